What follows belongs to an exercise in optimizing a design on an open flow for small area; a production flow would make more cautious choices.
At most, simulation tests tie the RTL to the original design; equivalence was not proved.
Runs are listed by start time; runs that overlapped did not see each other's results, and the first one shown may already differ from the original design.
The series may have gaps, and a smaller design here may also do less where the tests do not look.
Function not checked in run 13: the RTL went through the layout flow alone.
The clock cells of runs 7 to 16 come from the design's own scripts or RTL, not from TritonCTS.
The clock input has no modelled driver; a real chip could not lean on it and would need a root buffer or a full tree.
Power and IR drop assume default switching activity.

[design/flow/constraint.sdc]
create_clock -name core_clock -period 5.0 [get_ports {clk}]
set_input_delay 1.0000 -clock core_clock [delete_from_list [all_inputs] [get_ports {clk}]]
set_output_delay 1.0000 -clock core_clock [all_outputs]
set_load 0.01 [all_outputs]
[design/flow/config.mk]
export PLATFORM = sky130hd
export DESIGN_NAME = fifo_wrapper
export DESIGN_NICKNAME = fifo_wrapper
export VERILOG_FILES = /design/flow/design.v
export SDC_FILE = /design/flow/constraint.sdc
export NUM_CORES = 4
export LEC_CHECK = 0
export CAP_MARGIN = 20
export CORE_MARGIN = 2
export CORE_UTILIZATION = 40
export SLEW_MARGIN = 20
[design/flow/design.v]
module fifo_core (
    clk,                     
    reset,
    wr_en,                   
    rd_en,                   
    input_data,
    output_data,
    full,
    empty,
    count                    
);
parameter DEPTH = 16;            
parameter WIDTH = 8;             
parameter POINTER_WIDTH = 4;     
input clk;
input reset;
input wr_en;
input rd_en;
input [WIDTH-1:0] input_data;
output reg [WIDTH-1:0] output_data;
output reg full;
output reg empty;
output reg [POINTER_WIDTH:0] count;
reg [WIDTH-1:0] static_mem [DEPTH-1:0];     
reg [POINTER_WIDTH-1:0] wr_ptr;             
reg [POINTER_WIDTH-1:0] rd_ptr;             
reg [POINTER_WIDTH:0] fifo_count;           
always @ (*) begin
    if (reset) begin
        full = 1'b0;
        empty = 1'b1;
    end
    else begin
        full = (fifo_count == DEPTH);
        empty = (fifo_count == 0);
    end
end
always @(posedge clk) begin
    if (wr_en && !full)
        static_mem[wr_ptr] <= input_data;
end
always @(posedge clk or posedge reset) begin
    if (reset) begin
        wr_ptr <= 0;
    end else if (wr_en && !full) begin
        wr_ptr <= (wr_ptr + 1) % DEPTH;      
    end
end
always @(posedge clk or posedge reset) begin
    if (reset) begin
        rd_ptr <= 0;
        output_data <= 0;
    end else if (rd_en && !empty) begin
        output_data <= static_mem[rd_ptr];
        rd_ptr <= (rd_ptr + 1) % DEPTH;      
    end
end
always @(posedge clk or posedge reset) begin
    if (reset)
        fifo_count <= 0;
    else if (wr_en && !full && rd_en && !empty)
        fifo_count <= fifo_count;   
    else if (wr_en && !full)
        fifo_count <= fifo_count + 1;   
    else if (rd_en && !empty)
        fifo_count <= fifo_count - 1;   
end
always @(*) begin
    count = fifo_count;
end
endmodule
module fifo_csr (
    clk,
    reset,
    avalon_address,             
    avalon_write,               
    avalon_read,                
    avalon_writedata,           
    avalon_readdata,            
    full,                       
    empty,                      
    count,                      
    wr_en,                      
    rd_en,                      
    fifo_input_data,            
    fifo_output_data            
);
parameter WIDTH = 8;
parameter POINTER_WIDTH = 4;
parameter STATUS_REG_ADDR = 2'b00;          
parameter FIFO_READ_ADDR = 2'b01;           
parameter FIFO_WRITE_ADDR = 2'b10;          
parameter CONTROL_REG_ADDR = 2'b11;         
input clk;
input reset;
input [1:0] avalon_address;
input avalon_write;
input avalon_read;
input [WIDTH-1:0] avalon_writedata;
output [WIDTH-1:0] avalon_readdata;
input full;
input empty;
input [POINTER_WIDTH:0] count;
output wr_en;
output rd_en;
output [WIDTH-1:0] fifo_input_data;
input [WIDTH-1:0] fifo_output_data;
reg [WIDTH-1:0] control_reg;                
reg [WIDTH-1:0] csr_readdata;               
reg fifo_read_q;                            
assign wr_en = avalon_write && (avalon_address == FIFO_WRITE_ADDR);
assign rd_en = avalon_read && (avalon_address == FIFO_READ_ADDR);
assign fifo_input_data = avalon_writedata;
assign avalon_readdata = fifo_read_q ? fifo_output_data : csr_readdata;
always @(posedge clk or posedge reset) begin
    if (reset) begin
        control_reg <= 0;
        csr_readdata <= 0;
        fifo_read_q <= 0;
    end else begin
        if (avalon_write && avalon_address == CONTROL_REG_ADDR)
            control_reg <= avalon_writedata;       
        if (avalon_read) begin
            fifo_read_q <= (avalon_address == FIFO_READ_ADDR);
            case (avalon_address)
                STATUS_REG_ADDR: begin
                    csr_readdata <= {4'b0, full, empty, count};
                end
                CONTROL_REG_ADDR: begin
                    csr_readdata <= control_reg;     
                end
                default: begin
                end
            endcase
        end
    end
end
endmodule
module fifo_wrapper (
    clk,
    reset,
    avalon_address,             
    avalon_write,               
    avalon_read,                
    avalon_writedata,           
    avalon_readdata,            
    avalon_status               
);
parameter WIDTH = 8;
parameter DEPTH = 16;
parameter POINTER_WIDTH = 4;
input clk;
input reset;
input [1:0] avalon_address;
input avalon_write;
input avalon_read;
input [WIDTH-1:0] avalon_writedata;
output [WIDTH-1:0] avalon_readdata;
output [1:0] avalon_status;
wire wr_en, rd_en;
wire full, empty;
wire [WIDTH-1:0] fifo_output_data;
wire [POINTER_WIDTH:0] count;               
wire [WIDTH-1:0] fifo_input_data;
fifo_csr #(
    .WIDTH(WIDTH),
    .POINTER_WIDTH(POINTER_WIDTH)
) csr_inst (
    .clk(clk),
    .reset(reset),
    .avalon_address(avalon_address),
    .avalon_write(avalon_write),
    .avalon_read(avalon_read),
    .avalon_writedata(avalon_writedata),
    .avalon_readdata(avalon_readdata),
    .full(full),
    .empty(empty),
    .wr_en(wr_en),
    .rd_en(rd_en),
    .fifo_input_data(fifo_input_data),
    .fifo_output_data(fifo_output_data),
    .count(count)                           
);
fifo_core #(
    .DEPTH(DEPTH),
    .WIDTH(WIDTH),
    .POINTER_WIDTH(POINTER_WIDTH)
) core_inst (
    .clk(clk),
    .reset(reset),
    .wr_en(wr_en),
    .rd_en(rd_en),
    .input_data(fifo_input_data),
    .output_data(fifo_output_data),
    .full(full),
    .empty(empty),
    .count(count)                          
);
assign avalon_status = {full, empty};
endmodule
[design/flow/run.sh]
#!/bin/bash
# synth_recipe.tcl (not shown) runs the flow's synth.tcl, then flattens the netlist and writes it again
# the make line also repeats each setting of config.mk as NAME=value (left out here)
make -C /OpenROAD-flow-scripts/flow DESIGN_CONFIG=/design/flow/config.mk WORK_HOME=/design/flow/orfs CLKGATE_MAP_FILE= SYNTH_SCRIPT=/design/flow/synth_recipe.tcl finish
==> results of run 1 <==
[per-stage QoR]
| stage | cells | setup WS, ns | power, mW |
|---|---|---|---|
| 2_1_floorplan | 373 | 1.43 | 2.39 |
| 3_3_place_gp | 604 | 1.52 | 2.68 |
| 3_5_place_dp | 604 | 1.43 | 2.71 |
| 4_1_cts | 636 | 1.55 | 3.95 |
| 5_1_grt | 636 | 1.49 | 4.09 |
| 6_report | 636 | 1.60 | 3.90 |
[worst max-delay path: stages (launching register included)]
cell	delay (ns)
dfrtp_1	0.47
or4_4	0.61
o21ai_0	0.30
clkdlybuf4s50_1	0.60
[cells in the final DEF, fill, tap and decap left out, types with 2 or more instances in the layout]
cell	n
xnor2_1	8
o22ai_1	16
a21o_1	2
clkinv_2	5
o211ai_1	2
mux2_2	29
nor3_1	2
and4_1	4
nand4_1	3
clkdlybuf4s50_1	23
xor2_1	2
clkbuf_16	18
ha_1	11
inv_1	7
nand2_1	16
clkbuf_8	4
o21ai_0	10
and2_1	4
a21oi_1	10
dfrtp_1	37
nor3b_1	4
mux4_2	32
clkinv_4	3
edfxtp_1	128
buf_4	9
mux2i_1	7
and3_1	4
[cells by family after synthesis]
kind of cell,after synthesis
AO/OA/AOI/OAI,44
XOR/XNOR,10
adder cells (fa/ha/maj),12
buffers and inverters,28
flip-flops,166
multiplexers,68
AND/OR/NAND/NOR,45
[cell type report]
cell class / instances / area share [%]
Clock inverter: 10 / 0.844
Sequential cell: 166 / 61.0
Tap cell: 220 / 3.50
Inverter: 7 / 0.334
Clock buffer: 22 / 6.43
Multi-Input combinational cell: 179 / 24.1
Timing Repair Buffer: 32 / 3.79
[per-layer routing]
| layer | vias to the layer above | wire length [um] |
|---|---|---|
| met2 | 76 | 6950 |
| li1 | 1540 | - |
| met1 | 1812 | 6520 |
| met3 | 10 | 633 |
| met4 | 0 | 177 |
| met5 | - | 0 |
[worst min path at each step]
stage                        startpoint                        to  slack, ns  cells past startpoint
2_1_floorplan  csr_inst.csr_readdata[0]  csr_inst.csr_readdata[0]       0.45                      2
3_3_place_gp   csr_inst.csr_readdata[0]  csr_inst.csr_readdata[0]       0.47                      2
3_5_place_dp   csr_inst.csr_readdata[0]  csr_inst.csr_readdata[0]       0.48                      2
4_1_cts        csr_inst.csr_readdata[0]  csr_inst.csr_readdata[0]       0.49                      2
5_1_grt        csr_inst.csr_readdata[4]  csr_inst.csr_readdata[4]       0.53                      2
6_report       csr_inst.csr_readdata[0]  csr_inst.csr_readdata[0]       0.49                      2
[power by group through the flow]
| stage | clock network, mW | logic, mW | registers, mW |
|---|---|---|---|
| 3_3_place_gp | 0 | 0.828 | 1.85 |
| 6_report | 1.24 | 0.837 | 1.83 |
| 4_1_cts | 1.26 | 0.850 | 1.83 |
| 3_5_place_dp | 0 | 0.846 | 1.86 |
| 2_1_floorplan | 0 | 0.668 | 1.73 |
| 5_1_grt | 1.32 | 0.911 | 1.86 |
==> flow_metrics.py, run 1 <==
metrics = {
    "layout": {
        "num-nets-final": 429,
        "antennaDiodeCount": 0,
        "fillers": 1406,
        "seq_area_um2": 4800,
        "syn2layout_area_growth_pct": 15.4,
        "design_area_um2": 7860,
        "regMostFlops": "core_inst.static_mem",
        "layout-drive-gt1-share_pct": 25.5,
        "multi_input_area_um2": 1890,
        "largest_reg_flops": 128,
        "finish.utilization_pct": 47.2,
    },
    "drt": {
        "ant_nets": 0,
        "drc": 0,
        "drt_iter0_markers": 242,
        "routed_via_density": 5.41,
        "vias": 3438,
        "finalWirelength_um": 14300,
        "wl_per_cell_um": 22.5,
        "firstDrtPassIters": 4,
    },
    "timing": {
        "fin_crit_sh_pct": 68.0,
        "relSlewSlack_pct": 48.2,
        "finalHoldViolations": 0,
        "finalCriticalPeriod_ns": 3.40,
        "hold_ws_ns": 0.487,
        "rsz0062_at_grt": "false",
        "setup_viol": 0,
        "tightestPinTransition_ns": 0.775,
        "finClkSkew_ns": 0.0100,
        "fmax_mhz": 294,
        "setup-tns-final_ns": 0,
        "slew_violations": 0,
    },
    "placed_design": {
        "place.gp.congestion": 0.769,
        "numPortBuffers": 23,
        "dpl_cell_area_um2": 7290,
        "dpl.hpwl_um": 9320,
    },
    "power": {
        "intPower_mw": 2.79,
        "switching_share_pct": 28.4,
        "combPwrFrac_pct": 21.4,
        "p_seq_share_pct": 46.8,
        "p_sw_mw": 1.11,
        "vdd_ir_drop_max_v": 0.000261,
        "p_leak_nw": 2.67,
        "cellPowerDensity_nw_per_um2": 497,
        "clock_power_share_pct": 31.7,
    },
    "die": {
        "io_pins": 24,
        "rows": 47,
        "fp.dieW_um": 134,
        "core_um2": 16600,
        "start_util_pct": 40.9,
        "fp.dieH_um": 134,
        "die-area_um2": 18100,
    },
    "global_route": {
        "met3_usage_pct": 3.68,
        "grt_overflow": 0,
        "grt_pass1_vias": 3546,
        "grt_pass1_wl_um": 21800,
        "busiest_layer": "met2",
        "use_met1_pct": 24.0,
        "grt_usage_pct": 16.8,
        "antenna_found_initial": 0,
        "grt_max_degree": 35,
        "grtUsageMet2_pct": 26.0,
    },
    "clocking": {
        "cts_sinks": 166,
        "worst_skew_pair.late_latency_ns": 0.42,
        "cts_tree": "done",
        "cts_root_buffer": "clkbuf_16",
        "post-cts-setup-buffers": 0,
        "cts_buffer_depth": 2,
        "path_clk_slew_ns": 0.06,
        "cts_resized": 0,
        "numCtsBuffers": 17,
        "htreeDepth": 4,
        "ctsHoldBuffers": 0,
    },
    "worst_setup_path": {
        "r2r_setup_slack_ns": 2.37,
        "critPathLaunchType": "flop",
        "r2r_cells": 9,
        "rr_endpoint": "core_inst.fifo_count[4]",
        "regToRegStartpoint": "core_inst.fifo_count[0]",
        "endpoint": "avalon_status[0]",
        "startpoint": "core_inst.fifo_count[0]",
        "cp_max_fo": 6,
        "criticalPathCategory": "reg2out",
        "cp.arrival_ns": 2.40,
        "crit_required_ns": 4.00,
        "end_kind": "output port",
    },
    "synthesis": {
        "synthesis.nets": 399,
        "ys_ff_latch": 166,
        "ys_seq_area_share_pct": 70.4,
        "synth_mux_area_share_pct": 16.4,
        "syn_avg_cell_area_um2": 18.3,
        "synthXorXnorAreaFrac_pct": 1.29,
        "synth_compound_area_share_pct": 3.93,
        "yosys.area_share.adder_pct": 2.31,
        "synth_top_area_share_pct": 56.4,
        "synth_top_family_by_area": "multiplexers",
        "synth_edf_count": 128,
        "yosysWarningCount": 2,
        "syn_inst": 373,
        "synth_area_leaders": "edfxtp_1, dfrtp_1, mux4_2, mux2_2, ha_1",
        "ys.flop_type": "edfxtp_1",
        "synthArstFlopShare_pct": 22.9,
        "synthDistinctLibCells": 38,
        "yosysTopAreaCell": "edfxtp_1",
        "netlist_top_cells_count": "edfxtp_1, dfrtp_1, mux4_2",
        "synth.most_common_cell": "edfxtp_1",
        "yosys.area_share.simple_pct": 3.86,
        "synth_area_um2": 6810,
    },
    "run_status": {
        "status": "finished clean",
    },
    "run": {
        "maxCapViolCount": 0,
    },
    "worst_hold_path": {
        "hold_path_class": "reg2reg",
    },
}
==> inputs of run 2 (changes only) <==
==> design/flow/design.v (replaced) <==
module fifo_core (
    clk,
    reset,
    wr_en,
    rd_en,
    input_data,
    output_data,
    full,
    empty,
    count
);
parameter DEPTH = 16;
parameter WIDTH = 8;
parameter POINTER_WIDTH = 4;
input clk;
input reset;
input wr_en;
input rd_en;
input [WIDTH-1:0] input_data;
output [WIDTH-1:0] output_data;        
output full;
output empty;
output [POINTER_WIDTH:0] count;
reg [WIDTH-1:0] mem [DEPTH-1:0];
reg [POINTER_WIDTH:0] fifo_count;
assign full  = fifo_count[POINTER_WIDTH];
assign empty = (fifo_count == 0);
assign count = fifo_count;
wire push = wr_en && !full;
wire pop  = rd_en && !empty;
integer i;
always @(posedge clk) begin
    if (push) begin
        mem[0] <= input_data;
        for (i = 1; i < DEPTH; i = i + 1)
            mem[i] <= mem[i-1];
    end
end
always @(posedge clk or posedge reset) begin
    if (reset)
        fifo_count <= 0;
    else if (push)
        fifo_count <= fifo_count + 1'b1;
    else if (pop)
        fifo_count <= fifo_count - 1'b1;
end
assign output_data = mem[fifo_count[POINTER_WIDTH-1:0]];
endmodule
module fifo_csr (
    clk,
    reset,
    avalon_address,
    avalon_write,
    avalon_read,
    avalon_writedata,
    avalon_readdata,
    full,
    empty,
    count,
    wr_en,
    rd_en,
    fifo_input_data,
    fifo_output_data
);
parameter WIDTH = 8;
parameter POINTER_WIDTH = 4;
input clk;
input reset;
input [1:0] avalon_address;
input avalon_write;
input avalon_read;
input [WIDTH-1:0] avalon_writedata;
output [WIDTH-1:0] avalon_readdata;
input full;
input empty;
input [POINTER_WIDTH:0] count;
output wr_en;
output rd_en;
output [WIDTH-1:0] fifo_input_data;
input [WIDTH-1:0] fifo_output_data;
reg [WIDTH-1:0] control_reg;
reg [1:0] addr_q;                   
assign wr_en = avalon_write && (avalon_address == 2'b10);
assign rd_en = avalon_read && (avalon_address == 2'b01);
assign fifo_input_data = avalon_writedata;
always @(posedge clk or posedge reset) begin
    if (reset)
        control_reg <= 0;
    else if (avalon_write && avalon_address == 2'b11)
        control_reg <= avalon_writedata;
end
always @(posedge clk)
    addr_q <= avalon_address;
assign avalon_readdata = addr_q[1] ? control_reg :
                         addr_q[0] ? fifo_output_data :
                         {1'b0, full, empty, count};
endmodule
module fifo_wrapper (
    clk,
    reset,
    avalon_address,             
    avalon_write,               
    avalon_read,                
    avalon_writedata,           
    avalon_readdata,            
    avalon_status               
);
parameter WIDTH = 8;
parameter DEPTH = 16;
parameter POINTER_WIDTH = 4;
input clk;
input reset;
input [1:0] avalon_address;
input avalon_write;
input avalon_read;
input [WIDTH-1:0] avalon_writedata;
output [WIDTH-1:0] avalon_readdata;
output [1:0] avalon_status;
wire wr_en, rd_en;
wire full, empty;
wire [WIDTH-1:0] fifo_output_data;
wire [POINTER_WIDTH:0] count;               
wire [WIDTH-1:0] fifo_input_data;
fifo_csr #(
    .WIDTH(WIDTH),
    .POINTER_WIDTH(POINTER_WIDTH)
) csr_inst (
    .clk(clk),
    .reset(reset),
    .avalon_address(avalon_address),
    .avalon_write(avalon_write),
    .avalon_read(avalon_read),
    .avalon_writedata(avalon_writedata),
    .avalon_readdata(avalon_readdata),
    .full(full),
    .empty(empty),
    .wr_en(wr_en),
    .rd_en(rd_en),
    .fifo_input_data(fifo_input_data),
    .fifo_output_data(fifo_output_data),
    .count(count)                           
);
fifo_core #(
    .DEPTH(DEPTH),
    .WIDTH(WIDTH),
    .POINTER_WIDTH(POINTER_WIDTH)
) core_inst (
    .clk(clk),
    .reset(reset),
    .wr_en(wr_en),
    .rd_en(rd_en),
    .input_data(fifo_input_data),
    .output_data(fifo_output_data),
    .full(full),
    .empty(empty),
    .count(count)                          
);
assign avalon_status = {full, empty};
endmodule
==> flow_metrics.py, run 2 <==
metrics = {
    "run_status": {
        "status": "finished clean",
    },
    "drt": {
        "drc": 0,
        "wl_per_cell_um": 21.5,
        "drt_iter0_markers": 447,
        "vias": 3478,
        "routed_via_density": 5.76,
        "finalWirelength_um": 13000,
        "ant_nets": 0,
        "firstDrtPassIters": 6,
    },
    "worst_setup_path": {
        "startpoint": "core_inst.fifo_count[3]",
        "endpoint": "avalon_readdata[6]",
        "criticalPathCategory": "reg2out",
        "path_depth": 7,
        "critPathTopFamily": "buffers and inverters",
        "crit_required_ns": 4.00,
        "slowest_stage": "dfrtp_1",
        "r2r_cells": 5,
        "cp_max_fo": 22,
        "end_kind": "output port",
        "crit_chain": "buf_4 -> mux2_2 -> a32oi_1 -> o22ai_1 -> nor4_1 -> a21oi_1 -> clkdlybuf4s50_1",
        "cp.arrival_ns": 3.33,
        "path_buf_inv": 2,
        "regToRegStartpoint": "core_inst.fifo_count[0]",
        "rr_endpoint": "core_inst.fifo_count[1]",
        "crit_path_max_incr_delay_ns": 0.73,
        "r2r_setup_slack_ns": 2.59,
        "critPathLaunchType": "flop",
    },
    "global_route": {
        "grt_pass1_wl_um": 19900,
        "grt_overflow": 0,
        "grt_max_degree": 52,
        "grt_pass1_vias": 3465,
        "antenna_found_initial": 0,
        "grt_usage_pct": 17.1,
    },
    "synthesis": {
        "synthArstFlopShare_pct": 9.09,
        "ys.flop_type": "edfxtp_1",
        "ys_seq_area_share_pct": 71.6,
        "synth_top_area_share_pct": 65.4,
        "ys_ff_latch": 143,
        "syn_avg_cell_area_um2": 15.4,
        "synthDistinctLibCells": 54,
        "synthesis.nets": 400,
        "yosysTopAreaCell": "edfxtp_1",
        "yosysWarningCount": 3,
        "synth_area_um2": 5880,
        "syn_inst": 382,
        "synth_edf_count": 128,
        "synth_area_leaders": "edfxtp_1, dfrtp_1, a22oi_1, mux2_2, o21ai_0",
        "synth.most_common_cell": "edfxtp_1",
        "netlist_top_cells_count": "edfxtp_1, a22oi_1, mux2_2",
    },
    "clocking": {
        "cts_sinks": 143,
        "post-cts-setup-buffers": 0,
        "cts_resized": 0,
        "path_clk_slew_ns": 0.05,
        "cts_root_buffer": "clkbuf_16",
        "htreeDepth": 4,
        "ctsHoldBuffers": 0,
        "numCtsBuffers": 17,
        "worst_skew_pair.late_latency_ns": 0.42,
        "cts_buffer_depth": 2,
        "cts_tree": "done",
    },
    "die": {
        "start_util_pct": 40.7,
        "io_pins": 24,
        "die-area_um2": 15700,
        "rows": 44,
        "core_um2": 14400,
        "fp.dieW_um": 125,
        "fp.dieH_um": 125,
    },
    "timing": {
        "fmax_mhz": 231,
        "slew_violations": 0,
        "relSlewSlack_pct": 43.4,
        "finalHoldViolations": 0,
        "rsz0062_at_grt": "false",
        "setup_viol": 0,
        "setup-tns-final_ns": 0,
        "finalCriticalPeriod_ns": 4.33,
        "tightestPinTransition_ns": 0.848,
        "finClkSkew_ns": 0.00798,
        "fin_crit_sh_pct": 86.6,
    },
    "placed_design": {
        "dpl.hpwl_um": 8570,
        "numPortBuffers": 23,
        "place.gp.congestion": 0.873,
    },
    "layout": {
        "syn2layout_area_growth_pct": 16.5,
        "finish.utilization_pct": 47.5,
        "largest_reg_flops": 128,
        "antennaDiodeCount": 0,
        "fillers": 1297,
        "num-nets-final": 425,
        "final_common_cell": "edfxtp_1",
        "mostFrequentLayoutCells": "edfxtp_1, a22oi_1, clkdlybuf4s50_1",
        "layout-drive-gt1-share_pct": 15.0,
    },
    "worst_hold_path": {
        "hold_path_class": "reg2reg",
    },
    "power": {
        "vdd_ir_drop_max_v": 0.000251,
        "cellPowerDensity_nw_per_um2": 544,
        "p_leak_nw": 2.23,
    },
    "run": {
        "maxCapViolCount": 0,
    },
}
[run 2: cell types whose count changed in the layout (fill, tap and decap cells not counted), moves of 6 or more]
cell      change
a221oi_1      +6
a22oi_1      +35
dfrtp_1      -24
ha_1          -8
mux2_2       -13
mux4_2       -30
nor2_1       +11
nor2b_1       +9
xnor2_1       -6
[run 2: worst min-delay path by stage]
stage | startpoint | cells after the start | end
final | core_inst.mem[10][4] | 0 | core_inst.mem[11][4]
after global routing | core_inst.mem[0][1] | 0 | core_inst.mem[1][1]
after CTS | core_inst.mem[10][4] | 0 | core_inst.mem[11][4]
after detailed placement | core_inst.mem[0][1] | 0 | core_inst.mem[1][1]
after global placement | core_inst.mem[4][0] | 0 | core_inst.mem[5][0]
after floorplan | core_inst.mem[4][0] | 0 | core_inst.mem[5][0]
[run 2: per-stage QoR]
stage | hold WS (ns) | instance area [um^2] | worst slack, ns | instances | power (mW)
floorplan | 0.417 | 5880 | 0.503 | 382 | 2.22
global placement | 0.424 | 6290 | 1.15 | 572 | 2.54
detailed placement | 0.432 | 6290 | 1.09 | 572 | 2.55
CTS | 0.440 | 6850 | 0.613 | 604 | 3.74
global route | 0.450 | 6850 | 0.504 | 604 | 3.89
finish | 0.443 | 6850 | 0.672 | 604 | 3.73
[run 2: where the power goes]
part | internal [mW] | total, mW | leakage [nW] | switching [mW]
registers | 1.38 | 1.48 | 1.33 | 0.0988
clock network | 0.734 | 1.18 | 0.270 | 0.450
logic | 0.436 | 1.07 | 0.636 | 0.630
[run 2: routing by layer]
layer	GRT usage, %	share of wire (%)
met1	24.4	45
met2	25.2	46
met3	4.15	7.2
met4	6.86	1.9
met5	0	0
[run 2: layout make-up]
class	count	area [um^2]	share of cell area, %
flip-flops and latches	143	4210	61.5
repair buffers	33	318	4.64
multi-input cells	207	1510	22.1
clock buffers	26	499	7.29
well taps	184	230	3.36
clock inverters	6	60.1	0.877
inverters	5	21.3	0.311
[run 2: worst register-to-register path, cell delays in order (launching register included)]
cell	delay (ns)
dfrtp_1	0.89
buf_4	0.37
or4_4	0.26
nor2_8	0.05
o31ai_4	0.39
mux2_4	0.33
[run 2: cell families after synthesis]
logic type                 after synthesis  share of synthesized area (%)
and+or+nand+nor                         71                           6.94
adders and majority gates                4                          0.979
muxes                                   21                           4.43
buffers and inverters                   32                           2.66
xor gates and xnor gates                 4                          0.596
DFF                                    143                           71.6
AOI/OAI and AO/OA                      107                           12.8
==> inputs of run 3 (changes only) <==
--- a/design/flow/config.mk
+++ b/design/flow/config.mk
@@ -8,4 +8,7 @@
 export CAP_MARGIN = 20
 export CORE_MARGIN = 2
 export CORE_UTILIZATION = 40
+export CTS_BUF_LIST = sky130_fd_sc_hd__clkbuf_4 sky130_fd_sc_hd__clkbuf_8
+export CTS_CLUSTER_DIAMETER = 100
+export CTS_CLUSTER_SIZE = 40
 export SLEW_MARGIN = 20
==> flow_metrics.py, run 3 <==
metrics = {
    "clocking": {
        "htreeDepth": 4,
        "post-cts-setup-buffers": 0,
        "numCtsBuffers": 17,
        "path_clk_slew_ns": 0.07,
        "cts_buffer_depth": 2,
        "ctsHoldBuffers": 0,
        "cts_sinks": 143,
        "cts_root_buffer": "clkbuf_8",
        "cts_tree": "done",
        "worst_skew_pair.late_latency_ns": 0.45,
        "cts_resized": 0,
    },
    "global_route": {
        "grt_pass1_vias": 3457,
        "grt_overflow": 0,
        "grt_pass1_wl_um": 19900,
        "use_met1_pct": 24.5,
        "grtUsageMet2_pct": 24.8,
        "grt_usage_pct": 17.0,
        "grt_max_degree": 52,
        "antenna_found_initial": 0,
        "busiest_layer": "met2",
        "met3_usage_pct": 4.19,
    },
    "worst_setup_path": {
        "r2r_cells": 5,
        "r2r_setup_slack_ns": 2.57,
        "regToRegStartpoint": "core_inst.fifo_count[0]",
        "cp_max_fo": 22,
        "crit_required_ns": 4.00,
        "path_buf_inv": 2,
        "critPathTopFamily": "buffers and inverters",
        "slowest_stage": "dfrtp_1",
        "end_kind": "output port",
        "crit_path_max_incr_delay_ns": 0.73,
        "critPathLaunchType": "flop",
        "crit_chain": "buf_4 -> mux2_2 -> a32oi_1 -> o22ai_1 -> nor4_1 -> a21oi_1 -> clkdlybuf4s50_1",
        "criticalPathCategory": "reg2out",
        "rr_endpoint": "core_inst.fifo_count[1]",
        "cp.arrival_ns": 3.36,
    },
    "drt": {
        "drc": 0,
        "ant_nets": 0,
        "drt_iter0_markers": 364,
        "wl_per_cell_um": 21.4,
        "vias": 3460,
        "routed_via_density": 5.73,
        "finalWirelength_um": 13000,
        "firstDrtPassIters": 5,
    },
    "power": {
        "p_seq_share_pct": 43.1,
        "intPower_mw": 2.28,
        "clock_power_share_pct": 25.7,
        "total_power_mw": 3.42,
        "cellPowerDensity_nw_per_um2": 512,
        "p_leak_nw": 2.16,
        "combPwrFrac_pct": 31.2,
        "vdd_ir_drop_max_v": 0.000229,
        "p_sw_mw": 1.14,
        "switching_share_pct": 33.2,
    },
    "worst_hold_path": {
        "hold_path_class": "reg2reg",
        "hold_depth": 0,
        "hp-start": "core_inst.mem[10][4]",
        "min_to": "core_inst.mem[11][4]",
    },
    "layout": {
        "layout-drive-gt1-share_pct": 16.2,
        "final_common_cell": "edfxtp_1",
        "fillers": 1317,
        "instances_no_fill": 604,
        "mostFrequentLayoutCells": "edfxtp_1, a22oi_1, clkdlybuf4s50_1",
        "syn2layout_area_growth_pct": 13.6,
        "num-nets-final": 425,
        "antennaDiodeCount": 0,
        "largest_reg_flops": 128,
    },
    "synthesis": {
        "synth_area_um2": 5880,
        "synthArstFlopShare_pct": 9.09,
        "yosys.area_share.adder_pct": 0.979,
        "ys_ff_latch": 143,
        "synth_top_family_by_area": "compound AO/OA/AOI/OAI gates",
        "yosysTopAreaCell": "edfxtp_1",
        "syn_avg_cell_area_um2": 15.4,
        "synth_compound_area_share_pct": 12.8,
        "ys.flop_type": "edfxtp_1",
        "synth_area_leaders": "edfxtp_1, dfrtp_1, a22oi_1, mux2_2, o21ai_0",
        "yosysWarningCount": 3,
        "synth_mux_area_share_pct": 4.43,
        "yosys.area_share.simple_pct": 6.94,
        "synthesis.nets": 400,
        "ys_seq_area_share_pct": 71.6,
        "synth_edf_count": 128,
        "synthDistinctLibCells": 54,
        "netlist_top_cells_count": "edfxtp_1, a22oi_1, mux2_2",
        "syn_inst": 382,
        "synth.most_common_cell": "edfxtp_1",
        "synthXorXnorAreaFrac_pct": 0.596,
        "synth_top_area_share_pct": 65.4,
    },
    "timing": {
        "fmax_mhz": 229,
        "finalHoldViolations": 0,
        "tightestPinTransition_ns": 0.855,
        "rsz0062_at_grt": "false",
        "finalCriticalPeriod_ns": 4.36,
        "finClkSkew_ns": 0.0116,
        "slew_violations": 0,
        "setup-tns-final_ns": 0,
        "setup_viol": 0,
        "setup_slack_ns": 0.635,
        "relSlewSlack_pct": 43.0,
        "fin_crit_sh_pct": 87.3,
        "hold_ws_ns": 0.448,
    },
    "die": {
        "rows": 44,
        "io_pins": 24,
        "fp.dieW_um": 125,
        "start_util_pct": 40.7,
        "die-area_um2": 15700,
        "fp.dieH_um": 125,
        "core_um2": 14400,
    },
    "placed_design": {
        "numPortBuffers": 23,
        "place.gp.congestion": 0.873,
        "place_inst": 572,
        "dpl.hpwl_um": 8570,
        "place_ws_ns": 1.09,
    },
    "run_status": {
        "status": "finished clean",
    },
    "run": {
        "maxCapViolCount": 0,
    },
}
## run 3: worst register-to-register path: cells and delay by family, from the launching register on
kind	cells	cell delay (ns)
muxes	1	0.33
AOI/OAI and AO/OA	1	0.40
DFF	1	0.90
buffers and inverters	1	0.37
and+or+nand+nor	2	0.31
## run 3: cell families after synthesis
kind of cell	after synthesis
adders and majority gates	4
buffers and inverters	32
xor gates and xnor gates	4
and+or+nand+nor	71
muxes	21
AOI/OAI and AO/OA	107
DFF	143
## run 3: layer usage
| layer | part of all wire [%] | vias to the layer above |
|---|---|---|
| met5 | 0 | - |
| met4 | 1.9 | 0 |
| li1 | - | 1573 |
| met3 | 7.3 | 15 |
| met1 | 45 | 1704 |
| met2 | 46 | 168 |
## run 3: worst max-delay path by stage
stage,to,cells after the start,from
6_report,avalon_readdata[6],7,core_inst.fifo_count[3]
5_1_grt,avalon_readdata[6],7,core_inst.fifo_count[3]
4_1_cts,avalon_readdata[6],7,core_inst.fifo_count[3]
3_5_place_dp,avalon_readdata[6],7,core_inst.fifo_count[3]
3_3_place_gp,avalon_readdata[6],7,core_inst.fifo_count[3]
2_1_floorplan,core_inst.mem[0][0],3,avalon_write
## run 3: cell type report
type / count / area, um^2 / share of cell area [%]
multi-input combinational: 207 / 1510 / 22.6
clock buffer: 26 / 327 / 4.89
timing repair buffer: 33 / 318 / 4.76
inverter: 5 / 21.3 / 0.319
clock inverter: 6 / 60.1 / 0.900
tap: 184 / 230 / 3.45
sequential: 143 / 4210 / 63.0
## run 3: power groups by stage
stage	clock, mW	combinational [mW]	sequential, mW
after CTS	0.899	1.06	1.48
after floorplan	0	0.767	1.45
after global placement	0	1.04	1.50
after detailed placement	0	1.05	1.50
final	0.879	1.07	1.48
after global routing	0.950	1.15	1.49
## run 3: per-stage QoR
stage	utilization, %	instance area, um^2
3_5_place_dp	43.6	6290
6_report	46.3	6680
5_1_grt	46.3	6680
3_3_place_gp	43.6	6290
4_1_cts	46.3	6680
2_1_floorplan	-	5880
==> inputs of run 4 (changes only) <==
--- a/design/flow/config.mk
+++ b/design/flow/config.mk
@@ -8,7 +8,7 @@
 export CAP_MARGIN = 20
 export CORE_MARGIN = 2
 export CORE_UTILIZATION = 40
-export CTS_BUF_LIST = sky130_fd_sc_hd__clkbuf_4 sky130_fd_sc_hd__clkbuf_8
-export CTS_CLUSTER_DIAMETER = 100
-export CTS_CLUSTER_SIZE = 40
+export CTS_BUF_LIST = sky130_fd_sc_hd__clkbuf_2 sky130_fd_sc_hd__clkbuf_4
+export CTS_CLUSTER_DIAMETER = 60
+export CTS_CLUSTER_SIZE = 20
 export SLEW_MARGIN = 20
==> flow_metrics.py, run 4 <==
metrics = {
    "synthesis": {
        "synth.most_common_cell": "edfxtp_1",
        "netlist_top_cells_count": "edfxtp_1, a22oi_1, mux2_2",
        "synth_area_leaders": "edfxtp_1, dfrtp_1, a22oi_1, mux2_2, o21ai_0",
        "syn_inst": 382,
        "synthDistinctLibCells": 54,
        "ys.flop_type": "edfxtp_1",
        "synthesis.nets": 400,
        "ys_seq_area_share_pct": 71.6,
        "yosysTopAreaCell": "edfxtp_1",
        "ys_ff_latch": 143,
        "synth_top_area_share_pct": 65.4,
        "synthArstFlopShare_pct": 9.09,
        "yosysWarningCount": 3,
        "synth_area_um2": 5880,
        "synth_edf_count": 128,
        "syn_avg_cell_area_um2": 15.4,
    },
    "worst_setup_path": {
        "crit_chain": "buf_4 -> mux2_2 -> a32oi_1 -> o22ai_1 -> nor4_1 -> a21oi_1 -> clkdlybuf4s50_1",
        "crit_required_ns": 4.00,
        "criticalPathCategory": "reg2out",
        "end_kind": "output port",
        "path_buf_inv": 2,
        "cp.arrival_ns": 3.49,
        "slowest_stage": "dfrtp_1",
        "cp_max_fo": 22,
        "critPathLaunchType": "flop",
        "crit_path_max_incr_delay_ns": 0.74,
        "critPathTopFamily": "buffers and inverters",
    },
    "timing": {
        "rsz0062_at_grt": "false",
        "setup-tns-final_ns": 0,
        "tightestPinTransition_ns": 0.858,
        "fmax_mhz": 223,
        "finalCriticalPeriod_ns": 4.49,
        "slew_violations": 0,
        "fin_crit_sh_pct": 89.7,
        "finClkSkew_ns": 0.0173,
        "setup_viol": 0,
        "relSlewSlack_pct": 42.8,
        "finalHoldViolations": 0,
    },
    "clocking": {
        "cts_tree": "done",
        "cts_sinks": 143,
        "cts_buffer_depth": 2,
        "worst_skew_pair.late_latency_ns": 0.56,
        "numCtsBuffers": 17,
        "htreeDepth": 4,
        "cts_resized": 0,
        "ctsHoldBuffers": 0,
        "path_clk_slew_ns": 0.10,
        "post-cts-setup-buffers": 0,
        "cts_root_buffer": "clkbuf_4",
    },
    "drt": {
        "ant_nets": 0,
        "routed_via_density": 5.82,
        "firstDrtPassIters": 6,
        "wl_per_cell_um": 21.2,
        "drt_iter0_markers": 434,
        "vias": 3513,
        "finalWirelength_um": 12800,
        "drc": 0,
    },
    "power": {
        "p_leak_nw": 2.10,
        "vdd_ir_drop_max_v": 0.000200,
        "cellPowerDensity_nw_per_um2": 488,
    },
    "die": {
        "fp.dieH_um": 125,
        "die-area_um2": 15700,
        "io_pins": 24,
        "rows": 44,
        "fp.dieW_um": 125,
        "core_um2": 14400,
        "start_util_pct": 40.7,
    },
    "layout": {
        "fillers": 1332,
        "syn2layout_area_growth_pct": 11.1,
        "instances_no_fill": 604,
        "num-nets-final": 425,
        "mostFrequentLayoutCells": "edfxtp_1, a22oi_1, clkdlybuf4s50_1",
        "final_common_cell": "edfxtp_1",
        "layout-drive-gt1-share_pct": 15.2,
        "antennaDiodeCount": 0,
        "largest_reg_flops": 128,
    },
    "global_route": {
        "grt_pass1_wl_um": 19800,
        "grt_usage_pct": 16.9,
        "grt_max_degree": 52,
        "grt_overflow": 0,
        "antenna_found_initial": 0,
        "grt_pass1_vias": 3483,
    },
    "placed_design": {
        "place_inst": 572,
        "place.gp.congestion": 0.873,
        "numPortBuffers": 23,
        "dpl.hpwl_um": 8570,
    },
    "run_status": {
        "status": "finished clean",
    },
    "run": {
        "maxCapViolCount": 0,
    },
    "worst_hold_path": {
        "hold_path_class": "reg2reg",
    },
}
run 4: cell counts after synthesis:
Identical to the previous run, type by type.
run 4: worst paths after layout:
kind	to	slack, ns	cells after the start	from
setup / recovery	avalon_readdata[6]	0.51	7	core_inst.fifo_count[3]
hold / removal	core_inst.mem[11][4]	0.46	0	core_inst.mem[10][4]
setup reg to reg	core_inst.fifo_count[1]	2.57	5	core_inst.fifo_count[0]
hold reg to reg	core_inst.mem[11][4]	0.46	0	core_inst.mem[10][4]
max in group asynchronous	core_inst.fifo_count[2]	3.82	2	reset
min in group asynchronous	csr_inst.control_reg[1]	0.78	2	reset
run 4: stage by stage:
| stage | hold WS (ns) | area, um^2 | util, % | power, mW | setup slack (ns) |
|---|---|---|---|---|---|
| 5_1_grt | 0.456 | 6530 | 45.3 | 3.35 | 0.306 |
| 6_report | 0.456 | 6530 | 45.3 | 3.19 | 0.513 |
| 4_1_cts | 0.452 | 6530 | 45.3 | 3.20 | 0.460 |
| 3_3_place_gp | 0.424 | 6290 | 43.6 | 2.54 | 1.15 |
| 2_1_floorplan | 0.417 | 5880 | - | 2.22 | 0.503 |
| 3_5_place_dp | 0.432 | 6290 | 43.6 | 2.55 | 1.09 |
run 4: report_power, final:
part / switching [mW] / total (mW) / leakage, nW / internal [mW]
sequential: 0.0991 / 1.47 / 1.33 / 1.38
clock: 0.386 / 0.651 / 0.134 / 0.264
combinational: 0.629 / 1.06 / 0.636 / 0.436
total: 1.11 / 3.19 / 2.10 / 2.08
run 4: final cells by class:
| type | instances | area (um^2) | share of cell area (%) |
|---|---|---|---|
| multi-input combinational | 207 | 1510 | 23.1 |
| clock inverter | 10 | 75.1 | 1.15 |
| sequential | 143 | 4210 | 64.5 |
| tap | 184 | 230 | 3.53 |
| timing repair buffer | 33 | 318 | 4.87 |
| clock buffer | 22 | 165 | 2.53 |
| inverter | 5 | 21.3 | 0.326 |
run 4: cells by family (layout without fill, tap and decap cells):
family                   after synthesis  in the layout  synth area share [%]
AO/OA/AOI/OAI                        107            107                  12.8
buffers and inverters                 32             70                  2.66
adder cells (fa/ha/maj)                4              4                 0.979
multiplexers                          21             21                  4.43
XOR/XNOR                               4              4                 0.596
flip-flops                           143            143                  71.6
AND/OR/NAND/NOR                       71             71                  6.94
run 4: routing by layer:
metal | vias to the layer above | global-route usage (%) | routed length [um]
met5 | - | 0 | 0
met1 | 1736 | 24.2 | 5690
met4 | 0 | 7.32 | 297
li1 | 1577 | - | -
met3 | 22 | 3.81 | 859
met2 | 178 | 25.1 | 5990
==> inputs of run 5 (changes only) <==
--- a/design/flow/design.v
+++ b/design/flow/design.v
@@ -4,7 +4,7 @@
     wr_en,
     rd_en,
     input_data,
-    output_data,
+    mem_data,
     full,
     empty,
     count
@@ -17,7 +17,7 @@
 input wr_en;
 input rd_en;
 input [WIDTH-1:0] input_data;
-output [WIDTH-1:0] output_data;        
+output [DEPTH*WIDTH-1:0] mem_data;     
 output full;
 output empty;
 output [POINTER_WIDTH:0] count;
@@ -44,7 +44,12 @@
     else if (pop)
         fifo_count <= fifo_count - 1'b1;
 end
-assign output_data = mem[fifo_count[POINTER_WIDTH-1:0]];
+genvar g;
+generate
+    for (g = 0; g < DEPTH; g = g + 1) begin : g_mem
+        assign mem_data[g*WIDTH +: WIDTH] = mem[g];
+    end
+endgenerate
 endmodule
 module fifo_csr (
     clk,
@@ -60,9 +65,10 @@
     wr_en,
     rd_en,
     fifo_input_data,
-    fifo_output_data
+    mem_data
 );
 parameter WIDTH = 8;
+parameter DEPTH = 16;
 parameter POINTER_WIDTH = 4;
 input clk;
 input reset;
@@ -77,9 +83,9 @@
 output wr_en;
 output rd_en;
 output [WIDTH-1:0] fifo_input_data;
-input [WIDTH-1:0] fifo_output_data;
+input [DEPTH*WIDTH-1:0] mem_data;
 reg [WIDTH-1:0] control_reg;
-reg [1:0] addr_q;                   
+reg [1:0] addr_q;
 assign wr_en = avalon_write && (avalon_address == 2'b10);
 assign rd_en = avalon_read && (avalon_address == 2'b01);
 assign fifo_input_data = avalon_writedata;
@@ -91,9 +97,88 @@
 end
 always @(posedge clk)
     addr_q <= avalon_address;
-assign avalon_readdata = addr_q[1] ? control_reg :
-                         addr_q[0] ? fifo_output_data :
-                         {1'b0, full, empty, count};
+wire [WIDTH-1:0] status = {1'b0, full, empty, count};
+wire csel = addr_q[1];
+wire ssel = ~addr_q[1] & ~addr_q[0];
+wire psel = ~addr_q[1] & addr_q[0];
+wire [3:0] nlo;      
+wire [3:0] nhi;      
+wire [DEPTH-1:0] sel;
+wire [3:0] c = count[3:0];
+fifo_nand2 u_nlo0 (.a(~c[1]), .b(~c[0]), .y(nlo[0]));
+fifo_nand2 u_nlo1 (.a(~c[1]), .b( c[0]), .y(nlo[1]));
+fifo_nand2 u_nlo2 (.a( c[1]), .b(~c[0]), .y(nlo[2]));
+fifo_nand2 u_nlo3 (.a( c[1]), .b( c[0]), .y(nlo[3]));
+fifo_nand3 u_nhi0 (.a(~c[3]), .b(~c[2]), .c(psel), .y(nhi[0]));
+fifo_nand3 u_nhi1 (.a(~c[3]), .b( c[2]), .c(psel), .y(nhi[1]));
+fifo_nand3 u_nhi2 (.a( c[3]), .b(~c[2]), .c(psel), .y(nhi[2]));
+fifo_nand3 u_nhi3 (.a( c[3]), .b( c[2]), .c(psel), .y(nhi[3]));
+genvar g, b;
+generate
+    for (g = 0; g < DEPTH; g = g + 1) begin : g_sel
+        fifo_nor2 u_sel (.a(nlo[g % 4]), .b(nhi[g / 4]), .y(sel[g]));
+    end
+    for (b = 0; b < WIDTH; b = b + 1) begin : g_bit
+        wire [5:0] n;
+        wire [1:0] h;
+        fifo_aoi222 u_t0 (.a1(sel[0]),  .a2(mem_data[0*WIDTH+b]),
+                          .b1(sel[1]),  .b2(mem_data[1*WIDTH+b]),
+                          .c1(sel[2]),  .c2(mem_data[2*WIDTH+b]),  .y(n[0]));
+        fifo_aoi222 u_t1 (.a1(sel[3]),  .a2(mem_data[3*WIDTH+b]),
+                          .b1(sel[4]),  .b2(mem_data[4*WIDTH+b]),
+                          .c1(sel[5]),  .c2(mem_data[5*WIDTH+b]),  .y(n[1]));
+        fifo_aoi222 u_t2 (.a1(sel[6]),  .a2(mem_data[6*WIDTH+b]),
+                          .b1(sel[7]),  .b2(mem_data[7*WIDTH+b]),
+                          .c1(sel[8]),  .c2(mem_data[8*WIDTH+b]),  .y(n[2]));
+        fifo_aoi222 u_t3 (.a1(sel[9]),  .a2(mem_data[9*WIDTH+b]),
+                          .b1(sel[10]), .b2(mem_data[10*WIDTH+b]),
+                          .c1(sel[11]), .c2(mem_data[11*WIDTH+b]), .y(n[3]));
+        fifo_aoi222 u_t4 (.a1(sel[12]), .a2(mem_data[12*WIDTH+b]),
+                          .b1(sel[13]), .b2(mem_data[13*WIDTH+b]),
+                          .c1(sel[14]), .c2(mem_data[14*WIDTH+b]), .y(n[4]));
+        if (b == WIDTH-1) begin : g_nostat
+            fifo_aoi22 u_t5 (.a1(sel[15]), .a2(mem_data[15*WIDTH+b]),
+                             .b1(csel),    .b2(control_reg[b]), .y(n[5]));
+        end else begin : g_stat
+            fifo_aoi222 u_t5 (.a1(sel[15]), .a2(mem_data[15*WIDTH+b]),
+                              .b1(csel),    .b2(control_reg[b]),
+                              .c1(ssel),    .c2(status[b]), .y(n[5]));
+        end
+        fifo_nand3 u_h0 (.a(n[0]), .b(n[1]), .c(n[2]), .y(h[0]));
+        fifo_nand3 u_h1 (.a(n[3]), .b(n[4]), .c(n[5]), .y(h[1]));
+        fifo_or2   u_o  (.a(h[0]), .b(h[1]), .y(avalon_readdata[b]));
+    end
+endgenerate
+endmodule
+module fifo_nand2 (a, b, y);
+input a, b;
+output y;
+assign y = ~(a & b);
+endmodule
+module fifo_nand3 (a, b, c, y);
+input a, b, c;
+output y;
+assign y = ~(a & b & c);
+endmodule
+module fifo_nor2 (a, b, y);
+input a, b;
+output y;
+assign y = ~(a | b);
+endmodule
+module fifo_or2 (a, b, y);
+input a, b;
+output y;
+assign y = a | b;
+endmodule
+module fifo_aoi22 (a1, a2, b1, b2, y);
+input a1, a2, b1, b2;
+output y;
+assign y = ~((a1 & a2) | (b1 & b2));
+endmodule
+module fifo_aoi222 (a1, a2, b1, b2, c1, c2, y);
+input a1, a2, b1, b2, c1, c2;
+output y;
+assign y = ~((a1 & a2) | (b1 & b2) | (c1 & c2));
 endmodule
 module fifo_wrapper (
     clk,
@@ -118,11 +203,12 @@
 output [1:0] avalon_status;
 wire wr_en, rd_en;
 wire full, empty;
-wire [WIDTH-1:0] fifo_output_data;
+wire [DEPTH*WIDTH-1:0] mem_data;
 wire [POINTER_WIDTH:0] count;               
 wire [WIDTH-1:0] fifo_input_data;
 fifo_csr #(
     .WIDTH(WIDTH),
+    .DEPTH(DEPTH),
     .POINTER_WIDTH(POINTER_WIDTH)
 ) csr_inst (
     .clk(clk),
@@ -137,8 +223,8 @@
     .wr_en(wr_en),
     .rd_en(rd_en),
     .fifo_input_data(fifo_input_data),
-    .fifo_output_data(fifo_output_data),
-    .count(count)                           
+    .mem_data(mem_data),
+    .count(count)
 );
 fifo_core #(
     .DEPTH(DEPTH),
@@ -150,10 +236,10 @@
     .wr_en(wr_en),
     .rd_en(rd_en),
     .input_data(fifo_input_data),
-    .output_data(fifo_output_data),
+    .mem_data(mem_data),
     .full(full),
     .empty(empty),
-    .count(count)                          
+    .count(count)
 );
 assign avalon_status = {full, empty};
 endmodule
==> design/flow/flow/run.sh (new file) <==
#!/bin/bash
# Standard ORFS layout, with port buffers of the smallest buffer cell and a
# clock tree without dummy loads. Each tool's output goes to ORFS's own
# logs under orfs/logs; make's output goes to flow_make.log here.
set -euo pipefail
export BUFFER_PORTS_ARGS="-buffer_cell sky130_fd_sc_hd__buf_1"
export CTS_ARGS="-sink_clustering_enable -repair_clock_nets -dont_use_dummy_load -buf_list {sky130_fd_sc_hd__clkbuf_2 sky130_fd_sc_hd__clkbuf_4 sky130_fd_sc_hd__clkbuf_8} -sink_clustering_size 30 -sink_clustering_max_diameter 80"
bash standard.sh finish > flow_make.log 2>&1
==> design/flow/standard.sh (new file) <==
#!/bin/bash
# synth_recipe.tcl (not shown) runs the flow's synth.tcl, then flattens the netlist and writes it again
# the make line also repeats each setting of config.mk as NAME=value (left out here)
make -C /OpenROAD-flow-scripts/flow DESIGN_CONFIG=/design/flow/config.mk WORK_HOME=/design/flow/orfs CLKGATE_MAP_FILE= SYNTH_SCRIPT=/design/flow/synth_recipe.tcl "${@:-finish}"
--- a/design/flow/config.mk
+++ b/design/flow/config.mk
@@ -12,3 +12,5 @@
 export CTS_CLUSTER_DIAMETER = 60
 export CTS_CLUSTER_SIZE = 20
 export SLEW_MARGIN = 20
+export SYNTH_HIERARCHICAL = 1
+export SYNTH_MINIMUM_KEEP_SIZE = 0
removed: design/flow/run.sh
==> flow_metrics.py, run 5 <==
metrics = {
    "die": {
        "io_pins": 24,
        "fp.dieW_um": 120,
        "die-area_um2": 14400,
        "core_um2": 13200,
        "rows": 42,
        "start_util_pct": 40.8,
        "fp.dieH_um": 120,
    },
    "synthesis": {
        "ys_seq_area_share_pct": 78.2,
        "ys_ff_latch": 143,
        "yosysWarningCount": 9,
        "synth_top_area_share_pct": 71.4,
        "netlist_top_cells_count": "edfxtp_1, a222oi_1, nand3_1",
        "synthDistinctLibCells": 27,
        "synth_area_um2": 5380,
        "yosysTopAreaCell": "edfxtp_1",
        "syn_inst": 297,
        "synthArstFlopShare_pct": 9.09,
        "ys.flop_type": "edfxtp_1",
        "synthesis.nets": 315,
        "synth_area_leaders": "edfxtp_1, a222oi_1, dfrtp_1, nand3_1, mux2_2",
        "synth.most_common_cell": "edfxtp_1",
        "syn_avg_cell_area_um2": 18.1,
        "synth_edf_count": 128,
    },
    "power": {
        "total_power_mw": 2.53,
        "vdd_ir_drop_max_v": 0.000162,
        "cellPowerDensity_nw_per_um2": 431,
        "p_leak_nw": 1.90,
    },
    "clocking": {
        "numCtsBuffers": 17,
        "cts_resized": 0,
        "worst_skew_pair.late_latency_ns": 0.44,
        "cts_root_buffer": "clkbuf_8",
        "htreeDepth": 4,
        "path_clk_slew_ns": 0.06,
        "cts_sinks": 143,
        "cts_tree": "done",
        "cts_buffer_depth": 2,
        "ctsHoldBuffers": 0,
        "post-cts-setup-buffers": 0,
    },
    "drt": {
        "drt_iter0_markers": 472,
        "routed_via_density": 5.93,
        "finalWirelength_um": 11000,
        "drc": 0,
        "wl_per_cell_um": 21.8,
        "ant_nets": 0,
        "firstDrtPassIters": 6,
        "vias": 2985,
    },
    "timing": {
        "fmax_mhz": 271,
        "fin_crit_sh_pct": 73.8,
        "rsz0062_at_grt": "false",
        "relSlewSlack_pct": 43.3,
        "setup_viol": 0,
        "finalHoldViolations": 0,
        "setup-tns-final_ns": 0,
        "tightestPinTransition_ns": 0.847,
        "slew_violations": 0,
        "finClkSkew_ns": 0.0108,
        "finalCriticalPeriod_ns": 3.69,
    },
    "worst_setup_path": {
        "crit_path_max_incr_delay_ns": 0.69,
        "r2r_setup_slack_ns": 2.78,
        "critPathMostFrequentCell": "nand3_1",
        "end_kind": "output port",
        "regToRegStartpoint": "core_inst.fifo_count[4]",
        "startpoint": "csr_inst.addr_q[1]",
        "crit_chain": "nor2b_1 -> nand3_1 -> nor2_1 -> a222oi_1 -> nand3_1 -> or2_1 -> buf_1",
        "cp.arrival_ns": 2.69,
        "slowest_stage": "nor2_1",
        "criticalPathCategory": "reg2out",
        "cp_max_fo": 10,
        "critPathLaunchType": "flop",
        "crit_required_ns": 4.00,
        "path_buf_inv": 1,
        "critPathTopFamily": "simple AND/OR/NAND/NOR gates",
    },
    "layout": {
        "seq_area_um2": 4210,
        "final_common_cell": "edfxtp_1",
        "antennaDiodeCount": 0,
        "syn2layout_area_growth_pct": 8.92,
        "num-nets-final": 347,
        "multi_input_area_um2": 1050,
        "mostFrequentLayoutCells": "edfxtp_1, a222oi_1, buf_1",
        "fillers": 1142,
        "largest_reg_flops": 128,
        "layout-drive-gt1-share_pct": 10.4,
    },
    "global_route": {
        "antenna_found_initial": 0,
        "grt_usage_pct": 16.1,
        "grt_pass1_wl_um": 16700,
        "grt_max_degree": 66,
        "grt_overflow": 0,
        "grt_pass1_vias": 2882,
    },
    "run_status": {
        "status": "finished clean",
    },
    "worst_hold_path": {
        "hold_path_class": "in2async",
    },
    "placed_design": {
        "place.gp.congestion": 0.828,
        "numPortBuffers": 23,
        "dpl.hpwl_um": 7140,
    },
    "run": {
        "maxCapViolCount": 0,
    },
}
## run 5: metrics by stage
stage               cell area (um^2)  hold WS (ns)  setup WS [ns]  std cells  utilization [%]
floorplan                       5380         0.425          0.532        297                -
detailed placement              5630         0.431           1.75        486             42.7
CTS                             5860         0.427           1.28        503             44.5
global placement                5630         0.429           1.78        486             42.7
finish                          5860         0.450           1.31        503             44.5
global route                    5860         0.455           1.14        503             44.5
## run 5: cell families after synthesis
| kind of cell | share of synthesized area, % |
|---|---|
| adder cells (fa/ha/maj) | 1.07 |
| XOR/XNOR | 0.488 |
| multiplexers | 2.51 |
| AO/OA/AOI/OAI | 9.97 |
| buffers and inverters | 2.23 |
| AND/OR/NAND/NOR | 5.55 |
| flip-flops | 78.2 |
## run 5: layout make-up
class                   instances  share of cell area [%]
flip-flops and latches        143                    71.8
multi-input cells             133                    18.0
well taps                     176                    3.76
repair buffers                 24                    1.81
clock buffers                  17                    3.99
inverters                      10                   0.683
## run 5: routing by layer
layer  routed length [um]  global-route usage [%]  up-vias
li1                     -                       -     1307
met1                 4800                    22.6     1508
met2                 5060                    23.3      149
met3                  827                    3.80       21
met4                  293                    8.60        0
met5                    0                       0        -
## run 5: path summary, 6_finish.rpt
check                           cells past startpoint                 endpoint
worst max-delay path                                7       avalon_readdata[4]
worst min-delay path                                2  core_inst.fifo_count[4]
worst max register to register                      4     core_inst.mem[11][0]
worst min register to register                      0      core_inst.mem[6][6]
max in group asynchronous                           2  csr_inst.control_reg[1]
min in group core_clock                             0      core_inst.mem[6][6]
## run 5: modules after synthesis (local to each module, per instance), a selection
module        cells inside  times used  area [um^2]
fifo_aoi22               1           1         12.5
fifo_aoi222              1          47         10.0
fifo_nand2               1           4         3.75
fifo_nand3               1          20         5.00
fifo_nor2                1          16         3.75
fifo_or2                 1           8         6.26
fifo_wrapper             2           1         15.0
## run 5: where the power goes
part	switching (mW)	total, mW	internal, mW
registers	0.0868	1.48	1.39
logic	0.234	0.400	0.166
clock network	0.355	0.654	0.299
total	0.675	2.53	1.85
==> inputs of run 6 (changes only) <==
==> design/flow/run.sh (new file) <==
#!/bin/bash
# synth_recipe.tcl (not shown) runs the flow's synth.tcl, then flattens the netlist and writes it again
# the make line also repeats each setting of config.mk as NAME=value (left out here)
make -C /OpenROAD-flow-scripts/flow DESIGN_CONFIG=/design/flow/config.mk WORK_HOME=/design/flow/orfs CLKGATE_MAP_FILE= SYNTH_SCRIPT=/design/flow/synth_recipe.tcl finish
removed: design/flow/flow/run.sh
removed: design/flow/standard.sh
==> flow_metrics.py, run 6 <==
metrics = {
    "worst_setup_path": {
        "path_buf_inv": 1,
        "crit_chain": "nor2b_1 -> nand3_1 -> nor2_1 -> a222oi_1 -> nand3_1 -> or2_1 -> clkdlybuf4s50_1",
        "critPathLaunchType": "flop",
        "r2r_setup_slack_ns": 2.87,
        "critPathTopFamily": "simple AND/OR/NAND/NOR gates",
        "cp.arrival_ns": 3.20,
        "crit_required_ns": 4.00,
        "regToRegStartpoint": "core_inst.fifo_count[4]",
        "rr_endpoint": "core_inst.mem[9][4]",
        "slowest_stage": "nor2_1",
        "end_kind": "output port",
        "crit_path_max_incr_delay_ns": 0.69,
        "criticalPathCategory": "reg2out",
        "r2r_cells": 4,
        "critPathMostFrequentCell": "nand3_1",
        "cp_max_fo": 10,
    },
    "synthesis": {
        "synth_area_leaders": "edfxtp_1, a222oi_1, dfrtp_1, nand3_1, mux2_2",
        "synthArstFlopShare_pct": 9.09,
        "synth.most_common_cell": "edfxtp_1",
        "ys_seq_area_share_pct": 78.2,
        "netlist_top_cells_count": "edfxtp_1, a222oi_1, nand3_1",
        "syn_avg_cell_area_um2": 18.1,
        "ys_ff_latch": 143,
        "yosysWarningCount": 9,
        "synthesis.nets": 315,
        "synth_area_um2": 5380,
        "ys.flop_type": "edfxtp_1",
        "yosysTopAreaCell": "edfxtp_1",
        "syn_inst": 297,
        "synthDistinctLibCells": 27,
        "synth_top_area_share_pct": 71.4,
        "synth_edf_count": 128,
    },
    "worst_hold_path": {
        "min_to": "core_inst.mem[11][4]",
        "hold_depth": 0,
        "hold_path_class": "reg2reg",
        "hp-start": "core_inst.mem[10][4]",
    },
    "power": {
        "p_leak_nw": 1.97,
        "cellPowerDensity_nw_per_um2": 423,
        "total_power_mw": 2.55,
        "vdd_ir_drop_max_v": 0.000248,
    },
    "layout": {
        "largest_reg_flops": 128,
        "num-nets-final": 348,
        "syn2layout_area_growth_pct": 11.8,
        "design_area_um2": 6020,
        "final_common_cell": "edfxtp_1",
        "instances_no_fill": 519,
        "layout-drive-gt1-share_pct": 13.1,
        "fillers": 1127,
        "mostFrequentLayoutCells": "edfxtp_1, a222oi_1, clkdlybuf4s50_1",
        "antennaDiodeCount": 0,
        "finish.utilization_pct": 45.6,
    },
    "clocking": {
        "cts_sinks": 143,
        "ctsHoldBuffers": 0,
        "post-cts-setup-buffers": 0,
        "cts_tree": "done",
        "cts_root_buffer": "clkbuf_4",
        "htreeDepth": 4,
        "path_clk_slew_ns": 0.12,
        "numCtsBuffers": 17,
        "cts_resized": 0,
        "cts_buffer_depth": 2,
        "worst_skew_pair.late_latency_ns": 0.51,
    },
    "run_status": {
        "status": "finished clean",
    },
    "timing": {
        "setup-tns-final_ns": 0,
        "fin_crit_sh_pct": 84.0,
        "rsz0062_at_grt": "false",
        "setup_slack_ns": 0.802,
        "fmax_mhz": 238,
        "slew_violations": 0,
        "finalCriticalPeriod_ns": 4.20,
        "hold_ws_ns": 0.447,
        "setup_viol": 0,
        "finClkSkew_ns": 0.0153,
        "finalHoldViolations": 0,
        "relSlewSlack_pct": 43.7,
        "tightestPinTransition_ns": 0.841,
    },
    "drt": {
        "firstDrtPassIters": 6,
        "drc": 0,
        "vias": 2949,
        "drt_iter0_markers": 451,
        "wl_per_cell_um": 20.0,
        "routed_via_density": 5.68,
        "finalWirelength_um": 10400,
        "ant_nets": 0,
    },
    "global_route": {
        "grt_max_degree": 54,
        "grt_usage_pct": 15.4,
        "grt_overflow": 0,
        "grt_pass1_wl_um": 16200,
        "grt_pass1_vias": 2787,
        "antenna_found_initial": 0,
    },
    "placed_design": {
        "place.gp.congestion": 0.787,
        "place_inst": 487,
        "dpl.hpwl_um": 7100,
        "numPortBuffers": 23,
        "dpl_cell_area_um2": 5780,
        "place_ws_ns": 1.31,
    },
    "die": {
        "fp.dieH_um": 120,
        "die-area_um2": 14400,
        "core_um2": 13200,
        "rows": 42,
        "io_pins": 24,
        "start_util_pct": 40.8,
        "fp.dieW_um": 120,
    },
    "run": {
        "maxCapViolCount": 0,
    },
}
==> run 6: cell types whose count changed in the layout (fill, tap and decap cells not counted), sizes merged <==
| cell | delta |
|---|---|
| clkinvlp | +2 |
| bufinv | +1 |
| buf | -22 |
| clkdlybuf4s50 | +23 |
| clkinv | +11 |
| clkbuf | +1 |
==> run 6: how the worst max path moves through the flow <==
stage	startpoint	end	slack, ns	cells past startpoint
6_report	csr_inst.addr_q[1]	avalon_readdata[4]	0.80	7
5_1_grt	csr_inst.addr_q[1]	avalon_readdata[4]	0.62	7
4_1_cts	csr_inst.addr_q[1]	avalon_readdata[4]	0.72	7
3_5_place_dp	csr_inst.addr_q[1]	avalon_readdata[4]	1.31	7
3_3_place_gp	csr_inst.addr_q[1]	avalon_readdata[4]	1.36	7
2_1_floorplan	avalon_write	core_inst.fifo_count[1]	0.53	6
==> run 6: per-layer routing <==
metal | vias to the layer above | track usage (%) | routed length [um]
met5 | - | 0 | 0
met3 | 5 | 4.47 | 721
li1 | 1329 | - | -
met1 | 1484 | 22.4 | 4760
met4 | 0 | 5.29 | 87
met2 | 131 | 22.1 | 4820
==> run 6: logic make-up (layout without fill, tap and decap cells) <==
group | Yosys count | count (layout) | synth area share, %
flip-flops | 143 | 143 | 78.2
multiplexers | 11 | 11 | 2.51
XOR/XNOR | 3 | 3 | 0.488
AO/OA/AOI/OAI | 55 | 55 | 9.97
AND/OR/NAND/NOR | 60 | 60 | 5.55
adder cells (fa/ha/maj) | 4 | 4 | 1.07
buffers and inverters | 21 | 67 | 2.23
==> run 6: Yosys stat by module, one instance, submodules excluded, excerpt <==
module	flops+latches	cell area [um^2]	times used	cells
fifo_aoi222	0	10.0	47	1
fifo_or2	0	6.26	8	1
fifo_nand2	0	3.75	4	1
fifo_nand3	0	5.00	20	1
fifo_nor2	0	3.75	16	1
fifo_aoi22	0	12.5	1	1
fifo_wrapper	0	15.0	1	2
==> run 6: layout make-up <==
cell class	instances	area (um^2)	share of cell area (%)
Clock buffer	18	135	2.25
Clock inverter	14	101	1.68
Inverter	10	40.0	0.665
Multi-Input combinational cell	133	1050	17.5
Sequential cell	143	4210	69.9
Tap cell	176	220	3.66
Timing Repair Buffer	25	258	4.28
==> run 6: power by group <==
part           switching (mW)  leakage (nW)  total, mW  internal, mW
Sequential             0.0830          1.33       1.47          1.39
Combinational           0.235         0.515      0.456         0.221
Clock                   0.380         0.129      0.621         0.241
==> inputs of run 7 (changes only) <==
==> design/flow/flow/run.sh (new file) <==
#!/bin/bash
# Standard ORFS layout with two changes: port buffers use the smallest
# buffer cell, and the clock tree is a root buffer driving a few leaf
# buffers, each for one cluster of registers (flow/mycts.tcl, run as the
# CTS step's PRE_CTS_TCL hook). ORFS writes each tool's log under
# orfs/logs; make's own output goes to flow_make.log here.
set -euo pipefail
here=$(pwd)
export BUFFER_PORTS_ARGS="-buffer_cell sky130_fd_sc_hd__buf_1"
export PRE_CTS_TCL="$here/flow/mycts.tcl"
export MYCTS_ROOT=sky130_fd_sc_hd__clkbuf_4
export MYCTS_LEAF=sky130_fd_sc_hd__clkbuf_8
export MYCTS_NLEAF=8
export MYCTS_NX=2
bash standard.sh finish > flow_make.log 2>&1
==> design/flow/flow/mycts.tcl (new file) <==
# Manual clock tree: the clock port drives a root buffer, which drives
# NLEAF leaf buffers, each driving the clock pins of one cluster of
# registers (clusters split by position).  NLEAF 0: root drives all.
proc mycts { root_master leaf_master nleaf {nx 0} } {
  set db [ord::get_db]
  set block [ord::get_db_block]
  set clk [$block findNet clk]
  set sinks {}
  foreach it [$clk getITerms] {
    lappend sinks $it
  }
  # root buffer near the centroid of the sinks
  set sx 0; set sy 0; set n 0
  foreach it $sinks {
    set b [[$it getInst] getBBox]
    set sx [expr {$sx + ([$b xMin] + [$b xMax]) / 2}]
    set sy [expr {$sy + ([$b yMin] + [$b yMax]) / 2}]
    incr n
  }
  set cx [expr {$sx / $n}]; set cy [expr {$sy / $n}]
  set rm [$db findMaster $root_master]
  set root [odb::dbInst_create $block $rm clkbuf_root]
  set rnet [odb::dbNet_create $block clknet_root]
  $rnet setSigType CLOCK
  $root setLocation $cx $cy
  $root setPlacementStatus PLACED
  foreach it $sinks { $it disconnect }
  [$root findITerm A] connect $clk
  [$root findITerm X] connect $rnet
  if { $nleaf == 0 } {
    foreach it $sinks { $it connect $rnet }
    return
  }
  # split sinks into nleaf groups: sort by x into nx columns, then each by y
  set pts {}
  foreach it $sinks {
    set b [[$it getInst] getBBox]
    lappend pts [list $it [expr {([$b xMin] + [$b xMax]) / 2}] [expr {([$b yMin] + [$b yMax]) / 2}]]
  }
  if { $nx == 0 } { set nx [expr {$nleaf >= 4 ? 2 : 1}] }
  if { $nleaf == 2 && $nx == 0 } { set nx 2 }
  set ny [expr {$nleaf / $nx}]
  set pts [lsort -integer -index 1 $pts]
  set per [expr {int(ceil(double([llength $pts]) / $nx))}]
  set k 0
  for {set i 0} {$i < $nx} {incr i} {
    set col [lrange $pts [expr {$i * $per}] [expr {($i + 1) * $per - 1}]]
    set col [lsort -integer -index 2 $col]
    set per2 [expr {int(ceil(double([llength $col]) / $ny))}]
    for {set j 0} {$j < $ny} {incr j} {
      set grp [lrange $col [expr {$j * $per2}] [expr {($j + 1) * $per2 - 1}]]
      if { [llength $grp] == 0 } { continue }
      set gx 0; set gy 0
      foreach p $grp { set gx [expr {$gx + [lindex $p 1]}]; set gy [expr {$gy + [lindex $p 2]}] }
      set gx [expr {$gx / [llength $grp]}]; set gy [expr {$gy / [llength $grp]}]
      set lm [$db findMaster $leaf_master]
      set leaf [odb::dbInst_create $block $lm clkbuf_leaf_$k]
      set lnet [odb::dbNet_create $block clknet_leaf_$k]
      $lnet setSigType CLOCK
      $leaf setLocation $gx $gy
      $leaf setPlacementStatus PLACED
      [$leaf findITerm A] connect $rnet
      [$leaf findITerm X] connect $lnet
      foreach p $grp { [lindex $p 0] connect $lnet }
      incr k
    }
  }
}

# Used as ORFS's PRE_CTS_TCL hook: build the tree here and make the
# step's own clock_tree_synthesis call a no-op.
mycts $::env(MYCTS_ROOT) $::env(MYCTS_LEAF) $::env(MYCTS_NLEAF) $::env(MYCTS_NX)
proc clock_tree_synthesis { args } {
  puts "clock tree built by flow/mycts.tcl"
}
==> design/flow/standard.sh (new file) <==
#!/bin/bash
# synth_recipe.tcl (not shown) runs the flow's synth.tcl, then flattens the netlist and writes it again
# the make line also repeats each setting of config.mk as NAME=value (left out here)
make -C /OpenROAD-flow-scripts/flow DESIGN_CONFIG=/design/flow/config.mk WORK_HOME=/design/flow/orfs CLKGATE_MAP_FILE= SYNTH_SCRIPT=/design/flow/synth_recipe.tcl "${@:-finish}"
==> design/flow/config.mk (replaced) <==
export PLATFORM = sky130hd
export DESIGN_NAME = fifo_wrapper
export DESIGN_NICKNAME = fifo_wrapper
export VERILOG_FILES = /design/flow/design.v
export SDC_FILE = /design/flow/constraint.sdc
export NUM_CORES = 4
export LEC_CHECK = 0
export CAP_MARGIN = 20
export CORE_MARGIN = 2
export CORE_UTILIZATION = 70
export SLEW_MARGIN = 20
export SYNTH_HIERARCHICAL = 1
export SYNTH_MINIMUM_KEEP_SIZE = 0
removed: design/flow/run.sh
==> flow_metrics.py, run 7 <==
metrics = {
    "die": {
        "fp.dieH_um": 91.7,
        "die-area_um2": 8410,
        "rows": 31,
        "core_um2": 7370,
        "start_util_pct": 73.1,
        "io_pins": 24,
        "fp.dieW_um": 91.7,
    },
    "drt": {
        "finalWirelength_um": 10100,
        "routed_via_density": 7.14,
        "firstDrtPassIters": 6,
        "ant_nets": 0,
        "drt_iter0_markers": 486,
        "top_layer": "met4",
        "vias": 2986,
        "drc": 0,
        "routed-wl-met3_um": 1000,
        "wl_met2_um": 4600,
        "wl_met1_um": 4160,
        "wl_per_cell_um": 24.3,
    },
    "worst_setup_path": {
        "critPathLaunchType": "flop",
        "slowest_stage": "nor2_1",
        "criticalPathCategory": "reg2out",
        "end_kind": "output port",
        "cp.arrival_ns": 2.69,
        "crit_required_ns": 4.00,
        "cp_max_fo": 10,
        "crit_chain": "nor2b_1 -> nand3_1 -> nor2_1 -> a222oi_1 -> nand3_1 -> or2_1 -> buf_1",
        "path_buf_inv": 1,
        "critPathTopFamily": "simple AND/OR/NAND/NOR gates",
        "crit_path_max_incr_delay_ns": 0.69,
        "critPathMostFrequentCell": "nand3_1",
    },
    "synthesis": {
        "ys.flop_type": "edfxtp_1",
        "yosysTopAreaCell": "edfxtp_1",
        "synth_edf_count": 128,
        "yosysWarningCount": 9,
        "synth_area_um2": 5380,
        "synth_area_leaders": "edfxtp_1, a222oi_1, dfrtp_1, nand3_1, mux2_2",
        "syn_inst": 297,
        "ys_ff_latch": 143,
        "synth.most_common_cell": "edfxtp_1",
        "synthesis.nets": 315,
        "synthDistinctLibCells": 27,
        "synth_top_area_share_pct": 71.4,
        "ys_seq_area_share_pct": 78.2,
        "synthArstFlopShare_pct": 9.09,
        "syn_avg_cell_area_um2": 18.1,
        "netlist_top_cells_count": "edfxtp_1, a222oi_1, nand3_1",
    },
    "timing": {
        "fmax_mhz": 271,
        "slew_violations": 0,
        "relSlewSlack_pct": 42.4,
        "finalCriticalPeriod_ns": 3.69,
        "setup_slack_ns": 1.31,
        "finClkSkew_ns": 0.0129,
        "setup_viol": 0,
        "fin_crit_sh_pct": 73.8,
        "rsz0062_at_grt": "false",
        "finalHoldViolations": 0,
        "setup-tns-final_ns": 0,
        "hold_ws_ns": 0.448,
        "tightestPinTransition_ns": 0.861,
    },
    "clocking": {
        "worst_skew_pair.late_latency_ns": 0.46,
        "cts_resized": 0,
        "post-cts-setup-buffers": 0,
        "ctsHoldBuffers": 0,
        "path_clk_slew_ns": 0.11,
    },
    "layout": {
        "syn2layout_area_growth_pct": 4.97,
        "largest_reg_flops": 128,
        "instances_no_fill": 418,
        "num-nets-final": 339,
        "finish.utilization_pct": 76.7,
        "mostFrequentLayoutCells": "edfxtp_1, a222oi_1, buf_1",
        "final_common_cell": "edfxtp_1",
        "layout-drive-gt1-share_pct": 8.15,
        "antennaDiodeCount": 0,
    },
    "power": {
        "switching_share_pct": 26.8,
        "p_leak_nw": 1.84,
        "intPower_mw": 1.71,
        "clock_power_share_pct": 19.6,
        "p_sw_uw": 624,
        "combPwrFrac_pct": 17.1,
        "p_seq_share_pct": 63.2,
        "vdd_ir_drop_max_v": 0.000239,
        "cellPowerDensity_nw_per_um2": 412,
    },
    "placed_design": {
        "dpl.hpwl_um": 6830,
        "place.gp.congestion": 0.812,
        "place_inst": 409,
        "numPortBuffers": 23,
        "place_ws_ns": 1.89,
    },
    "run_status": {
        "status": "finished clean",
    },
    "global_route": {
        "grt_pass1_wl_um": 15600,
        "grt_max_degree": 75,
        "grt_pass1_vias": 2870,
        "antenna_found_initial": 0,
        "grt_overflow": 0,
        "grt_usage_pct": 24.3,
    },
    "run": {
        "maxCapViolCount": 0,
    },
    "worst_hold_path": {
        "hold_path_class": "reg2reg",
    },
}
-- run 7: cell counts after synthesis --
Identical to the previous run, type by type.
-- run 7: routing by layer --
metal	vias to the layer above	track usage [%]
li1	1295	-
met4	0	7.71
met5	-	0
met2	197	36.6
met1	1464	38.7
met3	30	2.47
-- run 7: kinds of logic after synthesis --
| kind of cell | after synthesis | synth area share, % |
|---|---|---|
| AND/OR/NAND/NOR | 60 | 5.55 |
| adder cells (fa/ha/maj) | 4 | 1.07 |
| buffers and inverters | 21 | 2.23 |
| XOR/XNOR | 3 | 0.488 |
| AO/OA/AOI/OAI | 55 | 9.97 |
| flip-flops | 143 | 78.2 |
| multiplexers | 11 | 2.51 |
-- run 7: area by class of cell --
cell class / instances / area, um^2
fill: 450 / 1720
tap: 99 / 124
timing repair buffer: 24 / 106
multi-input combinational: 133 / 1050
inverter: 10 / 40.0
sequential: 143 / 4210
buffer: 9 / 118
-- run 7: Yosys stat by module, one instance, submodules excluded, a selection --
module	cell area (um^2)	flip-flops and latches
fifo_aoi22	12.5	0
fifo_aoi222	10.0	0
fifo_nand2	3.75	0
fifo_nand3	5.00	0
fifo_nor2	3.75	0
fifo_or2	6.26	0
fifo_wrapper	15.0	0
-- run 7: per-stage QoR --
stage	total power [mW]	area, um^2
final	2.33	5650
after global routing	2.43	5650
after CTS	2.25	5650
after detailed placement	1.90	5530
after global placement	1.88	5530
after floorplan	1.77	5380
-- run 7: final timing paths --
check / startpoint / slack, ns / cells past startpoint / end
hold reg to reg: core_inst.mem[13][6] / 0.45 / 0 / core_inst.mem[14][6]
setup reg to reg: core_inst.fifo_count[4] / 2.85 / 4 / core_inst.mem[2][1]
hold / removal: core_inst.mem[13][6] / 0.45 / 0 / core_inst.mem[14][6]
max in group asynchronous: reset / 4.22 / 2 / csr_inst.control_reg[1]
min in group asynchronous: reset / 0.47 / 2 / core_inst.fifo_count[4]
setup / recovery: csr_inst.addr_q[1] / 1.31 / 7 / avalon_readdata[2]
-- run 7: power groups by stage --
stage | logic, mW | registers [mW] | clock network (mW)
2_1_floorplan | 0.303 | 1.47 | 0
3_3_place_gp | 0.381 | 1.50 | 0
3_5_place_dp | 0.398 | 1.50 | 0
4_1_cts | 0.398 | 1.50 | 0.348
5_1_grt | 0.441 | 1.49 | 0.499
6_report | 0.399 | 1.47 | 0.458
==> inputs of run 8 (changes only) <==
--- a/design/flow/config.mk
+++ b/design/flow/config.mk
@@ -7,7 +7,7 @@
 export LEC_CHECK = 0
 export CAP_MARGIN = 20
 export CORE_MARGIN = 2
-export CORE_UTILIZATION = 70
+export CORE_UTILIZATION = 40
 export SLEW_MARGIN = 20
 export SYNTH_HIERARCHICAL = 1
 export SYNTH_MINIMUM_KEEP_SIZE = 0
==> flow_metrics.py, run 8 <==
metrics = {
    "synthesis": {
        "synth_area_leaders": "edfxtp_1, a222oi_1, dfrtp_1, nand3_1, mux2_2",
        "syn_avg_cell_area_um2": 18.1,
        "synth_area_um2": 5380,
        "synth_top_area_share_pct": 71.4,
        "synth.most_common_cell": "edfxtp_1",
        "synthDistinctLibCells": 27,
        "syn_inst": 297,
        "ys_ff_latch": 143,
        "synthesis.nets": 315,
        "ys_seq_area_share_pct": 78.2,
        "ys.flop_type": "edfxtp_1",
        "yosysWarningCount": 9,
        "yosysTopAreaCell": "edfxtp_1",
        "synthArstFlopShare_pct": 9.09,
        "netlist_top_cells_count": "edfxtp_1, a222oi_1, nand3_1",
        "synth_edf_count": 128,
    },
    "global_route": {
        "busiest_layer": "met2",
        "grt_pass1_wl_um": 16400,
        "use_met1_pct": 22.7,
        "grtUsageMet2_pct": 22.7,
        "met3_usage_pct": 0.998,
        "grt_usage_pct": 14.7,
        "grt_pass1_vias": 2758,
        "grt_overflow": 0,
        "antenna_found_initial": 0,
        "grt_max_degree": 66,
    },
    "timing": {
        "rsz0062_at_grt": "false",
        "setup_viol": 0,
        "hold_ws_ns": 0.381,
        "slew_violations": 0,
        "finalHoldViolations": 0,
        "setup-tns-final_ns": 0,
        "relSlewSlack_pct": 45.5,
        "finalCriticalPeriod_ns": 3.78,
        "fmax_mhz": 265,
        "finClkSkew_ns": 0.00969,
        "fin_crit_sh_pct": 75.5,
        "tightestPinTransition_ns": 0.814,
    },
    "drt": {
        "routed_via_density": 5.79,
        "firstDrtPassIters": 5,
        "vias": 2867,
        "wl_per_cell_um": 21.8,
        "drt_iter0_markers": 411,
        "ant_nets": 0,
        "drc": 0,
        "finalWirelength_um": 10800,
    },
    "worst_setup_path": {
        "critPathLaunchType": "flop",
        "crit_required_ns": 4.00,
        "criticalPathCategory": "reg2out",
        "end_kind": "output port",
        "cp.arrival_ns": 2.78,
        "cp_max_fo": 10,
    },
    "clocking": {
        "post-cts-setup-buffers": 0,
        "path_clk_slew_ns": 0.11,
        "ctsHoldBuffers": 0,
        "worst_skew_pair.late_latency_ns": 0.49,
        "cts_resized": 0,
    },
    "die": {
        "start_util_pct": 40.8,
        "die-area_um2": 14400,
        "fp.dieH_um": 120,
        "rows": 42,
        "core_um2": 13200,
        "io_pins": 24,
        "fp.dieW_um": 120,
    },
    "power": {
        "cellPowerDensity_nw_per_um2": 408,
        "p_leak_nw": 1.84,
        "vdd_ir_drop_max_v": 0.000174,
    },
    "layout": {
        "antennaDiodeCount": 0,
        "layout-drive-gt1-share_pct": 8.15,
        "syn2layout_area_growth_pct": 6.76,
        "final_common_cell": "edfxtp_1",
        "num-nets-final": 339,
        "largest_reg_flops": 128,
        "mostFrequentLayoutCells": "edfxtp_1, a222oi_1, buf_1",
        "fillers": 1151,
        "instances_no_fill": 495,
    },
    "placed_design": {
        "dpl.hpwl_um": 7140,
        "numPortBuffers": 23,
        "place_inst": 486,
        "place.gp.congestion": 0.828,
    },
    "run_status": {
        "status": "finished clean",
    },
    "run": {
        "maxCapViolCount": 0,
    },
    "worst_hold_path": {
        "hold_path_class": "in2async",
    },
}
-- run 8: cell counts in the layout (fill, tap and decap cells not counted) --
No cell type changed its count.
-- run 8: power breakdown --
part | internal, mW | switching [mW] | total (mW)
Sequential | 1.39 | 0.0854 | 1.47
Combinational | 0.166 | 0.234 | 0.400
Clock | 0.153 | 0.322 | 0.474
-- run 8: final timing paths --
| kind | startpoint | end | slack [ns] | cells after the start |
|---|---|---|---|---|
| worst max-delay path | csr_inst.addr_q[1] | avalon_readdata[4] | 1.22 | 7 |
| worst min-delay path | reset | core_inst.fifo_count[3] | 0.38 | 2 |
| worst max register to register | core_inst.fifo_count[4] | core_inst.mem[11][0] | 2.78 | 4 |
| worst min register to register | core_inst.mem[12][7] | core_inst.mem[13][7] | 0.46 | 0 |
| max in group asynchronous | reset | csr_inst.control_reg[4] | 4.27 | 2 |
| min in group core_clock | core_inst.mem[12][7] | core_inst.mem[13][7] | 0.46 | 0 |
-- run 8: final cells by class --
type / instances / area, um^2 / area share (%)
Buffer: 9 / 118 / 2.05
Multi-Input combinational cell: 133 / 1050 / 18.4
Sequential cell: 143 / 4210 / 73.2
Inverter: 10 / 40.0 / 0.697
Timing Repair Buffer: 24 / 106 / 1.85
Tap cell: 176 / 220 / 3.83
-- run 8: kinds of logic (layout without fill, tap and decap cells) --
| group | Yosys count | after routing | share of synthesized area (%) |
|---|---|---|---|
| adders and majority gates | 4 | 4 | 1.07 |
| buffers and inverters | 21 | 43 | 2.23 |
| and+or+nand+nor | 60 | 60 | 5.55 |
| AOI/OAI and AO/OA | 55 | 55 | 9.97 |
| muxes | 11 | 11 | 2.51 |
| xor gates and xnor gates | 3 | 3 | 0.488 |
| DFF | 143 | 143 | 78.2 |
-- run 8: metrics by stage --
stage / power [mW] / setup WS (ns) / area (um^2) / util, %
finish: 2.35 / 1.22 / 5750 / 43.6
global route: 2.45 / 1.07 / 5750 / 43.6
CTS: 2.25 / 1.75 / 5750 / 43.6
detailed placement: 1.90 / 1.75 / 5630 / 42.7
global placement: 1.89 / 1.78 / 5630 / 42.7
floorplan: 1.77 / 0.532 / 5380 / -
-- run 8: routing by layer --
layer	part of all wire, %	routed length [um]	up-vias
met3	5.0	540	23
li1	-	-	1291
met1	45	4890	1459
met5	0	0	-
met2	47	5050	94
met4	2.8	302	0
-- run 8: worst max-delay path: stages (launching register included) --
cell and delay (ns):
dfxtp_1 0.41, nor2b_1 0.30, nand3_1 0.19, nor2_1 0.65
a222oi_1 0.28, nand3_1 0.17, or2_1 0.13, buf_1 0.16
-- run 8: Yosys stat by module (local to each module, per instance), excerpt --
module | flip-flops and latches | cell area (um^2)
fifo_or2 | 0 | 6.26
fifo_wrapper | 0 | 15.0
fifo_aoi22 | 0 | 12.5
fifo_nand2 | 0 | 3.75
fifo_nor2 | 0 | 3.75
fifo_aoi222 | 0 | 10.0
fifo_nand3 | 0 | 5.00
==> inputs of run 9 (changes only) <==
==> design/flow/design.v (replaced) <==
module fifo_core (
    clk,
    reset,
    wr_req_n,
    rd_en,
    input_data,
    mem_data,
    full,
    empty,
    count,
    count_n
);
parameter DEPTH = 16;
parameter WIDTH = 8;
parameter POINTER_WIDTH = 4;
input clk;
input reset;
input wr_req_n;                           
input rd_en;                           
input [WIDTH-1:0] input_data;
output [DEPTH*WIDTH-1:0] mem_data;     
output full;
output empty;
output [POINTER_WIDTH:0] count;
output [POINTER_WIDTH-1:0] count_n;    
reg [WIDTH-1:0] mem [DEPTH-1:0];
reg [POINTER_WIDTH:0] fifo_count;
wire [POINTER_WIDTH:0] count_next;
wire [4:0] c = fifo_count;
wire [3:0] cn;
wire push, pop, nonempty;
wire n01, n23, cn4;
assign full    = c[4];
assign count   = fifo_count;
assign count_n = cn;
fifo_inv   u_cn0 (.a(c[0]), .y(cn[0]));
fifo_inv   u_cn1 (.a(c[1]), .y(cn[1]));
fifo_inv   u_cn2 (.a(c[2]), .y(cn[2]));
fifo_inv   u_cn3 (.a(c[3]), .y(cn[3]));
fifo_inv   u_cn4  (.a(c[4]), .y(cn4));
fifo_nor2  u_n01  (.a(c[0]), .b(c[1]), .y(n01));
fifo_nor2  u_n23  (.a(c[2]), .b(c[3]), .y(n23));
fifo_nand3 u_ne   (.a(n01), .b(n23), .c(cn4), .y(nonempty));
fifo_inv   u_e    (.a(nonempty), .y(empty));
fifo_nor2  u_push (.a(c[4]), .b(wr_req_n), .y(push));
fifo_and2  u_pop  (.a(nonempty), .b(rd_en), .y(pop));
wire nu1, nd1, u2, d2, nu3, nd3, u4, d4;
wire t0n, t1, t2n, t3, t4n;
fifo_nand2 u_nu1 (.a(push), .b(c[0]),  .y(nu1));
fifo_nand2 u_nd1 (.a(pop),  .b(cn[0]), .y(nd1));
fifo_nor2  u_u2  (.a(nu1),  .b(cn[1]), .y(u2));
fifo_nor2  u_d2  (.a(nd1),  .b(c[1]),  .y(d2));
fifo_nand2 u_nu3 (.a(u2),   .b(c[2]),  .y(nu3));
fifo_nand2 u_nd3 (.a(d2),   .b(cn[2]), .y(nd3));
fifo_nor2  u_u4  (.a(nu3),  .b(cn[3]), .y(u4));
fifo_nor2  u_d4  (.a(nd3),  .b(c[3]),  .y(d4));
fifo_nor2  u_t0  (.a(push), .b(pop), .y(t0n));
fifo_nand2 u_t1  (.a(nu1),  .b(nd1), .y(t1));
fifo_nor2  u_t2  (.a(u2),   .b(d2),  .y(t2n));
fifo_nand2 u_t3  (.a(nu3),  .b(nd3), .y(t3));
fifo_nor2  u_t4  (.a(u4),   .b(d4),  .y(t4n));
fifo_xnor2 u_x0 (.a(c[0]), .b(t0n), .y(count_next[0]));
fifo_xor2  u_x1 (.a(c[1]), .b(t1),  .y(count_next[1]));
fifo_xnor2 u_x2 (.a(c[2]), .b(t2n), .y(count_next[2]));
fifo_xor2  u_x3 (.a(c[3]), .b(t3),  .y(count_next[3]));
fifo_xnor2 u_x4 (.a(c[4]), .b(t4n), .y(count_next[4]));
integer i;
always @(posedge clk) begin
    if (push) begin
        mem[0] <= input_data;
        for (i = 1; i < DEPTH; i = i + 1)
            mem[i] <= mem[i-1];
    end
end
always @(posedge clk or posedge reset) begin
    if (reset)
        fifo_count <= 0;
    else
        fifo_count <= count_next;
end
genvar g;
generate
    for (g = 0; g < DEPTH; g = g + 1) begin : g_mem
        assign mem_data[g*WIDTH +: WIDTH] = mem[g];
    end
endgenerate
endmodule
module fifo_inv (a, y);
input a;
output y;
assign y = ~a;
endmodule
module fifo_and2 (a, b, y);
input a, b;
output y;
assign y = a & b;
endmodule
module fifo_nand2 (a, b, y);
input a, b;
output y;
assign y = ~(a & b);
endmodule
module fifo_nand3 (a, b, c, y);
input a, b, c;
output y;
assign y = ~(a & b & c);
endmodule
module fifo_nor2 (a, b, y);
input a, b;
output y;
assign y = ~(a | b);
endmodule
module fifo_xor2 (a, b, y);
input a, b;
output y;
assign y = a ^ b;
endmodule
module fifo_xnor2 (a, b, y);
input a, b;
output y;
assign y = ~(a ^ b);
endmodule
module fifo_and3 (a, b, c, y);
input a, b, c;
output y;
assign y = a & b & c;
endmodule
module fifo_nand4 (a, b, c, d, y);
input a, b, c, d;
output y;
assign y = ~(a & b & c & d);
endmodule
module fifo_aoi22 (a1, a2, b1, b2, y);
input a1, a2, b1, b2;
output y;
assign y = ~((a1 & a2) | (b1 & b2));
endmodule
module fifo_aoi222 (a1, a2, b1, b2, c1, c2, y);
input a1, a2, b1, b2, c1, c2;
output y;
assign y = ~((a1 & a2) | (b1 & b2) | (c1 & c2));
endmodule
module fifo_csr (
    clk,
    reset,
    avalon_address,
    avalon_write,
    avalon_read,
    avalon_writedata,
    avalon_readdata,
    full,
    empty,
    count,
    count_n,
    wr_req_n,
    rd_en,
    fifo_input_data,
    mem_data
);
parameter WIDTH = 8;
parameter DEPTH = 16;
parameter POINTER_WIDTH = 4;
input clk;
input reset;
input [1:0] avalon_address;
input avalon_write;
input avalon_read;
input [WIDTH-1:0] avalon_writedata;
output [WIDTH-1:0] avalon_readdata;
input full;
input empty;
input [POINTER_WIDTH:0] count;
input [POINTER_WIDTH-1:0] count_n;
output wr_req_n;                       
output rd_en;
output [WIDTH-1:0] fifo_input_data;
input [DEPTH*WIDTH-1:0] mem_data;
reg [WIDTH-1:0] control_reg;
reg control_set;                    
reg [1:0] addr_q;
wire ctrl_we = avalon_write && (avalon_address == 2'b11);
assign wr_req_n = !(avalon_write && (avalon_address == 2'b10));
assign rd_en = avalon_read && (avalon_address == 2'b01);
assign fifo_input_data = avalon_writedata;
always @(posedge clk)
    if (ctrl_we)
        control_reg <= avalon_writedata;
always @(posedge clk or posedge reset) begin
    if (reset)
        control_set <= 1'b0;
    else if (ctrl_we)
        control_set <= 1'b1;
end
always @(posedge clk)
    addr_q <= avalon_address;
wire [WIDTH-1:0] status = {1'b0, full, empty, count};
wire csel, ssel, psel, aq0n;
fifo_and2  u_csel (.a(addr_q[1]), .b(control_set), .y(csel));
fifo_nor2  u_ssel (.a(addr_q[1]), .b(addr_q[0]), .y(ssel));
fifo_inv   u_aq0n (.a(addr_q[0]), .y(aq0n));
fifo_nor2  u_psel (.a(addr_q[1]), .b(aq0n), .y(psel));
wire [3:0] nlo;      
wire [3:0] nhi;      
wire [DEPTH-1:0] sel;
wire [3:0] c  = count[3:0];
wire [3:0] cn = count_n;
fifo_nand2 u_nlo0 (.a(cn[1]), .b(cn[0]), .y(nlo[0]));
fifo_nand2 u_nlo1 (.a(cn[1]), .b( c[0]), .y(nlo[1]));
fifo_nand2 u_nlo2 (.a( c[1]), .b(cn[0]), .y(nlo[2]));
fifo_nand2 u_nlo3 (.a( c[1]), .b( c[0]), .y(nlo[3]));
fifo_nand3 u_nhi0 (.a(cn[3]), .b(cn[2]), .c(psel), .y(nhi[0]));
fifo_nand3 u_nhi1 (.a(cn[3]), .b( c[2]), .c(psel), .y(nhi[1]));
fifo_nand3 u_nhi2 (.a( c[3]), .b(cn[2]), .c(psel), .y(nhi[2]));
fifo_nand3 u_nhi3 (.a( c[3]), .b( c[2]), .c(psel), .y(nhi[3]));
genvar g, b;
generate
    for (g = 0; g < DEPTH; g = g + 1) begin : g_sel
        fifo_nor2 u_sel (.a(nlo[g % 4]), .b(nhi[g / 4]), .y(sel[g]));
    end
    for (b = 0; b < WIDTH; b = b + 1) begin : g_bit
        wire [5:0] n;
        wire h;
        fifo_aoi222 u_t0 (.a1(sel[0]),  .a2(mem_data[0*WIDTH+b]),
                          .b1(sel[1]),  .b2(mem_data[1*WIDTH+b]),
                          .c1(sel[2]),  .c2(mem_data[2*WIDTH+b]),  .y(n[0]));
        fifo_aoi222 u_t1 (.a1(sel[3]),  .a2(mem_data[3*WIDTH+b]),
                          .b1(sel[4]),  .b2(mem_data[4*WIDTH+b]),
                          .c1(sel[5]),  .c2(mem_data[5*WIDTH+b]),  .y(n[1]));
        fifo_aoi222 u_t2 (.a1(sel[6]),  .a2(mem_data[6*WIDTH+b]),
                          .b1(sel[7]),  .b2(mem_data[7*WIDTH+b]),
                          .c1(sel[8]),  .c2(mem_data[8*WIDTH+b]),  .y(n[2]));
        fifo_aoi222 u_t3 (.a1(sel[9]),  .a2(mem_data[9*WIDTH+b]),
                          .b1(sel[10]), .b2(mem_data[10*WIDTH+b]),
                          .c1(sel[11]), .c2(mem_data[11*WIDTH+b]), .y(n[3]));
        fifo_aoi222 u_t4 (.a1(sel[12]), .a2(mem_data[12*WIDTH+b]),
                          .b1(sel[13]), .b2(mem_data[13*WIDTH+b]),
                          .c1(sel[14]), .c2(mem_data[14*WIDTH+b]), .y(n[4]));
        if (b == WIDTH-1) begin : g_nostat
            fifo_aoi22 u_t5 (.a1(sel[15]), .a2(mem_data[15*WIDTH+b]),
                             .b1(csel),    .b2(control_reg[b]), .y(n[5]));
        end else begin : g_stat
            fifo_aoi222 u_t5 (.a1(sel[15]), .a2(mem_data[15*WIDTH+b]),
                              .b1(csel),    .b2(control_reg[b]),
                              .c1(ssel),    .c2(status[b]), .y(n[5]));
        end
        fifo_and3  u_h (.a(n[0]), .b(n[1]), .c(n[2]), .y(h));
        fifo_nand4 u_o (.a(h), .b(n[3]), .c(n[4]), .d(n[5]), .y(avalon_readdata[b]));
    end
endgenerate
endmodule
module fifo_wrapper (
    clk,
    reset,
    avalon_address,             
    avalon_write,               
    avalon_read,                
    avalon_writedata,           
    avalon_readdata,            
    avalon_status               
);
parameter WIDTH = 8;
parameter DEPTH = 16;
parameter POINTER_WIDTH = 4;
input clk;
input reset;
input [1:0] avalon_address;
input avalon_write;
input avalon_read;
input [WIDTH-1:0] avalon_writedata;
output [WIDTH-1:0] avalon_readdata;
output [1:0] avalon_status;
wire wr_req_n, rd_en;
wire full, empty;
wire [DEPTH*WIDTH-1:0] mem_data;
wire [POINTER_WIDTH:0] count;               
wire [WIDTH-1:0] fifo_input_data;
wire [POINTER_WIDTH-1:0] count_n;
fifo_csr #(
    .WIDTH(WIDTH),
    .DEPTH(DEPTH),
    .POINTER_WIDTH(POINTER_WIDTH)
) csr_inst (
    .clk(clk),
    .reset(reset),
    .avalon_address(avalon_address),
    .avalon_write(avalon_write),
    .avalon_read(avalon_read),
    .avalon_writedata(avalon_writedata),
    .avalon_readdata(avalon_readdata),
    .full(full),
    .empty(empty),
    .wr_req_n(wr_req_n),
    .rd_en(rd_en),
    .fifo_input_data(fifo_input_data),
    .mem_data(mem_data),
    .count(count),
    .count_n(count_n)
);
fifo_core #(
    .DEPTH(DEPTH),
    .WIDTH(WIDTH),
    .POINTER_WIDTH(POINTER_WIDTH)
) core_inst (
    .clk(clk),
    .reset(reset),
    .wr_req_n(wr_req_n),
    .rd_en(rd_en),
    .input_data(fifo_input_data),
    .mem_data(mem_data),
    .full(full),
    .empty(empty),
    .count(count),
    .count_n(count_n)
);
assign avalon_status = {full, empty};
endmodule
==> flow_metrics.py, run 9 <==
metrics = {
    "run_status": {
        "status": "finished clean",
    },
    "synthesis": {
        "syn_avg_cell_area_um2": 18.5,
        "ys_seq_area_share_pct": 81.7,
        "synth_top_family_by_area": "compound AO/OA/AOI/OAI gates",
        "ys_ff_latch": 144,
        "yosys.area_share.simple_pct": 5.81,
        "yosysWarningCount": 9,
        "synthesis.nets": 296,
        "synthDistinctLibCells": 19,
        "synth_edf_count": 136,
        "synth_mux_area_share_pct": 0,
        "synth_area_leaders": "edfxtp_1, a222oi_1, dfrtp_1, nor2_1, buf_4",
        "yosysTopAreaCell": "edfxtp_1",
        "synthArstFlopShare_pct": 4.17,
        "netlist_top_cells_count": "edfxtp_1, a222oi_1, nor2_1",
        "synth_compound_area_share_pct": 9.40,
        "synth.most_common_cell": "edfxtp_1",
        "yosys.area_share.adder_pct": 0,
        "synth_area_um2": 5230,
        "synth_top_area_share_pct": 78.1,
        "synthXorXnorAreaFrac_pct": 0.837,
        "ys.flop_type": "edfxtp_1",
        "syn_inst": 282,
    },
    "timing": {
        "tightestPinTransition_ns": 0.710,
        "setup-tns-final_ns": 0,
        "finalCriticalPeriod_ns": 3.59,
        "rsz0062_at_grt": "false",
        "fmax_mhz": 279,
        "finalHoldViolations": 0,
        "finClkSkew_ns": 0.0114,
        "relSlewSlack_pct": 52.7,
        "fin_crit_sh_pct": 71.8,
        "slew_violations": 0,
        "setup_viol": 0,
    },
    "drt": {
        "finalWirelength_um": 9430,
        "routed_via_density": 5.71,
        "wl_per_cell_um": 19.8,
        "ant_nets": 0,
        "drt_iter0_markers": 511,
        "vias": 2717,
        "firstDrtPassIters": 6,
        "drc": 0,
    },
    "layout": {
        "mostFrequentLayoutCells": "edfxtp_1, a222oi_1, nor2_1",
        "instances_no_fill": 476,
        "finish.utilization_pct": 44.1,
        "final_common_cell": "edfxtp_1",
        "syn2layout_area_growth_pct": 6.96,
        "num-nets-final": 320,
        "layout-drive-gt1-share_pct": 4.28,
        "antennaDiodeCount": 0,
        "largest_reg_flops": 128,
    },
    "worst_setup_path": {
        "criticalPathCategory": "reg2out",
        "cp_max_fo": 8,
        "r2r_cells": 8,
        "critPathMostFrequentCell": "nor2_1",
        "crit_path_max_incr_delay_ns": 0.55,
        "cp.arrival_ns": 2.59,
        "critPathTopFamily": "simple AND/OR/NAND/NOR gates",
        "endpoint": "avalon_readdata[2]",
        "end_kind": "output port",
        "slowest_stage": "nor2_1",
        "path_buf_inv": 2,
        "crit_required_ns": 4.00,
        "startpoint": "csr_inst.addr_q[0]",
        "regToRegStartpoint": "core_inst.fifo_count[4]",
        "rr_endpoint": "core_inst.fifo_count[4]",
        "crit_chain": "inv_1 -> nor2_1 -> nand3_1 -> nor2_1 -> a222oi_1 -> and3_1 -> nand4_1 -> buf_1",
        "critPathLaunchType": "flop",
        "path_depth": 8,
        "r2r_setup_slack_ns": 2.92,
    },
    "run": {
        "maxCapViolCount": 0,
    },
    "clocking": {
        "path_clk_slew_ns": 0.11,
        "worst_skew_pair.late_latency_ns": 0.48,
        "cts_resized": 0,
        "post-cts-setup-buffers": 0,
        "ctsHoldBuffers": 0,
    },
    "power": {
        "p_leak_nw": 1.70,
        "vdd_ir_drop_max_v": 0.000145,
        "cellPowerDensity_nw_per_um2": 404,
    },
    "die": {
        "fp.dieW_um": 118,
        "core_um2": 12700,
        "die-area_um2": 14000,
        "fp.dieH_um": 118,
        "io_pins": 24,
        "rows": 41,
        "start_util_pct": 41.3,
    },
    "global_route": {
        "grt_max_degree": 131,
        "grt_overflow": 0,
        "antenna_found_initial": 0,
        "grt_pass1_vias": 2516,
        "grt_usage_pct": 13.1,
        "grt_pass1_wl_um": 14700,
    },
    "placed_design": {
        "place.gp.congestion": 0.829,
        "dpl.hpwl_um": 6410,
        "numPortBuffers": 23,
        "place_inst": 467,
    },
    "worst_hold_path": {
        "hold_path_class": "in2async",
    },
}
## run 9: power breakdown
part	internal (mW)	switching [mW]
clock	0.153	0.321
combinational	0.100	0.198
sequential	1.41	0.0774
total	1.66	0.596
## run 9: how the worst min path moves through the flow
stage                              start              endpoint  slack (ns)
CTS                 core_inst.mem[10][0]  core_inst.mem[11][0]        0.44
global route                       reset  csr_inst.control_set        0.33
floorplan            core_inst.mem[9][0]  core_inst.mem[10][0]        0.43
global placement     core_inst.mem[5][4]   core_inst.mem[6][4]        0.43
finish                             reset  csr_inst.control_set        0.32
detailed placement  core_inst.mem[10][0]  core_inst.mem[11][0]        0.43
## run 9: per-module statistics from Yosys, one instance, submodules excluded, excerpt
module	cell area (um^2)	times used
fifo_wrapper	15.0	1
fifo_aoi22	12.5	1
fifo_aoi222	10.0	47
fifo_xnor2	8.76	3
fifo_xor2	8.76	2
fifo_and2	6.26	2
fifo_and3	6.26	8
fifo_nand4	6.26	8
fifo_nand3	5.00	5
fifo_inv	3.75	7
fifo_nand2	3.75	10
fifo_nor2	3.75	28
## run 9: per-stage QoR
stage	total power, mW	hold WS, ns	setup slack, ns	area [um^2]
6_report	2.26	0.321	1.41	5590
2_1_floorplan	1.71	0.425	1.05	5240
3_3_place_gp	1.80	0.428	1.99	5480
4_1_cts	2.16	0.436	1.95	5590
5_1_grt	2.35	0.329	1.24	5590
3_5_place_dp	1.81	0.434	1.92	5480
## run 9: worst register-to-register path, delay by kind of cell (launching register included)
family                    cells  cell delay, ns
xor gates and xnor gates      1            0.17
DFF                           1            0.53
buffers and inverters         1            0.46
and+or+nand+nor               6            0.85
## run 9: layer usage
metal  track usage [%]  vias to the layer above  part of all wire, %
met5                 0                        -                    0
li1                  -                     1236                    -
met2              20.2                      120                   46
met4              2.33                        0                  2.0
met3             0.676                       13                  6.3
met1              20.8                     1348                   46
## run 9: cells by family (layout without fill, tap and decap cells)
group                     Yosys count  count (layout)
AOI/OAI and AO/OA                  49              49
xor gates and xnor gates            5               5
buffers and inverters              20              42
DFF                               144             144
and+or+nand+nor                    64              64
## run 9: cell type report
class / instances / area (um^2)
Timing Repair Buffer: 24 / 106
Buffer: 9 / 118
Fill cell: 1106 / 7080
Tap cell: 172 / 215
Sequential cell: 144 / 4270
Inverter: 9 / 33.8
Multi-Input combinational cell: 118 / 847
==> inputs of run 10 (changes only) <==
==> design/flow/flow/run.sh (replaced) <==
#!/bin/bash
# Standard ORFS layout with two changes: port buffers use the smallest
# buffer cell, and the clock tree is a root inverter driving a few leaf
# inverters, each for one cluster of registers (flow/mycts.tcl, run as the
# CTS step's PRE_CTS_TCL hook). ORFS writes each tool's log under
# orfs/logs; make's own output goes to flow_make.log here.
set -euo pipefail
here=$(pwd)
export BUFFER_PORTS_ARGS="-buffer_cell sky130_fd_sc_hd__buf_1"
export PRE_CTS_TCL="$here/flow/mycts.tcl"
export MYCTS_ROOT=sky130_fd_sc_hd__inv_6
export MYCTS_LEAF=sky130_fd_sc_hd__inv_16
export MYCTS_NLEAF=4
export MYCTS_NX=2
bash standard.sh finish > flow_make.log 2>&1
--- a/design/flow/flow/mycts.tcl
+++ b/design/flow/flow/mycts.tcl
@@ -1,5 +1,12 @@
-# Manual clock tree: the clock port drives a root buffer, which drives
-# NLEAF leaf buffers, each driving the clock pins of one cluster of
+proc outterm { inst } {
+  set t [$inst findITerm X]
+  if { $t == "NULL" || $t == "" } { set t [$inst findITerm Y] }
+  return $t
+}
+
+# Manual clock tree: the clock port drives a root buffer (or inverter),
+# which drives NLEAF leaf buffers (or inverters: both levels invert, so the
+# registers see the clock's polarity), each driving the clock pins of one cluster of
 # registers (clusters split by position).  NLEAF 0: root drives all.
 proc mycts { root_master leaf_master nleaf {nx 0} } {
   set db [ord::get_db]
@@ -26,7 +33,7 @@
   $root setPlacementStatus PLACED
   foreach it $sinks { $it disconnect }
   [$root findITerm A] connect $clk
-  [$root findITerm X] connect $rnet
+  [outterm $root] connect $rnet
   if { $nleaf == 0 } {
     foreach it $sinks { $it connect $rnet }
     return
@@ -60,7 +67,7 @@
       $leaf setLocation $gx $gy
       $leaf setPlacementStatus PLACED
       [$leaf findITerm A] connect $rnet
-      [$leaf findITerm X] connect $lnet
+      [outterm $leaf] connect $lnet
       foreach p $grp { [lindex $p 0] connect $lnet }
       incr k
     }
@@ -68,8 +75,13 @@
 }
 
 # Used as ORFS's PRE_CTS_TCL hook: build the tree here and make the
-# step's own clock_tree_synthesis call a no-op.
+# step's own repair_clock_inverters and clock_tree_synthesis calls no-ops.
 mycts $::env(MYCTS_ROOT) $::env(MYCTS_LEAF) $::env(MYCTS_NLEAF) $::env(MYCTS_NX)
 proc clock_tree_synthesis { args } {
   puts "clock tree built by flow/mycts.tcl"
 }
+# cts.tcl calls this right after the hook; it would clone each leaf
+# inverter once per register.
+proc repair_clock_inverters { args } {
+  puts "repair_clock_inverters skipped: flow/mycts.tcl's tree is balanced"
+}
==> flow_metrics.py, run 10 <==
metrics = {
    "die": {
        "start_util_pct": 41.3,
        "die-area_um2": 14000,
        "fp.dieH_um": 118,
        "fp.dieW_um": 118,
        "io_pins": 24,
        "rows": 41,
        "core_um2": 12700,
    },
    "power": {
        "vdd_ir_drop_max_v": 0.000182,
        "cellPowerDensity_nw_per_um2": 400,
        "p_leak_nw": 1.68,
    },
    "synthesis": {
        "synthesis.nets": 296,
        "ys_seq_area_share_pct": 81.7,
        "netlist_top_cells_count": "edfxtp_1, a222oi_1, nor2_1",
        "synth.most_common_cell": "edfxtp_1",
        "ys.flop_type": "edfxtp_1",
        "yosysWarningCount": 9,
        "synth_top_area_share_pct": 78.1,
        "synthArstFlopShare_pct": 4.17,
        "synthDistinctLibCells": 19,
        "synth_area_leaders": "edfxtp_1, a222oi_1, dfrtp_1, nor2_1, buf_4",
        "syn_avg_cell_area_um2": 18.5,
        "yosysTopAreaCell": "edfxtp_1",
        "ys_ff_latch": 144,
        "synth_area_um2": 5230,
        "synth_edf_count": 136,
        "syn_inst": 282,
    },
    "timing": {
        "hold_ws_ns": 0.461,
        "tightestPinTransition_ns": 0.691,
        "finalCriticalPeriod_ns": 3.36,
        "slew_violations": 0,
        "setup_viol": 0,
        "fin_crit_sh_pct": 67.2,
        "finClkSkew_ns": 0.0116,
        "setup-tns-final_ns": 0,
        "fmax_mhz": 297,
        "relSlewSlack_pct": 53.8,
        "rsz0062_at_grt": "false",
        "finalHoldViolations": 0,
    },
    "clocking": {
        "path_clk_slew_ns": 0.11,
        "worst_skew_pair.late_latency_ns": 0.25,
        "post-cts-setup-buffers": 0,
        "cts_resized": 0,
        "ctsHoldBuffers": 0,
    },
    "drt": {
        "drc": 0,
        "firstDrtPassIters": 7,
        "vias": 2711,
        "routed_via_density": 5.74,
        "ant_nets": 0,
        "finalWirelength_um": 9370,
        "drt_iter0_markers": 533,
        "wl_per_cell_um": 19.8,
    },
    "layout": {
        "largest_reg_flops": 128,
        "finish.utilization_pct": 43.9,
        "antennaDiodeCount": 0,
        "final_common_cell": "edfxtp_1",
        "layout-drive-gt1-share_pct": 3.00,
        "fillers": 1108,
        "syn2layout_area_growth_pct": 6.41,
        "mostFrequentLayoutCells": "edfxtp_1, a222oi_1, nor2_1",
        "num-nets-final": 316,
        "instances_no_fill": 472,
    },
    "global_route": {
        "grt_pass1_wl_um": 14700,
        "grt_overflow": 0,
        "grt_max_degree": 131,
        "grt_usage_pct": 13.0,
        "antenna_found_initial": 0,
        "grt_pass1_vias": 2490,
    },
    "worst_setup_path": {
        "end_kind": "output port",
        "slowest_stage": "nor2_1",
        "critPathLaunchType": "flop",
        "criticalPathCategory": "reg2out",
        "cp.arrival_ns": 2.36,
        "crit_required_ns": 4.00,
        "r2r_setup_slack_ns": 2.92,
        "crit_chain": "inv_1 -> nor2_1 -> nand3_1 -> nor2_1 -> a222oi_1 -> and3_1 -> nand4_1 -> buf_1",
        "crit_path_max_incr_delay_ns": 0.55,
        "critPathMostFrequentCell": "nor2_1",
        "cp_max_fo": 8,
    },
    "placed_design": {
        "place.gp.congestion": 0.829,
        "dpl.hpwl_um": 6410,
        "place_inst": 467,
        "numPortBuffers": 23,
    },
    "worst_hold_path": {
        "hold_path_class": "reg2reg",
    },
    "run": {
        "maxCapViolCount": 0,
    },
    "run_status": {
        "status": "finished clean",
    },
}
[run 10: cell count changes in the layout (fill, tap and decap cells not counted)]
cell	delta
inv_6	+1
clkbuf_4	-1
clkbuf_8	-8
inv_16	+4
[run 10: per-module statistics from Yosys (local to each module, per instance), a selection]
module        cell area (um^2)  copies in the design  cells inside
fifo_and2                 6.26                     2             1
fifo_and3                 6.26                     8             1
fifo_aoi22                12.5                     1             1
fifo_aoi222               10.0                    47             1
fifo_inv                  3.75                     7             1
fifo_nand2                3.75                    10             1
fifo_nand3                5.00                     5             1
fifo_nand4                6.26                     8             1
fifo_nor2                 3.75                    28             1
fifo_wrapper              15.0                     1             2
fifo_xnor2                8.76                     3             1
[run 10: layout make-up]
class / instances / area [um^2] / share of cell area (%)
tap: 172 / 215 / 3.87
sequential: 144 / 4270 / 76.8
timing repair buffer: 24 / 106 / 1.91
inverter: 14 / 123 / 2.20
multi-input combinational: 118 / 847 / 15.2
[run 10: kinds of logic (layout without fill, tap and decap cells)]
family                 count (synthesis)  after routing  share of synthesized area (%)
XOR/XNOR                               5              5                          0.837
buffers and inverters                 20             38                           2.22
AO/OA/AOI/OAI                         49             49                           9.40
flip-flops                           144            144                           81.7
AND/OR/NAND/NOR                       64             64                           5.81
[run 10: where the power goes]
part,leakage [nW],total (mW),internal (mW),switching [mW]
Clock,0.0437,0.438,0.0577,0.380
Sequential,1.33,1.49,1.41,0.0773
Combinational,0.313,0.299,0.100,0.199
Total,1.68,2.23,1.57,0.656
[run 10: final timing paths]
| kind | cells past startpoint | from | endpoint |
|---|---|---|---|
| worst max-delay path | 8 | csr_inst.addr_q[0] | avalon_readdata[2] |
| worst min-delay path | 0 | core_inst.mem[5][4] | core_inst.mem[6][4] |
| worst max register to register | 8 | core_inst.fifo_count[4] | core_inst.fifo_count[4] |
| worst min register to register | 0 | core_inst.mem[5][4] | core_inst.mem[6][4] |
| max in group asynchronous | 2 | reset | core_inst.fifo_count[1] |
| min in group asynchronous | 2 | reset | csr_inst.control_set |
[run 10: worst max-delay path: cells and delay by family (launching register included)]
family                 cells  cell delay (ns)
flip-flops                 1             0.35
AND/OR/NAND/NOR            5             1.29
AO/OA/AOI/OAI              1             0.24
buffers and inverters      2             0.23
[run 10: metal layers]
metal	vias up	share of wire (%)	wire, um	track usage [%]
met5	-	0	0	0
met3	10	6.1	576	0.676
met4	0	1.6	153	1.81
li1	1230	-	-	-
met2	113	47	4390	20.6
met1	1358	45	4250	20.5
[run 10: per-stage QoR]
step	area, um^2	power (mW)	setup slack (ns)
after floorplan	5240	1.71	1.05
after global placement	5480	1.80	1.99
after detailed placement	5480	1.81	1.92
after CTS	5570	2.15	1.95
after global routing	5570	2.32	1.46
final	5570	2.23	1.64
==> inputs of run 11 (changes only) <==
--- a/design/flow/design.v
+++ b/design/flow/design.v
@@ -8,7 +8,9 @@
     full,
     empty,
     count,
-    count_n
+    count_n,
+    ctrl_we,
+    ctrl_set
 );
 parameter DEPTH = 16;
 parameter WIDTH = 8;
@@ -23,6 +25,8 @@
 output empty;
 output [POINTER_WIDTH:0] count;
 output [POINTER_WIDTH-1:0] count_n;    
+input ctrl_we;                         
+output reg ctrl_set;                   
 reg [WIDTH-1:0] mem [DEPTH-1:0];
 reg [POINTER_WIDTH:0] fifo_count;
 wire [POINTER_WIDTH:0] count_next;
@@ -78,6 +82,14 @@
     else
         fifo_count <= count_next;
 end
+wire ctrl_set_next;
+fifo_or2 u_cset (.a(ctrl_set), .b(ctrl_we), .y(ctrl_set_next));
+always @(posedge clk or posedge reset) begin
+    if (reset)
+        ctrl_set <= 1'b0;
+    else
+        ctrl_set <= ctrl_set_next;
+end
 genvar g;
 generate
     for (g = 0; g < DEPTH; g = g + 1) begin : g_mem
@@ -110,6 +122,11 @@
 output y;
 assign y = ~(a | b);
 endmodule
+module fifo_or2 (a, b, y);
+input a, b;
+output y;
+assign y = a | b;
+endmodule
 module fifo_xor2 (a, b, y);
 input a, b;
 output y;
@@ -154,6 +171,8 @@
     count_n,
     wr_req_n,
     rd_en,
+    ctrl_we,
+    control_set,
     fifo_input_data,
     mem_data
 );
@@ -173,24 +192,19 @@
 input [POINTER_WIDTH-1:0] count_n;
 output wr_req_n;                       
 output rd_en;
+output ctrl_we;                     
+input control_set;                  
 output [WIDTH-1:0] fifo_input_data;
 input [DEPTH*WIDTH-1:0] mem_data;
 reg [WIDTH-1:0] control_reg;
-reg control_set;                    
 reg [1:0] addr_q;
-wire ctrl_we = avalon_write && (avalon_address == 2'b11);
+fifo_and3 u_cwe (.a(avalon_write), .b(avalon_address[1]), .c(avalon_address[0]), .y(ctrl_we));
 assign wr_req_n = !(avalon_write && (avalon_address == 2'b10));
 assign rd_en = avalon_read && (avalon_address == 2'b01);
 assign fifo_input_data = avalon_writedata;
 always @(posedge clk)
     if (ctrl_we)
         control_reg <= avalon_writedata;
-always @(posedge clk or posedge reset) begin
-    if (reset)
-        control_set <= 1'b0;
-    else if (ctrl_we)
-        control_set <= 1'b1;
-end
 always @(posedge clk)
     addr_q <= avalon_address;
 wire [WIDTH-1:0] status = {1'b0, full, empty, count};
@@ -275,6 +289,7 @@
 wire [POINTER_WIDTH:0] count;               
 wire [WIDTH-1:0] fifo_input_data;
 wire [POINTER_WIDTH-1:0] count_n;
+wire ctrl_we, ctrl_set;
 fifo_csr #(
     .WIDTH(WIDTH),
     .DEPTH(DEPTH),
@@ -291,6 +306,8 @@
     .empty(empty),
     .wr_req_n(wr_req_n),
     .rd_en(rd_en),
+    .ctrl_we(ctrl_we),
+    .control_set(ctrl_set),
     .fifo_input_data(fifo_input_data),
     .mem_data(mem_data),
     .count(count),
@@ -310,7 +327,9 @@
     .full(full),
     .empty(empty),
     .count(count),
-    .count_n(count_n)
+    .count_n(count_n),
+    .ctrl_we(ctrl_we),
+    .ctrl_set(ctrl_set)
 );
 assign avalon_status = {full, empty};
 endmodule
==> flow_metrics.py, run 11 <==
metrics = {
    "layout": {
        "layout-drive-gt1-share_pct": 2.68,
        "final_common_cell": "edfxtp_1",
        "largest_reg_flops": 128,
        "antennaDiodeCount": 0,
        "seq_area_um2": 4270,
        "multi_input_area_um2": 843,
        "mostFrequentLayoutCells": "edfxtp_1, a222oi_1, nor2_1",
        "syn2layout_area_growth_pct": 6.42,
        "num-nets-final": 315,
        "fillers": 1104,
    },
    "power": {
        "intPower_mw": 1.57,
        "p_seq_share_pct": 67.0,
        "vdd_ir_drop_max_v": 0.000180,
        "p_leak_nw": 1.68,
        "combPwrFrac_pct": 13.3,
        "switching_share_pct": 29.3,
        "clock_power_share_pct": 19.7,
        "cellPowerDensity_nw_per_um2": 399,
        "p_sw_uw": 650,
    },
    "timing": {
        "setup_viol": 0,
        "hold_ws_ns": 0.457,
        "slew_violations": 0,
        "finalCriticalPeriod_ns": 3.50,
        "tightestPinTransition_ns": 0.809,
        "relSlewSlack_pct": 45.8,
        "fmax_mhz": 286,
        "setup-tns-final_ns": 0,
        "finClkSkew_ns": 0.00928,
        "finalHoldViolations": 0,
        "rsz0062_at_grt": "false",
        "fin_crit_sh_pct": 70.0,
    },
    "global_route": {
        "grt_overflow": 0,
        "grt_max_degree": 131,
        "grt_pass1_vias": 2633,
        "antenna_found_initial": 0,
        "grt_usage_pct": 13.7,
        "grt_pass1_wl_um": 15400,
    },
    "clocking": {
        "cts_resized": 0,
        "path_clk_slew_ns": 0.10,
        "worst_skew_pair.late_latency_ns": 0.25,
        "post-cts-setup-buffers": 0,
        "ctsHoldBuffers": 0,
    },
    "synthesis": {
        "synth_edf_count": 136,
        "synth.most_common_cell": "edfxtp_1",
        "synth_area_leaders": "edfxtp_1, a222oi_1, dfrtp_1, nor2_1, buf_4",
        "syn_avg_cell_area_um2": 18.6,
        "netlist_top_cells_count": "edfxtp_1, a222oi_1, nor2_1",
        "yosysTopAreaCell": "edfxtp_1",
        "ys.flop_type": "edfxtp_1",
        "ys_seq_area_share_pct": 81.8,
        "syn_inst": 281,
        "synthesis.nets": 295,
        "yosysWarningCount": 9,
        "synth_top_area_share_pct": 78.2,
        "synthArstFlopShare_pct": 4.17,
        "ys_ff_latch": 144,
        "synthDistinctLibCells": 18,
        "synth_area_um2": 5220,
    },
    "drt": {
        "finalWirelength_um": 9800,
        "firstDrtPassIters": 7,
        "drt_iter0_markers": 572,
        "drc": 0,
        "wl_per_cell_um": 20.8,
        "routed_via_density": 5.71,
        "vias": 2691,
        "ant_nets": 0,
    },
    "worst_setup_path": {
        "r2r_cells": 8,
        "end_kind": "output port",
        "crit_path_max_incr_delay_ns": 0.67,
        "cp_max_fo": 8,
        "crit_chain": "inv_1 -> nor2_1 -> nand3_1 -> nor2_1 -> a222oi_1 -> and3_1 -> nand4_1 -> buf_1",
        "cp.arrival_ns": 2.50,
        "slowest_stage": "nor2_1",
        "critPathMostFrequentCell": "nor2_1",
        "critPathLaunchType": "flop",
        "criticalPathCategory": "reg2out",
        "crit_required_ns": 4.00,
    },
    "die": {
        "start_util_pct": 41.2,
        "core_um2": 12700,
        "fp.dieH_um": 118,
        "rows": 41,
        "fp.dieW_um": 118,
        "io_pins": 24,
        "die-area_um2": 14000,
    },
    "worst_hold_path": {
        "hold_path_class": "reg2reg",
        "hold_depth": 0,
    },
    "placed_design": {
        "dpl.hpwl_um": 6740,
        "place.gp.congestion": 0.818,
        "numPortBuffers": 23,
    },
    "run": {
        "maxCapViolCount": 0,
    },
    "run_status": {
        "status": "finished clean",
    },
}
==> run 11: final timing paths <==
path	start	to	slack (ns)
worst min register to register	core_inst.mem[6][3]	core_inst.mem[7][3]	0.46
worst max-delay path	csr_inst.addr_q[0]	avalon_readdata[0]	1.50
min in group asynchronous	reset	core_inst.ctrl_set	0.63
worst max register to register	core_inst.fifo_count[4]	core_inst.fifo_count[4]	2.98
max in group asynchronous	reset	core_inst.fifo_count[2]	4.15
worst min-delay path	core_inst.mem[6][3]	core_inst.mem[7][3]	0.46
==> run 11: Yosys stat by module (local to each module, per instance), excerpt <==
| module | flip-flops and latches | cells inside | copies in the design |
|---|---|---|---|
| fifo_nand2 | 0 | 1 | 10 |
| fifo_nand3 | 0 | 1 | 5 |
| fifo_and2 | 0 | 1 | 2 |
| fifo_aoi22 | 0 | 1 | 1 |
| fifo_aoi222 | 0 | 1 | 47 |
| fifo_xnor2 | 0 | 1 | 3 |
| fifo_inv | 0 | 1 | 7 |
| fifo_or2 | 0 | 1 | 1 |
| fifo_nor2 | 0 | 1 | 28 |
| fifo_xor2 | 0 | 1 | 2 |
| fifo_wrapper | 0 | 2 | 1 |
| fifo_and3 | 0 | 1 | 9 |
| fifo_nand4 | 0 | 1 | 8 |
==> run 11: kinds of logic (layout without fill, tap and decap cells) <==
family                    after synthesis  in the layout  synth area share [%]
AOI/OAI and AO/OA                      48             48                  9.25
buffers and inverters                  19             37                  2.16
xor gates and xnor gates                5              5                 0.839
DFF                                   144            144                  81.8
and+or+nand+nor                        65             65                  5.92
==> run 11: per-layer routing <==
layer / GRT usage (%) / part of all wire (%) / wire length, um / vias up
met4: 2.71 / 1.9 / 187 / 0
met1: 20.9 / 45 / 4370 / 1345
met3: 0.917 / 6.9 / 678 / 10
li1: - / - / - / 1225
met2: 21.8 / 47 / 4560 / 111
met5: 0 / 0 / 0 / -
==> run 11: area by class of cell <==
cell class / instances / share of cell area (%)
flip-flops and latches: 144 / 76.9
inverters: 13 / 2.14
multi-input cells: 118 / 15.2
well taps: 172 / 3.87
repair buffers: 24 / 1.91
==> run 11: power by group through the flow <==
stage	Sequential, mW	Combinational (mW)	Clock, mW
after floorplan	1.49	0.216	0
after global placement	1.51	0.294	0
after detailed placement	1.51	0.298	0
after CTS	1.51	0.298	0.336
after global routing	1.50	0.328	0.495
final	1.49	0.296	0.437
==> run 11: stage by stage <==
step	cells	cell area (um^2)	power, mW	utilization, %	worst slack (ns)
2_1_floorplan	281	5230	1.71	-	1.05
3_3_place_gp	466	5470	1.80	43.2	1.81
3_5_place_dp	466	5470	1.81	43.2	1.82
4_1_cts	471	5560	2.15	43.9	1.83
5_1_grt	471	5560	2.32	43.9	1.31
6_report	471	5560	2.22	43.9	1.50
==> run 11: worst max-delay path: cells and delay by family, from the launching register on <==
family                 cells  cell delay (ns)
buffers and inverters      2             0.21
DFF                        1             0.34
AOI/OAI and AO/OA          1             0.24
and+or+nand+nor            5             1.46
==> inputs of run 12 (changes only) <==
--- a/design/flow/config.mk
+++ b/design/flow/config.mk
@@ -5,9 +5,9 @@
 export SDC_FILE = /design/flow/constraint.sdc
 export NUM_CORES = 4
 export LEC_CHECK = 0
-export CAP_MARGIN = 20
+export CAP_MARGIN = 0
 export CORE_MARGIN = 2
 export CORE_UTILIZATION = 40
-export SLEW_MARGIN = 20
+export SLEW_MARGIN = 0
 export SYNTH_HIERARCHICAL = 1
 export SYNTH_MINIMUM_KEEP_SIZE = 0
==> flow_metrics.py, run 12 <==
metrics = {
    "drt": {
        "drc": 0,
        "ant_nets": 0,
        "drt_iter0_markers": 572,
        "finalWirelength_um": 9800,
        "routed_via_density": 5.71,
        "vias": 2691,
        "wl_per_cell_um": 20.8,
        "firstDrtPassIters": 7,
    },
    "global_route": {
        "grt_pass1_wl_um": 15400,
        "grt_max_degree": 131,
        "grt_usage_pct": 13.7,
        "grt_overflow": 0,
        "grt_pass1_vias": 2633,
        "antenna_found_initial": 0,
    },
    "worst_setup_path": {
        "end_kind": "output port",
        "criticalPathCategory": "reg2out",
        "regToRegStartpoint": "core_inst.fifo_count[4]",
        "startpoint": "csr_inst.addr_q[0]",
        "crit_required_ns": 4.00,
        "r2r_cells": 8,
        "cp.arrival_ns": 2.50,
        "rr_endpoint": "core_inst.fifo_count[4]",
        "r2r_setup_slack_ns": 2.98,
        "critPathLaunchType": "flop",
        "cp_max_fo": 8,
    },
    "synthesis": {
        "synth.most_common_cell": "edfxtp_1",
        "syn_avg_cell_area_um2": 18.6,
        "synthArstFlopShare_pct": 4.17,
        "synth_area_leaders": "edfxtp_1, a222oi_1, dfrtp_1, nor2_1, buf_4",
        "ys.flop_type": "edfxtp_1",
        "synth_top_area_share_pct": 78.2,
        "yosysWarningCount": 9,
        "synth_edf_count": 136,
        "synth_compound_area_share_pct": 9.25,
        "yosys.area_share.adder_pct": 0,
        "synth_top_family_by_area": "compound AO/OA/AOI/OAI gates",
        "synth_mux_area_share_pct": 0,
        "synth_area_um2": 5220,
        "ys_seq_area_share_pct": 81.8,
        "synthesis.nets": 295,
        "yosys.area_share.simple_pct": 5.92,
        "ys_ff_latch": 144,
        "yosysTopAreaCell": "edfxtp_1",
        "synthXorXnorAreaFrac_pct": 0.839,
        "synthDistinctLibCells": 18,
        "netlist_top_cells_count": "edfxtp_1, a222oi_1, nor2_1",
        "syn_inst": 281,
    },
    "worst_hold_path": {
        "min_to": "core_inst.mem[7][3]",
        "hold_depth": 0,
        "hp-start": "core_inst.mem[6][3]",
        "hold_path_class": "reg2reg",
    },
    "layout": {
        "mostFrequentLayoutCells": "edfxtp_1, a222oi_1, nor2_1",
        "syn2layout_area_growth_pct": 6.42,
        "final_common_cell": "edfxtp_1",
        "largest_reg_flops": 128,
        "fillers": 1104,
        "antennaDiodeCount": 0,
        "num-nets-final": 315,
        "multi_input_area_um2": 843,
        "layout-drive-gt1-share_pct": 2.68,
        "seq_area_um2": 4270,
        "finish.utilization_pct": 43.9,
    },
    "timing": {
        "fmax_mhz": 286,
        "setup_viol": 0,
        "tightestPinTransition_ns": 0.809,
        "fin_crit_sh_pct": 70.0,
        "relSlewSlack_pct": 45.8,
        "rsz0062_at_grt": "false",
        "setup-tns-final_ns": 0,
        "finalHoldViolations": 0,
        "finalCriticalPeriod_ns": 3.50,
        "slew_violations": 0,
        "finClkSkew_ns": 0.00928,
    },
    "power": {
        "p_leak_nw": 1.68,
        "p_sw_uw": 650,
        "intPower_mw": 1.57,
        "clock_power_share_pct": 19.7,
        "cellPowerDensity_nw_per_um2": 399,
        "vdd_ir_drop_max_v": 0.000180,
        "p_seq_share_pct": 67.0,
        "switching_share_pct": 29.3,
        "combPwrFrac_pct": 13.3,
    },
    "die": {
        "start_util_pct": 41.2,
        "core_um2": 12700,
        "die-area_um2": 14000,
        "io_pins": 24,
        "fp.dieH_um": 118,
        "fp.dieW_um": 118,
        "rows": 41,
    },
    "run_status": {
        "status": "finished clean",
    },
    "clocking": {
        "ctsHoldBuffers": 0,
        "worst_skew_pair.late_latency_ns": 0.25,
        "cts_resized": 0,
        "path_clk_slew_ns": 0.10,
        "post-cts-setup-buffers": 0,
    },
    "placed_design": {
        "numPortBuffers": 23,
        "dpl.hpwl_um": 6740,
        "place.gp.congestion": 0.818,
    },
    "run": {
        "maxCapViolCount": 0,
    },
}
==> run 12: cell counts after synthesis <==
Identical to the previous run, type by type.
==> run 12: power by group through the flow <==
stage               Clock [mW]  Combinational [mW]  Sequential (mW)
floorplan                    0               0.216             1.49
global placement             0               0.294             1.51
detailed placement           0               0.298             1.51
CTS                      0.336               0.298             1.51
global route             0.495               0.328             1.50
finish                   0.437               0.296             1.49
==> run 12: logic make-up (layout without fill, tap and decap cells) <==
kind of cell    Yosys count  in the layout
simple gates             65             65
xor+xnor                  5              5
buf+inv                  19             37
flops                   144            144
compound gates           48             48
==> run 12: worst max-delay path, stage by stage (launching register included) <==
cell and delay [ns]:
dfxtp_1 0.34, inv_1 0.04, nor2_1 0.24, nand3_1 0.20
nor2_1 0.67, a222oi_1 0.24, and3_1 0.24, nand4_1 0.11
buf_1 0.17
==> run 12: per-module statistics from Yosys (local to each module, per instance), excerpt <==
| module | times used | area [um^2] | flops+latches |
|---|---|---|---|
| fifo_wrapper | 1 | 15.0 | 0 |
| fifo_aoi22 | 1 | 12.5 | 0 |
| fifo_aoi222 | 47 | 10.0 | 0 |
| fifo_xnor2 | 3 | 8.76 | 0 |
| fifo_xor2 | 2 | 8.76 | 0 |
| fifo_and2 | 2 | 6.26 | 0 |
| fifo_and3 | 9 | 6.26 | 0 |
| fifo_nand4 | 8 | 6.26 | 0 |
| fifo_or2 | 1 | 6.26 | 0 |
| fifo_nand3 | 5 | 5.00 | 0 |
| fifo_nand2 | 10 | 3.75 | 0 |
| fifo_nor2 | 28 | 3.75 | 0 |
==> run 12: layer usage <==
layer	up-vias	wire length (um)	GRT usage, %
met5	-	0	0
li1	1225	-	-
met1	1345	4370	20.9
met2	111	4560	21.8
met3	10	678	0.917
met4	0	187	2.71
==> run 12: cell type report <==
cell class | count | area share, %
inverter | 13 | 2.14
sequential | 144 | 76.9
multi-input combinational | 118 | 15.2
tap | 172 | 3.87
timing repair buffer | 24 | 1.91
==> run 12: worst max path at each step <==
stage,end,slack [ns],cells after the start
final,avalon_readdata[0],1.50,8
after global routing,avalon_readdata[0],1.31,8
after CTS,avalon_readdata[0],1.83,8
after detailed placement,avalon_readdata[0],1.82,8
after global placement,avalon_readdata[0],1.81,8
after floorplan,core_inst.fifo_count[4],1.05,8
==> run 12: per-stage QoR <==
stage / hold WS [ns] / cells / area (um^2) / total power [mW] / setup slack [ns]
after floorplan: 0.422 / 281 / 5230 / 1.71 / 1.05
after global placement: 0.428 / 466 / 5470 / 1.80 / 1.81
after detailed placement: 0.436 / 466 / 5470 / 1.81 / 1.82
after CTS: 0.433 / 471 / 5560 / 2.15 / 1.83
after global routing: 0.469 / 471 / 5560 / 2.32 / 1.31
final: 0.457 / 471 / 5560 / 2.22 / 1.50
==> inputs of run 13 (changes only) <==
--- a/design/flow/design.v
+++ b/design/flow/design.v
@@ -1,7 +1,7 @@
 module fifo_core (
     clk,
     reset,
-    wr_req_n,
+    wr_req,
     rd_en,
     input_data,
     mem_data,
@@ -17,7 +17,7 @@
 parameter POINTER_WIDTH = 4;
 input clk;
 input reset;
-input wr_req_n;                           
+input wr_req;                          
 input rd_en;                           
 input [WIDTH-1:0] input_data;
 output [DEPTH*WIDTH-1:0] mem_data;     
@@ -32,7 +32,7 @@
 wire [POINTER_WIDTH:0] count_next;
 wire [4:0] c = fifo_count;
 wire [3:0] cn;
-wire push, pop, nonempty;
+wire push, push_hi, pop, nonempty;
 wire n01, n23, cn4;
 assign full    = c[4];
 assign count   = fifo_count;
@@ -46,7 +46,8 @@
 fifo_nor2  u_n23  (.a(c[2]), .b(c[3]), .y(n23));
 fifo_nand3 u_ne   (.a(n01), .b(n23), .c(cn4), .y(nonempty));
 fifo_inv   u_e    (.a(nonempty), .y(empty));
-fifo_nor2  u_push (.a(c[4]), .b(wr_req_n), .y(push));
+fifo_and2  u_push    (.a(wr_req), .b(cn4), .y(push));
+fifo_and2  u_push_hi (.a(wr_req), .b(cn4), .y(push_hi));
 fifo_and2  u_pop  (.a(nonempty), .b(rd_en), .y(pop));
 wire nu1, nd1, u2, d2, nu3, nd3, u4, d4;
 wire t0n, t1, t2n, t3, t4n;
@@ -72,7 +73,13 @@
 always @(posedge clk) begin
     if (push) begin
         mem[0] <= input_data;
-        for (i = 1; i < DEPTH; i = i + 1)
+        for (i = 1; i < DEPTH/2; i = i + 1)
+            mem[i] <= mem[i-1];
+    end
+end
+always @(posedge clk) begin
+    if (push_hi) begin
+        for (i = DEPTH/2; i < DEPTH; i = i + 1)
             mem[i] <= mem[i-1];
     end
 end
@@ -169,7 +176,7 @@
     empty,
     count,
     count_n,
-    wr_req_n,
+    wr_req,
     rd_en,
     ctrl_we,
     control_set,
@@ -190,7 +197,7 @@
 input empty;
 input [POINTER_WIDTH:0] count;
 input [POINTER_WIDTH-1:0] count_n;
-output wr_req_n;                       
+output wr_req;
 output rd_en;
 output ctrl_we;                     
 input control_set;                  
@@ -199,7 +206,7 @@
 reg [WIDTH-1:0] control_reg;
 reg [1:0] addr_q;
 fifo_and3 u_cwe (.a(avalon_write), .b(avalon_address[1]), .c(avalon_address[0]), .y(ctrl_we));
-assign wr_req_n = !(avalon_write && (avalon_address == 2'b10));
+assign wr_req = avalon_write && (avalon_address == 2'b10);
 assign rd_en = avalon_read && (avalon_address == 2'b01);
 assign fifo_input_data = avalon_writedata;
 always @(posedge clk)
@@ -283,7 +290,7 @@
 input [WIDTH-1:0] avalon_writedata;
 output [WIDTH-1:0] avalon_readdata;
 output [1:0] avalon_status;
-wire wr_req_n, rd_en;
+wire wr_req, rd_en;
 wire full, empty;
 wire [DEPTH*WIDTH-1:0] mem_data;
 wire [POINTER_WIDTH:0] count;               
@@ -304,7 +311,7 @@
     .avalon_readdata(avalon_readdata),
     .full(full),
     .empty(empty),
-    .wr_req_n(wr_req_n),
+    .wr_req(wr_req),
     .rd_en(rd_en),
     .ctrl_we(ctrl_we),
     .control_set(ctrl_set),
@@ -320,7 +327,7 @@
 ) core_inst (
     .clk(clk),
     .reset(reset),
-    .wr_req_n(wr_req_n),
+    .wr_req(wr_req),
     .rd_en(rd_en),
     .input_data(fifo_input_data),
     .mem_data(mem_data),
--- a/design/flow/config.mk
+++ b/design/flow/config.mk
@@ -5,9 +5,9 @@
 export SDC_FILE = /design/flow/constraint.sdc
 export NUM_CORES = 4
 export LEC_CHECK = 0
-export CAP_MARGIN = 0
+export CAP_MARGIN = 20
 export CORE_MARGIN = 2
 export CORE_UTILIZATION = 40
-export SLEW_MARGIN = 0
+export SLEW_MARGIN = 20
 export SYNTH_HIERARCHICAL = 1
 export SYNTH_MINIMUM_KEEP_SIZE = 0
==> flow_metrics.py, run 13 <==
metrics = {
    "die": {
        "io_pins": 24,
        "rows": 41,
        "core_um2": 12700,
        "fp.dieW_um": 118,
        "die-area_um2": 14000,
        "fp.dieH_um": 118,
        "start_util_pct": 41.3,
    },
    "global_route": {
        "grt_usage_pct": 13.6,
        "grt_overflow": 0,
        "grt_pass1_vias": 2595,
        "grt_pass1_wl_um": 15200,
        "antenna_found_initial": 0,
        "grt_max_degree": 49,
    },
    "placed_design": {
        "numPortBuffers": 23,
        "place_ws_ns": 1.94,
        "dpl.hpwl_um": 6880,
        "place_inst": 468,
        "place.gp.congestion": 0.864,
    },
    "synthesis": {
        "syn_avg_cell_area_um2": 18.6,
        "synthesis.nets": 296,
        "yosysTopAreaCell": "edfxtp_1",
        "synth_edf_count": 136,
        "ys_ff_latch": 144,
        "synth_top_area_share_pct": 78.0,
        "ys.flop_type": "edfxtp_1",
        "synth.most_common_cell": "edfxtp_1",
        "synth_area_leaders": "edfxtp_1, a222oi_1, dfrtp_1, nor2_1, buf_4",
        "netlist_top_cells_count": "edfxtp_1, a222oi_1, nor2_1",
        "synthDistinctLibCells": 17,
        "yosysWarningCount": 9,
        "synth_area_um2": 5230,
        "synthArstFlopShare_pct": 4.17,
        "syn_inst": 282,
        "ys_seq_area_share_pct": 81.7,
    },
    "worst_setup_path": {
        "crit_required_ns": 4.00,
        "regToRegStartpoint": "core_inst.fifo_count[4]",
        "cp.arrival_ns": 2.40,
        "critPathLaunchType": "flop",
        "cp_max_fo": 8,
        "startpoint": "csr_inst.addr_q[0]",
        "criticalPathCategory": "reg2out",
        "end_kind": "output port",
    },
    "clocking": {
        "cts_resized": 0,
        "post-cts-setup-buffers": 0,
        "ctsHoldBuffers": 0,
        "worst_skew_pair.late_latency_ns": 0.25,
        "path_clk_slew_ns": 0.11,
    },
    "drt": {
        "finalWirelength_um": 9760,
        "drt_iter0_markers": 508,
        "wl_per_cell_um": 20.6,
        "firstDrtPassIters": 6,
        "drc": 0,
        "vias": 2732,
        "ant_nets": 0,
        "routed_via_density": 5.78,
    },
    "layout": {
        "final_common_cell": "edfxtp_1",
        "syn2layout_area_growth_pct": 6.24,
        "num-nets-final": 317,
        "mostFrequentLayoutCells": "edfxtp_1, a222oi_1, nor2_1",
        "antennaDiodeCount": 0,
        "largest_reg_flops": 128,
        "finish.utilization_pct": 43.9,
        "instances_no_fill": 473,
        "layout-drive-gt1-share_pct": 3.32,
    },
    "power": {
        "vdd_ir_drop_max_v": 0.000176,
        "p_leak_nw": 1.69,
        "clock_power_share_pct": 19.9,
        "total_power_mw": 2.23,
        "p_sw_uw": 659,
        "switching_share_pct": 29.6,
        "cellPowerDensity_nw_per_um2": 401,
        "intPower_mw": 1.57,
        "p_seq_share_pct": 66.6,
        "combPwrFrac_pct": 13.5,
    },
    "timing": {
        "tightestPinTransition_ns": 0.775,
        "finalCriticalPeriod_ns": 3.40,
        "setup-tns-final_ns": 0,
        "relSlewSlack_pct": 48.4,
        "fmax_mhz": 294,
        "slew_violations": 0,
        "rsz0062_at_grt": "false",
        "finalHoldViolations": 0,
        "setup_slack_ns": 1.60,
        "finClkSkew_ns": 0.0114,
        "fin_crit_sh_pct": 67.9,
        "setup_viol": 0,
    },
    "run": {
        "maxCapViolCount": 0,
    },
    "worst_hold_path": {
        "hp-start": "core_inst.mem[7][0]",
        "hold_path_class": "reg2reg",
    },
    "run_status": {
        "status": "finished clean",
    },
}
run 13: changes by cell type after synthesis:
| cell | delta |
|---|---|
| nor2_1 | -1 |
| and2_1 | +2 |
| and3b_1 | +1 |
| nand3b_1 | -1 |
run 13: kinds of logic after synthesis:
logic type | Yosys count | share of synthesized area, %
flops | 144 | 81.7
simple gates | 66 | 6.10
compound gates | 48 | 9.23
buf+inv | 19 | 2.15
xor+xnor | 5 | 0.837
run 13: final timing paths:
path	endpoint	slack (ns)	cells after the start
max	avalon_readdata[1]	1.60	8
max in group asynchronous	core_inst.fifo_count[1]	4.17	2
max reg2reg	core_inst.mem[5][7]	2.86	3
min reg2reg	core_inst.mem[8][0]	0.46	0
min in group asynchronous	core_inst.fifo_count[4]	0.62	2
min	core_inst.mem[8][0]	0.46	0
run 13: power by group through the flow:
stage / logic, mW / registers (mW) / clock network, mW
4_1_cts: 0.300 / 1.51 / 0.336
5_1_grt: 0.328 / 1.50 / 0.502
3_5_place_dp: 0.301 / 1.51 / 0
3_3_place_gp: 0.295 / 1.51 / 0
2_1_floorplan: 0.216 / 1.49 / 0
6_report: 0.300 / 1.48 / 0.444
run 13: layer usage:
layer | track usage, % | vias to the layer above | share of wire (%)
li1 | - | 1233 | -
met1 | 21.1 | 1361 | 46
met4 | 1.64 | 0 | 1.4
met3 | 1.45 | 9 | 7.3
met5 | 0 | - | 0
met2 | 21.3 | 129 | 45
run 13: layout make-up:
type,count,area [um^2]
multi-input combinational,119,850
timing repair buffer,25,101
inverter,13,119
sequential,144,4270
fill,1105,7110
tap,172,215
run 13: worst max-delay path, cell delays in order (launching register included):
cell and delay (ns):
dfxtp_1 0.34, inv_1 0.04, nor2_1 0.22, nand3_1 0.18, nor2_1 0.60, a222oi_1 0.24
and3_1 0.23, nand4_1 0.14, buf_1 0.17
run 13: modules after synthesis (local to each module, per instance), a selection:
module        times used  cell area, um^2  flops+latches
fifo_aoi22             1             12.5              0
fifo_nand3             5             5.00              0
fifo_aoi222           47             10.0              0
fifo_and3              9             6.26              0
fifo_inv               7             3.75              0
fifo_xor2              2             8.76              0
fifo_xnor2             3             8.76              0
fifo_and2              4             6.26              0
fifo_nor2             27             3.75              0
fifo_or2               1             6.26              0
fifo_nand4             8             6.26              0
fifo_wrapper           1             15.0              0
fifo_nand2            10             3.75              0
run 13: per-stage QoR:
| stage | hold slack [ns] | instance area (um^2) |
|---|---|---|
| 6_report | 0.459 | 5560 |
| 5_1_grt | 0.473 | 5560 |
| 4_1_cts | 0.434 | 5560 |
| 3_5_place_dp | 0.434 | 5470 |
| 3_3_place_gp | 0.426 | 5470 |
| 2_1_floorplan | 0.422 | 5230 |
==> inputs of run 14 (changes only) <==
==> design/flow/design.v: back to that of run 11 <==
--- a/design/flow/flow/run.sh
+++ b/design/flow/flow/run.sh
@@ -9,7 +9,7 @@
 export BUFFER_PORTS_ARGS="-buffer_cell sky130_fd_sc_hd__buf_1"
 export PRE_CTS_TCL="$here/flow/mycts.tcl"
 export MYCTS_ROOT=sky130_fd_sc_hd__inv_6
-export MYCTS_LEAF=sky130_fd_sc_hd__inv_16
-export MYCTS_NLEAF=4
-export MYCTS_NX=2
+export MYCTS_LEAF=sky130_fd_sc_hd__inv_8
+export MYCTS_NLEAF=6
+export MYCTS_NX=3
 bash standard.sh finish > flow_make.log 2>&1
==> flow_metrics.py, run 14 <==
metrics = {
    "global_route": {
        "grt_pass1_wl_um": 15400,
        "grt_usage_pct": 13.7,
        "antenna_found_initial": 0,
        "grt_overflow": 0,
        "grt_pass1_vias": 2633,
        "grt_max_degree": 131,
    },
    "placed_design": {
        "dpl_cell_area_um2": 5470,
        "numPortBuffers": 23,
        "place_inst": 466,
        "dpl.hpwl_um": 6740,
        "place.gp.congestion": 0.818,
    },
    "drt": {
        "firstDrtPassIters": 7,
        "drc": 0,
        "wl_per_cell_um": 20.9,
        "finalWirelength_um": 9870,
        "ant_nets": 0,
        "vias": 2736,
        "drt_iter0_markers": 631,
        "routed_via_density": 5.78,
    },
    "worst_setup_path": {
        "critPathLaunchType": "flop",
        "cp.arrival_ns": 2.49,
        "slowest_stage": "nor2_1",
        "crit_required_ns": 4.00,
        "cp_max_fo": 8,
        "critPathMostFrequentCell": "nor2_1",
        "end_kind": "output port",
        "criticalPathCategory": "reg2out",
        "crit_chain": "inv_1 -> nor2_1 -> nand3_1 -> nor2_1 -> a222oi_1 -> and3_1 -> nand4_1 -> buf_1",
        "crit_path_max_incr_delay_ns": 0.68,
    },
    "layout": {
        "num-nets-final": 317,
        "largest_reg_flops": 128,
        "design_area_um2": 5550,
        "layout-drive-gt1-share_pct": 3.32,
        "instances_no_fill": 473,
        "antennaDiodeCount": 0,
        "final_common_cell": "edfxtp_1",
        "syn2layout_area_growth_pct": 6.18,
        "fillers": 1104,
        "mostFrequentLayoutCells": "edfxtp_1, a222oi_1, nor2_1",
    },
    "run_status": {
        "status": "finished clean",
    },
    "die": {
        "rows": 41,
        "start_util_pct": 41.2,
        "core_um2": 12700,
        "fp.dieW_um": 118,
        "fp.dieH_um": 118,
        "io_pins": 24,
        "die-area_um2": 14000,
    },
    "synthesis": {
        "synth_top_area_share_pct": 78.2,
        "ys.flop_type": "edfxtp_1",
        "synthDistinctLibCells": 18,
        "synth_area_leaders": "edfxtp_1, a222oi_1, dfrtp_1, nor2_1, buf_4",
        "syn_avg_cell_area_um2": 18.6,
        "synthesis.nets": 295,
        "netlist_top_cells_count": "edfxtp_1, a222oi_1, nor2_1",
        "ys_seq_area_share_pct": 81.8,
        "synth_edf_count": 136,
        "yosysWarningCount": 9,
        "synth_area_um2": 5220,
        "syn_inst": 281,
        "synthArstFlopShare_pct": 4.17,
        "synth.most_common_cell": "edfxtp_1",
        "ys_ff_latch": 144,
        "yosysTopAreaCell": "edfxtp_1",
    },
    "timing": {
        "fmax_mhz": 287,
        "setup-tns-final_ns": 0,
        "rsz0062_at_grt": "false",
        "fin_crit_sh_pct": 69.7,
        "finalCriticalPeriod_ns": 3.49,
        "slew_violations": 0,
        "relSlewSlack_pct": 44.6,
        "setup_viol": 0,
        "finalHoldViolations": 0,
        "finClkSkew_ns": 0.00915,
        "tightestPinTransition_ns": 0.827,
    },
    "power": {
        "combPwrFrac_pct": 13.5,
        "switching_share_pct": 28.9,
        "cellPowerDensity_nw_per_um2": 396,
        "p_leak_nw": 1.67,
        "clock_power_share_pct": 18.7,
        "vdd_ir_drop_max_v": 0.000161,
        "intPower_mw": 1.56,
        "p_sw_uw": 634,
        "p_seq_share_pct": 67.8,
    },
    "clocking": {
        "path_clk_slew_ns": 0.12,
        "worst_skew_pair.late_latency_ns": 0.23,
        "ctsHoldBuffers": 0,
        "post-cts-setup-buffers": 0,
        "cts_resized": 0,
    },
    "run": {
        "maxCapViolCount": 0,
    },
    "worst_hold_path": {
        "hold_path_class": "reg2reg",
    },
}
==> run 14: cell count changes after synthesis, sizes merged <==
cell,delta
and2,-2
and3b,-1
nand3b,+1
nor2,+1
==> run 14: worst paths after layout <==
check                                        start                       to  slack, ns  cells after the start
hold / removal                 core_inst.mem[5][0]      core_inst.mem[6][0]       0.45                      0
hold reg to reg                core_inst.mem[5][0]      core_inst.mem[6][0]       0.45                      0
setup reg to reg           core_inst.fifo_count[4]  core_inst.fifo_count[4]       3.02                      8
max in group asynchronous                    reset  core_inst.fifo_count[2]       4.13                      2
setup / recovery                csr_inst.addr_q[0]       avalon_readdata[0]       1.51                      8
min in group asynchronous                    reset  core_inst.fifo_count[3]       0.65                      2
==> run 14: area by class of cell <==
class                           count  area, um^2  area share (%)
Sequential cell                   144        4270            77.1
Multi-Input combinational cell    118         843            15.2
Tap cell                          172         215            3.88
Timing Repair Buffer               24         106            1.92
Inverter                           15         106            1.92
==> run 14: stage by stage <==
step                hold WS, ns  util [%]  power, mW  setup slack [ns]
finish                    0.452      43.8       2.19              1.51
global route              0.471      43.8       2.30              1.31
CTS                       0.433      43.8       2.12              1.83
detailed placement        0.436      43.2       1.81              1.82
global placement          0.428      43.2       1.80              1.81
floorplan                 0.422         -       1.71              1.05
==> run 14: power by group through the flow <==
stage               combinational (mW)  sequential, mW  clock [mW]
floorplan                        0.216            1.49           0
global placement                 0.294            1.51           0
detailed placement               0.298            1.51           0
CTS                              0.298            1.51       0.305
global route                     0.328            1.50       0.470
finish                           0.296            1.49       0.411
==> run 14: kinds of logic (layout without fill, tap and decap cells) <==
logic type / count (synthesis) / count (layout) / synth area share, %
and+or+nand+nor: 65 / 65 / 5.92
xor gates and xnor gates: 5 / 5 / 0.839
AOI/OAI and AO/OA: 48 / 48 / 9.25
DFF: 144 / 144 / 81.8
buffers and inverters: 19 / 39 / 2.16
==> run 14: modules after synthesis, one instance, submodules excluded, excerpt <==
| module | area (um^2) | cells inside | times used | flops+latches |
|---|---|---|---|---|
| fifo_xnor2 | 8.76 | 1 | 3 | 0 |
| fifo_xor2 | 8.76 | 1 | 2 | 0 |
| fifo_nand4 | 6.26 | 1 | 8 | 0 |
| fifo_nand2 | 3.75 | 1 | 10 | 0 |
| fifo_nor2 | 3.75 | 1 | 28 | 0 |
| fifo_inv | 3.75 | 1 | 7 | 0 |
==> run 14: per-layer routing <==
layer  routed length (um)  vias to the layer above  part of all wire (%)  global-route usage (%)
met1                 4460                     1371                    45                    20.8
met2                 4620                      115                    47                    21.9
met4                  235                        0                   2.4                    2.79
li1                     -                     1236                     -                       -
met5                    0                        -                     0                       0
met3                  554                       14                   5.6                    1.01
==> run 14: worst max-delay path, delay by kind of cell, from the launching register on <==
kind / cells / cell delay [ns]
and+or+nand+nor: 5 / 1.46
DFF: 1 / 0.34
AOI/OAI and AO/OA: 1 / 0.24
buffers and inverters: 2 / 0.21
==> inputs of run 15 (changes only) <==
--- a/design/flow/config.mk
+++ b/design/flow/config.mk
@@ -8,6 +8,7 @@
 export CAP_MARGIN = 20
 export CORE_MARGIN = 2
 export CORE_UTILIZATION = 40
+export PLACE_DENSITY = 0.9
 export SLEW_MARGIN = 20
 export SYNTH_HIERARCHICAL = 1
 export SYNTH_MINIMUM_KEEP_SIZE = 0
==> flow_metrics.py, run 15 <==
metrics = {
    "run_status": {
        "status": "finished clean",
    },
    "worst_setup_path": {
        "critPathLaunchType": "flop",
        "r2r_cells": 2,
        "crit_path_max_incr_delay_ns": 0.55,
        "rr_endpoint": "core_inst.mem[2][0]",
        "path_buf_inv": 2,
        "end_kind": "output port",
        "crit_chain": "inv_1 -> nand3_1 -> nor2_1 -> a222oi_1 -> and3_1 -> nand4_1 -> buf_1",
        "criticalPathCategory": "reg2out",
        "startpoint": "core_inst.fifo_count[3]",
        "r2r_setup_slack_ns": 3.00,
        "critPathTopFamily": "simple AND/OR/NAND/NOR gates",
        "cp_max_fo": 8,
        "slowest_stage": "nor2_1",
        "regToRegStartpoint": "core_inst.fifo_count[4]",
        "path_depth": 7,
        "cp.arrival_ns": 2.34,
        "crit_required_ns": 4.00,
    },
    "timing": {
        "relSlewSlack_pct": 45.6,
        "setup-tns-final_ns": 0,
        "finalHoldViolations": 0,
        "rsz0062_at_grt": "false",
        "setup_viol": 0,
        "hold_ws_ns": 0.454,
        "fin_crit_sh_pct": 66.8,
        "tightestPinTransition_ns": 0.817,
        "finalCriticalPeriod_ns": 3.34,
        "slew_violations": 0,
        "finClkSkew_ns": 0.0112,
        "fmax_mhz": 299,
    },
    "synthesis": {
        "yosysWarningCount": 9,
        "yosysTopAreaCell": "edfxtp_1",
        "synthesis.nets": 295,
        "synth_compound_area_share_pct": 9.25,
        "yosys.area_share.simple_pct": 5.92,
        "synthDistinctLibCells": 18,
        "ys_seq_area_share_pct": 81.8,
        "synth_area_um2": 5220,
        "synth_top_area_share_pct": 78.2,
        "synthXorXnorAreaFrac_pct": 0.839,
        "ys_ff_latch": 144,
        "synth_edf_count": 136,
        "netlist_top_cells_count": "edfxtp_1, a222oi_1, nor2_1",
        "synthArstFlopShare_pct": 4.17,
        "syn_avg_cell_area_um2": 18.6,
        "synth_mux_area_share_pct": 0,
        "ys.flop_type": "edfxtp_1",
        "yosys.area_share.adder_pct": 0,
        "synth_area_leaders": "edfxtp_1, a222oi_1, dfrtp_1, nor2_1, buf_4",
        "synth.most_common_cell": "edfxtp_1",
        "syn_inst": 281,
        "synth_top_family_by_area": "compound AO/OA/AOI/OAI gates",
    },
    "clocking": {
        "cts_resized": 0,
        "post-cts-setup-buffers": 0,
        "path_clk_slew_ns": 0.12,
        "worst_skew_pair.late_latency_ns": 0.23,
        "ctsHoldBuffers": 0,
    },
    "global_route": {
        "grt_overflow": 0,
        "grt_pass1_vias": 2738,
        "grt_usage_pct": 13.9,
        "antenna_found_initial": 0,
        "grt_max_degree": 69,
        "grt_pass1_wl_um": 15600,
    },
    "die": {
        "fp.dieH_um": 118,
        "die-area_um2": 14000,
        "io_pins": 24,
        "rows": 41,
        "start_util_pct": 41.2,
        "core_um2": 12700,
        "fp.dieW_um": 118,
    },
    "layout": {
        "instances_no_fill": 474,
        "fillers": 1069,
        "syn2layout_area_growth_pct": 6.09,
        "num-nets-final": 318,
        "antennaDiodeCount": 0,
        "layout-drive-gt1-share_pct": 3.64,
        "finish.utilization_pct": 43.7,
        "largest_reg_flops": 128,
        "final_common_cell": "edfxtp_1",
        "mostFrequentLayoutCells": "edfxtp_1, a222oi_1, nor2_1",
        "seq_area_um2": 4270,
        "multi_input_area_um2": 843,
    },
    "power": {
        "vdd_ir_drop_max_v": 0.000142,
        "combPwrFrac_pct": 13.5,
        "cellPowerDensity_nw_per_um2": 396,
        "intPower_mw": 1.56,
        "p_leak_nw": 1.68,
        "p_sw_uw": 633,
        "total_power_mw": 2.19,
        "switching_share_pct": 28.9,
        "clock_power_share_pct": 18.3,
        "p_seq_share_pct": 68.2,
    },
    "drt": {
        "drc": 0,
        "ant_nets": 0,
        "finalWirelength_um": 10300,
        "wl_per_cell_um": 21.7,
        "firstDrtPassIters": 7,
        "routed_via_density": 6.02,
        "drt_iter0_markers": 579,
        "vias": 2853,
    },
    "placed_design": {
        "place.gp.congestion": 0.949,
        "dpl.hpwl_um": 7320,
        "numPortBuffers": 23,
        "place_inst": 467,
    },
    "run": {
        "maxCapViolCount": 0,
    },
    "worst_hold_path": {
        "hold_path_class": "reg2reg",
        "hold_depth": 0,
        "hp-start": "core_inst.mem[11][6]",
        "min_to": "core_inst.mem[12][6]",
    },
}
-- run 15: cell types whose count changed in the layout (fill, tap and decap cells not counted) --
cell | before | now
buf_12 | 1 | 0
buf_4 | 0 | 2
-- run 15: cells by family after synthesis --
family                    Yosys count
buffers and inverters              19
and+or+nand+nor                    65
xor gates and xnor gates            5
AOI/OAI and AO/OA                  48
DFF                               144
-- run 15: per-stage QoR --
| step | instance area (um^2) | setup WS (ns) |
|---|---|---|
| after floorplan | 5230 | 1.05 |
| after global placement | 5460 | 2.05 |
| after detailed placement | 5460 | 1.95 |
| after CTS | 5540 | 1.94 |
| after global routing | 5540 | 1.50 |
| final | 5540 | 1.66 |
-- run 15: metal layers --
layer  vias up  wire (um)  global-route usage, %
met4         0        142                   2.26
met2       198       5230                   24.5
met3        13        787                   1.69
met1      1412       4120                   19.0
li1       1230          -                      -
met5         -          0                      0
-- run 15: worst max path at each step --
stage / end / slack [ns]
after CTS: avalon_readdata[4] / 1.94
after detailed placement: avalon_readdata[2] / 1.95
after global routing: avalon_readdata[2] / 1.50
after floorplan: core_inst.fifo_count[4] / 1.05
final: avalon_readdata[2] / 1.66
after global placement: avalon_readdata[2] / 2.05
-- run 15: area by class of cell --
type | count | area share, %
sequential | 144 | 77.1
tap | 172 | 3.88
multi-input combinational | 118 | 15.2
inverter | 15 | 1.92
timing repair buffer | 25 | 1.83
-- run 15: power by group through the flow --
stage          registers, mW  clock network [mW]  logic (mW)
2_1_floorplan           1.49                   0       0.216
3_3_place_gp            1.51                   0       0.279
3_5_place_dp            1.52                   0       0.291
4_1_cts                 1.52               0.305       0.291
5_1_grt                 1.51               0.452       0.318
6_report                1.50               0.400       0.296
-- run 15: modules after synthesis (local to each module, per instance), excerpt --
module / copies in the design / flip-flops and latches
fifo_xor2: 2 / 0
fifo_nor2: 28 / 0
fifo_and2: 2 / 0
fifo_and3: 9 / 0
fifo_xnor2: 3 / 0
fifo_nand4: 8 / 0
fifo_or2: 1 / 0
fifo_nand3: 5 / 0
fifo_aoi22: 1 / 0
==> inputs of run 16 (changes only) <==
--- a/design/flow/design.v
+++ b/design/flow/design.v
@@ -2,7 +2,8 @@
     clk,
     reset,
     wr_req_n,
-    rd_en,
+    avalon_read,
+    avalon_address,
     input_data,
     mem_data,
     full,
@@ -18,7 +19,8 @@
 input clk;
 input reset;
 input wr_req_n;                           
-input rd_en;                           
+input avalon_read;                     
+input [1:0] avalon_address;
 input [WIDTH-1:0] input_data;
 output [DEPTH*WIDTH-1:0] mem_data;     
 output full;
@@ -47,7 +49,8 @@
 fifo_nand3 u_ne   (.a(n01), .b(n23), .c(cn4), .y(nonempty));
 fifo_inv   u_e    (.a(nonempty), .y(empty));
 fifo_nor2  u_push (.a(c[4]), .b(wr_req_n), .y(push));
-fifo_and2  u_pop  (.a(nonempty), .b(rd_en), .y(pop));
+fifo_and4b u_pop  (.an(avalon_address[1]), .b(avalon_address[0]), .c(avalon_read),
+                   .d(nonempty), .y(pop));
 wire nu1, nd1, u2, d2, nu3, nd3, u4, d4;
 wire t0n, t1, t2n, t3, t4n;
 fifo_nand2 u_nu1 (.a(push), .b(c[0]),  .y(nu1));
@@ -137,6 +140,11 @@
 output y;
 assign y = ~(a ^ b);
 endmodule
+module fifo_and4b (an, b, c, d, y);
+input an, b, c, d;
+output y;
+assign y = ~an & b & c & d;
+endmodule
 module fifo_and3 (a, b, c, y);
 input a, b, c;
 output y;
@@ -170,7 +178,6 @@
     count,
     count_n,
     wr_req_n,
-    rd_en,
     ctrl_we,
     control_set,
     fifo_input_data,
@@ -191,7 +198,6 @@
 input [POINTER_WIDTH:0] count;
 input [POINTER_WIDTH-1:0] count_n;
 output wr_req_n;                       
-output rd_en;
 output ctrl_we;                     
 input control_set;                  
 output [WIDTH-1:0] fifo_input_data;
@@ -200,7 +206,6 @@
 reg [1:0] addr_q;
 fifo_and3 u_cwe (.a(avalon_write), .b(avalon_address[1]), .c(avalon_address[0]), .y(ctrl_we));
 assign wr_req_n = !(avalon_write && (avalon_address == 2'b10));
-assign rd_en = avalon_read && (avalon_address == 2'b01);
 assign fifo_input_data = avalon_writedata;
 always @(posedge clk)
     if (ctrl_we)
@@ -283,7 +288,7 @@
 input [WIDTH-1:0] avalon_writedata;
 output [WIDTH-1:0] avalon_readdata;
 output [1:0] avalon_status;
-wire wr_req_n, rd_en;
+wire wr_req_n;
 wire full, empty;
 wire [DEPTH*WIDTH-1:0] mem_data;
 wire [POINTER_WIDTH:0] count;               
@@ -305,7 +310,6 @@
     .full(full),
     .empty(empty),
     .wr_req_n(wr_req_n),
-    .rd_en(rd_en),
     .ctrl_we(ctrl_we),
     .control_set(ctrl_set),
     .fifo_input_data(fifo_input_data),
@@ -321,7 +325,8 @@
     .clk(clk),
     .reset(reset),
     .wr_req_n(wr_req_n),
-    .rd_en(rd_en),
+    .avalon_read(avalon_read),
+    .avalon_address(avalon_address),
     .input_data(fifo_input_data),
     .mem_data(mem_data),
     .full(full),
==> flow_metrics.py, run 16 <==
metrics = {
    "run_status": {
        "status": "finished clean",
    },
    "timing": {
        "setup-tns-final_ns": 0,
        "setup_slack_ns": 1.61,
        "finalHoldViolations": 0,
        "tightestPinTransition_ns": 0.717,
        "finalCriticalPeriod_ns": 3.39,
        "rsz0062_at_grt": "false",
        "fin_crit_sh_pct": 67.8,
        "finClkSkew_ns": 0.00880,
        "fmax_mhz": 295,
        "setup_viol": 0,
        "relSlewSlack_pct": 52.2,
        "slew_violations": 0,
    },
    "global_route": {
        "grt_usage_pct": 12.5,
        "grt_overflow": 0,
        "antenna_found_initial": 0,
        "grt_pass1_wl_um": 14500,
        "grt_max_degree": 131,
        "grt_pass1_vias": 2768,
    },
    "die": {
        "core_um2": 12700,
        "fp.dieW_um": 118,
        "fp.dieH_um": 118,
        "die-area_um2": 14000,
        "rows": 41,
        "start_util_pct": 41.2,
        "io_pins": 24,
    },
    "layout": {
        "finish.utilization_pct": 43.7,
        "largest_reg_flops": 128,
        "fillers": 1082,
        "mostFrequentLayoutCells": "edfxtp_1, a222oi_1, nor2_1",
        "final_common_cell": "edfxtp_1",
        "num-nets-final": 316,
        "antennaDiodeCount": 0,
        "layout-drive-gt1-share_pct": 3.33,
        "syn2layout_area_growth_pct": 6.19,
    },
    "placed_design": {
        "numPortBuffers": 23,
        "place.gp.congestion": 0.899,
        "place_ws_ns": 1.93,
        "dpl.hpwl_um": 6560,
    },
    "clocking": {
        "worst_skew_pair.late_latency_ns": 0.22,
        "cts_resized": 0,
        "post-cts-setup-buffers": 0,
        "ctsHoldBuffers": 0,
        "path_clk_slew_ns": 0.11,
    },
    "synthesis": {
        "synthDistinctLibCells": 18,
        "yosysWarningCount": 9,
        "ys_ff_latch": 144,
        "synth_top_area_share_pct": 78.3,
        "syn_avg_cell_area_um2": 18.6,
        "synthesis.nets": 294,
        "synth.most_common_cell": "edfxtp_1",
        "syn_inst": 280,
        "ys.flop_type": "edfxtp_1",
        "synthArstFlopShare_pct": 4.17,
        "ys_seq_area_share_pct": 81.9,
        "synth_area_um2": 5220,
        "synth_area_leaders": "edfxtp_1, a222oi_1, dfrtp_1, nor2_1, buf_4",
        "synth_edf_count": 136,
        "netlist_top_cells_count": "edfxtp_1, a222oi_1, nor2_1",
        "yosysTopAreaCell": "edfxtp_1",
    },
    "worst_setup_path": {
        "cp_max_fo": 8,
        "criticalPathCategory": "reg2out",
        "cp.arrival_ns": 2.39,
        "slowest_stage": "nor2_1",
        "crit_required_ns": 4.00,
        "crit_path_max_incr_delay_ns": 0.53,
        "critPathMostFrequentCell": "nor2_1",
        "critPathLaunchType": "flop",
        "crit_chain": "inv_1 -> nor2_1 -> nand3_1 -> nor2_1 -> a222oi_1 -> and3_1 -> nand4_1 -> buf_1",
        "end_kind": "output port",
    },
    "power": {
        "p_seq_share_pct": 68.2,
        "intPower_mw": 1.56,
        "cellPowerDensity_nw_per_um2": 394,
        "p_sw_uw": 621,
        "p_leak_nw": 1.67,
        "combPwrFrac_pct": 13.6,
        "clock_power_share_pct": 18.1,
        "switching_share_pct": 28.5,
        "vdd_ir_drop_max_v": 0.000192,
    },
    "drt": {
        "routed_via_density": 5.94,
        "vias": 2803,
        "drt_iter0_markers": 634,
        "wl_per_cell_um": 19.6,
        "ant_nets": 0,
        "drc": 0,
        "firstDrtPassIters": 7,
        "finalWirelength_um": 9270,
    },
    "run": {
        "maxCapViolCount": 0,
    },
    "worst_hold_path": {
        "hold_path_class": "reg2reg",
    },
}
==> run 16: logic make-up (layout without fill, tap and decap cells) <==
logic type                after synthesis  in the layout  synth area share [%]
xor gates and xnor gates                5              5                 0.839
DFF                                   144            144                  81.9
and+or+nand+nor                        64             64                  5.83
buffers and inverters                  19             39                  2.16
AOI/OAI and AO/OA                      48             48                  9.26
==> run 16: final timing paths <==
check | from | endpoint | slack [ns] | cells past startpoint
worst max-delay path | csr_inst.addr_q[0] | avalon_readdata[3] | 1.61 | 8
worst max register to register | core_inst.fifo_count[4] | core_inst.fifo_count[4] | 3.10 | 8
max in group asynchronous | reset | core_inst.fifo_count[2] | 4.15 | 2
min in group asynchronous | reset | core_inst.fifo_count[3] | 0.65 | 2
worst min-delay path | core_inst.mem[5][3] | core_inst.mem[6][3] | 0.46 | 0
worst min register to register | core_inst.mem[5][3] | core_inst.mem[6][3] | 0.46 | 0
==> run 16: layout make-up <==
type	count	area, um^2	area share [%]
multi-input cells	117	838	15.1
well taps	172	215	3.88
flip-flops and latches	144	4270	77.1
inverters	15	106	1.92
repair buffers	24	106	1.92
==> run 16: per-stage QoR <==
| stage | instances | power (mW) | cell area (um^2) | hold slack, ns |
|---|---|---|---|---|
| after floorplan | 280 | 1.71 | 5230 | 0.422 |
| after global routing | 472 | 2.27 | 5540 | 0.470 |
| after detailed placement | 465 | 1.81 | 5460 | 0.433 |
| final | 472 | 2.18 | 5540 | 0.458 |
| after CTS | 472 | 2.12 | 5540 | 0.433 |
| after global placement | 465 | 1.79 | 5460 | 0.430 |
==> run 16: critical path, delay by kind of cell, from the launching register on <==
| family | cells | cell delay, ns |
|---|---|---|
| simple gates | 5 | 1.34 |
| flops | 1 | 0.36 |
| compound gates | 1 | 0.26 |
| buf+inv | 2 | 0.21 |
==> run 16: power by group through the flow <==
stage	clock network, mW	logic [mW]	registers [mW]
floorplan	0	0.216	1.49
global placement	0	0.280	1.51
detailed placement	0	0.294	1.51
CTS	0.305	0.296	1.52
global route	0.443	0.325	1.50
finish	0.396	0.297	1.49
==> run 16: Yosys stat by module (local to each module, per instance), excerpt <==
module / flops+latches / cells inside
fifo_wrapper: 0 / 2
fifo_nand2: 0 / 1
fifo_aoi222: 0 / 1
fifo_and3: 0 / 1
fifo_xnor2: 0 / 1
fifo_inv: 0 / 1
fifo_nand3: 0 / 1
fifo_and4b: 0 / 1
fifo_or2: 0 / 1
fifo_xor2: 0 / 1
fifo_nor2: 0 / 1
==> run 16: routing by layer <==
layer  part of all wire (%)  track usage, %  up-vias
met5                      0               0        -
li1                       -               -     1232
met3                    9.3            1.93       12
met1                     39            16.7     1382
met4                    1.3            1.28        0
met2                     50            22.4      177

separate check: timing with driven ports:
No port has a modelled driver above. Below, the same layouts with a new extraction and two added sets of constraints.
Step 1 assumes that a clkbuf_16 drives the clock port and a buf_2 every other input.
Step 2 moves the port delays by t, midway between the first and last clock arrival at a register: inputs arrive t later, outputs are due t later. That takes back most of the time a late clock gives input paths.
Three values: ideal ports, drivers, drivers and shift; two values: the first two.
run	shift t [ns]	setup WS [ns]	slew at the worst register clock pin (ns)
run 1	0.455	1.599 / 1.562 / 1.410	0.06 / 0.06
run 2	0.459	0.672 / 0.631 / 1.089	0.06 / 0.06
run 3	0.480	0.635 / 0.597 / 1.077	0.08 / 0.08
run 4	0.587	0.513 / 0.477 / 1.065	0.12 / 0.12
run 5	0.461	1.310 / 1.277 / 1.738	0.07 / 0.07
run 6	0.540	0.802 / 0.767 / 1.307	0.12 / 0.12
run 7	0.485	1.311 / 1.283 / 1.768	0.11 / 0.11
run 8	0.512	1.224 / 1.193 / 1.705	0.11 / 0.11
run 9	0.503	1.411 / 1.383 / 1.886	0.11 / 0.11
run 10	0.287	1.638 / 1.595 / 1.882	0.11 / 0.11
run 11	0.286	1.502 / 1.458 / 1.744	0.11 / 0.11
run 12	0.286	1.502 / 1.458 / 1.744	0.11 / 0.11
run 13	0.289	1.603 / 1.559 / 1.848	0.11 / 0.11
run 14	0.271	1.515 / 1.470 / 1.740	0.12 / 0.12
run 15	0.266	1.658 / 1.615 / 1.881	0.12 / 0.12
run 16	0.265	1.609 / 1.564 / 1.828	0.11 / 0.11
After both steps setup and hold are still met in every run listed. The setup slack of run 1, which loses most, moves by -0.037 ns with the drivers and by -0.189 ns with both steps.
